What follows belongs to an exercise in optimizing a design on an open flow for small area; a production flow would make more cautious choices.
At most, simulation tests tie the RTL to the original design; equivalence was not proved.
Runs are listed by start time; runs that overlapped did not see each other's results, and the first one shown may already differ from the original design.
Some runs may be left out. An edit can pass the tests and still lose a function that they never use.
The RTL of run 3 was laid out without a check of its function.
Power figures rest on the tool's default switching activity, not on a simulated workload.

==> design/flow/design.v <==
module uart_top 
#(
    parameter sysclk = 50000000,
    parameter low_baudrate = 4800
)
(    
    input  wire       clk,
    input  wire       rst,
    input  wire [2:0] sel,        
    input  wire [7:0] tx_data_in,
    input  wire       tx_start,
    output wire       tx_out,     
    output wire       tx_done,    
    input  wire       rx_in,      
    output wire       rx_done,    
    output wire       flag,       
    output wire [7:0] rx_data_out 
);
    wire w_baud_tick;
    baud_generator #(
        .sysclk(sysclk), 
        .low_baudrate(low_baudrate)
    ) baud_gen_inst (
        .clk(clk),
        .rst(rst),
        .sel(sel),
        .baud_tick(w_baud_tick)
    );
    Tx tx_inst (
        .clk(clk),
        .rst(rst),
        .baud_tick(w_baud_tick), 
        .tx_start(tx_start),
        .transmit_data(tx_data_in),
        .tx_stop(tx_done),       
        .tx_out(tx_out)
    );
    Rx #(
        .sysclk(sysclk), 
        .low_baudrate(low_baudrate)
    ) rx_inst (
        .clk(clk),
        .rst(rst),
        .sel(sel),              
        .rx_in(rx_in),
        .rx_done(rx_done),
        .flag(flag),
        .data_received(rx_data_out)
    );
endmodule
module Tx(
    input [7:0] transmit_data,
    input baud_tick,
    input clk,
    input rst,
    input tx_start,
    output reg tx_stop,
    output reg tx_out
);
    reg [7:0] data_reg;
    reg [3:0] bit_index;
    reg [3:0] state;
    always@(posedge clk or posedge rst) begin
        if(rst) begin
            state <= 0;
            data_reg <= 0;
            tx_out <= 1;
            tx_stop <= 0;
            bit_index <= 0;
        end else begin 
            tx_stop <= 0;
            case(state)
                0: begin  
                    bit_index <= 0;
                    tx_out <= 1;
                    if(tx_start == 1) begin
                        state <= 1;
                        data_reg <= transmit_data;
                    end else begin 
                        state <= state;
                    end
                end
                1: begin   
                    tx_out <= 0;
                    if(baud_tick == 1) begin
                        state <= 2;
                    end else begin
                        state <= state;
                    end
                end
                2: begin  
                    tx_out <= data_reg[bit_index];
                    if (baud_tick == 1) begin
                        if(bit_index < 7) begin
                            bit_index <= bit_index + 1;
                        end else begin
                            bit_index <= 0;
                            state <= 3;
                        end
                    end else begin
                        state <= state;
                    end
                end
                3: begin  
                    tx_out <= ^data_reg;
                    if(baud_tick == 1) begin
                        state <= 4;
                    end else begin
                        state <= state;
                    end
                end
                4: begin  
                    tx_out <= 1;
                    if(baud_tick == 1) begin
                        tx_stop <= 1;
                        state <= 0;
                    end else begin
                        state <= state;
                    end
                end
                default: state <= 0;
            endcase
        end
    end
endmodule
module Rx #(
    parameter sysclk = 50000000,
    parameter low_baudrate = 4800
) (
    input  wire       rx_in,
    input  wire       clk,
    input  wire       rst,
    input  wire [2:0] sel,
    output reg        rx_done,
    output reg        flag,
    output reg  [7:0] data_received
);
    localparam base_baudrate = sysclk / low_baudrate;
    reg [2:0]   state;
    reg [7:0]   data_reg;
    reg [2:0]   bit_index;
    reg [13:0]  clk_count;
    wire [13:0] count_per_tick;
    assign count_per_tick = base_baudrate >> sel;
    always @(posedge clk or posedge rst) begin
        if (rst) begin
            state         <= 0;
            bit_index     <= 0;
            data_reg      <= 0;
            rx_done       <= 0;
            data_received <= 0;
            flag          <= 0;
            clk_count     <= 0;
        end else begin
            rx_done <= 0;
            case (state)
                0: begin
                    clk_count <= 0;
                    bit_index <= 0;
                    if (rx_in == 0) begin
                        state <= 1;
                    end
                end
                1: begin
                    if (clk_count == (count_per_tick >> 1)) begin
                        if (rx_in == 0) begin
                            clk_count <= 0;
                            state     <= 2;
                        end else begin
                            state <= 0;
                        end
                    end else begin
                        clk_count <= clk_count + 1;
                    end
                end
                2: begin
                    if (clk_count == count_per_tick) begin
                        clk_count <= 0;
                        data_reg[bit_index] <= rx_in;
                        if (bit_index < 7) begin
                            bit_index <= bit_index + 1;
                        end else begin
                            bit_index <= 0;
                            state     <= 3;
                        end
                    end else begin
                        clk_count <= clk_count + 1;
                    end
                end
                3: begin
                    if (clk_count == count_per_tick) begin
                        clk_count <= 0;
                        flag      <= rx_in ^ (^data_reg);
                        state     <= 4;
                    end else begin
                        clk_count <= clk_count + 1;
                    end
                end
                4: begin
                    if (clk_count == count_per_tick) begin
                        rx_done       <= 1;
                        data_received <= data_reg;
                        state         <= 0;
                    end else begin
                        clk_count <= clk_count + 1;
                    end
                end
                default: state <= 0;
            endcase
        end
    end
endmodule
module baud_generator
#(parameter sysclk = 50000000,
 parameter low_baudrate = 4800)
(
 input clk,
 input rst,
 input [2:0] sel,
 output reg baud_tick
);
 wire [13:0] count_per_tick;
 reg [13:0] count;
 localparam integer base_baudrate = (sysclk / low_baudrate);
 assign count_per_tick = base_baudrate >> sel;
 always@(posedge clk or posedge rst) begin
    if( rst) begin
       count <= 1'b0;
       baud_tick <= 1'b0;
   end else begin
       if(count < count_per_tick-1) begin
            count <= count + 1;
            baud_tick <= 0;
       end else begin
            count <= 0;
            baud_tick <= 1'b1;
       end
   end
 end
endmodule
==> design/flow/run.sh <==
#!/bin/bash
# synth_recipe.tcl (not shown) runs the flow's synth.tcl, then flattens the netlist and writes it again
# the make line also repeats each setting of config.mk as NAME=value (left out here)
make -C /OpenROAD-flow-scripts/flow DESIGN_CONFIG=/design/flow/config.mk WORK_HOME=/design/flow/orfs CLKGATE_MAP_FILE= SYNTH_SCRIPT=/design/flow/synth_recipe.tcl finish
==> design/flow/config.mk <==
export PLATFORM = sky130hd
export DESIGN_NAME = uart_top
export DESIGN_NICKNAME = uart_top
export VERILOG_FILES = /design/flow/design.v
export SDC_FILE = /design/flow/constraint.sdc
export NUM_CORES = 4
export LEC_CHECK = 0
export CAP_MARGIN = 20
export CORE_MARGIN = 2
export CORE_UTILIZATION = 40
export SLEW_MARGIN = 20
==> design/flow/constraint.sdc <==
create_clock -name core_clock -period 20.0 [get_ports {clk}]
set_input_delay 4.0000 -clock core_clock [delete_from_list [all_inputs] [get_ports {clk}]]
set_output_delay 4.0000 -clock core_clock [all_outputs]
set_load 0.01 [all_outputs]
==> impl_results.md, run 1 <==
- Synthesized Nets: 569
- Die area: approximately 0.013 mm^2
- Yosys top cell by area: dfrtp_1
- Asr flop ratio synth: between 90% and 100%
- Final HPWL DP: 7811 um
- Synth top area share: 35.09%
- WP data arrival: around 8000 ps
- CP max-delay cell: clkdlybuf4s50_1
- Sequential area share after synthesis: a little over a third
- Worst min path class: register to register
- Mean Syn Cell Area: ~9.3 um^2
- M1 GR Usage: 24.41%
- Skew-Pair Late Insertion Delay: roughly 330 ps
- ANT cells: 0
- Vias per cell: about 5.7
- VDD IR max: between 0.00004 and 0.00005 V
- Starting Density: between 40% and 50%
- Setup WS post-layout: 11,980 ps
- TritonCTS Buffers: 9
- Crit path buf inv count: 3
- RSZ-0062 raised after global routing: false
- Io pins: 27
- Worst-path maximum fanout: 20
- Synth Cell Area: roughly 0.005 mm^2
- Req. time, crit path: 20,210 ps
- Largest stage delay on the critical path: about 800 ps
- Cts repair resizes: 0
- Synth cell count leaders: 69 x dfrtp_1, 36 x nand2_1, 35 x nor2_1
- Setup TNS: 0 ps
- 1st-pass router iterations: 7
- Max_cap viols: 0
- Ys flop type: dfrtp_1
- Crit-path cells: clkdlybuf4s50_1 -> inv_1 -> ha_1 -> inv_1 -> and3_1 -> nand3_1 -> nor3_1 -> nor2b_1 -> ha_1 -> a21o_1 -> a21o_1 -> a21oi_1 -> nor2b_1 -> o21ai_0 -> nand2_1 -> or2_2
- Clock skew: about 5.3 ps
- Busiest layer in global routing: met2
- Endpoints failing setup: 0
- Height of the die: around 110 um
- Part of the cycle the worst path needs: 40.08%
- RePlAce Congestion: between 0.9 and 1
- Clk sinks: 70
- CTS tree: built
- Fin crit period: about 8000 ps
- Slew Viols, Final: 0
- Synth Instances: roughly 530
- Root buf cell: clkbuf_16
- Post-route ant nets: 0
- Largest delay share family, worst path: simple AND/OR/NAND/NOR gates
- Area contributors post-synth: dfrtp_1 35%, ha_1 6.6%, xnor2_1 4.8%, mux2_2 4.6%, xor2_1 3.2%
- GR Util met2: around 28%
- Final Hold Violating Endpoints: 0
- IO buf count: 26
- GR Util met3: about 3.7%
- Clk pin slew, worst setup/hold paths: around 60 ps
- Grt total ovfl: 0
- Postcts setup bufs: 0
- DRC viols: 0
- Status: complete, no violations
- Leakage power: 2.330 nW
- DRT Wirelength: between 10,000 and 15,000 um
- Die span in x: between 100 and 150 um
- First-pass GRT wire length: between 15,000 and 20,000 um
- Synth unique cells: 70
- Drt initial violations: 220
- Worst slew pin tran: approximately 880 ps
- Vias in the first global route: approximately 3,800
- Core Rows: 40
- FF+latch count, synth: 70
- PwrDens: a little over 100 mW/mm^2
- Routed length per instance: approximately 16 um
- Number of synthesized flops with an enable pin: 0
- Largest net degree at the start of global routing: between 70 and 80
- Total global routing track utilization: roughly 18%
- Nets: around 580
- Core area: ~0.012 mm^2
- Setup crit end kind: register
- Count leader, synth: dfrtp_1
- F_max: 124.7 MHz
- DP Worst Slack: 11,420 ps
- Crit path launch type: input port
- Layout cells sized above 1: 10.76%
- Vias: 3,910
- Initial antenna violation count: 0
- Slew headroom: between 40% and 50%
- FF-to-FF setup slack: 16,970 ps
- Synth Warn #: 3
- Post-CTS Hold Fix Bufs: 0
- Biggest regs: baud_gen_inst.count x14, rx_inst.clk_count x14
- Max Root-Sink Buffers: 2
- CTS H-tree depth: 3
- Number of fill cells: around 1,200
- Critical Setup Path Class: input port to register
- Area Growth Syn to Fin: 10.83%
==> logic make-up (layout without fill, tap and decap cells) <==
kind of cell | count (synthesis) | count (layout) | synth area share (%)
flops | 70 | 70 | 35.62
xor+xnor | 46 | 46 | 8.340
mux | 30 | 30 | 7.145
fa+ha+maj | 26 | 26 | 6.611
buf+inv | 61 | 72 | 7.221
compound gates | 115 | 115 | 15.69
simple gates | 180 | 180 | 19.37
==> final timing paths <==
path / from / to / cells after the start
worst min register to register: rx_inst.data_received[7]$_DFFE_PP0P_ / rx_inst.data_received[7]$_DFFE_PP0P_ / 1
worst max register to register: rx_inst.clk_count[3]$_DFFE_PP0P_ / rx_inst.data_reg[6]$_DFFE_PP0P_ / 8
min in group asynchronous: rst / rx_inst.flag$_DFFE_PP0P_ / 3
max in group asynchronous: rst / tx_inst.data_reg[5]$_DFFE_PP0P_ / 3
worst max-delay path: sel[0] / baud_gen_inst.baud_tick$_DFF_PP0_ / 16
worst min-delay path: rx_inst.data_received[7]$_DFFE_PP0P_ / rx_inst.data_received[7]$_DFFE_PP0P_ / 1
==> routing by layer <==
metal / part of all wire [%] / vias to the layer above
met1: 48 / 1912
met3: 4.4 / 14
met4: 1.5 / 0
li1: - / 1892
met5: 0 / -
met2: 46 / 92
==> placed cells by master (no fill, tap or decap), types with 9 or more instances in the layout <==
cell type        count
inv_1               26
xnor2_1             27
dfrtp_1             69
clkdlybuf4s50_1     26
a21oi_1             19
nand2_1             36
a21o_1              10
mux2_2              20
o21ai_0             24
xor2_1              18
clkbuf_16            9
nor2_1              35
ha_1                26
nand3_1             25
nor3_1              24
==> layout make-up <==
| type | instances | area, um^2 | share of cell area (%) |
|---|---|---|---|
| Tap cell | 147 | 183.9 | 3.372 |
| Timing Repair Buffer | 29 | 282.8 | 5.185 |
| Sequential cell | 70 | 1753 | 32.14 |
| Multi-Input combinational cell | 397 | 2816 | 51.64 |
| Clock inverter | 6 | 87.58 | 1.606 |
| Inverter | 28 | 105.1 | 1.927 |
| Clock buffer | 9 | 225.2 | 4.129 |
==> through the flow <==
stage	area (um^2)	hold slack (ps)	power, mW	util, %	instances
final	5454	502.5	0.5661	45.41	686
after global routing	5454	520.5	0.6083	45.41	686
after CTS	5443	502.8	0.5716	45.31	685
after detailed placement	5130	489.5	0.3991	42.71	670
after global placement	5130	483.4	0.3940	42.71	670
after floorplan	4921	450.8	0.3586	-	528
==> power by group <==
part	internal [mW]	switching [mW]	total (mW)
registers	0.170	0.0385	0.208
logic	0.0925	0.0973	0.190
clock network	0.108	0.0597	0.168
total	0.371	0.196	0.566
==> inputs of run 2 (changes only) <==
==> design/flow/design.v (replaced) <==
module uart_top
#(
    parameter sysclk = 50000000,
    parameter low_baudrate = 4800
)
(
    input  wire       clk,
    input  wire       rst,
    input  wire [2:0] sel,
    input  wire [7:0] tx_data_in,
    input  wire       tx_start,
    output reg        tx_out,
    output reg        tx_done,
    input  wire       rx_in,
    output reg        rx_done,
    output reg        flag,
    output reg  [7:0] rx_data_out
);
    localparam integer BASE = sysclk / low_baudrate;
    localparam integer W    = 14;              
    localparam [W-1:0] TB   = BASE;
    localparam [W-1:0] HB   = BASE >> 1;
    function [W-1:0] inc;
        input [W-1:0] c;
        input [W-1:0] s;
        integer i;
        reg cy;
        begin
            cy = 1'b0;
            for (i = 0; i < W; i = i + 1) begin
                cy = s[i] | cy;
                inc[i] = c[i] ^ cy;
                cy = cy & c[i];
            end
        end
    endfunction
    reg [W-1:0] step, hi;
    integer k;
    always @* begin
        for (k = 0; k < W; k = k + 1) begin
            step[k] = (sel == k);
            hi[k]   = (k >= sel);
        end
    end
    wire [W-1:0] tm = TB & hi;         
    wire [W-1:0] hm = HB & hi;         
    reg  [W-1:0] b;
    wire         tick = &(b | ~tm);
    always @(posedge clk or posedge rst)
        if (rst)       b <= 0;
        else if (tick) b <= step;
        else           b <= inc(b, step);
    reg [3:0] ts;
    reg [7:0] td;
    wire t_idle = (ts == 4'd2);
    always @(posedge clk)
        if (t_idle) td <= tx_data_in;
    always @(posedge clk or posedge rst)
        if (rst) begin
            ts <= 4'd2; tx_out <= 1'b1; tx_done <= 1'b0;
        end else begin
            tx_done <= tick && (ts == 4'd1);
            if (ts[3])             tx_out <= td[ts[2:0]];
            else if (ts == 4'd0)   tx_out <= ^td;
            else                   tx_out <= (ts != 4'd7);
            if (t_idle) begin
                if (tx_start) ts <= 4'd7;
            end else if (tick)
                ts <= ts + 4'd1;
        end
    reg [3:0]   rs;
    reg [W-1:0] rc;
    reg [7:0]   rd;
    wire r_idle  = (rs == 4'd2);
    wire r_start = (rs == 4'd7);
    wire hitt    = &(rc | ~tm);
    wire hith    = &(rc | ~hm);
    wire r_hit   = r_start ? hith : hitt;
    always @(posedge clk)
        if (r_idle || r_hit) rc <= 0;
        else                 rc <= inc(rc, step);
    always @(posedge clk)
        if (hitt && rs[3]) rd <= {rx_in, rd[7:1]};
    always @(posedge clk or posedge rst)
        if (rst) begin
            rs <= 4'd2; rx_done <= 1'b0; flag <= 1'b0; rx_data_out <= 8'd0;
        end else begin
            rx_done <= 1'b0;
            if (r_idle) begin
                if (!rx_in) rs <= 4'd7;
            end else if (r_start) begin
                if (hith) rs <= rx_in ? 4'd2 : 4'd8;
            end else if (hitt) begin
                rs <= rs + 4'd1;
                if (rs == 4'd0) flag <= rx_in ^ (^rd);
                if (rs == 4'd1) begin
                    rx_done <= 1'b1; rx_data_out <= rd;
                end
            end
        end
endmodule
==> run 2 against run 1 <==
  * Critical path depth increased by 7
  * Combinational power decreased by 52%
  * Still clean on timing, DRC and antenna
  * Worst setup slack worse by 700 ps
==> impl_results.md, run 2 <==
- Int Pwr: about 280 uW
- Skew-Pair Late Insertion Delay: approximately 350 ps
- Final Hold Violating Endpoints: 0
- Starting Density: 41.51%
- Mean Syn Cell Area: about 13 um^2
- Area Growth Syn to Fin: 17.73%
- Total global routing track utilization: 14.07%
- Io pins: 27
- Ys flop type: dfrtp_1
- CTS H-tree depth: 3
- Post-route ant nets: 0
- Fin area: roughly 0.0038 mm^2
- Die span in x: around 94 um
- DRC viols: 0
- Number of fill cells: just over 700
- Clk sinks: 64
- Slew headroom: between 60% and 70%
- Hold Path Origin: rd[5]$_DFFE_PP_
- Vias per cell: about 5.0
- Vias in the first global route: 1,978
- Req. time, crit path: about 20,000 ps
- Count leader, synth: ha_1
- Nets: roughly 340
- Worst slew pin tran: slightly below 600 ps
- VDD IR max: 0.00004346 V
- IO buf count: 26
- Max Root-Sink Buffers: 2
- Postcts setup bufs: 0
- CTS tree: built
- Hold Slack: 509.5 ps
- Cts repair resizes: 0
- Critical Path Start: sel[2]
- Area contributors post-synth: dfrtp_1 24%, edfxtp_1 15%, ha_1 13%, dfxtp_1 8.7%, xnor2_1 3.8%
- Core area: approximately 0.0078 mm^2
- Status: complete, no violations
- Worst min path class: register to register
- Grt total ovfl: 0
- Slew Viols, Final: 0
- ANT cells: 0
- F_max: 114.7 MHz
- Layout cells sized above 1: between 15 and 20%
- Die area: ~0.0088 mm^2
- Power share of the clock group: between 30% and 40%
- WP data arrival: around 9000 ps
- Worst-path maximum fanout: 14
- Switching power: around 120 uW
- Synth top area share: roughly a quarter
- Register share of total power: between 40% and 50%
- R2r startpoint: rc[0]$_SDFF_PP0_
- Part of the cycle the worst path needs: 43.59%
- First-pass GRT wire length: 9432 um
- 1st-pass router iterations: 4
- Logic pwr share: between 20% and 30%
- Synth Warn #: 1
- Commonest non-fill, non-tap cell in the layout: ha_1
- Fin crit period: 8718 ps
- Final HPWL DP: about 3700 um
- Vias: just under 2,000
- Core Rows: 32
- Endpoints failing setup: 0
- Synth Cell Area: 0.003224 mm^2
- Sequential area share after synthesis: 50.10%
- Final Power: about 400 uW
- Post-CTS Hold Fix Bufs: 0
- Most frequent cells in the layout: 34 x ha_1, 31 x dfrtp_1, 26 x clkdlybuf4s50_1, 19 x and2_1, 16 x edfxtp_1
- DP Area: approximately 0.0036 mm^2
- DRT Wirelength: around 5300 um
- Biggest regs: b x14, rc x14
- Drt initial violations: 58
- Initial antenna violation count: 0
- TritonCTS Buffers: 9
- Max_cap viols: 0
- Height of the die: approximately 94 um
- Synth cell count leaders: 34 x ha_1, 31 x dfrtp_1, 19 x and2_1
- Clk pin slew, worst setup/hold paths: ~90 ps
- RSZ-0062 raised after global routing: false
- Asr flop ratio synth: between 50 and 60%
- Critical Setup Path Class: input port to register
- PwrDens: around 110 mW/mm^2
- Number of synthesized flops with an enable pin: 16
- Synth Instances: 256
- RePlAce Congestion: around 0.8
- Root buf cell: clkbuf_8
- Net Sw Frac: between 20% and 30%
- Crit path launch type: input port
- Routed length per instance: about 14 um
- Leakage power: about 1.7 nW
- Clock skew: 11.34 ps
- FF+latch count, synth: 64
- Synth unique cells: 52
- Largest net degree at the start of global routing: 35
- Yosys top cell by area: dfrtp_1
- Setup TNS: 0 ps
- Synthesized Nets: 305
- Setup crit end kind: register
-- run 2: changes by cell type after synthesis, sizes merged, moves of 16 or more --
cell / delta
nor3: -22
a21oi: -16
dfrtp: -38
nor2: -28
xor2: -16
o21ai: -18
and2: +18
inv: -18
nand3: -17
edfxtp: +16
nand2: -29
-- run 2: cell type report --
type                            instances  area, um^2  share of cell area [%]
Inverter                                9       33.78                  0.8899
Clock inverter                          7       103.9                   2.736
Clock buffer                            9       123.9                   3.263
Multi-Input combinational cell        176        1524                   40.14
Sequential cell                        64        1615                   42.55
Tap cell                              102       127.6                   3.362
Timing Repair Buffer                   27       267.8                   7.053
-- run 2: metal layers --
metal | track usage [%] | share of wire [%]
met2 | 20.71 | 44
met4 | 7.971 | 2.3
met3 | 3.130 | 2.9
met1 | 19.06 | 51
met5 | 0 | 0
-- run 2: worst max-delay path, stage by stage --
cell and delay (ps):
clkdlybuf4s50_1 800, nor3_1 160, ha_1 210, or2_2 300, ha_1 170, or2_2 290, ha_1 170, nand2b_1 140
ha_1 190, nand2b_1 150, ha_1 170, nand2b_1 140, ha_1 170, or2_2 300, ha_1 170, nand2b_1 140
ha_1 200, ha_1 180, ha_1 180, ha_1 180, ha_1 170, ha_1 260, and2_1 130
-- run 2: power by group through the flow --
stage	Clock [mW]	Sequential, mW	Combinational, mW
after CTS	0.131	0.180	0.0932
after global routing	0.136	0.184	0.110
after floorplan	0	0.177	0.0758
after global placement	0	0.183	0.0911
final	0.127	0.180	0.0912
after detailed placement	0	0.183	0.0922
-- run 2: cells by family (layout without fill, tap and decap cells) --
family / count (synthesis) / count (layout) / synth area share [%]
and+or+nand+nor: 73 / 73 / 13.47
DFF: 64 / 64 / 50.10
muxes: 17 / 17 / 7.489
xor gates and xnor gates: 17 / 17 / 5.045
buffers and inverters: 16 / 52 / 2.638
AOI/OAI and AO/OA: 35 / 35 / 8.071
adders and majority gates: 34 / 34 / 13.19
-- run 2: path summary, 6_finish.rpt --
kind | depth (start not counted) | to | slack (ps)
max | 23 | rc[12]$_SDFF_PP0_ | 11280
min | 0 | rd[4]$_DFFE_PP_ | 510
max reg2reg | 21 | rc[12]$_SDFF_PP0_ | 15640
min reg2reg | 0 | rd[4]$_DFFE_PP_ | 510
max in group asynchronous | 3 | tx_out$_DFF_PP1_ | 15590
min in group asynchronous | 3 | rx_data_out[0]$_DFFE_PP0P_ | 4050
-- run 2: per-stage QoR --
stage / worst slack [ps] / utilization (%) / std cells
2_1_floorplan: 11920 / - / 256
3_3_place_gp: 10930 / 45.94 / 378
3_5_place_dp: 10910 / 45.94 / 378
4_1_cts: 11260 / 48.87 / 394
5_1_grt: 11000 / 48.87 / 394
6_report: 11280 / 48.87 / 394
==> inputs of run 3 (changes only) <==
==> design/flow/design.v (replaced) <==
module uart_top
#(
    parameter sysclk = 50000000,
    parameter low_baudrate = 4800
)
(
    input  wire       clk,
    input  wire       rst,
    input  wire [2:0] sel,
    input  wire [7:0] tx_data_in,
    input  wire       tx_start,
    output reg        tx_out,
    output wire       tx_done,
    input  wire       rx_in,
    output wire       rx_done,
    output reg        flag,
    output reg  [7:0] rx_data_out
);
    localparam integer BASE = sysclk / low_baudrate;
    localparam integer W    = 14;              
    localparam [W-1:0] TB   = BASE;
    localparam [W-1:0] HB   = BASE >> 1;
    localparam [3:0] S_PAR = 4'd0, S_STOP = 4'd1, S_DONE = 4'd2,
                     S_IDLE = 4'd3, S_START = 4'd7, S_D0 = 4'd8;
    function [W-1:0] inc;
        input [W-1:0] c;
        input [W-1:0] s;
        integer i;
        reg cy;
        begin
            cy = 1'b0;
            for (i = 0; i < W; i = i + 1) begin
                cy = s[i] | cy;
                inc[i] = c[i] ^ cy;
                cy = cy & c[i];
            end
        end
    endfunction
    reg [W-1:0] step, hi;
    integer k;
    always @* begin
        for (k = 0; k < W; k = k + 1) begin
            step[k] = (sel == k);
            hi[k]   = (k >= sel);
        end
    end
    wire [W-1:0] tm = TB & hi;         
    wire [W-1:0] hm = HB & hi;         
    reg  [W-1:0] b;
    wire         tick = &(b | ~tm);
    always @(posedge clk or posedge rst)
        if (rst)       b <= 0;
        else if (tick) b <= step;
        else           b <= inc(b, step);
    reg  [3:0] ts;
    reg  [7:0] td;
    wire t_ready = (ts[3:1] == 3'b001);            
    assign tx_done = (ts == S_DONE);
    always @(posedge clk)
        if (t_ready) td <= tx_data_in;
    wire tpar = ^td;
    always @(posedge clk or posedge rst)
        if (rst) begin
            ts <= S_IDLE; tx_out <= 1'b1;
        end else begin
            if (ts[3])             tx_out <= td[ts[2:0]];
            else if (ts == S_PAR)  tx_out <= tpar;
            else                   tx_out <= (ts != S_START);
            if (t_ready)   ts <= tx_start ? S_START : S_IDLE;
            else if (tick) ts <= ts + 4'd1;
        end
    reg  [3:0]   rs;
    reg  [W-1:0] rc;
    reg  [7:0]   rd;
    wire r_ready = (rs[3:1] == 3'b001);            
    wire r_start = (rs == S_START);
    wire hitt    = &(rc | ~tm);
    wire hith    = &(rc | ~hm);
    assign rx_done = (rs == S_DONE);
    always @(posedge clk)
        if (r_ready || (r_start ? hith : hitt)) rc <= 0;
        else                                    rc <= inc(rc, step);
    always @(posedge clk)
        if (hitt && rs[3]) rd <= {rx_in, rd[7:1]};
    wire rpar = ^rd;
    always @(posedge clk or posedge rst)
        if (rst) begin
            rs <= S_IDLE; flag <= 1'b0; rx_data_out <= 8'd0;
        end else begin
            if (r_ready)
                rs <= rx_in ? S_IDLE : S_START;
            else if (r_start) begin
                if (hith) rs <= rx_in ? S_IDLE : S_D0;
            end else if (hitt) begin
                rs <= rs + 4'd1;
                if (rs == S_PAR)  flag <= rx_in ^ rpar;
                if (rs == S_STOP) rx_data_out <= rd;
            end
        end
endmodule
==> run 3 against run 2 <==
  * Largest power group unchanged
  * Highest routed layer unchanged
  * Largest cell class unchanged
  * Worst setup slack improved by 28 ps
  * Critical path type unchanged
  * Total power up 1.8%
  * First-iteration DRC count down 1.7%
  * Sequential share of layout area shrank 0.41 points
  * Sequential cell count down 2
==> impl_results.md, run 3 <==
- Slew Viols, Final: 0
- 1st-pass router iterations: 4
- Synth Warn #: 1
- Area contributors post-synth: dfrtp_1 21%, edfxtp_1 15%, ha_1 13%, dfxtp_1 8.8%, and2_1 4.5%
- CTS tree: built
- Initial antenna violation count: 0
- Io pins: 27
- Max_cap viols: 0
- Clk sinks: slightly above 60
- WP data arrival: 8930 ps
- Post-layout util: about half
- Cts repair resizes: 0
- Synth cell count leaders: 33 x ha_1, 27 x dfrtp_1, 23 x and2_1
- Synthesized Nets: 311
- Final HPWL DP: around 3700 um
- Worst min path class: register to register
- Vias in the first global route: 2,030
- Max Root-Sink Buffers: 2
- IO buf count: 26
- Core area: a little under 0.008 mm^2
- Clock skew: between 10 and 15 ps
- RSZ-0062 raised after global routing: false
- Yosys top cell by area: dfrtp_1
- Number of synthesized flops with an enable pin: 16
- VDD IR max: around 0.000066 V
- Synth top area share: about a fifth
- Clk pin slew, worst setup/hold paths: roughly 70 ps
- Synth Instances: 263
- Mean Syn Cell Area: about 12 um^2
- DRC viols: 0
- Height of the die: ~93 um
- Largest net degree at the start of global routing: 33
- Multi-input gate area: between 0.0015 and 0.002 mm^2
- First-pass GRT wire length: ~10000 um
- TritonCTS Buffers: 9
- Core Rows: 32
- Hold Slack: 501.5 ps
- Synth Cell Area: roughly 0.0032 mm^2
- Ys flop type: dfrtp_1
- Grt total ovfl: 0
- RePlAce Congestion: roughly 0.76
- Setup crit end kind: register
- Total global routing track utilization: 14.49%
- Status: complete, no violations
- Count leader, synth: ha_1
- Biggest regs: b x14, rc x14
- Post-CTS Hold Fix Bufs: 0
- Starting Density: roughly two fifths
- Vias: ~2,000
- Area Growth Syn to Fin: 17.42%
- Nets: 341
- Fin cells: 400
- FF+latch count, synth: 62
- Endpoints failing setup: 0
- Final Hold Violating Endpoints: 0
- Sequential area share after synthesis: 49.49%
- F_max: 115.1 MHz
- Most frequent cells in the layout: 33 x ha_1, 27 x dfrtp_1, 26 x clkdlybuf4s50_1, 23 x and2_1, 16 x edfxtp_1
- Crit path launch type: input port
- Post-route ant nets: 0
- Placed Cells: 384
- Req. time, crit path: 20,240 ps
- Leakage power: roughly 1.7 nW
- Skew-Pair Late Insertion Delay: around 350 ps
- Fin crit period: 8690 ps
- PwrDens: about 110 mW/mm^2
- ANT cells: 0
- Postcts setup bufs: 0
- Layout cells sized above 1: 15.10%
- Routed length per instance: 13.15 um
- Slew headroom: 62.01%
- Setup TNS: 0 ps
- CTS H-tree depth: 3
- Vias per cell: ~4.9
- DRT Wirelength: ~5300 um
- Root buf cell: clkbuf_8
- Reg area: 0.001568 mm^2
- Worst-path maximum fanout: 14
- Part of the cycle the worst path needs: between 40% and 50%
- Die area: slightly below 0.009 mm^2
- Die span in x: slightly above 90 um
- Critical Setup Path Class: input port to register
- Asr flop ratio synth: approximately half
- Synth unique cells: 51
- Worst slew pin tran: between 500 and 600 ps
- Number of fill cells: around 730
- Commonest non-fill, non-tap cell in the layout: ha_1
- Drt initial violations: 57
==> run 3: report_power, final <==
part | switching, mW | internal (mW)
clock | 0.0496 | 0.0696
sequential | 0.0202 | 0.160
combinational | 0.0499 | 0.0565
==> run 3: path summary, 6_finish.rpt <==
check | from | end | slack, ps | depth (start not counted)
min in group asynchronous | rst | rx_data_out[1]$_DFFE_PP0P_ | 4050 | 3
worst max register to register | b[0]$_DFF_PP0_ | b[13]$_DFF_PP0_ | 15590 | 22
max in group asynchronous | rst | ts[0]$_DFFE_PP1P_ | 15610 | 3
worst min register to register | rd[3]$_DFFE_PP_ | rd[2]$_DFFE_PP_ | 500 | 0
worst max-delay path | sel[2] | rc[13]$_SDFF_PP0_ | 11310 | 24
worst min-delay path | rd[3]$_DFFE_PP_ | rd[2]$_DFFE_PP_ | 500 | 0
==> run 3: area by class of cell <==
class	instances	area share, %
inverters	7	0.7064
repair buffers	28	7.400
well taps	102	3.431
multi-input cells	185	40.77
clock inverters	5	2.018
flip-flops and latches	62	42.15
clock buffers	11	3.532
==> run 3: worst max-delay path: stages <==
cell             delay (ps)
clkdlybuf4s50_1         750
nor3_1                  150
ha_1                    200
or2_2                   290
ha_1                    170
or2_2                   290
ha_1                    170
nand2b_1                140
ha_1                    170
nand2b_1                140
ha_1                    160
nand2b_1                140
ha_1                    180
or2_2                   300
ha_1                    170
nand2b_1                140
ha_1                    190
ha_1                    180
ha_1                    180
ha_1                    180
ha_1                    180
ha_1                    180
xor2_1                  130
and2_1                  150
==> run 3: per-stage QoR <==
stage	instance area [um^2]	power, mW	setup WS [ps]
floorplan	3168	0.2692	11820
global placement	3513	0.2892	11020
detailed placement	3513	0.2906	10940
CTS	3720	0.4116	11300
global route	3720	0.4418	10940
finish	3720	0.4058	11310
==> run 3: per-layer routing <==
| metal | GRT usage (%) | vias to the layer above | share of wire [%] |
|---|---|---|---|
| li1 | - | 992 | - |
| met1 | 20.33 | 955 | 50 |
| met2 | 20.29 | 20 | 45 |
| met3 | 3.626 | 9 | 2.9 |
| met4 | 8.333 | 0 | 2.2 |
| met5 | 0 | - | 0 |
==> run 3: cells by family (layout without fill, tap and decap cells) <==
logic type      Yosys count  count (layout)  share of synthesized area [%]
mux                      16              16                          6.319
flops                    62              62                          49.49
simple gates             83              83                          15.28
buf+inv                  16              51                          2.646
compound gates           36              36                          8.097
xor+xnor                 17              17                          5.134
fa+ha+maj                33              33                          13.03
==> inputs of run 4 (changes only) <==
--- a/design/flow/design.v
+++ b/design/flow/design.v
@@ -48,7 +48,7 @@
     wire [W-1:0] hm = HB & hi;         
     reg  [W-1:0] b;
     wire         tick = &(b | ~tm);
-    always @(posedge clk or posedge rst)
+    always @(posedge clk)
         if (rst)       b <= 0;
         else if (tick) b <= step;
         else           b <= inc(b, step);
==> run 4 against run 3 <==
  * Largest cell class is now multi-input gates
  * Design area down 1.8%
  * Still clean on timing, DRC and antenna
  * Fmax down 1.2%
  * Sequential share of layout area down 1.2 points
  * Critical path type unchanged
  * Synthesized cell count down 1.1%
==> impl_results.md, run 4 <==
- Setup TNS: 0 ps
- Grt total ovfl: 0
- Clk sinks: between 60 and 70
- Synth Warn #: 1
- WP data arrival: between 9000 and 10,000 ps
- Clock skew: slightly below 7 ps
- Worst-path maximum fanout: 13
- DP Worst Slack: between 10,000 and 15,000 ps
- Core Rows: 32
- Count leader, synth: ha_1
- Commonest non-fill, non-tap cell in the layout: ha_1
- Postcts setup bufs: 0
- Final HPWL DP: roughly 3500 um
- Nets: 338
- Height of the die: 91.90 um
- F_max: between 100 and 150 MHz
- Multi-input gate area: between 0.0015 and 0.002 mm^2
- FF+latch count, synth: 62
- Die span in x: between 90 and 100 um
- Initial antenna violation count: 0
- Skew-Pair Late Insertion Delay: about 340 ps
- First-pass GRT wire length: 8576 um
- Status: complete, no violations
- DRC viols: 0
- Synth top area share: between 15 and 20%
- Mean Syn Cell Area: ~12 um^2
- Area Growth Syn to Fin: 18.22%
- Worst slew pin tran: 831.1 ps
- Max Root-Sink Buffers: 2
- Starting Density: 40.63%
- Most frequent cells in the layout: 33 x ha_1, 28 x dfxtp_1, 26 x clkdlybuf4s50_1, 21 x and2_1, 20 x nor2_1
- IO buf count: 26
- Drt initial violations: ~50
- Fin crit period: slightly below 9000 ps
- Final Hold Violating Endpoints: 0
- Post-route ant nets: 0
- Synthesized Nets: slightly above 300
- VDD IR max: between 0.00006 and 0.00007 V
- Io pins: 27
- Critical Setup Path Class: input port to register
- Ys flop type: dfxtp_1
- FF-to-FF setup slack: roughly 15,000 ps
- Slew headroom: between 40 and 50%
- Core area: 0.007607 mm^2
- Worst min path class: register to register
- Reg area: 0.001498 mm^2
- Post-layout util: between 40% and 50%
- Number of fill cells: roughly 700
- Total global routing track utilization: a little over an eighth
- Vias: 1,872
- Routed length per instance: around 12 um
- Synth Instances: between 200 and 300
- DP Area: 0.003431 mm^2
- Part of the cycle the worst path needs: roughly 44%
- Leakage power: around 1.6 nW
- Crit path launch type: input port
- DRT Wirelength: 4853 um
- Req. time, crit path: ~20,000 ps
- Final Power: roughly 340 uW
- Layout cells sized above 1: ~17%
- Synth Cell Area: between 0.003 and 0.004 mm^2
- 1st-pass router iterations: 4
- Die area: roughly 0.0084 mm^2
- Synth cell count leaders: 33 x ha_1, 28 x dfxtp_1, 21 x and2_1
- Vias per cell: approximately 4.7
- PwrDens: 92.81 mW/mm^2
- Biggest regs: b x14, rc x14
- Max_cap viols: 0
- Post-CTS Hold Fix Bufs: 0
- Placed Cells: 381
- Root buf cell: clkbuf_8
- Largest net degree at the start of global routing: 19
- Fin area: approximately 0.0037 mm^2
- Vias in the first global route: between 1,500 and 2,000
- Sequential area share after synthesis: ~48%
- RSZ-0062 raised after global routing: false
- Hold Slack: 500.3 ps
- Cts repair resizes: 0
- Area contributors post-synth: dfxtp_1 18%, edfxtp_1 16%, ha_1 13%, dfrtp_1 11%, xnor2_1 4.5%
- TritonCTS Buffers: 9
- Asr flop ratio synth: between 20% and 30%
- Slew Viols, Final: 0
- Synth unique cells: 45
- RePlAce Congestion: 0.7152
- Endpoints failing setup: 0
- Clk pin slew, worst setup/hold paths: ~70 ps
- CTS H-tree depth: 3
- Setup WS post-layout: 11,210 ps
- Number of synthesized flops with an enable pin: 16
- Fin cells: between 300 and 400
- Yosys top cell by area: dfxtp_1
- ANT cells: 0
- Setup crit end kind: register
- CTS tree: built
-- run 4: changes by cell type after synthesis, sizes merged, moves of 4 or more --
cell	previous run	this run
nor2	5	22
dfrtp	27	13
dfxtp	14	28
o21ai	11	2
mux2i	2	8
nand2b	10	6
-- run 4: power breakdown --
| part | leakage [nW] | internal, mW | switching [mW] | total (mW) |
|---|---|---|---|---|
| clock | 0.109 | 0.0705 | 0.0501 | 0.121 |
| combinational | 0.875 | 0.0307 | 0.0249 | 0.0556 |
| sequential | 0.603 | 0.151 | 0.0116 | 0.163 |
-- run 4: layer usage --
layer | track usage, % | vias up | wire length [um]
met1 | 15.31 | 870 | 2234
met4 | 5.224 | 0 | 85
li1 | - | 964 | -
met5 | 0 | - | 0
met2 | 21.94 | 31 | 2333
met3 | 5.012 | 7 | 200
-- run 4: cell families (layout without fill, tap and decap cells) --
group / Yosys count / count (layout) / share of synthesized area (%)
simple gates: 84 / 84 / 15.39
mux: 22 / 22 / 8.785
xor+xnor: 19 / 19 / 5.385
fa+ha+maj: 33 / 33 / 13.36
flops: 62 / 62 / 48.46
buf+inv: 18 / 53 / 2.996
compound gates: 22 / 22 / 5.627
-- run 4: area by class of cell --
| class | instances | share of cell area (%) |
|---|---|---|
| sequential | 62 | 40.99 |
| tap | 102 | 3.493 |
| clock inverter | 7 | 2.705 |
| timing repair buffer | 27 | 7.329 |
| clock buffer | 9 | 3.390 |
| inverter | 10 | 1.027 |
| multi-input combinational | 180 | 41.06 |
-- run 4: worst paths after layout --
path | startpoint | to | cells after the start
max | sel[2] | rc[13]$_SDFF_PP0_ | 24
min | rd[7]$_DFFE_PP_ | rd[6]$_DFFE_PP_ | 0
max reg2reg | rc[0]$_SDFF_PP0_ | rc[13]$_SDFF_PP0_ | 22
min reg2reg | rd[7]$_DFFE_PP_ | rd[6]$_DFFE_PP_ | 0
max in group asynchronous | rst | rs[2]$_DFFE_PP0P_ | 2
min in group asynchronous | rst | ts[2]$_DFFE_PP0P_ | 2
-- run 4: critical path, stage by stage --
cell and delay, ps:
clkdlybuf4s50_1 710, nor3_1 160, ha_1 200, or2_2 290, ha_1 170, or2_2 290
ha_1 170, nand2b_1 140, ha_1 170, nand2b_1 140, ha_1 160, nand2b_1 140
ha_1 170, or2_2 290, ha_1 170, or2_2 290, ha_1 190, ha_1 180
ha_1 180, ha_1 190, ha_1 180, ha_1 190, xor2_1 140, and2_1 150
==> inputs of run 5 (changes only) <==
--- a/design/flow/config.mk
+++ b/design/flow/config.mk
@@ -8,4 +8,7 @@
 export CAP_MARGIN = 20
 export CORE_MARGIN = 2
 export CORE_UTILIZATION = 40
+export CTS_BUF_LIST = sky130_fd_sc_hd__clkbuf_8 sky130_fd_sc_hd__clkbuf_16
+export CTS_CLUSTER_DIAMETER = 500
+export CTS_CLUSTER_SIZE = 100
 export SLEW_MARGIN = 20
==> run 5 against run 4 <==
  * Critical path type unchanged
  * Synthesized cell count stayed put
  * Clock skew stayed put
  * Total power stayed put
==> impl_results.md, run 5 <==
- Status: complete, no violations
- Setup TNS: 0 ps
- Synth cell count leaders: 33 x ha_1, 28 x dfxtp_1, 21 x and2_1
- Max_cap viols: 0
- Worst slew pin tran: approximately 830 ps
- Total global routing track utilization: around an eighth
- Commonest non-fill, non-tap cell in the layout: ha_1
- Area Growth Syn to Fin: 18.22%
- Endpoints failing setup: 0
- Largest net degree at the start of global routing: 19
- Drt initial violations: between 40 and 50
- DRT Wirelength: around 4900 um
- Biggest regs: b x14, rc x14
- Req. time, crit path: roughly 20,000 ps
- Skew-Pair Late Insertion Delay: 340 ps
- Ys flop type: dfxtp_1
- Setup crit end kind: register
- RePlAce Congestion: 0.7152
- Count leader, synth: ha_1
- Synth Instances: 260
- Sequential area share after synthesis: 48.46%
- Largest delay share family, worst path: adder cells
- Clk sinks: 62
- Worst min path class: register to register
- Grt total ovfl: 0
- Vias per cell: 4.715
- PwrDens: 92.81 mW/mm^2
- Yosys top cell by area: dfxtp_1
- FF+latch count, synth: 62
- Die area: 0.008446 mm^2
- Worst-path maximum fanout: 13
- Crit path buf inv count: 1
- Fin crit period: 8794 ps
- F_max: approximately 110 MHz
- Vias in the first global route: between 1,500 and 2,000
- DP Worst Slack: 10,830 ps
- Routed length per instance: about 12 um
- Mean Syn Cell Area: 11.89 um^2
- CTS H-tree depth: 3
- Area contributors post-synth: dfxtp_1 18%, edfxtp_1 16%, ha_1 13%, dfrtp_1 11%, xnor2_1 4.5%
- WP data arrival: 9030 ps
- Initial antenna violation count: 0
- Synth Warn #: 1
- Postcts setup bufs: 0
- Starting Density: between 40% and 50%
- RSZ-0062 raised after global routing: false
- Largest stage delay on the critical path: 710 ps
- Asr flop ratio synth: between 20% and 30%
- VDD IR max: approximately 0.00007 V
- Final HPWL DP: about 3500 um
- Core area: 0.007607 mm^2
- Number of synthesized flops with an enable pin: 16
- Max Root-Sink Buffers: 2
- Setup WS post-layout: roughly 11,000 ps
- Cts repair resizes: 0
- Slew headroom: ~45%
- ANT cells: 0
- DRC viols: 0
- Clock skew: roughly 6.8 ps
- Post-layout util: 48.03%
- Final Power: around 340 uW
- CP most frequent cell: ha_1
- Synthesized Nets: 308
- Die span in x: about 90 um
- Part of the cycle the worst path needs: between 40% and 50%
- Most frequent cells in the layout: 33 x ha_1, 28 x dfxtp_1, 26 x clkdlybuf4s50_1, 21 x and2_1, 20 x nor2_1
- Final Hold Violating Endpoints: 0
- IO buf count: 26
- Root buf cell: clkbuf_8
- Core Rows: 32
- Nets: 338
- Synth top area share: 18.14%
- 1st-pass router iterations: 4
- Hold Slack: 500.3 ps
- Io pins: 27
- Vias: 1,872
- Slew Viols, Final: 0
- Clk pin slew, worst setup/hold paths: 70 ps
- Crit-path cells: clkdlybuf4s50_1 -> nor3_1 -> ha_1 -> or2_2 -> ha_1 -> or2_2 -> ha_1 -> nand2b_1 -> ha_1 -> nand2b_1 -> ha_1 -> nand2b_1 -> ha_1 -> or2_2 -> ha_1 -> or2_2 -> ha_1 -> ha_1 -> ha_1 -> ha_1 -> ha_1 -> ha_1 -> xor2_1 -> and2_1
- Critical Setup Path Class: input port to register
- Crit path launch type: input port
- CTS tree: built
- Post-route ant nets: 0
- Post-CTS Hold Fix Bufs: 0
- Height of the die: between 90 and 100 um
- First-pass GRT wire length: 8576 um
- TritonCTS Buffers: 9
- Leakage power: approximately 1.6 nW
- Synth unique cells: 45
- Synth Cell Area: approximately 0.003 mm^2
- Layout cells sized above 1: about 17%
- CP max-delay cell: clkdlybuf4s50_1
-- run 5: where the power goes --
group / switching [mW] / internal, mW / total (mW)
registers: 0.0116 / 0.151 / 0.163
clock network: 0.0501 / 0.0705 / 0.121
logic: 0.0249 / 0.0307 / 0.0556
-- run 5: kinds of logic (layout without fill, tap and decap cells) --
group | Yosys count | count (layout) | share of synthesized area [%]
and+or+nand+nor | 84 | 84 | 15.39
xor gates and xnor gates | 19 | 19 | 5.385
adders and majority gates | 33 | 33 | 13.36
DFF | 62 | 62 | 48.46
muxes | 22 | 22 | 8.785
AOI/OAI and AO/OA | 22 | 22 | 5.627
buffers and inverters | 18 | 53 | 2.996
-- run 5: path summary, 6_finish.rpt --
| check | from | slack [ps] | depth (start not counted) | to |
|---|---|---|---|---|
| hold reg to reg | rd[7]$_DFFE_PP_ | 500 | 0 | rd[6]$_DFFE_PP_ |
| max in group asynchronous | rst | 15120 | 2 | rs[2]$_DFFE_PP0P_ |
| min in group asynchronous | rst | 4420 | 2 | ts[2]$_DFFE_PP0P_ |
| setup reg to reg | rc[0]$_SDFF_PP0_ | 15470 | 22 | rc[13]$_SDFF_PP0_ |
| setup / recovery | sel[2] | 11210 | 24 | rc[13]$_SDFF_PP0_ |
| hold / removal | rd[7]$_DFFE_PP_ | 500 | 0 | rd[6]$_DFFE_PP_ |
-- run 5: per-stage QoR --
stage	instances	instance area, um^2
after floorplan	260	3090
after global placement	381	3431
after detailed placement	381	3431
after CTS	397	3654
after global routing	397	3654
final	397	3654
-- run 5: metal layers --
layer | vias up | part of all wire (%) | GRT usage (%)
met5 | - | 0 | 0
met1 | 870 | 46 | 15.31
met2 | 31 | 48 | 21.94
li1 | 964 | - | -
met4 | 0 | 1.8 | 5.224
met3 | 7 | 4.1 | 5.012
-- run 5: final cells by class --
class / instances / area, um^2
clock buffers: 9 / 123.9
multi-input cells: 180 / 1500
repair buffers: 27 / 267.8
clock inverters: 7 / 98.84
inverters: 10 / 37.54
flip-flops and latches: 62 / 1498
fillers: 699 / 3954
well taps: 102 / 127.6
==> inputs of run 6 (changes only) <==
--- a/design/flow/config.mk
+++ b/design/flow/config.mk
@@ -8,7 +8,6 @@
 export CAP_MARGIN = 20
 export CORE_MARGIN = 2
 export CORE_UTILIZATION = 40
-export CTS_BUF_LIST = sky130_fd_sc_hd__clkbuf_8 sky130_fd_sc_hd__clkbuf_16
-export CTS_CLUSTER_DIAMETER = 500
-export CTS_CLUSTER_SIZE = 100
+export CTS_BUF_LIST = sky130_fd_sc_hd__clkbuf_4
+export CTS_CLUSTER_SIZE = 20
 export SLEW_MARGIN = 20
==> run 6 against run 5 <==
  * Synthesized cell count unchanged
  * Worst setup slack better by 68 ps
  * Area after synthesis unchanged
  * Fmax up 0.78%
  * Total power down 6.5%
  * Clock-buffer cell count unchanged
  * Sequential cell count unchanged
  * Critical endpoint unchanged
==> impl_results.md, run 6 <==
- ANT cells: 0
- Worst-path maximum fanout: 13
- Endpoints failing setup: 0
- Ys flop type: dfxtp_1
- Status: complete, no violations
- Postcts setup bufs: 0
- Req. time, crit path: 20,310 ps
- Nets: about 340
- Synth Instances: 260
- Crit path launch type: input port
- Setup WS post-layout: 11,270 ps
- DP Area: 0.003431 mm^2
- Total global routing track utilization: 13.17%
- Post-route ant nets: 0
- Slew headroom: 43.50%
- First-pass GRT wire length: between 8000 and 9000 um
- Crit-path cells: clkdlybuf4s50_1 -> nor3_1 -> ha_1 -> or2_2 -> ha_1 -> or2_2 -> ha_1 -> nand2b_1 -> ha_1 -> nand2b_1 -> ha_1 -> nand2b_1 -> ha_1 -> or2_2 -> ha_1 -> or2_2 -> ha_1 -> ha_1 -> ha_1 -> ha_1 -> ha_1 -> ha_1 -> xor2_1 -> and2_1
- Io pins: 27
- Critical Setup Path Class: input port to register
- Final Hold Violating Endpoints: 0
- Number of synthesized flops with an enable pin: 16
- Count leader, synth: ha_1
- Height of the die: between 90 and 100 um
- DP Worst Slack: ~11,000 ps
- Fin area: ~0.0036 mm^2
- Fin cells: between 300 and 400
- Fin crit period: 8726 ps
- Cts repair resizes: 0
- Part of the cycle the worst path needs: roughly 44%
- Worst min path class: register to register
- F_max: ~110 MHz
- 1st-pass router iterations: 4
- Clk pin slew, worst setup/hold paths: approximately 110 ps
- Max_cap viols: 0
- Number of fill cells: 709
- Setup TNS: 0 ps
- Die area: around 0.0084 mm^2
- Vias in the first global route: 1,901
- Vias: 1,880
- Clk sinks: 62
- Clock skew: ~10 ps
- Routed length per instance: about 12 um
- WP data arrival: between 9000 and 10,000 ps
- Post-layout util: 47.29%
- CP most frequent cell: ha_1
- DRT Wirelength: 4870 um
- FF+latch count, synth: between 60 and 70
- Grt total ovfl: 0
- Area Growth Syn to Fin: 16.40%
- Synthesized Nets: roughly 310
- Worst slew pin tran: around 850 ps
- Drt initial violations: 32
- Biggest regs: b x14, rc x14
- TritonCTS Buffers: 9
- CTS H-tree depth: 3
- Final HPWL DP: around 3500 um
- Synth Cell Area: between 0.003 and 0.004 mm^2
- Root buf cell: clkbuf_4
- Commonest non-fill, non-tap cell in the layout: ha_1
- Initial antenna violation count: 0
- Die span in x: 91.90 um
- CP max-delay cell: clkdlybuf4s50_1
- Hold Slack: 509.4 ps
- RePlAce Congestion: between 0.7 and 0.8
- Synth top area share: 18.14%
- Core Rows: 32
- Vias per cell: ~4.7
- Most frequent cells in the layout: 33 x ha_1, 28 x dfxtp_1, 26 x clkdlybuf4s50_1, 21 x and2_1, 20 x nor2_1
- Starting Density: around 41%
- Largest stage delay on the critical path: between 700 and 800 ps
- Skew-Pair Late Insertion Delay: 400 ps
- VDD IR max: around 0.000048 V
- Final Power: about 320 uW
- Leakage power: 1.564 nW
- Area contributors post-synth: dfxtp_1 18%, edfxtp_1 16%, ha_1 13%, dfrtp_1 11%, xnor2_1 4.5%
- Mean Syn Cell Area: 11.89 um^2
- Layout cells sized above 1: 17.29%
- RSZ-0062 raised after global routing: false
- PwrDens: slightly below 90 mW/mm^2
- Placed Cells: ~380
- Core area: between 0.007 and 0.008 mm^2
- Synth unique cells: 45
- Synth Warn #: 1
- DRC viols: 0
- Largest net degree at the start of global routing: 19
- Max Root-Sink Buffers: 2
- Sequential area share after synthesis: approximately half
- Yosys top cell by area: dfxtp_1
- Post-CTS Hold Fix Bufs: 0
- IO buf count: 26
- Slew Viols, Final: 0
- Synth cell count leaders: 33 x ha_1, 28 x dfxtp_1, 21 x and2_1
- CTS tree: built
- Asr flop ratio synth: roughly 29%
- Setup crit end kind: register
[run 6: cell counts after synthesis]
No cell type changed its count.
[run 6: critical path: cells and delay by family]
kind / cells / cell delay [ps]
and+or+nand+nor: 9 / 1890
adders and majority gates: 13 / 2320
buffers and inverters: 1 / 710
xor gates and xnor gates: 1 / 140
[run 6: cell families (layout without fill, tap and decap cells)]
group	after synthesis	after routing	share of synthesized area, %
flip-flops	62	62	48.46
AND/OR/NAND/NOR	84	84	15.39
multiplexers	22	22	8.785
AO/OA/AOI/OAI	22	22	5.627
adder cells (fa/ha/maj)	33	33	13.36
buffers and inverters	18	53	2.996
XOR/XNOR	19	19	5.385
[run 6: where the power goes]
part	internal (mW)	switching, mW	leakage, nW
clock	0.0510	0.0475	0.0861
combinational	0.0307	0.0249	0.875
sequential	0.151	0.0116	0.603
total	0.233	0.0841	1.56
[run 6: routing by layer]
metal	track usage (%)	part of all wire, %
met2	21.88	47
met3	4.519	3.9
met5	0	0
met4	6.343	2.2
met1	15.21	47
[run 6: worst paths after layout]
check                                  from                         end  slack [ps]  cells past startpoint
max in group asynchronous               rst           rs[2]$_DFFE_PP0P_       15190                      2
min in group asynchronous               rst  rx_data_out[4]$_DFFE_PP0P_        4360                      2
hold / removal              rd[7]$_DFFE_PP_             rd[6]$_DFFE_PP_         510                      0
setup reg to reg           rc[0]$_SDFF_PP0_           rc[13]$_SDFF_PP0_       15470                     22
hold reg to reg             rd[7]$_DFFE_PP_             rd[6]$_DFFE_PP_         510                      0
setup / recovery                     sel[2]           rc[13]$_SDFF_PP0_       11270                     24
[run 6: layout make-up]
class                           count  area (um^2)  area share [%]
Tap cell                          102        127.6           3.548
Clock buffer                        9        67.56           1.878
Multi-Input combinational cell    180         1500           41.70
Clock inverter                      7        98.84           2.748
Sequential cell                    62         1498           41.63
Timing Repair Buffer               27        267.8           7.443
Inverter                           10        37.54           1.043
==> inputs of run 7 (changes only) <==
==> design/flow/flow/run.sh (new file) <==
#!/bin/bash
# Own flow: the standard flow, except that
#  - the standard synthesis's combinational logic is mapped again by ABC for
#    area (flow/remap.tcl); the flip-flops are kept as they are (same
#    instances, names and cells);
#  - the port buffers that global placement inserts are buf_1.
# Each tool's output goes to a log file of its own in the work folder.
set -euo pipefail
W=$(pwd)
R=$W/orfs/results/$FLOW_PLATFORM/uart_top/base
LIB=$FLOW_HOME/platforms/$FLOW_PLATFORM/lib/sky130_fd_sc_hd__tt_025C_1v80.lib
YOSYS=$FLOW_HOME/../tools/install/yosys/bin/yosys
[ -x "$YOSYS" ] || YOSYS=yosys

bash standard.sh synth > "$W/1_standard_synth.log" 2>&1
cp "$R/1_2_yosys.v" "$W/1_standard_yosys.v"

REMAP_LIB=$LIB REMAP_IN=$W/1_standard_yosys.v REMAP_TOP=$FLOW_TOP \
REMAP_OUT=$W/1_remap.v REMAP_STAT=$W/1_remap_stat.txt \
  "$YOSYS" -c "$W/flow/remap.tcl" > "$W/1_remap.log" 2>&1

cp "$W/1_remap.v" "$R/1_2_yosys.v"
rm -f "$R/1_synth.odb" "$R/1_synth.sdc"
bash standard.sh synth > "$W/1_remap_synth_odb.log" 2>&1

bash standard.sh BUFFER_PORTS_ARGS="-buffer_cell sky130_fd_sc_hd__buf_1" finish > "$W/2_finish.log" 2>&1
==> design/flow/flow/remap.tcl (new file) <==
# Re-map the combinational logic of the standard synthesis netlist for area.
# The flip-flops stay as they are (same instances, names and cells).
set lib $::env(REMAP_LIB)
yosys read_liberty -ignore_miss_func -ignore_miss_dir $lib
yosys read_verilog $::env(REMAP_IN)
yosys hierarchy -top $::env(REMAP_TOP)
foreach c {dfrtp_1 dfrtp_2 dfrtp_4 dfrtn_1 dfstp_1 dfstp_2 dfstp_4 dfxtp_1 dfxtp_2 dfxtp_4 dfxbp_1 dfxbp_2 dfrbp_1 dfrbp_2 dfsbp_1 dfsbp_2 dfbbp_1 dfbbn_1 dfbbn_2 edfxtp_1 edfxbp_1 sdfxtp_1 conb_1} {
  catch { yosys blackbox sky130_fd_sc_hd__$c }
}
yosys flatten
yosys rename -hide w:*.* x:* %d
yosys opt -purge
yosys abc -liberty $lib -dont_use sky130_fd_sc_hd__lpflow_bleeder_1 -dont_use sky130_fd_sc_hd__lpflow_clkbufkapwr_1 -dont_use sky130_fd_sc_hd__lpflow_clkbufkapwr_16 -dont_use sky130_fd_sc_hd__lpflow_clkbufkapwr_2 -dont_use sky130_fd_sc_hd__lpflow_clkbufkapwr_4 -dont_use sky130_fd_sc_hd__lpflow_clkbufkapwr_8 -dont_use sky130_fd_sc_hd__lpflow_clkinvkapwr_1 -dont_use sky130_fd_sc_hd__lpflow_clkinvkapwr_16 -dont_use sky130_fd_sc_hd__lpflow_clkinvkapwr_2 -dont_use sky130_fd_sc_hd__lpflow_clkinvkapwr_4 -dont_use sky130_fd_sc_hd__lpflow_clkinvkapwr_8 -dont_use sky130_fd_sc_hd__lpflow_decapkapwr_12 -dont_use sky130_fd_sc_hd__lpflow_decapkapwr_3 -dont_use sky130_fd_sc_hd__lpflow_decapkapwr_4 -dont_use sky130_fd_sc_hd__lpflow_decapkapwr_6 -dont_use sky130_fd_sc_hd__lpflow_decapkapwr_8 -dont_use sky130_fd_sc_hd__lpflow_inputiso0n_1 -dont_use sky130_fd_sc_hd__lpflow_inputiso0p_1 -dont_use sky130_fd_sc_hd__lpflow_inputiso1n_1 -dont_use sky130_fd_sc_hd__lpflow_inputiso1p_1 -dont_use sky130_fd_sc_hd__lpflow_inputisolatch_1 -dont_use sky130_fd_sc_hd__lpflow_isobufsrc_1 -dont_use sky130_fd_sc_hd__lpflow_isobufsrc_16 -dont_use sky130_fd_sc_hd__lpflow_isobufsrc_2 -dont_use sky130_fd_sc_hd__lpflow_isobufsrc_4 -dont_use sky130_fd_sc_hd__lpflow_isobufsrc_8 -dont_use sky130_fd_sc_hd__lpflow_isobufsrckapwr_16 -dont_use sky130_fd_sc_hd__lpflow_lsbuf_lh_hl_isowell_tap_1 -dont_use sky130_fd_sc_hd__lpflow_lsbuf_lh_hl_isowell_tap_2 -dont_use sky130_fd_sc_hd__lpflow_lsbuf_lh_hl_isowell_tap_4 -dont_use sky130_fd_sc_hd__lpflow_lsbuf_lh_isowell_4 -dont_use sky130_fd_sc_hd__lpflow_lsbuf_lh_isowell_tap_1 -dont_use sky130_fd_sc_hd__lpflow_lsbuf_lh_isowell_tap_2 -dont_use sky130_fd_sc_hd__lpflow_lsbuf_lh_isowell_tap_4 -dont_use sky130_fd_sc_hd__probe_p_8 -dont_use sky130_fd_sc_hd__probec_p_8 
yosys opt_clean -purge
yosys read_liberty -lib -ignore_redef -ignore_miss_func -ignore_miss_dir $lib
yosys hilomap -singleton -hicell sky130_fd_sc_hd__conb_1 HI -locell sky130_fd_sc_hd__conb_1 LO
yosys insbuf -buf sky130_fd_sc_hd__buf_4 A X
yosys check -assert -mapped
yosys tee -o $::env(REMAP_STAT) stat -liberty $lib
yosys write_verilog -noattr -nohex -nodec $::env(REMAP_OUT)
==> design/flow/standard.sh (new file) <==
#!/bin/bash
# synth_recipe.tcl (not shown) runs the flow's synth.tcl, then flattens the netlist and writes it again
# the make line also repeats each setting of config.mk as NAME=value (left out here)
make -C /OpenROAD-flow-scripts/flow DESIGN_CONFIG=/design/flow/config.mk WORK_HOME=/design/flow/orfs CLKGATE_MAP_FILE= SYNTH_SCRIPT=/design/flow/synth_recipe.tcl "${@:-finish}"
removed: design/flow/run.sh
==> run 7 against run 6 <==
  * Non-clock buffer count shrank 1
  * Area after synthesis is 13% lower
  * Critical path depth decreased by 12
  * Worst setup slack better by 2000 ps
  * Critical path type unchanged
  * Largest cell class is now registers
==> impl_results.md, run 7 <==
- Postcts setup bufs: 0
- Status: complete, no violations
- IO buf count: 26
- Post-layout util: a little under half
- Final Hold Violating Endpoints: 0
- Worst slew pin tran: approximately 890 ps
- Synth Instances: 262
- TritonCTS Buffers: 9
- Initial antenna violation count: 0
- Req. time, crit path: approximately 20,000 ps
- Slew headroom: between 40% and 50%
- Worst-path maximum fanout: 10
- Clk pin slew, worst setup/hold paths: approximately 100 ps
- Crit path launch type: input port
- Io pins: 27
- PwrDens: 89.64 mW/mm^2
- Multi-input gate area: approximately 0.0012 mm^2
- Clock skew: ~19 ps
- Layout cells sized above 1: 6.908%
- Routed length per instance: between 10 and 15 um
- Synthesized Nets: between 200 and 300
- Nets: 314
- Clk sinks: between 60 and 70
- Worst min path class: register to register
- Final HPWL DP: between 3000 and 4000 um
- Biggest regs: b x14, rc x14
- Slew Viols, Final: 0
- Die area: ~0.0074 mm^2
- Final Power: approximately 270 uW
- Part of the cycle the worst path needs: about a third
- Root buf cell: clkbuf_4
- Post-CTS Hold Fix Bufs: 0
- Grt total ovfl: 0
- Drt initial violations: 77
- Vias per cell: 5.255
- Starting Density: about two fifths
- DRT Wirelength: roughly 5000 um
- DRC viols: 0
- Skew-Pair Late Insertion Delay: 410 ps
- Total global routing track utilization: ~15%
- First-pass GRT wire length: 8445 um
- 1st-pass router iterations: 4
- Mean Syn Cell Area: slightly above 10 um^2
- RSZ-0062 raised after global routing: false
- Largest net degree at the start of global routing: 23
- Most frequent cells in the layout: 28 x nor2_1, 28 x dfxtp_1, 26 x nand2_1, 26 x nor3_1, 26 x buf_1
- RePlAce Congestion: between 0.7 and 0.8
- Core Rows: 29
- Max_cap viols: 0
- Height of the die: 86.09 um
- Setup TNS: 0 ps
- Vias: 2,002
- VDD IR max: just under 0.00005 V
- CTS H-tree depth: 3
- Critical Setup Path Class: input port to register
- Endpoints failing setup: 0
- Synth Cell Area: 0.002695 mm^2
- Leakage power: 1.117 nW
- Setup crit end kind: register
- Fin crit period: 6697 ps
- Synth Warn #: 1
- ANT cells: 0
- F_max: ~150 MHz
- Vias in the first global route: between 1,500 and 2,000
- CTS tree: built
- Cts repair resizes: 0
- Number of fill cells: around 610
- Post-route ant nets: 0
- Reg area: 0.001498 mm^2
- Die span in x: between 80 and 90 um
- Max Root-Sink Buffers: 2
- WP data arrival: about 7000 ps
- Area Growth Syn to Fin: 11.51%
- Core area: 0.006422 mm^2
## run 7: path summary, 6_finish.rpt
| kind | startpoint | to | slack (ps) | depth (start not counted) |
|---|---|---|---|---|
| setup reg to reg | rc[0]$_SDFF_PP0_ | rc[12]$_SDFF_PP0_ | 17020 | 11 |
| max in group asynchronous | rst | rs[1]$_DFFE_PP1P_ | 15920 | 2 |
| hold reg to reg | rc[13]$_SDFF_PP0_ | rc[13]$_SDFF_PP0_ | 470 | 1 |
| min in group asynchronous | rst | rx_data_out[4]$_DFFE_PP0P_ | 3690 | 2 |
| hold / removal | rc[13]$_SDFF_PP0_ | rc[13]$_SDFF_PP0_ | 470 | 1 |
| setup / recovery | sel[0] | rc[12]$_SDFF_PP0_ | 13300 | 12 |
## run 7: critical path, cell delays in order
cell      delay, ps
buf_1           280
nor3b_1         540
o21a_1          240
o21ai_0         120
a21boi_0        320
o21ai_0         170
a21boi_0        340
o21a_1          190
o21a_1          200
and4_1          300
and3_1          200
nor3_1           50
## run 7: final cells by class
cell class / count / area share, %
clock inverter: 4 / 0.8743
timing repair buffer: 26 / 3.247
inverter: 5 / 0.6245
multi-input combinational: 195 / 39.22
sequential: 62 / 49.83
tap: 77 / 3.206
clock buffer: 12 / 2.998
## run 7: layer usage
metal  track usage (%)  vias to the layer above  part of all wire [%]
li1                  -                     1043                     -
met1             18.28                      923                    48
met2             23.54                       30                    47
met3             6.256                        6                   4.3
met4             4.906                        0                   1.1
met5                 0                        -                     0
## run 7: stage by stage
| stage | cell area [um^2] | hold slack (ps) | worst slack [ps] | std cells |
|---|---|---|---|---|
| final | 3005 | 472.0 | 13300 | 381 |
| after global routing | 3005 | 492.6 | 12910 | 381 |
| after CTS | 3005 | 474.8 | 13360 | 381 |
| after detailed placement | 2889 | 453.2 | 12920 | 365 |
| after global placement | 2889 | 450.9 | 13040 | 365 |
| after floorplan | 2695 | 436.1 | 13590 | 262 |
## run 7: where the power goes
group          switching (mW)  internal, mW  leakage (nW)  total (mW)
clock                  0.0443        0.0293        0.0572      0.0737
combinational          0.0190        0.0171         0.457      0.0361
sequential             0.0137         0.146         0.603       0.160
total                  0.0770         0.192          1.12       0.269
==> inputs of run 8 (changes only) <==
--- a/design/flow/design.v
+++ b/design/flow/design.v
@@ -58,13 +58,16 @@
     assign tx_done = (ts == S_DONE);
     always @(posedge clk)
         if (t_ready) td <= tx_data_in;
-    wire tpar = ^td;
+    reg tp;                                        
+    always @(posedge clk)
+        if (t_ready)            tp <= 1'b0;
+        else if (tick && ts[3]) tp <= tp ^ td[ts[2:0]];
     always @(posedge clk or posedge rst)
         if (rst) begin
             ts <= S_IDLE; tx_out <= 1'b1;
         end else begin
             if (ts[3])             tx_out <= td[ts[2:0]];
-            else if (ts == S_PAR)  tx_out <= tpar;
+            else if (ts == S_PAR)  tx_out <= tp;
             else                   tx_out <= (ts != S_START);
             if (t_ready)   ts <= tx_start ? S_START : S_IDLE;
             else if (tick) ts <= ts + 4'd1;
@@ -82,7 +85,10 @@
         else                                    rc <= inc(rc, step);
     always @(posedge clk)
         if (hitt && rs[3]) rd <= {rx_in, rd[7:1]};
-    wire rpar = ^rd;
+    reg rp;                                        
+    always @(posedge clk)
+        if (r_ready)            rp <= 1'b0;
+        else if (hitt && rs[3]) rp <= rp ^ rx_in;
     always @(posedge clk or posedge rst)
         if (rst) begin
             rs <= S_IDLE; flag <= 1'b0; rx_data_out <= 8'd0;
@@ -93,7 +99,7 @@
                 if (hith) rs <= rx_in ? S_IDLE : S_D0;
             end else if (hitt) begin
                 rs <= rs + 4'd1;
-                if (rs == S_PAR)  flag <= rx_in ^ rpar;
+                if (rs == S_PAR)  flag <= rx_in ^ rp;
                 if (rs == S_STOP) rx_data_out <= rd;
             end
         end
==> run 8 against run 7 <==
  * Still clean
  * Core utilization grew 1.0 points
  * Critical path depth is the same
  * Hold slack lost 15 ps
  * Clock skew shrank 6.9 ps
  * Worst setup slack gained 130 ps
  * Total power grew 10%
  * Sequential power is essentially flat
  * Global-route usage grew 0.52 points
  * Synthesized cell count shrank 4.2%
  * First-iteration DRC count shrank 3.9%
  * Register-to-register slack gained 120 ps
  * Non-clock buffer count grew 1
  * Largest cell class unchanged
  * Largest power group unchanged
==> impl_results.md, run 8 <==
- CP max-delay cell: nor3b_1
- Synth Warn #: 1
- Logic pwr share: between 10% and 20%
- Fin cells: 371
- Critical Setup Path Class: input port to register
- Placed Cells: around 360
- TritonCTS Buffers: 9
- Setup TNS: 0 ps
- CTS H-tree depth: 3
- Worst slew pin tran: between 800 and 900 ps
- Final HPWL DP: 3409 um
- Worst min path class: register to register
- Hold Path Origin: rd[2]$_DFFE_PP_
- WP data arrival: between 6000 and 7000 ps
- Synth Instances: between 200 and 300
- Clock skew: around 12 ps
- F_max: 152.4 MHz
- Crit-path cells: buf_1 -> nor3b_1 -> o21a_1 -> o21ai_0 -> a21oi_1 -> o21ai_0 -> a21boi_0 -> o21a_1 -> o2111a_1 -> and2_0 -> a21oi_1 -> nor3b_1
- Vias: roughly 2,000
- Net Sw Frac: a little over a quarter
- Routed length per instance: roughly 13 um
- Die area: 0.007341 mm^2
- Final Hold Violating Endpoints: 0
- Setup crit end kind: register
- Skew-Pair Late Insertion Delay: 410 ps
- Total global routing track utilization: 15.37%
- Root buf cell: clkbuf_4
- Initial antenna violation count: 0
- Fin crit period: roughly 6600 ps
- 1st-pass router iterations: 4
- R2r startpoint: b[0]$_SDFF_PP0_
- Endpoints failing setup: 0
- DRC viols: 0
- Post-route ant nets: 0
- Switching power: 80.99 uW
- Drt initial violations: between 70 and 80
- Post-CTS Hold Fix Bufs: 0
- First-pass GRT wire length: just under 9000 um
- Core Rows: 29
- Max Root-Sink Buffers: 2
- VDD IR max: about 0.000058 V
- Int Pwr: ~220 uW
- Io pins: 27
- Starting Density: 41.79%
- WHS Endpoint: rd[1]$_DFFE_PP_
- Synth Cell Area: 0.002669 mm^2
- Depth of the worst register-to-register path: 11
- Clk sinks: 64
- Slew Viols, Final: 0
- CTS tree: built
- Post-layout util: between 40 and 50%
- Layout cells sized above 1: 8.503%
- Part of the cycle the worst path needs: between 30% and 40%
- Largest net degree at the start of global routing: 24
- Status: complete, no violations
- Register share of total power: a little over half
- Vias per cell: 5.388
- Slew headroom: a little under half
- Max_cap viols: 0
- FF-to-FF setup slack: between 15,000 and 20,000 ps
- RSZ-0062 raised after global routing: false
- Height of the die: about 86 um
- Hold Slack: approximately 460 ps
- Nets: approximately 300
- Most frequent cells in the layout: 30 x dfxtp_1, 26 x nor3_1, 26 x buf_1, 25 x nor2_1, 19 x nand2_1
- Biggest regs: b x14, rc x14
- Commonest non-fill, non-tap cell in the layout: dfxtp_1
- IO buf count: 26
- Setup WS post-layout: around 13,000 ps
- Die span in x: between 80 and 90 um
- Vias in the first global route: roughly 2,000
- RePlAce Congestion: 0.7665
- PwrDens: 97.36 mW/mm^2
- Hold Path Stages: 0
- Postcts setup bufs: 0
- Clk pin slew, worst setup/hold paths: between 100 and 150 ps
- DP Worst Slack: approximately 13,000 ps
- Synthesized Nets: around 270
- Crit path launch type: input port
- Largest stage delay on the critical path: 550 ps
- Leakage power: 1.182 nW
- Req. time, crit path: 20,330 ps
- Grt total ovfl: 0
- ANT cells: 0
- Mean Syn Cell Area: 10.63 um^2
- Core area: between 0.006 and 0.007 mm^2
- Worst-path maximum fanout: 11
- Cts repair resizes: 0
- Area Growth Syn to Fin: 14.49%
- Power share of the clock group: between 30% and 40%
- DRT Wirelength: between 4000 and 5000 um
- Worst R2R End: b[12]$_SDFF_PP0_
[run 8: per-stage QoR]
step / area (um^2) / power [mW]
5_1_grt: 3055 / 0.3157
3_3_place_gp: 2877 / 0.1957
4_1_cts: 3047 / 0.3005
6_report: 3055 / 0.2975
3_5_place_dp: 2877 / 0.1973
2_1_floorplan: 2669 / 0.1868
[run 8: how the worst max path moves through the flow]
stage / to / from / slack (ps)
after global routing: b[12]$_SDFF_PP0_ / sel[0] / 13130
final: b[12]$_SDFF_PP0_ / sel[0] / 13440
after global placement: rc[12]$_SDFF_PP0_ / sel[2] / 13150
after floorplan: b[12]$_SDFF_PP0_ / sel[0] / 13720
after CTS: b[12]$_SDFF_PP0_ / sel[0] / 13460
after detailed placement: b[12]$_SDFF_PP0_ / sel[0] / 13020
[run 8: power groups by stage]
stage	sequential [mW]	combinational [mW]	clock [mW]
finish	0.160	0.0355	0.102
global route	0.162	0.0412	0.112
CTS	0.160	0.0351	0.106
detailed placement	0.162	0.0353	0
global placement	0.162	0.0336	0
floorplan	0.159	0.0274	0
[run 8: critical path, delay by kind of cell]
kind | cells | cell delay, ps
AOI/OAI and AO/OA | 8 | 1640
and+or+nand+nor | 3 | 950
buffers and inverters | 1 | 300
[run 8: area by class of cell]
class | instances | area [um^2]
clock buffer | 9 | 67.56
clock inverter | 7 | 102.6
inverter | 7 | 26.28
fill | 582 | 3331
tap | 77 | 96.34
sequential | 64 | 1538
timing repair buffer | 27 | 105.1
multi-input combinational | 180 | 1120
[run 8: per-layer routing]
| metal | track usage, % | up-vias | wire, um |
|---|---|---|---|
| met5 | 0 | - | 0 |
| met4 | 8.081 | 0 | 89 |
| met3 | 4.812 | 7 | 184 |
| met2 | 24.29 | 32 | 2234 |
| met1 | 18.89 | 932 | 2347 |
| li1 | - | 1028 | - |
==> inputs of run 9 (changes only) <==
--- a/design/flow/flow/run.sh
+++ b/design/flow/flow/run.sh
@@ -23,4 +23,4 @@
 rm -f "$R/1_synth.odb" "$R/1_synth.sdc"
 bash standard.sh synth > "$W/1_remap_synth_odb.log" 2>&1
 
-bash standard.sh BUFFER_PORTS_ARGS="-buffer_cell sky130_fd_sc_hd__buf_1" finish > "$W/2_finish.log" 2>&1
+bash standard.sh BUFFER_PORTS_ARGS="-buffer_cell sky130_fd_sc_hd__buf_1" CTS_ARGS="-buf_list sky130_fd_sc_hd__clkbuf_4 -root_buf sky130_fd_sc_hd__clkbuf_4 -sink_clustering_enable -sink_clustering_size 30 -sink_clustering_max_diameter 200 -dont_use_dummy_load -repair_clock_nets" finish > "$W/2_finish.log" 2>&1
==> run 9 against run 8 <==
  * Still clean
  * Worst setup slack got worse by 28 ps
  * Clock skew up 34 ps
  * Sequential share of layout area rose by 1.7 points
  * Area after synthesis is the same
  * Die area unchanged
  * Critical path depth did not move
  * Total power down 15%
  * Critical endpoint unchanged
==> impl_results.md, run 9 <==
- Vias per cell: ~5.4
- RePlAce Congestion: 0.7665
- Post-route ant nets: 0
- Fin crit period: 6592 ps
- DRT Wirelength: approximately 4800 um
- R2r startpoint: b[0]$_SDFF_PP0_
- Skew-Pair Late Insertion Delay: between 400 and 500 ps
- Largest net degree at the start of global routing: 24
- 1st-pass router iterations: 4
- Die area: 0.007341 mm^2
- Routed length per instance: ~13 um
- Cts repair resizes: 0
- Post-CTS Hold Fix Bufs: 0
- CTS H-tree depth: 3
- Busiest layer in global routing: met2
- Vias: approximately 2,000
- Core area: between 0.006 and 0.007 mm^2
- VDD IR max: 0.00003360 V
- Io pins: 27
- Height of the die: 85.68 um
- Worst R2R End: b[12]$_SDFF_PP0_
- Total global routing track utilization: 15.27%
- Crit path launch type: input port
- ANT cells: 0
- RSZ-0062 raised after global routing: false
- GR Util met3: under 10%
- Clock skew: 46.42 ps
- FF-to-FF setup slack: between 15,000 and 20,000 ps
- CP endpoint: b[12]$_SDFF_PP0_
- Hold Slack: around 450 ps
- Most frequent cells in the layout: 30 x dfxtp_1, 26 x nor3_1, 26 x buf_1, 25 x nor2_1, 19 x nand2_1
- GR Util met2: a little under a quarter
- Root buf cell: clkbuf_4
- Clk pin slew, worst setup/hold paths: around 120 ps
- Critical Setup Path Class: input port to register
- Number of fill cells: roughly 590
- Leakage power: approximately 1.1 nW
- DP Worst Slack: ~13,000 ps
- Biggest regs: b x14, rc x14
- Worst-path maximum fanout: 11
- First-pass GRT wire length: 8721 um
- Grt total ovfl: 0
- Setup TNS: 0 ps
- Final HPWL DP: 3409 um
- Clk sinks: 64
- Layout cells sized above 1: 6.272%
- Req. time, crit path: approximately 20,000 ps
- Synth Cell Area: between 0.002 and 0.003 mm^2
- Synth Warn #: 1
- Final Hold Violating Endpoints: 0
- Commonest non-fill, non-tap cell in the layout: dfxtp_1
- Area Growth Syn to Fin: 10.64%
- Slew headroom: 45.38%
- Synthesized Nets: roughly 270
- Setup crit end kind: register
- Mean Syn Cell Area: around 11 um^2
- Critical Path Start: sel[0]
- Synth Instances: around 250
- PwrDens: between 80 and 90 mW/mm^2
- Worst min path class: register to register
- IO buf count: 26
- F_max: ~150 MHz
- Starting Density: about two fifths
- M1 GR Usage: around a fifth
- Worst slew pin tran: around 800 ps
- Depth of the worst register-to-register path: 11
- WP data arrival: about 7000 ps
- Nets: between 300 and 400
- DRC viols: 0
- Slew Viols, Final: 0
- Status: complete, no violations
- Core Rows: 29
- Max_cap viols: 0
- Max Root-Sink Buffers: 2
- Endpoints failing setup: 0
- Die span in x: approximately 86 um
- CTS tree: built
- Vias in the first global route: 1,944
- Part of the cycle the worst path needs: 32.96%
- Final Power: 254.0 uW
- Setup WS post-layout: 13,410 ps
- Post-layout util: 46.24%
- Postcts setup bufs: 0
- Drt initial violations: between 60 and 70
- Initial antenna violation count: 0
- TritonCTS Buffers: 9
## run 9: worst max-delay path: stages
cell and delay (ps):
buf_1 300, nor3b_1 540, o21a_1 210, o21ai_0 130, a21oi_1 280, o21ai_0 160
a21boi_0 340, o21a_1 190, o2111a_1 230, and2_0 230, a21oi_1 100, nor3b_1 170
## run 9: stage by stage
stage	area [um^2]	instances
final	2953	364
after global routing	2953	364
after CTS	2944	364
after detailed placement	2877	355
after global placement	2877	355
after floorplan	2669	251
## run 9: layer usage
layer | share of wire (%) | wire length [um]
met5 | 0 | 0
met4 | 2.4 | 114
met3 | 3.8 | 183
met2 | 46 | 2203
met1 | 48 | 2294
## run 9: worst min path at each step
| stage | endpoint | start | cells after the start |
|---|---|---|---|
| final | rd[5]$_DFFE_PP_ | rd[6]$_DFFE_PP_ | 0 |
| after global routing | rd[1]$_DFFE_PP_ | rd[2]$_DFFE_PP_ | 0 |
| after CTS | rd[5]$_DFFE_PP_ | rd[6]$_DFFE_PP_ | 0 |
| after detailed placement | rd[1]$_DFFE_PP_ | rd[2]$_DFFE_PP_ | 0 |
| after global placement | rd[2]$_DFFE_PP_ | rd[3]$_DFFE_PP_ | 0 |
| after floorplan | rd[0]$_DFFE_PP_ | rd[1]$_DFFE_PP_ | 0 |
## run 9: final cells by class
cell class / count / area (um^2) / share of cell area (%)
flip-flops and latches: 64 / 1538 / 52.08
multi-input cells: 180 / 1120 / 37.92
repair buffers: 27 / 105.1 / 3.559
well taps: 77 / 96.34 / 3.263
clock buffers: 9 / 67.56 / 2.288
inverters: 7 / 26.28 / 0.8898
## run 9: power breakdown
part           internal (mW)  switching (mW)
sequential             0.148          0.0119
combinational         0.0165          0.0188
clock                 0.0209          0.0377
==> inputs of run 10 (changes only) <==
--- a/design/flow/flow/run.sh
+++ b/design/flow/flow/run.sh
@@ -23,4 +23,4 @@
 rm -f "$R/1_synth.odb" "$R/1_synth.sdc"
 bash standard.sh synth > "$W/1_remap_synth_odb.log" 2>&1
 
-bash standard.sh BUFFER_PORTS_ARGS="-buffer_cell sky130_fd_sc_hd__buf_1" CTS_ARGS="-buf_list sky130_fd_sc_hd__clkbuf_4 -root_buf sky130_fd_sc_hd__clkbuf_4 -sink_clustering_enable -sink_clustering_size 30 -sink_clustering_max_diameter 200 -dont_use_dummy_load -repair_clock_nets" finish > "$W/2_finish.log" 2>&1
+bash standard.sh BUFFER_PORTS_ARGS="-buffer_cell sky130_fd_sc_hd__buf_1" CTS_ARGS="-buf_list sky130_fd_sc_hd__clkbuf_8 -root_buf sky130_fd_sc_hd__clkbuf_8 -sink_clustering_enable -sink_clustering_size 64 -sink_clustering_max_diameter 500 -dont_use_dummy_load -repair_clock_nets" finish > "$W/2_finish.log" 2>&1
==> run 10 against run 9 <==
  * Still clean on timing, DRC and antenna
  * Total power grew 8.8%
  * Non-clock buffer count is the same
  * First-iteration DRC count grew 17%
  * Core utilization grew 0.88 points
==> impl_results.md, run 10 <==
- DRC viols: 0
- Synth Warn #: 1
- Largest net degree at the start of global routing: 24
- Postcts setup bufs: 0
- Worst slew pin tran: just over 800 ps
- Mean Syn Cell Area: 10.63 um^2
- Crit path buf inv count: 1
- Crit path launch type: input port
- Fin cells: 364
- Biggest regs: b x14, rc x14
- Largest delay share family, worst path: compound AO/OA/AOI/OAI gates
- Endpoints failing setup: 0
- Vias in the first global route: ~2,000
- Vias: just under 2,000
- Max_cap viols: 0
- GR Util met3: 4.139%
- Final Power: approximately 280 uW
- Area Growth Syn to Fin: 12.75%
- Nets: about 300
- Final Hold Violating Endpoints: 0
- Setup WS post-layout: 13,350 ps
- Routed length per instance: 13.26 um
- CTS tree: built
- Post-layout util: around 47%
- IO buf count: 26
- TritonCTS Buffers: 9
- Setup TNS: 0 ps
- PwrDens: approximately 92 mW/mm^2
- Post-CTS Hold Fix Bufs: 0
- VDD IR max: between 0.00003 and 0.00004 V
- Part of the cycle the worst path needs: between 30% and 40%
- Clk pin slew, worst setup/hold paths: about 80 ps
- DP Worst Slack: about 13,000 ps
- Commonest non-fill, non-tap cell in the layout: dfxtp_1
- Die area: 0.007341 mm^2
- Fin crit period: about 6700 ps
- Most frequent cells in the layout: 30 x dfxtp_1, 26 x nor3_1, 26 x buf_1, 25 x nor2_1, 19 x nand2_1
- Vias per cell: ~5.5
- Skew-Pair Late Insertion Delay: 340 ps
- RSZ-0062 raised after global routing: false
- Starting Density: 41.79%
- Clk sinks: 64
- Root buf cell: clkbuf_8
- M1 GR Usage: approximately 19%
- Synth Instances: between 200 and 300
- Core area: around 0.0064 mm^2
- Placed Cells: around 360
- Worst-path maximum fanout: 11
- Cts repair resizes: 0
- Leakage power: 1.160 nW
- Core Rows: 29
- Die span in x: approximately 86 um
- Setup crit end kind: register
- DP Area: between 0.002 and 0.003 mm^2
- F_max: 150.3 MHz
- Height of the die: 85.68 um
- CTS H-tree depth: 3
- ANT cells: 0
- Largest stage delay on the critical path: around 540 ps
- Hold Slack: about 450 ps
- Critical Setup Path Class: input port to register
- 1st-pass router iterations: 4
- Post-route ant nets: 0
- First-pass GRT wire length: between 8000 and 9000 um
- CP max-delay cell: nor3b_1
- Drt initial violations: 81
- Total global routing track utilization: 15.33%
- Final HPWL DP: around 3400 um
- RePlAce Congestion: between 0.7 and 0.8
- Initial antenna violation count: 0
- Synth Cell Area: around 0.0027 mm^2
- Status: complete, no violations
- Req. time, crit path: roughly 20,000 ps
- Fin area: 0.003009 mm^2
- Worst min path class: register to register
- Slew Viols, Final: 0
- Clock skew: 30.79 ps
- Busiest layer in global routing: met2
- Number of fill cells: ~580
- GR Util met2: between 20% and 30%
- Synthesized Nets: about 270
- Max Root-Sink Buffers: 2
- Grt total ovfl: 0
- WP data arrival: 6900 ps
- Crit-path cells: buf_1 -> nor3b_1 -> o21a_1 -> o21ai_0 -> a21oi_1 -> o21ai_0 -> a21boi_0 -> o21a_1 -> o2111a_1 -> and2_0 -> a21oi_1 -> nor3b_1
- DRT Wirelength: a little under 5000 um
- Io pins: 27
- Slew headroom: around 45%
- Layout cells sized above 1: under 10%
[run 10: worst paths after layout]
check | start | end | slack [ps] | cells after the start
setup / recovery | sel[0] | b[12]$_SDFF_PP0_ | 13350 | 12
hold / removal | rd[2]$_DFFE_PP_ | rd[1]$_DFFE_PP_ | 450 | 0
setup reg to reg | b[0]$_SDFF_PP0_ | b[12]$_SDFF_PP0_ | 17150 | 11
hold reg to reg | rd[2]$_DFFE_PP_ | rd[1]$_DFFE_PP_ | 450 | 0
max in group asynchronous | rst | rx_data_out[0]$_DFFE_PP0P_ | 15830 | 2
min in group asynchronous | rst | rx_data_out[4]$_DFFE_PP0P_ | 3770 | 2
[run 10: where the power goes]
part / switching [mW] / internal [mW] / leakage, nW
clock: 0.0406 / 0.0399 / 0.0647
combinational: 0.0192 / 0.0165 / 0.480
sequential: 0.0116 / 0.148 / 0.615
[run 10: area by class of cell]
cell class / count / area, um^2 / share of cell area [%]
Clock buffer: 9 / 123.9 / 4.116
Inverter: 7 / 26.28 / 0.8732
Timing Repair Buffer: 27 / 105.1 / 3.493
Sequential cell: 64 / 1538 / 51.10
Tap cell: 77 / 96.34 / 3.202
Multi-Input combinational cell: 180 / 1120 / 37.21
[run 10: per-layer routing]
layer | routed length, um | vias to the layer above
met5 | 0 | -
met4 | 110 | 0
met3 | 169 | 12
met1 | 2305 | 933
li1 | - | 1014
met2 | 2241 | 30
==> inputs of run 11 (changes only) <==
--- a/design/flow/design.v
+++ b/design/flow/design.v
@@ -58,16 +58,13 @@
     assign tx_done = (ts == S_DONE);
     always @(posedge clk)
         if (t_ready) td <= tx_data_in;
-    reg tp;                                        
-    always @(posedge clk)
-        if (t_ready)            tp <= 1'b0;
-        else if (tick && ts[3]) tp <= tp ^ td[ts[2:0]];
+    wire tpar = ^td;
     always @(posedge clk or posedge rst)
         if (rst) begin
             ts <= S_IDLE; tx_out <= 1'b1;
         end else begin
             if (ts[3])             tx_out <= td[ts[2:0]];
-            else if (ts == S_PAR)  tx_out <= tp;
+            else if (ts == S_PAR)  tx_out <= tpar;
             else                   tx_out <= (ts != S_START);
             if (t_ready)   ts <= tx_start ? S_START : S_IDLE;
             else if (tick) ts <= ts + 4'd1;
@@ -85,10 +82,7 @@
         else                                    rc <= inc(rc, step);
     always @(posedge clk)
         if (hitt && rs[3]) rd <= {rx_in, rd[7:1]};
-    reg rp;                                        
-    always @(posedge clk)
-        if (r_ready)            rp <= 1'b0;
-        else if (hitt && rs[3]) rp <= rp ^ rx_in;
+    wire rpar = ^rd;
     always @(posedge clk or posedge rst)
         if (rst) begin
             rs <= S_IDLE; flag <= 1'b0; rx_data_out <= 8'd0;
@@ -99,7 +93,7 @@
                 if (hith) rs <= rx_in ? S_IDLE : S_D0;
             end else if (hitt) begin
                 rs <= rs + 4'd1;
-                if (rs == S_PAR)  flag <= rx_in ^ rp;
+                if (rs == S_PAR)  flag <= rx_in ^ rpar;
                 if (rs == S_STOP) rx_data_out <= rd;
             end
         end
--- a/design/flow/flow/run.sh
+++ b/design/flow/flow/run.sh
@@ -23,4 +23,4 @@
 rm -f "$R/1_synth.odb" "$R/1_synth.sdc"
 bash standard.sh synth > "$W/1_remap_synth_odb.log" 2>&1
 
-bash standard.sh BUFFER_PORTS_ARGS="-buffer_cell sky130_fd_sc_hd__buf_1" CTS_ARGS="-buf_list sky130_fd_sc_hd__clkbuf_8 -root_buf sky130_fd_sc_hd__clkbuf_8 -sink_clustering_enable -sink_clustering_size 64 -sink_clustering_max_diameter 500 -dont_use_dummy_load -repair_clock_nets" finish > "$W/2_finish.log" 2>&1
+bash standard.sh BUFFER_PORTS_ARGS="-buffer_cell sky130_fd_sc_hd__buf_1" CTS_ARGS="-buf_list sky130_fd_sc_hd__clkbuf_4 -root_buf sky130_fd_sc_hd__clkbuf_4 -sink_clustering_enable -sink_clustering_size 30 -sink_clustering_max_diameter 200 -dont_use_dummy_load -repair_clock_nets" finish > "$W/2_finish.log" 2>&1
==> design/flow/flow/remap.tcl (replaced) <==
# Re-map the combinational logic of the standard synthesis netlist for area.
# The flip-flops stay as they are (same instances, names and cells).
set lib $::env(REMAP_LIB)
yosys read_liberty -ignore_miss_func -ignore_miss_dir $lib
yosys read_verilog $::env(REMAP_IN)
yosys hierarchy -top $::env(REMAP_TOP)
foreach c {dfrtp_1 dfrtp_2 dfrtp_4 dfrtn_1 dfstp_1 dfstp_2 dfstp_4 dfxtp_1 dfxtp_2 dfxtp_4 dfxbp_1 dfxbp_2 dfrbp_1 dfrbp_2 dfsbp_1 dfsbp_2 dfbbp_1 dfbbn_1 dfbbn_2 edfxtp_1 edfxbp_1 sdfxtp_1 conb_1} {
  catch { yosys blackbox sky130_fd_sc_hd__$c }
}
yosys flatten
yosys rename -hide w:*.* x:* %d
yosys opt -purge
yosys abc -liberty $lib -dont_use sky130_fd_sc_hd__lpflow_bleeder_1 -dont_use sky130_fd_sc_hd__lpflow_clkbufkapwr_1 -dont_use sky130_fd_sc_hd__lpflow_clkbufkapwr_16 -dont_use sky130_fd_sc_hd__lpflow_clkbufkapwr_2 -dont_use sky130_fd_sc_hd__lpflow_clkbufkapwr_4 -dont_use sky130_fd_sc_hd__lpflow_clkbufkapwr_8 -dont_use sky130_fd_sc_hd__lpflow_clkinvkapwr_1 -dont_use sky130_fd_sc_hd__lpflow_clkinvkapwr_16 -dont_use sky130_fd_sc_hd__lpflow_clkinvkapwr_2 -dont_use sky130_fd_sc_hd__lpflow_clkinvkapwr_4 -dont_use sky130_fd_sc_hd__lpflow_clkinvkapwr_8 -dont_use sky130_fd_sc_hd__lpflow_decapkapwr_12 -dont_use sky130_fd_sc_hd__lpflow_decapkapwr_3 -dont_use sky130_fd_sc_hd__lpflow_decapkapwr_4 -dont_use sky130_fd_sc_hd__lpflow_decapkapwr_6 -dont_use sky130_fd_sc_hd__lpflow_decapkapwr_8 -dont_use sky130_fd_sc_hd__lpflow_inputiso0n_1 -dont_use sky130_fd_sc_hd__lpflow_inputiso0p_1 -dont_use sky130_fd_sc_hd__lpflow_inputiso1n_1 -dont_use sky130_fd_sc_hd__lpflow_inputiso1p_1 -dont_use sky130_fd_sc_hd__lpflow_inputisolatch_1 -dont_use sky130_fd_sc_hd__lpflow_isobufsrc_1 -dont_use sky130_fd_sc_hd__lpflow_isobufsrc_16 -dont_use sky130_fd_sc_hd__lpflow_isobufsrc_2 -dont_use sky130_fd_sc_hd__lpflow_isobufsrc_4 -dont_use sky130_fd_sc_hd__lpflow_isobufsrc_8 -dont_use sky130_fd_sc_hd__lpflow_isobufsrckapwr_16 -dont_use sky130_fd_sc_hd__lpflow_lsbuf_lh_hl_isowell_tap_1 -dont_use sky130_fd_sc_hd__lpflow_lsbuf_lh_hl_isowell_tap_2 -dont_use sky130_fd_sc_hd__lpflow_lsbuf_lh_hl_isowell_tap_4 -dont_use sky130_fd_sc_hd__lpflow_lsbuf_lh_isowell_4 -dont_use sky130_fd_sc_hd__lpflow_lsbuf_lh_isowell_tap_1 -dont_use sky130_fd_sc_hd__lpflow_lsbuf_lh_isowell_tap_2 -dont_use sky130_fd_sc_hd__lpflow_lsbuf_lh_isowell_tap_4 -dont_use sky130_fd_sc_hd__probe_p_8 -dont_use sky130_fd_sc_hd__probec_p_8  -script "+strash;dch,-f;amap;strash;dch,-f;amap;topo"
yosys opt_clean -purge
yosys read_liberty -lib -ignore_redef -ignore_miss_func -ignore_miss_dir $lib
yosys hilomap -singleton -hicell sky130_fd_sc_hd__conb_1 HI -locell sky130_fd_sc_hd__conb_1 LO
yosys insbuf -buf sky130_fd_sc_hd__buf_4 A X
yosys check -assert -mapped
yosys tee -o $::env(REMAP_STAT) stat -liberty $lib
yosys write_verilog -noattr -nohex -nodec $::env(REMAP_OUT)
==> run 11 against run 10 <==
  * Clock power shrank 26%
  * Die area grew 0.81%
  * Sequential cell count shrank 2
  * Still clean on timing, DRC and antenna
  * First-iteration DRC count shrank 9.9%
  * Largest cell class unchanged
  * Critical endpoint unchanged
==> impl_results.md, run 11 <==
- Clk sinks: 62
- Core area: 0.006422 mm^2
- Layout cells sized above 1: around 4.1%
- Core Rows: 29
- Final Hold Violating Endpoints: 0
- VDD IR max: between 0.00006 and 0.00007 V
- Mean Syn Cell Area: 8.853 um^2
- Die span in x: 86.03 um
- Post-layout util: a little under half
- Io pins: 27
- Endpoints failing setup: 0
- Routed length per instance: 11.88 um
- CTS H-tree depth: 3
- 1st-pass router iterations: 4
- Clock skew: approximately 18 ps
- Starting Density: 41.91%
- Crit path buf inv count: 4
- Synth Warn #: 1
- CP max-delay cell: nor3_1
- Die area: between 0.007 and 0.008 mm^2
- Clk pin slew, worst setup/hold paths: 100 ps
- First-pass GRT wire length: about 8500 um
- Synthesized Nets: between 300 and 400
- Met2 wire length: around 2200 um
- CTS tree: built
- DRT Wirelength: about 4900 um
- Critical Setup Path Class: input port to register
- Largest stage delay on the critical path: about 290 ps
- Grt total ovfl: 0
- Crit path launch type: input port
- Fin crit period: approximately 7000 ps
- Synth Cell Area: 0.002691 mm^2
- Wire length on met3: about 190 um
- Height of the die: roughly 86 um
- Synth Instances: 304
- Final HPWL DP: 3663 um
- WP data arrival: about 7200 ps
- DP Area: slightly below 0.003 mm^2
- Total global routing track utilization: roughly 15%
- IO buf count: 26
- Largest net degree at the start of global routing: 22
- Commonest non-fill, non-tap cell in the layout: nor2_1
- Setup TNS: 0 ps
- Root buf cell: clkbuf_4
- PwrDens: slightly below 100 mW/mm^2
- ANT cells: 0
- TritonCTS Buffers: 9
- Max Root-Sink Buffers: 2
- Worst slew pin tran: roughly 830 ps
- Largest delay share family, worst path: simple AND/OR/NAND/NOR gates
- Nets: about 360
- Leakage power: roughly 1.1 nW
- CP most frequent cell: nor2_1
- Part of the cycle the worst path needs: 34.60%
- Status: complete, no violations
- Worst-path maximum fanout: 5
- Crit-path cells: buf_1 -> clkinv_1 -> nor3_1 -> clkinv_1 -> o21ai_0 -> clkinv_1 -> o21ai_0 -> and2_0 -> o21a_1 -> nor2_1 -> nor2_1 -> nor2_1 -> nor2_1 -> o21a_1 -> or2_0 -> and3_1 -> and3_1 -> and2_0 -> nor2_1 -> nor3_1
- Post-CTS Hold Fix Bufs: 0
- Req. time, crit path: a little over 20,000 ps
- Vias in the first global route: just under 2,000
- Initial antenna violation count: 0
- Slew headroom: between 40 and 50%
- Setup crit end kind: register
- Postcts setup bufs: 0
- Highest routed layer: met4
- DRC viols: 0
- Most frequent cells in the layout: 65 x nor2_1, 41 x clkinv_1, 29 x nor3_1, 28 x dfxtp_1, 26 x buf_1
- Biggest regs: b x14, rc x14
- Max_cap viols: 0
- RePlAce Congestion: just under 0.9
- M1 WL: around 2500 um
- Vias: around 2,100
- Post-route ant nets: 0
- F_max: approximately 140 MHz
- RSZ-0062 raised after global routing: false
- Skew-Pair Late Insertion Delay: approximately 400 ps
- Drt initial violations: 73
- Vias per cell: slightly above 5
- Area Growth Syn to Fin: 9.716%
- Slew Viols, Final: 0
- Cts repair resizes: 0
- Worst min path class: register to register
- Fin area: 0.002953 mm^2
[run 11: path summary, 6_finish.rpt]
kind | startpoint | to | slack, ps | cells past startpoint
hold / removal | rc[9]$_SDFF_PP0_ | rc[9]$_SDFF_PP0_ | 460 | 1
hold reg to reg | rc[9]$_SDFF_PP0_ | rc[9]$_SDFF_PP0_ | 460 | 1
max in group asynchronous | rst | rs[3]$_DFFE_PP0P_ | 16000 | 2
min in group asynchronous | rst | rx_data_out[4]$_DFFE_PP0P_ | 3620 | 2
setup / recovery | sel[0] | b[12]$_SDFF_PP0_ | 13080 | 20
setup reg to reg | b[0]$_SDFF_PP0_ | b[12]$_SDFF_PP0_ | 16970 | 17
[run 11: area by class of cell]
class / count / area (um^2)
multi-input cells: 201 / 1040
inverters: 41 / 153.9
fillers: 632 / 3470
repair buffers: 26 / 97.59
well taps: 77 / 96.34
flip-flops and latches: 62 / 1498
clock buffers: 9 / 67.56
[run 11: power by group]
part,switching (mW),leakage [nW],internal [mW]
registers,0.0135,0.600,0.152
clock network,0.0389,0.0414,0.0209
logic,0.0357,0.421,0.0240
[run 11: through the flow]
step	power [mW]	setup slack, ps	std cells	hold WS (ps)
2_1_floorplan	0.2134	13300	304	423.1
3_3_place_gp	0.2264	12870	407	435.0
3_5_place_dp	0.2284	12710	407	444.4
4_1_cts	0.2880	13140	416	458.1
5_1_grt	0.3029	12470	416	479.7
6_report	0.2848	13080	416	459.7
[run 11: worst register-to-register path: stages, from the launching register on]
cell and delay [ps]:
dfxtp_1 320, clkinv_1 70, o21ai_0 230, clkinv_1 110
o21ai_0 200, and2_0 210, o21a_1 180, nor2_1 60
nor2_1 180, nor2_1 60, nor2_1 170, o21a_1 160
or2_0 160, and3_1 220, and3_1 230, and2_0 190
nor2_1 50, nor3_1 150
[run 11: layer usage]
metal	vias up	global-route usage [%]
li1	1145	-
met1	956	18.36
met2	31	22.83
met3	12	3.561
met4	0	8.802
met5	-	0
==> inputs of run 12 (changes only) <==
--- a/design/flow/design.v
+++ b/design/flow/design.v
@@ -58,13 +58,16 @@
     assign tx_done = (ts == S_DONE);
     always @(posedge clk)
         if (t_ready) td <= tx_data_in;
-    wire tpar = ^td;
+    reg tp;                                        
+    always @(posedge clk)
+        if (t_ready)            tp <= 1'b0;
+        else if (tick && ts[3]) tp <= tp ^ td[ts[2:0]];
     always @(posedge clk or posedge rst)
         if (rst) begin
             ts <= S_IDLE; tx_out <= 1'b1;
         end else begin
             if (ts[3])             tx_out <= td[ts[2:0]];
-            else if (ts == S_PAR)  tx_out <= tpar;
+            else if (ts == S_PAR)  tx_out <= tp;
             else                   tx_out <= (ts != S_START);
             if (t_ready)   ts <= tx_start ? S_START : S_IDLE;
             else if (tick) ts <= ts + 4'd1;
@@ -82,7 +85,10 @@
         else                                    rc <= inc(rc, step);
     always @(posedge clk)
         if (hitt && rs[3]) rd <= {rx_in, rd[7:1]};
-    wire rpar = ^rd;
+    reg rp;                                        
+    always @(posedge clk)
+        if (r_ready)            rp <= 1'b0;
+        else if (hitt && rs[3]) rp <= rp ^ rx_in;
     always @(posedge clk or posedge rst)
         if (rst) begin
             rs <= S_IDLE; flag <= 1'b0; rx_data_out <= 8'd0;
@@ -93,7 +99,7 @@
                 if (hith) rs <= rx_in ? S_IDLE : S_D0;
             end else if (hitt) begin
                 rs <= rs + 4'd1;
-                if (rs == S_PAR)  flag <= rx_in ^ rpar;
+                if (rs == S_PAR)  flag <= rx_in ^ rp;
                 if (rs == S_STOP) rx_data_out <= rd;
             end
         end
==> run 12 against run 11 <==
  * Worst setup slack improved by 140 ps
  * Critical endpoint unchanged
  * Largest cell class unchanged
  * Critical path depth is the same
  * Synthesized cell count is 9.2% lower
==> impl_results.md, run 12 <==
- CTS tree: built
- Die span in x: between 80 and 90 um
- RSZ-0062 raised after global routing: false
- Hold Path Stages: 0
- Worst R2R End: b[12]$_SDFF_PP0_
- Clock skew: 31.11 ps
- Vias: roughly 2,100
- Core area: around 0.0063 mm^2
- M1 WL: ~2500 um
- Endpoints failing setup: 0
- Part of the cycle the worst path needs: approximately a third
- Synthesized Nets: roughly 290
- Core Rows: 29
- Most frequent cells in the layout: 50 x nor2_1, 30 x clkinv_1, 30 x dfxtp_1, 26 x buf_1, 25 x nor3_1
- Biggest regs: b x14, rc x14
- Drt initial violations: between 70 and 80
- Depth of the worst register-to-register path: 16
- PwrDens: 95.22 mW/mm^2
- Initial antenna violation count: 0
- WHS Endpoint: rd[2]$_DFFE_PP_
- Status: complete, no violations
- Grt total ovfl: 0
- Fin crit period: 6778 ps
- Multi-input gate area: roughly 980 um^2
- Worst-path maximum fanout: 6
- Routed length per instance: 12.48 um
- CTS H-tree depth: 3
- Post-layout util: a little under half
- Req. time, crit path: 20,300 ps
- Commonest non-fill, non-tap cell in the layout: nor2_1
- Hold Path Origin: rd[3]$_DFFE_PP_
- Worst slew pin tran: 874.8 ps
- Vias per cell: 5.290
- Cts repair resizes: 0
- Setup TNS: 0 ps
- Clk sinks: 64
- Clk pin slew, worst setup/hold paths: approximately 110 ps
- Highest routed layer: met4
- Die area: about 0.0072 mm^2
- Layout cells sized above 1: 4.808%
- First-pass GRT wire length: 8066 um
- TritonCTS Buffers: 9
- DP Area: roughly 0.0028 mm^2
- Wire length on met3: 174 um
- Max Root-Sink Buffers: 2
- Largest net degree at the start of global routing: 23
- Root buf cell: clkbuf_4
- R2r startpoint: b[0]$_SDFF_PP0_
- Max_cap viols: 0
- VDD IR max: 0.00004094 V
- 1st-pass router iterations: 4
- Leakage power: approximately 1.1 nW
- RePlAce Congestion: roughly 0.80
- Reg area: 0.001538 mm^2
- Skew-Pair Late Insertion Delay: roughly 400 ps
- ANT cells: 0
- FF-to-FF setup slack: about 17,000 ps
- Crit path launch type: input port
- IO buf count: 26
- Post-route ant nets: 0
- Fin area: roughly 0.0029 mm^2
- Slew headroom: about two fifths
- WP data arrival: between 7000 and 8000 ps
- Met2 wire length: 2056 um
- Vias in the first global route: around 1,800
- Io pins: 27
- Starting Density: between 40% and 50%
- Synth Warn #: 1
- Slew Viols, Final: 0
- Hold Slack: 469.6 ps
- Mean Syn Cell Area: ~9.5 um^2
- Synth Instances: 276
- DRT Wirelength: a little under 5000 um
- DRC viols: 0
- Total global routing track utilization: between 10% and 20%
- Postcts setup bufs: 0
- Nets: 329
- F_max: 147.5 MHz
- Height of the die: roughly 85 um
- Worst min path class: register to register
- Number of fill cells: 632
- Final Hold Violating Endpoints: 0
- Final HPWL DP: about 3400 um
- Area Growth Syn to Fin: 10.24%
- Critical Setup Path Class: input port to register
- Setup crit end kind: register
- Synth Cell Area: 0.002626 mm^2
- Post-CTS Hold Fix Bufs: 0
[run 12: per-stage QoR]
step                      setup slack [ps]  instances  power (mW)
final                                13220        389      0.2757
after global routing                 12660        389      0.2954
after CTS                            13220        389      0.2797
after detailed placement             12840        380      0.2202
after global placement               12830        380      0.2200
after floorplan                      13570        276      0.2071
[run 12: final cells by class]
cell class / count / share of cell area, %
Sequential cell: 64 / 53.11
Multi-Input combinational cell: 182 / 33.71
Inverter: 30 / 3.889
Timing Repair Buffer: 27 / 3.630
Tap cell: 77 / 3.328
Clock buffer: 9 / 2.334
[run 12: worst max-delay path: stages]
cell	delay, ps
buf_1	140
nor2_1	230
clkinv_1	140
nor2_1	210
a21oi_1	120
nor2b_1	180
o21ai_0	120
nand2b_1	130
nand2_1	80
o21ai_0	100
nor2b_1	210
nor2_1	90
o22ai_1	180
nand2_1	110
o21ai_0	170
and3_1	280
and3_1	230
and2_0	170
nor2_1	50
nor3_1	150
[run 12: layer usage]
layer	track usage, %	vias up
li1	-	1068
met4	7.792	0
met2	20.74	30
met1	19.49	952
met3	3.307	8
met5	0	-
[run 12: where the power goes]
group	internal (mW)	total (mW)	switching, mW
Clock	0.0209	0.0586	0.0377
Sequential	0.154	0.166	0.0118
Combinational	0.0210	0.0516	0.0306
Total	0.196	0.276	0.0800
[run 12: worst max-delay path by stage]
stage	start	to
2_1_floorplan	sel[0]	b[12]$_SDFF_PP0_
3_3_place_gp	sel[0]	b[12]$_SDFF_PP0_
3_5_place_dp	sel[0]	b[12]$_SDFF_PP0_
4_1_cts	sel[0]	b[12]$_SDFF_PP0_
5_1_grt	sel[0]	b[12]$_SDFF_PP0_
6_report	sel[0]	b[12]$_SDFF_PP0_
==> inputs of run 13 (changes only) <==
--- a/design/flow/design.v
+++ b/design/flow/design.v
@@ -47,27 +47,25 @@
     wire [W-1:0] tm = TB & hi;         
     wire [W-1:0] hm = HB & hi;         
     reg  [W-1:0] b;
-    wire         tick = &(b | ~tm);
+    wire [W-1:0] bn   = inc(b, step);
+    wire         tick = ~|b;
     always @(posedge clk)
-        if (rst)       b <= 0;
-        else if (tick) b <= step;
-        else           b <= inc(b, step);
+        if (rst || &(bn | ~tm)) b <= 0;
+        else                    b <= bn;
     reg  [3:0] ts;
     reg  [7:0] td;
     wire t_ready = (ts[3:1] == 3'b001);            
     assign tx_done = (ts == S_DONE);
+    wire t_bit = td[ts[2:0]];
     always @(posedge clk)
         if (t_ready) td <= tx_data_in;
-    reg tp;                                        
-    always @(posedge clk)
-        if (t_ready)            tp <= 1'b0;
-        else if (tick && ts[3]) tp <= tp ^ td[ts[2:0]];
+        else if (tick && ts[3] && ts[2:0] != 3'd0) td[0] <= td[0] ^ t_bit;
     always @(posedge clk or posedge rst)
         if (rst) begin
             ts <= S_IDLE; tx_out <= 1'b1;
         end else begin
-            if (ts[3])             tx_out <= td[ts[2:0]];
-            else if (ts == S_PAR)  tx_out <= tp;
+            if (ts[3])             tx_out <= t_bit;
+            else if (ts == S_PAR)  tx_out <= td[0];
             else                   tx_out <= (ts != S_START);
             if (t_ready)   ts <= tx_start ? S_START : S_IDLE;
             else if (tick) ts <= ts + 4'd1;
==> run 13 against run 12 <==
  * Design area fell by 0.43%
  * Still clean
  * Sequential share of layout area shrank 0.46 points
  * Non-clock buffer count fell by 1
  * Fmax shrank 11%
  * Total power is 21% higher
  * Critical endpoint is now b[1]$_SDFF_PP0_
  * Worst setup slack worse by 870 ps
  * Register-to-register slack lost 1100 ps
  * Hold slack got worse by 39 ps
  * Clock power hardly changed
  * Clock skew decreased by 2.0 ps
==> impl_results.md, run 13 <==
- CTS H-tree depth: 3
- Part of the cycle the worst path needs: between 30% and 40%
- Skew-Pair Late Insertion Delay: ~400 ps
- IO buf count: 26
- WHS Endpoint: rd[0]$_DFFE_PP_
- TritonCTS Buffers: 9
- Setup TNS: 0 ps
- Slew Viols, Final: 0
- Commonest non-fill, non-tap cell in the layout: nor2_1
- Die span in x: 84.66 um
- F_max: roughly 130 MHz
- Root buf cell: clkbuf_4
- Crit path launch type: input port
- Slew headroom: 31.35%
- CTS tree: built
- Status: complete, no violations
- Cts repair resizes: 0
- Synth Warn #: 1
- Largest net degree at the start of global routing: 20
- Max Root-Sink Buffers: 2
- Die area: slightly above 0.007 mm^2
- Worst R2R End: b[1]$_SDFF_PP0_
- Postcts setup bufs: 0
- Endpoints failing setup: 0
- Nets: 332
- Setup crit end kind: register
- Total global routing track utilization: around 15%
- Number of fill cells: 620
- Hold Path Stages: 0
- DRC viols: 0
- Height of the die: between 80 and 90 um
- Synth Instances: 280
- Clock skew: slightly below 30 ps
- Worst min path class: register to register
- Vias: 2,039
- Routed length per instance: approximately 13 um
- First-pass GRT wire length: about 8600 um
- Synth Cell Area: 0.002602 mm^2
- Mean Syn Cell Area: 9.295 um^2
- Core area: approximately 0.0063 mm^2
- VDD IR max: about 0.000058 V
- DRT Wirelength: around 5000 um
- ANT cells: 0
- Depth of the worst register-to-register path: 23
- Final HPWL DP: 3564 um
- Grt total ovfl: 0
- Max_cap viols: 0
- Most frequent cells in the layout: 56 x nor2_1, 33 x clkinv_1, 29 x nor3_1, 29 x dfxtp_1, 26 x buf_1
- Area Growth Syn to Fin: 10.77%
- Vias per cell: 5.202
- Final Hold Violating Endpoints: 0
- Fin crit period: approximately 7700 ps
- Vias in the first global route: roughly 1,900
- Initial antenna violation count: 0
- Biggest regs: b x14, rc x14
- Clk pin slew, worst setup/hold paths: around 110 ps
- Post-CTS Hold Fix Bufs: 0
- Hold Path Origin: rd[1]$_DFFE_PP_
- Io pins: 27
- Clk sinks: 63
- Hold Slack: between 400 and 500 ps
- 1st-pass router iterations: 4
- WP data arrival: ~8000 ps
- Post-route ant nets: 0
- Worst slew pin tran: around 1000 ps
- FF-to-FF setup slack: between 15,000 and 20,000 ps
- Starting Density: between 40% and 50%
- Worst-path maximum fanout: 14
- Req. time, crit path: roughly 20,000 ps
- Critical Setup Path Class: input port to register
- PwrDens: approximately 120 mW/mm^2
- Synthesized Nets: between 200 and 300
- Leakage power: between 1 and 1.5 nW
- Core Rows: 29
- Drt initial violations: between 100 and 150
- Layout cells sized above 1: roughly 4.8%
- RePlAce Congestion: ~0.87
- RSZ-0062 raised after global routing: false
- R2r startpoint: b[0]$_SDFF_PP0_
==> run 13: layout make-up <==
class	count	area (um^2)	share of cell area (%)
repair buffers	26	97.59	3.385
inverters	33	123.9	4.297
clock buffers	9	67.56	2.344
well taps	77	96.34	3.342
flip-flops and latches	63	1518	52.65
multi-input cells	184	979.7	33.98
==> run 13: power breakdown <==
part	switching, mW	internal, mW	leakage (nW)	total (mW)
clock	0.0380	0.0209	0.0414	0.0589
sequential	0.0219	0.165	0.608	0.187
combinational	0.0511	0.0357	0.418	0.0868
total	0.111	0.222	1.07	0.333
==> run 13: worst max-delay path, cell delays in order <==
cell	delay, ps
buf_1	120
nor2_1	190
clkinv_1	100
nor2_1	150
clkinv_1	100
nor2_1	130
nor2_1	70
nor2_1	170
o21a_1	190
o21a_1	150
nor2_1	60
nor2_1	120
or2_0	150
nand2_1	70
o21ai_0	100
nor2b_1	200
nor2_1	70
nor2_1	150
nand2_1	110
nor2_1	170
nand2_1	110
nor2_1	160
nand2_1	100
nor2_1	90
a21oi_1	80
o41ai_4	640
a211oi_1	120
==> run 13: per-layer routing <==
metal | track usage [%] | part of all wire (%)
met5 | 0 | 0
met2 | 23.34 | 44
met4 | 5.628 | 2.5
met1 | 19.25 | 48
met3 | 6.588 | 5.6
==> run 13: metrics by stage <==
step	utilization (%)	total power [mW]	setup WS (ps)	std cells	instance area, um^2
floorplan	-	0.2543	11960	280	2603
global placement	44.41	0.2743	11840	383	2804
detailed placement	44.41	0.2777	11680	383	2804
CTS	45.48	0.3380	12080	392	2872
global route	45.66	0.3598	11690	392	2883
finish	45.66	0.3331	12350	392	2883
==> run 13: worst max-delay path by stage <==
stage	start	endpoint	slack, ps	cells past startpoint
floorplan	sel[0]	b[6]$_SDFF_PP0_	11960	26
global placement	sel[0]	b[6]$_SDFF_PP0_	11840	27
detailed placement	sel[0]	b[1]$_SDFF_PP0_	11680	27
CTS	sel[0]	b[1]$_SDFF_PP0_	12080	27
global route	sel[0]	b[6]$_SDFF_PP0_	11690	27
finish	sel[0]	b[1]$_SDFF_PP0_	12350	27
==> inputs of run 14 (changes only) <==
==> design/flow/flow/remap.tcl (replaced) <==
# Re-map the combinational logic of the standard synthesis netlist for area.
# The flip-flops stay as they are (same instances, names and cells). Several
# ABC scripts are tried and the smallest result is kept.
set lib $::env(REMAP_LIB)
yosys read_liberty -ignore_miss_func -ignore_miss_dir $lib
yosys read_verilog $::env(REMAP_IN)
yosys hierarchy -top $::env(REMAP_TOP)
set ffcells {dfrtp_1 dfrtp_2 dfrtp_4 dfrtn_1 dfstp_1 dfstp_2 dfstp_4 dfxtp_1 dfxtp_2 dfxtp_4 dfxbp_1 dfxbp_2 dfrbp_1 dfrbp_2 dfsbp_1 dfsbp_2 dfbbp_1 dfbbn_1 dfbbn_2 edfxtp_1 edfxbp_1 sdfxtp_1 conb_1}
foreach c $ffcells { catch { yosys blackbox sky130_fd_sc_hd__$c } }
yosys flatten
yosys rename -hide w:*.* x:* %d
yosys opt -purge
yosys design -save base
set scripts {
  {+strash;dch,-f;amap;strash;dch,-f;amap;topo}
  {+strash;dch,-f;map,-a;strash;dch,-f;amap;topo}
  {+strash;dch,-f;amap;topo}
  {+strash;dc2;dch,-f;amap;strash;dch,-f;amap;topo}
  {+strash;&get,-n;&dch,-f;&nf,-a;&put;strash;dch,-f;amap;topo}
  {}
}
set best_area 1e30
set rounds 6
if { [info exists ::env(REMAP_ROUNDS)] } { set rounds $::env(REMAP_ROUNDS) }
for { set r 0 } { $r < $rounds } { incr r } {
  set round_best_area $best_area
  set i 0
  foreach s $scripts {
    yosys design -load base
    if { $s eq "" } {
      yosys abc -liberty $lib -dont_use sky130_fd_sc_hd__lpflow_bleeder_1 -dont_use sky130_fd_sc_hd__lpflow_clkbufkapwr_1 -dont_use sky130_fd_sc_hd__lpflow_clkbufkapwr_16 -dont_use sky130_fd_sc_hd__lpflow_clkbufkapwr_2 -dont_use sky130_fd_sc_hd__lpflow_clkbufkapwr_4 -dont_use sky130_fd_sc_hd__lpflow_clkbufkapwr_8 -dont_use sky130_fd_sc_hd__lpflow_clkinvkapwr_1 -dont_use sky130_fd_sc_hd__lpflow_clkinvkapwr_16 -dont_use sky130_fd_sc_hd__lpflow_clkinvkapwr_2 -dont_use sky130_fd_sc_hd__lpflow_clkinvkapwr_4 -dont_use sky130_fd_sc_hd__lpflow_clkinvkapwr_8 -dont_use sky130_fd_sc_hd__lpflow_decapkapwr_12 -dont_use sky130_fd_sc_hd__lpflow_decapkapwr_3 -dont_use sky130_fd_sc_hd__lpflow_decapkapwr_4 -dont_use sky130_fd_sc_hd__lpflow_decapkapwr_6 -dont_use sky130_fd_sc_hd__lpflow_decapkapwr_8 -dont_use sky130_fd_sc_hd__lpflow_inputiso0n_1 -dont_use sky130_fd_sc_hd__lpflow_inputiso0p_1 -dont_use sky130_fd_sc_hd__lpflow_inputiso1n_1 -dont_use sky130_fd_sc_hd__lpflow_inputiso1p_1 -dont_use sky130_fd_sc_hd__lpflow_inputisolatch_1 -dont_use sky130_fd_sc_hd__lpflow_isobufsrc_1 -dont_use sky130_fd_sc_hd__lpflow_isobufsrc_16 -dont_use sky130_fd_sc_hd__lpflow_isobufsrc_2 -dont_use sky130_fd_sc_hd__lpflow_isobufsrc_4 -dont_use sky130_fd_sc_hd__lpflow_isobufsrc_8 -dont_use sky130_fd_sc_hd__lpflow_isobufsrckapwr_16 -dont_use sky130_fd_sc_hd__lpflow_lsbuf_lh_hl_isowell_tap_1 -dont_use sky130_fd_sc_hd__lpflow_lsbuf_lh_hl_isowell_tap_2 -dont_use sky130_fd_sc_hd__lpflow_lsbuf_lh_hl_isowell_tap_4 -dont_use sky130_fd_sc_hd__lpflow_lsbuf_lh_isowell_4 -dont_use sky130_fd_sc_hd__lpflow_lsbuf_lh_isowell_tap_1 -dont_use sky130_fd_sc_hd__lpflow_lsbuf_lh_isowell_tap_2 -dont_use sky130_fd_sc_hd__lpflow_lsbuf_lh_isowell_tap_4 -dont_use sky130_fd_sc_hd__probe_p_8 -dont_use sky130_fd_sc_hd__probec_p_8 
    } else {
      yosys abc -liberty $lib -dont_use sky130_fd_sc_hd__lpflow_bleeder_1 -dont_use sky130_fd_sc_hd__lpflow_clkbufkapwr_1 -dont_use sky130_fd_sc_hd__lpflow_clkbufkapwr_16 -dont_use sky130_fd_sc_hd__lpflow_clkbufkapwr_2 -dont_use sky130_fd_sc_hd__lpflow_clkbufkapwr_4 -dont_use sky130_fd_sc_hd__lpflow_clkbufkapwr_8 -dont_use sky130_fd_sc_hd__lpflow_clkinvkapwr_1 -dont_use sky130_fd_sc_hd__lpflow_clkinvkapwr_16 -dont_use sky130_fd_sc_hd__lpflow_clkinvkapwr_2 -dont_use sky130_fd_sc_hd__lpflow_clkinvkapwr_4 -dont_use sky130_fd_sc_hd__lpflow_clkinvkapwr_8 -dont_use sky130_fd_sc_hd__lpflow_decapkapwr_12 -dont_use sky130_fd_sc_hd__lpflow_decapkapwr_3 -dont_use sky130_fd_sc_hd__lpflow_decapkapwr_4 -dont_use sky130_fd_sc_hd__lpflow_decapkapwr_6 -dont_use sky130_fd_sc_hd__lpflow_decapkapwr_8 -dont_use sky130_fd_sc_hd__lpflow_inputiso0n_1 -dont_use sky130_fd_sc_hd__lpflow_inputiso0p_1 -dont_use sky130_fd_sc_hd__lpflow_inputiso1n_1 -dont_use sky130_fd_sc_hd__lpflow_inputiso1p_1 -dont_use sky130_fd_sc_hd__lpflow_inputisolatch_1 -dont_use sky130_fd_sc_hd__lpflow_isobufsrc_1 -dont_use sky130_fd_sc_hd__lpflow_isobufsrc_16 -dont_use sky130_fd_sc_hd__lpflow_isobufsrc_2 -dont_use sky130_fd_sc_hd__lpflow_isobufsrc_4 -dont_use sky130_fd_sc_hd__lpflow_isobufsrc_8 -dont_use sky130_fd_sc_hd__lpflow_isobufsrckapwr_16 -dont_use sky130_fd_sc_hd__lpflow_lsbuf_lh_hl_isowell_tap_1 -dont_use sky130_fd_sc_hd__lpflow_lsbuf_lh_hl_isowell_tap_2 -dont_use sky130_fd_sc_hd__lpflow_lsbuf_lh_hl_isowell_tap_4 -dont_use sky130_fd_sc_hd__lpflow_lsbuf_lh_isowell_4 -dont_use sky130_fd_sc_hd__lpflow_lsbuf_lh_isowell_tap_1 -dont_use sky130_fd_sc_hd__lpflow_lsbuf_lh_isowell_tap_2 -dont_use sky130_fd_sc_hd__lpflow_lsbuf_lh_isowell_tap_4 -dont_use sky130_fd_sc_hd__probe_p_8 -dont_use sky130_fd_sc_hd__probec_p_8  -script $s
    }
    yosys opt_clean -purge
    yosys read_liberty -lib -ignore_redef -ignore_miss_func -ignore_miss_dir $lib
    set f $::env(REMAP_STAT).try
    yosys tee -q -o $f stat -liberty $lib
    set fh [open $f]; set txt [read $fh]; close $fh
    regexp {Chip area for module '[^']*': ([0-9.]+)} $txt -> area
    puts "remap round $r try $i: area $area script {$s}"
    if { $area < $best_area } { set best_area $area; set best "$r/$i"; yosys design -save best }
    incr i
  }
  if { $best_area >= $round_best_area } { break }
  # the next round starts from the best netlist so far, as plain gates
  yosys design -load best
  yosys read_liberty -overwrite -ignore_miss_func -ignore_miss_dir $lib
  foreach c $ffcells { catch { yosys blackbox sky130_fd_sc_hd__$c } }
  yosys flatten
  yosys rename -hide w:*.* x:* %d
  yosys opt -purge
  yosys design -save base
}
puts "remap: keeping try $best, area $best_area"
yosys design -load best
yosys hilomap -singleton -hicell sky130_fd_sc_hd__conb_1 HI -locell sky130_fd_sc_hd__conb_1 LO
yosys insbuf -buf sky130_fd_sc_hd__buf_4 A X
yosys check -assert -mapped
yosys tee -o $::env(REMAP_STAT) stat -liberty $lib
yosys write_verilog -noattr -nohex -nodec $::env(REMAP_OUT)
==> run 14 against run 13 <==
  * Wire length fell by 4.8%
  * Die area fell by 1.6%
  * Cell count decreased by 1.8%
  * Sequential power fell by 3%
  * Non-clock buffer count up 2
  * Combinational power is 8.5% lower
  * Sequential share of layout area grew 0.79 points
  * Largest cell class unchanged
  * Clock skew shrank 12 ps
  * Register-to-register slack lost 190 ps
  * Synthesized cell count fell by 3.2%
  * Fmax down 0.58%
  * Clock power is essentially flat
==> impl_results.md, run 14 <==
- Final Hold Violating Endpoints: 0
- GR Util met2: a little over a fifth
- Biggest regs: b x14, rc x14
- Vias per cell: 5.122
- First-pass GRT wire length: just over 8000 um
- Mean Syn Cell Area: around 9.4 um^2
- Routed length per instance: about 12 um
- F_max: between 100 and 150 MHz
- Number of fill cells: 624
- Vias: just under 2,000
- WP data arrival: about 8000 ps
- Synth Instances: ~270
- Drt initial violations: 70
- Initial antenna violation count: 0
- RSZ-0062 raised after global routing: false
- Final Power: about 320 uW
- Starting Density: approximately two fifths
- Die span in x: between 80 and 90 um
- DRT Wirelength: 4709 um
- Nets: between 300 and 400
- Post-route ant nets: 0
- Area Growth Syn to Fin: 11.00%
- Core Rows: 29
- M1 GR Usage: a little under a fifth
- Leakage power: between 1 and 1.5 nW
- Fin crit period: approximately 7700 ps
- Vias in the first global route: between 1,500 and 2,000
- Max_cap viols: 0
- Post-CTS Hold Fix Bufs: 0
- Endpoints failing setup: 0
- Worst min path class: register to register
- 1st-pass router iterations: 4
- Most frequent cells in the layout: 48 x nor2_1, 29 x dfxtp_1, 28 x nor3_1, 27 x clkinv_1, 26 x buf_1
- Grt total ovfl: 0
- Postcts setup bufs: 0
- Core area: 0.006277 mm^2
- Height of the die: 83.98 um
- Skew-Pair Late Insertion Delay: slightly below 400 ps
- Clk pin slew, worst setup/hold paths: around 80 ps
- Largest net degree at the start of global routing: 20
- RePlAce Congestion: 0.8244
- CTS tree: built
- Critical Setup Path Class: input port to register
- Die area: approximately 0.0071 mm^2
- Reg area: 0.001518 mm^2
- Req. time, crit path: around 20,000 ps
- Max Root-Sink Buffers: 2
- Multi-input gate area: 944.7 um^2
- Total global routing track utilization: around 15%
- Io pins: 27
- Synth Warn #: 1
- Final HPWL DP: ~3500 um
- DRC viols: 0
- Status: complete, no violations
- FF-to-FF setup slack: about 16,000 ps
- PwrDens: around 110 mW/mm^2
- Part of the cycle the worst path needs: between 30% and 40%
- ANT cells: 0
- Commonest non-fill, non-tap cell in the layout: nor2_1
- Synthesized Nets: 286
- Busiest layer in global routing: met2
- Crit path launch type: input port
- Cts repair resizes: 0
- Layout cells sized above 1: between 5 and 6%
- Worst slew pin tran: between 700 and 800 ps
- Root buf cell: clkbuf_4
- CTS H-tree depth: 3
- Setup TNS: 0 ps
- Synth Cell Area: between 0.002 and 0.003 mm^2
- GR Util met3: approximately 5.3%
- Clock skew: 17.19 ps
- Slew headroom: between 50 and 60%
- Setup crit end kind: register
- VDD IR max: approximately 0.000056 V
- Worst-path maximum fanout: 8
- Clk sinks: 63
- IO buf count: 26
- TritonCTS Buffers: 9
- Slew Viols, Final: 0
## run 14: cell count changes in the layout (fill, tap and decap cells not counted), sizes merged, moves of 3 or more
cell	previous run	this run
clkinv	33	27
nand2	18	22
nor2	56	48
o21ai	16	20
o22ai	5	9
nor2b	4	0
or4	0	3
## run 14: worst paths after layout
kind,from,end,cells after the start
min reg2reg,rd[4]$_DFFE_PP_,rd[3]$_DFFE_PP_,0
max in group asynchronous,rst,rs[0]$_DFFE_PP1P_,2
max,sel[2],b[3]$_SDFF_PP0_,28
min,rd[4]$_DFFE_PP_,rd[3]$_DFFE_PP_,0
min in group asynchronous,rst,ts[2]$_DFFE_PP0P_,2
max reg2reg,b[0]$_SDFF_PP0_,b[3]$_SDFF_PP0_,26
## run 14: critical path, cell delays in order
cell	delay (ps)
buf_1	200
clkinv_1	200
and3_1	210
o21a_1	200
o21a_1	200
o21a_1	180
or2_0	240
nand2_1	90
nand2b_1	70
nand2_1	70
o21ai_0	90
nand2_1	90
o21ai_0	90
nand2_1	100
clkinv_1	70
nand2_1	80
clkinv_1	70
nand2_1	80
clkinv_1	70
nand2_1	80
clkinv_1	70
nand2_1	80
o21ai_0	120
a211oi_1	220
o21ai_0	100
o21ai_0	550
buf_4	280
nor3_1	60
## run 14: layout make-up
class / instances / share of cell area [%]
Sequential cell: 63 / 53.44
Timing Repair Buffer: 28 / 3.965
Multi-Input combinational cell: 181 / 33.26
Tap cell: 77 / 3.392
Clock buffer: 9 / 2.379
Inverter: 27 / 3.568
## run 14: power breakdown
| part | switching (mW) | internal (mW) | leakage [nW] |
|---|---|---|---|
| Clock | 0.0381 | 0.0209 | 0.0414 |
| Combinational | 0.0465 | 0.0330 | 0.405 |
| Sequential | 0.0191 | 0.163 | 0.605 |
| Total | 0.104 | 0.217 | 1.05 |
## run 14: stage by stage
step / instance area, um^2 / util (%) / hold slack, ps / cells / setup WS, ps
5_1_grt: 2840 / 45.25 / 477.4 / 385 / 11750
3_3_place_gp: 2768 / 44.09 / 435.7 / 376 / 12110
6_report: 2840 / 45.25 / 458.1 / 385 / 12300
4_1_cts: 2840 / 45.25 / 461.3 / 385 / 12300
3_5_place_dp: 2773 / 44.17 / 440.2 / 376 / 11890
2_1_floorplan: 2559 / - / 426.8 / 271 / 12420
## run 14: routing by layer
layer	routed length (um)	part of all wire [%]
met4	45	0.96
met5	0	0
met3	227	4.8
met2	2113	45
met1	2322	49
==> inputs of run 15 (changes only) <==
--- a/design/flow/config.mk
+++ b/design/flow/config.mk
@@ -7,7 +7,7 @@
 export LEC_CHECK = 0
 export CAP_MARGIN = 20
 export CORE_MARGIN = 2
-export CORE_UTILIZATION = 40
+export CORE_UTILIZATION = 65
 export CTS_BUF_LIST = sky130_fd_sc_hd__clkbuf_4
 export CTS_CLUSTER_SIZE = 20
 export SLEW_MARGIN = 20
==> run 15 against run 14 <==
  * Still clean on timing, DRC and antenna
  * Clock skew is 8.1 ps higher
  * Global-route usage is 9.5 points higher
  * Clock power is 2% lower
  * Sequential share of layout area is 0.69 points higher
  * Sequential cell count stayed put
  * Hold slack improved by 8.6 ps
  * Area after synthesis unchanged
  * Cell count is 7.5% lower
  * Die area decreased by 37%
  * Critical endpoint is now b[2]$_SDFF_PP0_
==> impl_results.md, run 15 <==
- Commonest non-fill, non-tap cell in the layout: nor2_1
- 1st-pass router iterations: 5
- Routed length per instance: approximately 13 um
- Clk sinks: 63
- Number of fill cells: 272
- Setup crit end kind: register
- Setup TNS: 0 ps
- CP endpoint: b[2]$_SDFF_PP0_
- Max_cap viols: 0
- Skew-Pair Late Insertion Delay: approximately 400 ps
- Final Hold Violating Endpoints: 0
- Worst slew pin tran: between 600 and 700 ps
- WP data arrival: ~8000 ps
- Core Rows: 22
- F_max: 130.9 MHz
- Crit path launch type: input port
- Register share of total power: approximately 57%
- Critical Path Start: sel[2]
- Clock skew: approximately 25 ps
- Biggest regs: b x14, rc x14
- R2r startpoint: b[0]$_SDFF_PP0_
- Int Pwr: 217.2 uW
- Critical Setup Path Class: input port to register
- Power share of the clock group: between 10% and 20%
- Status: complete, no violations
- VDD IR max: just under 0.00008 V
- Layout cells sized above 1: 5.519%
- DRC viols: 0
- Leakage power: 1.051 nW
- Height of the die: between 60 and 70 um
- Die area: 0.004454 mm^2
- Drt initial violations: about 180
- PwrDens: around 110 mW/mm^2
- CTS H-tree depth: 3
- Io pins: 27
- Switching power: around 100 uW
- IO buf count: 26
- Cts repair resizes: 0
- ANT cells: 0
- Nets: about 330
- Total global routing track utilization: 24.15%
- Logic pwr share: 25.0%
- Final HPWL DP: approximately 3500 um
- RSZ-0062 raised after global routing: false
- Slew headroom: a little over half
- Clk pin slew, worst setup/hold paths: ~100 ps
- Part of the cycle the worst path needs: 38.21%
- Depth of the worst register-to-register path: 26
- Root buf cell: clkbuf_4
- Req. time, crit path: just over 20,000 ps
- TritonCTS Buffers: 9
- Mean Syn Cell Area: about 9.4 um^2
- Worst R2R End: b[2]$_SDFF_PP0_
- CTS tree: built
- Die span in x: between 60 and 70 um
- Largest net degree at the start of global routing: 20
- Post-route ant nets: 0
- Initial antenna violation count: 0
- Area Growth Syn to Fin: 9.584%
- Net Sw Frac: about a third
- Most frequent cells in the layout: 48 x nor2_1, 29 x dfxtp_1, 28 x nor3_1, 27 x clkinv_1, 26 x buf_1
- DRT Wirelength: about 4800 um
- Vias: 2,020
- Postcts setup bufs: 0
- Synth Cell Area: 0.002559 mm^2
- Worst-path maximum fanout: 9
- Vias in the first global route: 1,803
- Slew Viols, Final: 0
- Synthesized Nets: 286
- Synth Instances: between 200 and 300
- Fin crit period: approximately 7600 ps
- DP Worst Slack: about 12,000 ps
- Synth Warn #: 1
- Vias per cell: approximately 5.7
- Post-CTS Hold Fix Bufs: 0
- FF-to-FF setup slack: between 15,000 and 20,000 ps
- Endpoints failing setup: 0
- Setup WS post-layout: 12,360 ps
- Starting Density: between 60% and 70%
- Core area: ~0.0037 mm^2
- RePlAce Congestion: 0.8883
- First-pass GRT wire length: roughly 7800 um
- Max Root-Sink Buffers: 2
- Grt total ovfl: 0
- Worst min path class: register to register
==> run 15: cell counts in the layout (fill, tap and decap cells not counted) <==
No cell type changed its count.
==> run 15: power by group through the flow <==
stage               Sequential (mW)  Combinational (mW)  Clock, mW
finish                        0.183              0.0805     0.0579
detailed placement            0.186              0.0797          0
global placement              0.185              0.0775          0
floorplan                     0.181              0.0637          0
global route                  0.187              0.0917     0.0643
CTS                           0.183              0.0804     0.0590
==> run 15: per-stage QoR <==
step	instances	power, mW	hold WS (ps)	instance area, um^2	utilization (%)
finish	356	0.3218	466.8	2804	75.45
detailed placement	347	0.2655	440.2	2731	73.50
CTS	356	0.3225	464.7	2799	75.32
floorplan	271	0.2447	426.8	2559	-
global route	356	0.3429	481.4	2804	75.45
global placement	347	0.2622	432.0	2731	73.50
==> run 15: layer usage <==
layer	GRT usage [%]	vias up	share of wire [%]
met4	13.27	0	2.2
met5	0	-	0
met1	29.79	903	46
met3	7.095	11	5.2
li1	-	1045	-
met2	38.00	61	46
==> run 15: cell type report <==
type	instances	area [um^2]	area share (%)
Clock buffer	9	67.56	2.410
Inverter	27	101.3	3.614
Multi-Input combinational cell	181	944.7	33.69
Sequential cell	63	1518	54.13
Tap cell	48	60.06	2.142
Timing Repair Buffer	28	112.6	4.016
==> run 15: critical path, cell delays in order <==
cell and delay, ps:
buf_1 230, clkinv_1 200, and3_1 210, o21a_1 200
o21a_1 200, o21a_1 180, or2_0 230, nand2_1 80
nand2b_1 70, nand2_1 80, o21ai_0 90, nand2_1 90
o21ai_0 90, nand2_1 100, clkinv_1 70, nand2_1 80
clkinv_1 70, nand2_1 80, clkinv_1 70, nand2_1 80
clkinv_1 70, nand2_1 80, o21ai_0 120, a211oi_1 220
o21ai_0 110, o21ai_0 460, buf_4 270, nor3_1 60
==> run 15: how the worst min path moves through the flow <==
stage | cells past startpoint | endpoint | from | slack [ps]
after floorplan | 0 | rd[0]$_DFFE_PP_ | rd[1]$_DFFE_PP_ | 430
after global placement | 0 | rd[6]$_DFFE_PP_ | rd[7]$_DFFE_PP_ | 430
after detailed placement | 0 | rd[6]$_DFFE_PP_ | rd[7]$_DFFE_PP_ | 440
after CTS | 0 | rd[6]$_DFFE_PP_ | rd[7]$_DFFE_PP_ | 460
after global routing | 0 | rd[6]$_DFFE_PP_ | rd[7]$_DFFE_PP_ | 480
final | 0 | rd[6]$_DFFE_PP_ | rd[7]$_DFFE_PP_ | 470
==> inputs of run 16 (changes only) <==
==> design/flow/config.mk (replaced) <==
export PLATFORM = sky130hd
export DESIGN_NAME = uart_top
export DESIGN_NICKNAME = uart_top
export VERILOG_FILES = /design/flow/design.v
export SDC_FILE = /design/flow/constraint.sdc
export NUM_CORES = 4
export LEC_CHECK = 0
export CAP_MARGIN = 0
export CORE_MARGIN = 2
export CORE_UTILIZATION = 40
export CTS_BUF_LIST = sky130_fd_sc_hd__clkbuf_4
export CTS_CLUSTER_SIZE = 20
export SLEW_MARGIN = 0
==> run 16 against run 15 <==
  * Sequential cell count unchanged
  * Clock-buffer cell count unchanged
  * Fmax down 1.0%
  * Via count down 1.8%
  * Clock skew shrank 1.8 ps
  * Wire length is 2.7% lower
  * Total power is 0.23% lower
  * Combinational power is 1% lower
  * Design area up 1.1%
  * Clock power rose by 3%
  * Critical path depth unchanged
  * Critical endpoint is now b[3]$_SDFF_PP0_
  * Largest cell class unchanged
  * Highest routed layer unchanged
==> impl_results.md, run 16 <==
- Crit path launch type: input port
- GR Util met2: between 20 and 25%
- IO buf count: 26
- Req. time, crit path: around 20,000 ps
- Most frequent cells in the layout: 48 x nor2_1, 29 x dfxtp_1, 28 x nor3_1, 27 x clkinv_1, 26 x buf_1
- CTS H-tree depth: 3
- DP Worst Slack: 11,920 ps
- Endpoints failing setup: 0
- Die span in x: 83.98 um
- Skew-Pair Late Insertion Delay: 410 ps
- Postcts setup bufs: 0
- Root buf cell: clkbuf_4
- Layout cells sized above 1: under 10%
- Placed Cells: 376
- Fin crit period: a little under 8000 ps
- Status: complete, no violations
- Clk sinks: 63
- Clk pin slew, worst setup/hold paths: 100 ps
- Slew headroom: around 24%
- Biggest regs: b x14, rc x14
- Vias: 1,984
- Synth Warn #: 1
- WP data arrival: ~8000 ps
- Max Root-Sink Buffers: 2
- Setup TNS: 0 ps
- CTS tree: built
- Die area: a little over 0.007 mm^2
- Core area: around 0.0063 mm^2
- Largest stage delay on the critical path: approximately 600 ps
- Busiest layer in global routing: met2
- Vias per cell: around 5
- Synth Instances: approximately 270
- TritonCTS Buffers: 9
- Clock skew: approximately 23 ps
- Max_cap viols: 0
- Height of the die: ~84 um
- Worst slew pin tran: approximately 1100 ps
- Setup crit end kind: register
- ANT cells: 0
- Io pins: 27
- Drt initial violations: 99
- Area Growth Syn to Fin: 10.81%
- Part of the cycle the worst path needs: a little under 40%
- Fin cells: between 300 and 400
- Final HPWL DP: about 3400 um
- Starting Density: between 40 and 50%
- Commonest non-fill, non-tap cell in the layout: nor2_1
- 1st-pass router iterations: 6
- Slew Viols, Final: 0
- Depth of the worst register-to-register path: 26
- Routed length per instance: 12.11 um
- RSZ-0062 raised after global routing: false
- Nets: between 300 and 400
- Hold Path Stages: 0
- Initial antenna violation count: 0
- Vias in the first global route: ~1,800
- VDD IR max: 0.00005684 V
- Synth Cell Area: roughly 0.0026 mm^2
- PwrDens: roughly 110 mW/mm^2
- Multi-input gate area: roughly 940 um^2
- Post-CTS Hold Fix Bufs: 0
- Setup WS post-layout: 12,280 ps
- Mean Syn Cell Area: 9.442 um^2
- Reg area: approximately 0.0015 mm^2
- Worst min path class: register to register
- M1 GR Usage: approximately 20%
- CP most frequent cell: nand2_1
- Grt total ovfl: 0
- Core Rows: 29
- GR Util met3: roughly 4.1%
- Final Hold Violating Endpoints: 0
- Largest net degree at the start of global routing: 20
- First-pass GRT wire length: about 8000 um
- CP max-delay cell: o21ai_0
- Leakage power: 1.050 nW
- DRC viols: 0
- Total global routing track utilization: approximately 14%
- F_max: roughly 130 MHz
- RePlAce Congestion: ~0.8
- Worst-path maximum fanout: 8
- DRT Wirelength: 4664 um
- Synthesized Nets: between 200 and 300
- Critical Setup Path Class: input port to register
- Cts repair resizes: 0
- Number of fill cells: approximately 620
- Post-route ant nets: 0
==> run 16: per-stage QoR <==
stage               area [um^2]  total power [mW]  util, %  hold WS, ps
global placement           2768            0.2630    44.09        435.7
floorplan                  2559            0.2447        -        426.8
CTS                        2835            0.3244    45.17        446.9
detailed placement         2768            0.2647    44.09        440.2
global route               2835            0.3446    45.17        461.6
finish                     2835            0.3210    45.17        447.2
==> run 16: worst paths after layout <==
kind | slack, ps | endpoint | startpoint
setup / recovery | 12280 | b[3]$_SDFF_PP0_ | sel[2]
hold / removal | 450 | rd[1]$_DFFE_PP_ | rd[2]$_DFFE_PP_
setup reg to reg | 15960 | b[3]$_SDFF_PP0_ | b[0]$_SDFF_PP0_
hold reg to reg | 450 | rd[1]$_DFFE_PP_ | rd[2]$_DFFE_PP_
max in group asynchronous | 16050 | rs[0]$_DFFE_PP1P_ | rst
min in group asynchronous | 3570 | ts[2]$_DFFE_PP0P_ | rst
==> run 16: final cells by class <==
| cell class | count | area share, % |
|---|---|---|
| well taps | 77 | 3.398 |
| clock buffers | 9 | 2.383 |
| inverters | 27 | 3.575 |
| flip-flops and latches | 63 | 53.53 |
| repair buffers | 28 | 3.972 |
| multi-input cells | 181 | 33.14 |
==> run 16: layer usage <==
| layer | share of wire [%] | routed length [um] |
|---|---|---|
| met1 | 50 | 2334 |
| met2 | 43 | 2025 |
| met3 | 4.1 | 192 |
| met4 | 2.4 | 112 |
| met5 | 0 | 0 |
==> run 16: critical path: cells and delay by family <==
family	cells	cell delay, ps
AO/OA/AOI/OAI	9	1810
buffers and inverters	7	950
AND/OR/NAND/NOR	12	1240
==> run 16: report_power, final <==
group | internal, mW | switching, mW | leakage [nW] | total [mW]
logic | 0.0329 | 0.0464 | 0.404 | 0.0793
clock network | 0.0209 | 0.0385 | 0.0414 | 0.0594
registers | 0.163 | 0.0191 | 0.605 | 0.182
total | 0.217 | 0.104 | 1.05 | 0.321
==> inputs of run 17 (changes only) <==
--- a/design/flow/flow/remap.tcl
+++ b/design/flow/flow/remap.tcl
@@ -18,6 +18,10 @@
   {+strash;dc2;dch,-f;amap;strash;dch,-f;amap;topo}
   {+strash;&get,-n;&dch,-f;&nf,-a;&put;strash;dch,-f;amap;topo}
   {}
+  {+strash;&get,-n;&deepsyn,-T,30;&put;dch,-f;amap;strash;dch,-f;amap;topo}
+  {+strash;&get,-n;&synch2;&dc2;&put;dch,-f;amap;topo}
+  {+strash;ifraig;dc2;dch,-f;map,-a;mfs;strash;dch,-f;amap;topo}
+  {+strash;dch,-f;amap,-F,1000;strash;dch,-f;amap;topo}
 }
 set best_area 1e30
 set rounds 6
--- a/design/flow/config.mk
+++ b/design/flow/config.mk
@@ -5,9 +5,9 @@
 export SDC_FILE = /design/flow/constraint.sdc
 export NUM_CORES = 4
 export LEC_CHECK = 0
-export CAP_MARGIN = 0
+export CAP_MARGIN = 20
 export CORE_MARGIN = 2
 export CORE_UTILIZATION = 40
 export CTS_BUF_LIST = sky130_fd_sc_hd__clkbuf_4
 export CTS_CLUSTER_SIZE = 20
-export SLEW_MARGIN = 0
+export SLEW_MARGIN = 20
==> run 17 against run 16 <==
  * Die area fell by 0.70%
  * Area after synthesis is 0.73% lower
  * Sequential share of layout area is 0.36 points higher
  * Sequential cell count unchanged
  * Core utilization hardly changed
  * Fmax grew 11%
  * Critical path depth down 12
  * Via count fell by 1.8%
  * Hold slack got worse by 2.9 ps
  * Design area decreased by 0.66%
  * Critical endpoint is now rx_data_out[4]$_DFFE_PP0P_
  * Largest cell class unchanged
==> impl_results.md, run 17 <==
- Post-layout util: 45.13%
- Die area: about 0.007 mm^2
- Clk sinks: 63
- Root buf cell: clkbuf_4
- Max_cap viols: 0
- Max Root-Sink Buffers: 2
- 1st-pass router iterations: 4
- Postcts setup bufs: 0
- Worst slew pin tran: ~840 ps
- Worst min path class: register to register
- Final Hold Violating Endpoints: 0
- Vias: roughly 1,900
- Routed length per instance: between 10 and 15 um
- ANT cells: 0
- Height of the die: ~84 um
- Mean Syn Cell Area: 9.621 um^2
- Multi-input gate area: 917.1 um^2
- Post-CTS Hold Fix Bufs: 0
- Reg area: 0.001518 mm^2
- Critical Path Start: sel[2]
- Synth Instances: between 200 and 300
- Layout cells sized above 1: under 10%
- Hold Slack: 444.2 ps
- WP data arrival: approximately 7200 ps
- F_max: about 140 MHz
- Most frequent cells in the layout: 51 x nor2_1, 30 x clkinv_1, 29 x dfxtp_1, 28 x nor3_1, 26 x buf_1
- Worst-path maximum fanout: 9
- Vias per cell: ~5.2
- Drt initial violations: 83
- TritonCTS Buffers: 9
- Final HPWL DP: 3490 um
- Grt total ovfl: 0
- Biggest regs: b x14, rc x14
- Req. time, crit path: about 20,000 ps
- R2r startpoint: b[0]$_SDFF_PP0_
- First-pass GRT wire length: between 8000 and 9000 um
- Core Rows: 29
- CTS tree: built
- Critical Setup Path Class: input port to register
- Skew-Pair Late Insertion Delay: about 390 ps
- Part of the cycle the worst path needs: between 30% and 40%
- Largest net degree at the start of global routing: 20
- IO buf count: 26
- Crit path launch type: input port
- Total global routing track utilization: 14.79%
- Cts repair resizes: 0
- Slew headroom: between 40% and 50%
- PwrDens: roughly 110 mW/mm^2
- Clk pin slew, worst setup/hold paths: around 90 ps
- Synthesized Nets: around 280
- Post-route ant nets: 0
- Die span in x: about 84 um
- Starting Density: between 40% and 50%
- Slew Viols, Final: 0
- Synth Cell Area: 0.002540 mm^2
- Endpoints failing setup: 0
- CTS H-tree depth: 3
- Io pins: 27
- Initial antenna violation count: 0
- Status: complete, no violations
- Setup TNS: 0 ps
- Fin crit period: 6946 ps
- DRT Wirelength: roughly 4700 um
- RSZ-0062 raised after global routing: false
- RePlAce Congestion: roughly 0.84
- Nets: around 320
- Hold Path Origin: rd[7]$_DFFE_PP_
- Core area: around 0.0062 mm^2
- Commonest non-fill, non-tap cell in the layout: nor2_1
- VDD IR max: about 0.000063 V
- Vias in the first global route: 1,854
- Leakage power: approximately 1 nW
- Setup crit end kind: register
- DRC viols: 0
- Clock skew: around 27 ps
- Synth Warn #: 1
- Number of fill cells: slightly above 600
- Area Growth Syn to Fin: 10.89%
==> run 17: area by class of cell <==
class	count	area share (%)
Timing Repair Buffer	27	3.732
Inverter	30	3.998
Multi-Input combinational cell	171	32.56
Sequential cell	63	53.89
Clock buffer	9	2.399
Tap cell	77	3.421
==> run 17: where the power goes <==
group	internal, mW	switching (mW)	total (mW)
Sequential	0.161	0.0172	0.179
Combinational	0.0303	0.0466	0.0770
Clock	0.0209	0.0366	0.0575
Total	0.213	0.100	0.313
==> run 17: path summary, 6_finish.rpt <==
path / cells after the start / to / slack (ps)
setup reg to reg: 14 / rx_data_out[4]$_DFFE_PP0P_ / 16570
min in group asynchronous: 2 / rs[3]$_DFFE_PP0P_ / 3610
max in group asynchronous: 2 / rs[0]$_DFFE_PP1P_ / 16020
hold / removal: 0 / rd[6]$_DFFE_PP_ / 440
setup / recovery: 16 / rx_data_out[4]$_DFFE_PP0P_ / 13050
hold reg to reg: 0 / rd[6]$_DFFE_PP_ / 440
==> run 17: metrics by stage <==
stage                     cell area (um^2)  total power, mW  cells  setup slack (ps)
final                                 2816           0.3132    377             13050
after global placement                2749           0.2561    368             12910
after floorplan                       2540           0.2387    264             13070
after global routing                  2816           0.3368    377             12810
after detailed placement              2749           0.2593    368             12700
after CTS                             2816           0.3169    377             13110
==> run 17: critical path, stage by stage <==
cell       delay (ps)
buf_1             240
nor2_1             90
o21ai_0           100
nor2b_1           100
o21a_1            200
o21a_1            180
nor2_1            180
clkinv_1          110
o21ai_0           220
nor2b_1           170
o2111ai_1         150
clkinv_1          100
nand4_1           120
nor2_1            530
clkinv_1          440
o22a_1            270
==> run 17: routing by layer <==
metal	global-route usage, %	share of wire, %	up-vias
met1	18.20	48	887
met4	7.478	2.2	0
met3	5.539	3.7	10
met5	0	0	-
met2	22.76	46	29
li1	-	-	1023
==> inputs of run 18 (changes only) <==
--- a/design/flow/design.v
+++ b/design/flow/design.v
@@ -55,21 +55,20 @@
     reg  [3:0] ts;
     reg  [7:0] td;
     wire t_ready = (ts[3:1] == 3'b001);            
-    assign tx_done = (ts == S_DONE);
+    assign tx_done = (ts == S_DONE) && !rst;
     wire t_bit = td[ts[2:0]];
     always @(posedge clk)
         if (t_ready) td <= tx_data_in;
         else if (tick && ts[3] && ts[2:0] != 3'd0) td[0] <= td[0] ^ t_bit;
     always @(posedge clk or posedge rst)
-        if (rst) begin
-            ts <= S_IDLE; tx_out <= 1'b1;
-        end else begin
-            if (ts[3])             tx_out <= t_bit;
-            else if (ts == S_PAR)  tx_out <= td[0];
-            else                   tx_out <= (ts != S_START);
-            if (t_ready)   ts <= tx_start ? S_START : S_IDLE;
-            else if (tick) ts <= ts + 4'd1;
-        end
+        if (rst)                   tx_out <= 1'b1;
+        else if (ts[3])            tx_out <= t_bit;
+        else if (ts == S_PAR)      tx_out <= td[0];
+        else                       tx_out <= (ts != S_START);
+    always @(posedge clk)
+        if (rst)                   ts <= S_IDLE;
+        else if (t_ready)          ts <= tx_start ? S_START : S_IDLE;
+        else if (tick)             ts <= ts + 4'd1;
     reg  [3:0]   rs;
     reg  [W-1:0] rc;
     reg  [7:0]   rd;
@@ -77,7 +76,7 @@
     wire r_start = (rs == S_START);
     wire hitt    = &(rc | ~tm);
     wire hith    = &(rc | ~hm);
-    assign rx_done = (rs == S_DONE);
+    assign rx_done = (rs == S_DONE) && !rst;
     always @(posedge clk)
         if (r_ready || (r_start ? hith : hitt)) rc <= 0;
         else                                    rc <= inc(rc, step);
@@ -87,18 +86,17 @@
     always @(posedge clk)
         if (r_ready)            rp <= 1'b0;
         else if (hitt && rs[3]) rp <= rp ^ rx_in;
+    always @(posedge clk)
+        if (rst)               rs <= S_IDLE;
+        else if (r_ready)      rs <= rx_in ? S_IDLE : S_START;
+        else if (r_start) begin
+            if (hith)          rs <= rx_in ? S_IDLE : S_D0;
+        end else if (hitt)     rs <= rs + 4'd1;
     always @(posedge clk or posedge rst)
         if (rst) begin
-            rs <= S_IDLE; flag <= 1'b0; rx_data_out <= 8'd0;
-        end else begin
-            if (r_ready)
-                rs <= rx_in ? S_IDLE : S_START;
-            else if (r_start) begin
-                if (hith) rs <= rx_in ? S_IDLE : S_D0;
-            end else if (hitt) begin
-                rs <= rs + 4'd1;
-                if (rs == S_PAR)  flag <= rx_in ^ rp;
-                if (rs == S_STOP) rx_data_out <= rd;
-            end
+            flag <= 1'b0; rx_data_out <= 8'd0;
+        end else if (hitt && !r_ready && !r_start) begin
+            if (rs == S_PAR)  flag <= rx_in ^ rp;
+            if (rs == S_STOP) rx_data_out <= rd;
         end
 endmodule
==> run 18 against run 17 <==
  * Clock power about the same
  * Core utilization rose by 1.5 points
  * Non-clock buffer count rose by 1
  * Sequential share of layout area is 1.2 points lower
  * Die area fell by 1.1%
  * Clock skew shrank 7.5 ps
  * Sequential power down 19%
  * Area after synthesis is 1.1% lower
  * Sequential cell count did not move
  * Critical endpoint is now rx_done
==> impl_results.md, run 18 <==
- DP Worst Slack: roughly 11,000 ps
- Largest net degree at the start of global routing: 17
- CP max-delay cell: nor3_1
- TritonCTS Buffers: 9
- Req. time, crit path: around 16,000 ps
- Cts repair resizes: 0
- Die span in x: about 83 um
- RSZ-0062 raised after global routing: false
- Max_cap viols: 0
- CP most frequent cell: buf_1
- First-pass GRT wire length: roughly 8000 um
- Commonest non-fill, non-tap cell in the layout: nor2_1
- Area Growth Syn to Fin: 11.21%
- Critical Setup Path Class: input port to output port
- Largest delay share family, worst path: buffers and inverters
- Leakage power: between 0.9 and 1 nW
- Critical path depth: 3
- Postcts setup bufs: 0
- Crit path launch type: input port
- Reg area: ~0.0015 mm^2
- Max Root-Sink Buffers: 2
- Multi-input gate area: ~970 um^2
- Fin area: around 0.0028 mm^2
- Depth of the worst register-to-register path: 23
- DP Area: between 0.002 and 0.003 mm^2
- Synth Cell Area: approximately 0.0025 mm^2
- IO buf count: 26
- Grt total ovfl: 0
- Synth Warn #: 1
- Synthesized Nets: about 280
- Worst-path maximum fanout: 6
- Vias in the first global route: 1,813
- Worst slew pin tran: ~800 ps
- Clk sinks: 63
- Status: complete, no violations
- Hold Slack: approximately 440 ps
- Slew headroom: around 47%
- Final HPWL DP: about 3400 um
- RePlAce Congestion: approximately 0.72
- Crit-path cells: buf_1 -> nor3_1 -> buf_1
- Clk pin slew, worst setup/hold paths: approximately 100 ps
- Setup WS post-layout: around 11,000 ps
- FF-to-FF setup slack: roughly 16,000 ps
- Most frequent cells in the layout: 52 x nor2_1, 37 x dfxtp_1, 29 x nor3_1, 26 x buf_1, 21 x clkinv_1
- Height of the die: approximately 83 um
- Worst min path class: register to register
- Largest stage delay on the critical path: around 190 ps
- 1st-pass router iterations: 4
- Number of fill cells: slightly below 600
- Core area: about 0.0060 mm^2
- Mean Syn Cell Area: ~9.4 um^2
- Final Hold Violating Endpoints: 0
- PwrDens: roughly 83 mW/mm^2
- Die area: approximately 0.0069 mm^2
- Synth Instances: roughly 270
- Vias: 1,988
- CTS H-tree depth: 3
- Layout cells sized above 1: around 4.3%
- Fin crit period: ~8500 ps
- Drt initial violations: 124
- Slew Viols, Final: 0
- Part of the cycle the worst path needs: around 43%
- Skew-Pair Late Insertion Delay: 380 ps
- Hold Path Stages: 0
- Post-route ant nets: 0
- Clock skew: between 15 and 20 ps
- ANT cells: 0
- Root buf cell: clkbuf_4
- DRT Wirelength: around 4600 um
- Vias per cell: between 5 and 6
- WP data arrival: 4510 ps
- Starting Density: 41.92%
- Routed length per instance: roughly 12 um
- Core Rows: 28
- Nets: 320
- CTS tree: built
- Setup TNS: 0 ps
- Io pins: 27
- Crit path buf inv count: 2
- VDD IR max: a little over 0.00004 V
- Post-CTS Hold Fix Bufs: 0
- Biggest regs: b x14, rc x14
- Endpoints failing setup: 0
- Initial antenna violation count: 0
- DRC viols: 0
- F_max: 117.5 MHz
- Total global routing track utilization: between 10 and 15%
- Setup crit end kind: output port
run 18: worst reg2reg max path, cell delays in order, from the launching register on:
cell and delay, ps:
dfxtp_1 380, o21ai_0 110, nor2b_1 190, nor2_1 70
nor2_1 130, nor2_1 70, nor2_1 120, or2_0 140
nand2_1 70, nand2b_1 90, nand2_1 60, o21ai_0 100
nand2_1 100, o21ai_0 110, nand2_1 110, nor2_1 170
nand2_1 100, nor2_1 170, nand2_1 110, nor2_1 170
o21ai_0 160, o41ai_2 620, buf_4 280, a211oi_1 60
run 18: report_power, final:
part	switching, mW	leakage, nW	internal [mW]
Combinational	0.0177	0.335	0.0103
Sequential	0.00475	0.589	0.141
Clock	0.0367	0.0414	0.0209
Total	0.0591	0.966	0.172
run 18: final cells by class:
cell class	instances	area share (%)
clock buffers	9	2.419
repair buffers	28	4.032
flip-flops and latches	63	52.73
inverters	21	2.823
well taps	75	3.360
multi-input cells	182	34.63
run 18: path summary, 6_finish.rpt:
check                                 from                         end
max                                    rst                     rx_done
min                        rd[7]$_DFFE_PP_             rd[6]$_DFFE_PP_
max reg2reg                b[0]$_SDFF_PP0_             b[8]$_SDFF_PP0_
min reg2reg                rd[7]$_DFFE_PP_             rd[6]$_DFFE_PP_
max in group asynchronous              rst            tx_out$_DFF_PP1_
min in group asynchronous              rst  rx_data_out[0]$_DFFE_PP0P_
run 18: metal layers:
| layer | GRT usage [%] | wire length (um) | vias to the layer above |
|---|---|---|---|
| met5 | 0 | 0 | - |
| met4 | 6.706 | 48 | 0 |
| met3 | 4.672 | 193 | 5 |
| met2 | 21.70 | 2026 | 33 |
| met1 | 18.64 | 2282 | 902 |
| li1 | - | - | 1048 |
run 18: through the flow:
step,power (mW),cells,utilization (%)
after detailed placement,0.1765,369,45.49
after CTS,0.2349,378,46.62
after global routing,0.2465,378,46.62
after global placement,0.1765,369,45.49
after floorplan,0.1671,266,-
final,0.2309,378,46.62

[re-timing with driven ports]
The results above use ideal ports. As a check the final layouts listed here were re-extracted and re-timed, cells and wires unchanged.
Step 1 assumes that a clkbuf_16 drives the clock port and a buf_2 every other input.
Step 2 times the ports against the registers' clock, not the clock port: input delays grow and output delays shrink by t, the midpoint of the rising clock arrivals with the driver on.
Three values: ideal, step 1, step 2; two values: the first two.
| run | t, ns | setup WS [ns] | clock arrival spread, ns | slew at the worst register clock pin (ns) |
|---|---|---|---|---|
| run 1 | 0.367 | 11.984 / 12.000 / 11.633 | 0.006 / 0.005 | 0.06 / 0.06 |
| run 2 | 0.373 | 11.282 / 11.289 / 10.916 | 0.016 / 0.016 | 0.09 / 0.09 |
| run 3 | 0.371 | 11.310 / 11.314 / 10.943 | 0.012 / 0.012 | 0.08 / 0.08 |
| run 4 | 0.363 | 11.206 / 11.216 / 10.852 | 0.008 / 0.007 | 0.07 / 0.07 |
| run 5 | 0.363 | 11.206 / 11.216 / 10.852 | 0.008 / 0.007 | 0.07 / 0.07 |
| run 6 | 0.426 | 11.275 / 11.285 / 10.859 | 0.011 / 0.011 | 0.11 / 0.11 |
| run 7 | 0.423 | 13.303 / 13.307 / 12.884 | 0.020 / 0.019 | 0.11 / 0.11 |
| run 8 | 0.431 | 13.436 / 13.437 / 13.006 | 0.013 / 0.013 | 0.12 / 0.12 |
| run 9 | 0.415 | 13.408 / 13.409 / 12.994 | 0.047 / 0.046 | 0.12 / 0.12 |
| run 10 | 0.356 | 13.345 / 13.348 / 12.993 | 0.030 / 0.031 | 0.08 / 0.08 |
| run 11 | 0.417 | 13.081 / 13.085 / 12.668 | 0.022 / 0.022 | 0.10 / 0.10 |
| run 12 | 0.408 | 13.222 / 13.231 / 12.823 | 0.031 / 0.031 | 0.11 / 0.11 |
| run 13 | 0.418 | 12.349 / 12.354 / 11.936 | 0.036 / 0.036 | 0.11 / 0.11 |
| run 14 | 0.409 | 12.304 / 12.310 / 11.900 | 0.018 / 0.017 | 0.10 / 0.10 |
| run 15 | 0.408 | 12.359 / 12.361 / 11.953 | 0.026 / 0.026 | 0.10 / 0.10 |
| run 16 | 0.420 | 12.280 / 12.284 / 11.864 | 0.023 / 0.024 | 0.10 / 0.10 |
| run 17 | 0.398 | 13.054 / 13.055 / 12.656 | 0.027 / 0.027 | 0.10 / 0.10 |
| run 18 | 0.396 | 11.492 / 11.469 / 11.469 | 0.021 / 0.021 | 0.10 / 0.10 |
After both steps every run listed still meets setup and hold. The setup slack of run 8, which loses most, moves by +0.001 ns with the drivers and by -0.430 ns with both steps.
